Context: an optimization exercise on an open-source flow, tuned for small area. The choices shown serve that exercise and are no tape-out recipe. Where RTL was checked, it was by simulation tests only, not by an equivalence proof against the original. Order is by start time. A run may have started before the one above it ended, and the first run may already hold edits. Some runs may be left out. An edit can pass the tests and still lose a function that they never use. Only the layout flow was run in runs 3, 4 and 6; the RTL was not checked for function there.

### flow/run.sh
#!/bin/bash
# synth_recipe.tcl (not shown) runs the flow's synth.tcl, then flattens the netlist and writes it again
# the make line also repeats each setting of config.mk as NAME=value (left out here)
make -C /OpenROAD-flow-scripts/flow DESIGN_CONFIG=/design/flow/config.mk WORK_HOME=/design/flow/orfs CLKGATE_MAP_FILE= SYNTH_SCRIPT=/design/flow/synth_recipe.tcl finish
### flow/config.mk
export PLATFORM = sky130hd
export DESIGN_NAME = Tradeoff_52bits
export DESIGN_NICKNAME = Tradeoff_52bits
export VERILOG_FILES = /design/flow/design.v
export SDC_FILE = /design/flow/constraint.sdc
export NUM_CORES = 4
export LEC_CHECK = 0
export CAP_MARGIN = 20
export CORE_MARGIN = 2
export CORE_UTILIZATION = 30
export SLEW_MARGIN = 20
### flow/constraint.sdc
create_clock -name core_clock -period 110.0 [get_ports {clk}]
set_input_delay 22.0000 -clock core_clock [delete_from_list [all_inputs] [get_ports {clk}]]
set_output_delay 22.0000 -clock core_clock [all_outputs]
set_load 0.01 [all_outputs]
### flow/design.v
`timescale 1ns/1ps
module Tradeoff_52bits(clk, rst_n, W, found, N);
parameter A = 50861 , W_BITS = 69, A_BITS = 16 , N_BITS = 53 , L_BITS = 7;
localparam [2:0] idle=3'b000, pre=3'b001,load=3'b010, lLUT=3'b011, 
                 R2_stage=3'b100, rLUT=3'b101, out=3'b110, done=3'b111;
input clk, rst_n;
input   [W_BITS-1:0]   W;
output reg  [N_BITS-1:0]   N;
output reg  found;
reg [2:0] ps;
reg [A_BITS-1 :0] R2, R1;
wire signed [L_BITS:0] l_val;
SEC_rLUT52bits rLUT_inst (
    .r(R2),
    .l(l_val) 
);
reg signed [L_BITS:0] h1, h2;
wire  [A_BITS-1:0] r_val;
SEC_lLUT52bits lLUT_inst (
    .l(h1),
    .r(r_val) 
);
function [L_BITS:0] abs;
    input signed [L_BITS:0] val;
    abs = val[L_BITS] ? ~val + 1 : val;
endfunction
reg     [L_BITS:0] H;
reg     s;               
reg 	[N_BITS-1:0]	Q;
reg 	[A_BITS-1:0]	R;
wire signed [A_BITS:0] decide;
assign decide = R - R1;
reg [W_BITS-1:0]  W_new;
always@(posedge clk or negedge rst_n) begin
    if(!rst_n) begin
        ps <= idle;
        R <= 0;
        Q <= 0;
        found <= 0;
        N <= 0;
        h1 <= 0;
        h2 <= 0;
        R1 <= 0;
        R2 <= 0;
    end
    else begin
        case(ps)
            idle: begin
                found <= 0;
                s <= 0;
                H <= 0;
                ps <= pre;
                end
		pre: begin
		     Q <= W / A;
		     ps <= load;
		   end
            load: begin
                R <= W - (A * Q);
                h1 <= (s == 0) ? -(H + 1) : (H + 1); 
                ps <= lLUT;
                end
            lLUT: begin
                if(R == 0) begin
                    N <= Q;
                    found <= 1;
                    ps <= idle;
                end
                else begin
                    R1 <= r_val;
                    ps <= R2_stage;
                    end
                end
            R2_stage: begin
                R2 <= (decide < 0) ? (decide + A) : (decide);
                ps <= rLUT;
            end
            rLUT: begin
                h2 <= l_val;
                ps <= out;
                end
	    	out: begin
		     W_new <= W - ((s ? 1 : -1) * (1 << (abs(h1) - 1))) - ((h2[L_BITS] ? -1 : 1) * (1 << (abs(h2) - 1)));
		     ps <= done;
		   end
            done: begin
                if(h2 != 0)begin
                   N <= W_new / A ;
                   found <= 1;
                   ps <= idle;
                end
                else begin
                    ps <= load; 
                    if (s == 0) 
                        s <= 1;
                    else begin 
                        s <= 0; 
                        H <= H + 1; 
                    end
                    if (H == (W_BITS - 1) && s == 1) begin
                        ps <= idle;      
                        found <= 1;
                        N <= Q;
                    end
                end
            end
        endcase
    end
end
endmodule
module SEC_lLUT52bits(l, r);
input	signed	[7:0]	l;
output	reg	[15:0]	r;
always@(*) begin
	case(l)
		1: r = 1;
		-1: r = 50860;
		2: r = 2;
		-2: r = 50859;
		3: r = 4;
		-3: r = 50857;
		4: r = 8;
		-4: r = 50853;
		5: r = 16;
		-5: r = 50845;
		6: r = 32;
		-6: r = 50829;
		7: r = 64;
		-7: r = 50797;
		8: r = 128;
		-8: r = 50733;
		9: r = 256;
		-9: r = 50605;
		10: r = 512;
		-10: r = 50349;
		11: r = 1024;
		-11: r = 49837;
		12: r = 2048;
		-12: r = 48813;
		13: r = 4096;
		-13: r = 46765;
		14: r = 8192;
		-14: r = 42669;
		15: r = 16384;
		-15: r = 34477;
		16: r = 32768;
		-16: r = 18093;
		17: r = 14675;
		-17: r = 36186;
		18: r = 29350;
		-18: r = 21511;
		19: r = 7839;
		-19: r = 43022;
		20: r = 15678;
		-20: r = 35183;
		21: r = 31356;
		-21: r = 19505;
		22: r = 11851;
		-22: r = 39010;
		23: r = 23702;
		-23: r = 27159;
		24: r = 47404;
		-24: r = 3457;
		25: r = 43947;
		-25: r = 6914;
		26: r = 37033;
		-26: r = 13828;
		27: r = 23205;
		-27: r = 27656;
		28: r = 46410;
		-28: r = 4451;
		29: r = 41959;
		-29: r = 8902;
		30: r = 33057;
		-30: r = 17804;
		31: r = 15253;
		-31: r = 35608;
		32: r = 30506;
		-32: r = 20355;
		33: r = 10151;
		-33: r = 40710;
		34: r = 20302;
		-34: r = 30559;
		35: r = 40604;
		-35: r = 10257;
		36: r = 30347;
		-36: r = 20514;
		37: r = 9833;
		-37: r = 41028;
		38: r = 19666;
		-38: r = 31195;
		39: r = 39332;
		-39: r = 11529;
		40: r = 27803;
		-40: r = 23058;
		41: r = 4745;
		-41: r = 46116;
		42: r = 9490;
		-42: r = 41371;
		43: r = 18980;
		-43: r = 31881;
		44: r = 37960;
		-44: r = 12901;
		45: r = 25059;
		-45: r = 25802;
		46: r = 50118;
		-46: r = 743;
		47: r = 49375;
		-47: r = 1486;
		48: r = 47889;
		-48: r = 2972;
		49: r = 44917;
		-49: r = 5944;
		50: r = 38973;
		-50: r = 11888;
		51: r = 27085;
		-51: r = 23776;
		52: r = 3309;
		-52: r = 47552;
		53: r = 6618;
		-53: r = 44243;
		54: r = 13236;
		-54: r = 37625;
		55: r = 26472;
		-55: r = 24389;
		56: r = 2083;
		-56: r = 48778;
		57: r = 4166;
		-57: r = 46695;
		58: r = 8332;
		-58: r = 42529;
		59: r = 16664;
		-59: r = 34197;
		60: r = 33328;
		-60: r = 17533;
		61: r = 15795;
		-61: r = 35066;
		62: r = 31590;
		-62: r = 19271;
		63: r = 12319;
		-63: r = 38542;
		64: r = 24638;
		-64: r = 26223;
		65: r = 49276;
		-65: r = 1585;
		66: r = 47691;
		-66: r = 3170;
		67: r = 44521;
		-67: r = 6340;
		68: r = 38181;
		-68: r = 12680;
		default: r = 0;
	endcase
end
endmodule
module SEC_rLUT52bits(r, l);
input 	[15:0]	r;
output	reg	signed	[7:0]	l;
always@(*) begin
	case(r)
		1: l = +1;
		50860: l = -1;
		2: l = +2;
		50859: l = -2;
		4: l = +3;
		50857: l = -3;
		8: l = +4;
		50853: l = -4;
		16: l = +5;
		50845: l = -5;
		32: l = +6;
		50829: l = -6;
		64: l = +7;
		50797: l = -7;
		128: l = +8;
		50733: l = -8;
		256: l = +9;
		50605: l = -9;
		512: l = +10;
		50349: l = -10;
		1024: l = +11;
		49837: l = -11;
		2048: l = +12;
		48813: l = -12;
		4096: l = +13;
		46765: l = -13;
		8192: l = +14;
		42669: l = -14;
		16384: l = +15;
		34477: l = -15;
		32768: l = +16;
		18093: l = -16;
		14675: l = +17;
		36186: l = -17;
		29350: l = +18;
		21511: l = -18;
		7839: l = +19;
		43022: l = -19;
		15678: l = +20;
		35183: l = -20;
		31356: l = +21;
		19505: l = -21;
		11851: l = +22;
		39010: l = -22;
		23702: l = +23;
		27159: l = -23;
		47404: l = +24;
		3457: l = -24;
		43947: l = +25;
		6914: l = -25;
		37033: l = +26;
		13828: l = -26;
		23205: l = +27;
		27656: l = -27;
		46410: l = +28;
		4451: l = -28;
		41959: l = +29;
		8902: l = -29;
		33057: l = +30;
		17804: l = -30;
		15253: l = +31;
		35608: l = -31;
		30506: l = +32;
		20355: l = -32;
		10151: l = +33;
		40710: l = -33;
		20302: l = +34;
		30559: l = -34;
		40604: l = +35;
		10257: l = -35;
		30347: l = +36;
		20514: l = -36;
		9833: l = +37;
		41028: l = -37;
		19666: l = +38;
		31195: l = -38;
		39332: l = +39;
		11529: l = -39;
		27803: l = +40;
		23058: l = -40;
		4745: l = +41;
		46116: l = -41;
		9490: l = +42;
		41371: l = -42;
		18980: l = +43;
		31881: l = -43;
		37960: l = +44;
		12901: l = -44;
		25059: l = +45;
		25802: l = -45;
		50118: l = +46;
		743: l = -46;
		49375: l = +47;
		1486: l = -47;
		47889: l = +48;
		2972: l = -48;
		44917: l = +49;
		5944: l = -49;
		38973: l = +50;
		11888: l = -50;
		27085: l = +51;
		23776: l = -51;
		3309: l = +52;
		47552: l = -52;
		6618: l = +53;
		44243: l = -53;
		13236: l = +54;
		37625: l = -54;
		26472: l = +55;
		24389: l = -55;
		2083: l = +56;
		48778: l = -56;
		4166: l = +57;
		46695: l = -57;
		8332: l = +58;
		42529: l = -58;
		16664: l = +59;
		34197: l = -59;
		33328: l = +60;
		17533: l = -60;
		15795: l = +61;
		35066: l = -61;
		31590: l = +62;
		19271: l = -62;
		12319: l = +63;
		38542: l = -63;
		24638: l = +64;
		26223: l = -64;
		49276: l = +65;
		1585: l = -65;
		47691: l = +66;
		3170: l = -66;
		44521: l = +67;
		6340: l = -67;
		38181: l = +68;
		12680: l = -68;
		default: l = 0;
	endcase
end
endmodule
==> reports/metrics.cfg, run 1 <==
[cts]
root_buffer=clkbuf_16
worstSkewPairLatency_ns=0.79
clkSinkCount=252
cts_tree=yes
numCtsBuffers=46
h-tree-depth=2
cts_buffer_depth=3
clk_pin_slew_worst_paths_ns=0.07

[detailed_routing]
firstDrtPassIters=10
ant_nets=0
routed_wl_um=998000
num_vias=250000
drc=0
wl_per_cell_um=23.9
initialDrtViolationCount=27200
viasPerCell=6.00

[yosys]
netlist_area_um2=238000
synth_top_cells_by_area=fa_1 (12%), xnor2_1 (7.0%), nor2_1 (4.3%)
synth_top_area_frac=0.121
async_reset_ff_frac=0.690
synth_cells=30900
yosysWarningCount=3
synthMuxAreaShare=0.0266
synth_compound_area_frac=0.297
synth-seq-area-share=0.0281
synth_seq_cells=252
synth-simple-area-share=0.278
yosys.area.top_type=fa_1
synth_edf_count=78
ys_types=261
synthAdderAreaFrac=0.165
syn_area_per_cell_um2=7.71
synth-xor-area-share=0.108
ys.flop_type=dfrtp_1
synth_nets=33200
synth_top_family_by_area=compound AO/OA/AOI/OAI gates

[placement]
place_hpwl_um=829000
gp_congestion=0.998
place_ws_ns=-0.553
io_buffers=124

[timing]
finalHoldViolCount=0
finalSetupViolCount=0
final.period_utilization=0.966
layout_min_cycle_time_ns=106.31
relSlewSlack=0.152
worstMarginPinSlew_ns=1.26
fmax_ghz=0.00941
grt_setup_unrepaired=true
clock_skew_ns=0.129
layout_setup_ws_ns=3.69
setup_tns_ns=0
slew_violations=0

[cells_and_area]
nets=33400
final_cell_mix=nor2_1 (2713), nand2_1 (2671), inv_1 (2107), xnor2_1 (1874), a21oi_1 (1669)
drive_gt1_frac=0.181
syn2layout_area_growth_pct=5.90
regArea_um2=6700
final_common_cell=nor2_1
multiInputGateArea_um2=209000
fin_util=0.318
nFillCells=85500

[worst_hold_path]
hold_path.class=reg2reg
hold_start=N[49]

[grt]
grt_pass1_wl_um=1510000
grtUsageTotal=0.236
antenna_found_initial=40
gr-total-overflow=0
grt_pass1_vias=238000
grt_start_max_net_pins=75

[worst_setup_path]
path_class=in2reg
crit_start=W[2]
critPathRequiredTime_ns=110.64
path_max_fanout=53
start_kind=input pin
reg2reg_from=W_new[1]
rrSetupSlack_ns=6.11
slowest_stage=or4_1
worstSetupEndpointType=register
critPathMostFrequentCell=buf_4
critPathArrivalTime_ns=106.95
max_stage_delay_ns=0.72

[die]
dieArea_um2=801000
ios=125
die_w_um=895
fp.dieH_um=895
row_count=327
start_util=0.301
core_um2=792000

[flow_run]
max_cap_viol_count=0

[status]
outcome=timing/DRC/antenna clean

what timing repair did:
action	in CTS	in global routing
cloned	0	10
gates resized for setup	1	150
endpoints found under the setup margin	1	5
pin swaps	0	35
hold buffers	0	0
buffers inserted	0	46
synthesized netlist by cell type (142+ instances only):
cell,n
a2111oi_0,142
a211oi_1,372
a21o_1,181
a21o_2,166
a21oi_1,1672
a21oi_2,169
a31oi_1,406
and2_1,242
and2_2,204
and3_1,176
and3_2,198
buf_6,316
clkbuf_1,341
clkbuf_8,364
dfrtp_1,174
fa_1,1436
ha_1,814
inv_1,2111
mux2i_1,368
nand2_1,2672
nand2b_1,168
nand3_1,1046
nand4_1,497
nor2_1,2726
nor3_1,1093
nor4_1,428
o2111ai_1,168
o211ai_1,310
o21a_1,282
o21ai_0,1356
o21ai_1,248
o21bai_1,172
o22ai_1,249
o31ai_1,266
or2_2,259
or3_1,271
or4_1,168
xnor2_1,1895
xor2_1,665
routing by layer:
metal,wire length [um],vias to the layer above,share of wire,global-route usage
li1,-,115000,-,-
met1,452000,123000,0.45,0.336
met2,439000,10600,0.44,0.373
met3,72900,1422,0.073,0.0305
met4,34400,18,0.034,0.0698
met5,115,-,0.00012,0
through the flow:
stage | cells | hold WS [ns] | cell area (um^2)
6_report | 41700 | 0.475 | 252000
5_1_grt | 41700 | 0.514 | 252000
3_5_place_dp | 41500 | 0.471 | 249000
3_3_place_gp | 41500 | 0.466 | 249000
4_1_cts | 41600 | 0.481 | 251000
2_1_floorplan | 30900 | 0.449 | 238000
cells by family (layout without fill, tap and decap cells):
| family | Yosys count | after routing |
|---|---|---|
| simple gates | 12200 | 12200 |
| buf+inv | 3651 | 3911 |
| xor+xnor | 2745 | 2745 |
| flops | 252 | 252 |
| other cells | 0 | 15 |
| compound gates | 9218 | 9227 |
| fa+ha+maj | 2285 | 2285 |
| mux | 573 | 573 |
final cells by class:
class / count / share of cell area
Sequential cell: 252 / 0.0266
Clock inverter: 32 / 0.00144
Multi-Input combinational cell: 27000 / 0.830
Tap cell: 10500 / 0.0522
Antenna cell: 15 / 0.000149
Inverter: 2150 / 0.0322
Clock buffer: 54 / 0.00505
Timing Repair Buffer: 1675 / 0.0519
final timing paths:
check,to,depth (start not counted)
min reg2reg,N[49],2
min in group asynchronous,Q[25],1
max in group asynchronous,R2[10],3
max reg2reg,N[0],254
min,N[49],2
max,Q[0],278
state kept, by name (all words and copies together) (netlist names), 16 cells and up:
| name | cells |
|---|---|
| R1 | 16 |
| N | 53 |
| R | 16 |
| W_new | 69 |
| Q | 53 |
| R2 | 16 |
critical path: cells and delay by family:
family | cells | cell delay [ns]
AOI/OAI and AO/OA | 136 | 41.58
adders and majority gates | 1 | 0.39
and+or+nand+nor | 87 | 28.30
muxes | 6 | 1.90
buffers and inverters | 38 | 10.03
xor gates and xnor gates | 10 | 2.33
Power of run 1 is left out: the tool's default activity adds up to more than one toggle a clock period on the data nets, which glitch-free logic cannot reach.
==> inputs of run 2 (changes only) <==
==> flow/design.v (replaced) <==
`timescale 1ns/1ps
module Tradeoff_52bits(clk, rst_n, W, found, N);
input clk, rst_n;
input [68:0] W;
output reg found;
output reg [52:0] N;
localparam [17:0] A = 18'd50861;
localparam [2:0] P1 = 3'd0, SRCH = 3'd1, BRW = 3'd2, LOAD = 3'd3, HENS = 3'd4;
reg [2:0] ph;
reg [6:0] cnt;           
reg [2:0] kk;            
reg sc;                  
reg cyc;                 
reg sgn;                 
reg [16:0] V;            
reg [6:0] bc, bb;        
reg bsc, bsh;            
reg [1:0] car;           
wire wi = W[cnt];
wire dc = (cnt == bc);
wire db = (cnt == bb);
wire [2:0] dlt = (dc ? (bsc ? 3'd1 : 3'd7) : 3'd0) +
                 (db ? (bsh ? 3'd1 : 3'd7) : 3'd0);       
wire is_dbl = (cnt[6] & cnt[2]) | (kk > cnt[6:4]);
wire dbl = (ph == SRCH) & is_dbl & (cnt != 7'd0);
wire chk = (ph == SRCH) & ~is_dbl;
wire [2:0] xd = (ph == P1) ? {2'b00, wi} : (dlt - {2'b00, wi});
wire xzero = ((ph == P1) & (cnt == 7'd0)) | (ph == LOAD);
wire [17:0] Vx = {V[16], V};
wire [17:0] X = xzero ? 18'd0 : (dbl ? {V[15:0], 2'b00} : Vx);
wire odd = X[0] ^ xd[0];
wire f = (V[15:0] >= 16'd25431);
reg [17:0] Kc;
always @(*) begin
    case (kk)
        3'd0: Kc = 18'd1;
        3'd1: Kc = 18'd22819;
        3'd2: Kc = 18'd42704;
        3'd3: Kc = 18'd16677;
        default: Kc = 18'd10461;
    endcase
end
wire [17:0] C0 = sc ? (18'd0 - Kc) : (Kc - A);
wire [17:0] Cc = cyc ? (sgn ? C0 + A : C0 - A) : C0;
reg [17:0] Y;
always @(*) begin
    if (ph == SRCH)
        Y = dbl ? (f ? (18'd0 - (A << 1)) : 18'd0) : Cc;
    else if (ph == LOAD)
        Y = (car == 2'b11) ? 18'd282 : (car == 2'b01) ? ((A - 18'd141) << 1) : 18'd0;
    else
        Y = (odd ? A : 18'd0) + {{15{xd[2]}}, xd};
end
wire [17:0] S = X + Y;
reg [3:0] e;
integer j;
always @(*) begin
    e = 4'd0;
    for (j = 15; j >= 0; j = j - 1)
        if (S[j]) e = j;
end
wire nz = |S[15:0];
wire [17:0] above = S & ~((18'd2 << e) - 18'd1);    
wire [17:0] fill = S[17] ? ~((18'd2 << e) - 18'd1) : 18'd0;
wire pat = nz & (above == fill);
wire [6:0] bnew = cnt + {3'd0, e};
wire bok = ~(bnew[6] & (|bnew[5:2]));
wire [6:0] cnew = {cnt[6:4] - kk, cnt[3:0]};
wire better = {cnew, sc} < {bc, bsc};
wire hit = chk & pat & bok & better;
wire valid = ~(bc[6] & bc[5]);
wire zero = (V == 17'd0) | (V == A[16:0]);
wire [3:0] bt = {3'b000, wi} - {dlt[2], dlt} + {{2{car[1]}}, car};
always @(posedge clk) begin
    N <= {odd, N[52:1]};
    if ((ph == P1) | (ph == HENS) | (ph == LOAD) | dbl)
        V <= S[17:1];
    if (ph == P1) begin
        bc <= 7'h7f; bsc <= 1'b1; bb <= 7'h7f; bsh <= 1'b1;
        car <= 2'b00;
    end else if (hit) begin
        bc <= cnew; bsc <= sc; bb <= bnew; bsh <= ~S[17];
    end else if (ph == BRW)
        car <= bt[2:1];
    if (chk & ~cyc) sgn <= S[17];
end
always @(posedge clk or negedge rst_n) begin
    if (!rst_n) begin
        ph <= P1; cnt <= 7'd0; found <= 1'b0;
        kk <= 3'd0; sc <= 1'b0; cyc <= 1'b0;
    end else begin
        found <= 1'b0;
        case (ph)
            P1: begin
                if (cnt == 7'd68) begin ph <= SRCH; cnt <= 7'd69; end
                else cnt <= cnt + 7'd1;
                {kk, sc, cyc} <= 5'd0;
            end
            SRCH: begin
                if ((cnt == 7'd69) & zero) begin ph <= LOAD; end
                else if (is_dbl) begin
                    {kk, sc, cyc} <= 5'd0;
                    if (cnt == 7'd0) ph <= valid ? BRW : HENS;
                    else cnt <= cnt - 7'd1;
                end else
                    {kk, sc, cyc} <= {kk, sc, cyc} + 5'd1;
            end
            BRW: begin
                if (cnt == 7'd68) begin ph <= LOAD; cnt <= 7'd0; end
                else cnt <= cnt + 7'd1;
            end
            LOAD: begin ph <= HENS; cnt <= 7'd0; end
            default: begin
                if (cnt == 7'd52) begin ph <= P1; cnt <= 7'd0; found <= 1'b1; end
                else cnt <= cnt + 7'd1;
            end
        endcase
    end
end
endmodule
==> reports/metrics.cfg, run 2 <==
[worst_hold_path]
hold_start=N[41]
whs_path_depth=0  ; -2
hold_path.class=reg2reg
worstHoldEndpoint=N[40]

[timing]
setup_tns_ns=0  ; unchanged
relSlewSlack=0.337  ; +0.185
fmax_ghz=0.0304  ; +220%
grt_setup_unrepaired=false
finalHoldViolCount=0  ; unchanged
worstMarginPinSlew_ns=0.991  ; -0.269 ns
clock_skew_ns=0.00886  ; -0.120 ns
finalSetupViolCount=0  ; unchanged
slew_violations=0  ; unchanged
layout_min_cycle_time_ns=32.91  ; -73.39 ns
final.period_utilization=0.299  ; -0.667

[grt]
grtUsageTotal=0.169  ; -0.0677
grt_start_max_net_pins=37  ; -51%
gr-total-overflow=0  ; unchanged
grt_pass1_vias=8058  ; -97%
grt_pass1_wl_um=43100  ; -97%
antenna_found_initial=0  ; -100%

[die]
dieArea_um2=31800  ; -96%
row_count=63  ; -81%
die_w_um=178  ; -80%
fp.dieH_um=178  ; -80%
start_util=0.306  ; +0.00569
ios=125  ; unchanged
core_um2=29800  ; -96%

[yosys]
yosysMostFrequentCell=nor2_1
synth_commonest_cells=nor2_1 (90), nand2_1 (73), dfxtp_1 (71)
yosys.area.top_type=dfxtp_1
synth_cells=1043  ; -97%
yosysWarningCount=1  ; -2
synth_top_area_frac=0.156  ; +0.0350
synth_seq_cells=105  ; -58%
async_reset_ff_frac=0.152  ; -0.538
syn_area_per_cell_um2=8.75  ; +13%
ys.flop_type=dfxtp_1
synth-seq-area-share=0.259  ; +0.231
synth_nets=1192  ; -96%
synth_top_cells_by_area=dfxtp_1 (16%), ha_1 (9.6%), edfxtp_1 (5.9%)
synth_edf_count=18  ; -77%
netlist_area_um2=9130  ; -96%
ys_types=102  ; -61%

[worst_setup_path]
start_kind=input pin
max_stage_delay_ns=0.76  ; +0.04 ns
path_max_fanout=11  ; -79%
slowest_stage=nor2_1
r2r_end=bb[4]
r2r_cells=40  ; -84%
critPathMostFrequentCell=ha_1
reg2reg_from=cnt[0]
path_class=in2reg
rrSetupSlack_ns=98.31  ; +92.20 ns
critPathRequiredTime_ns=110.20  ; -0.44 ns
worstSetupEndpointType=register
crit_start=W[38]
critPathArrivalTime_ns=33.11  ; -73.84 ns

[cells_and_area]
reg_top3=N (53), V (17)
drive_gt1_frac=0.0841  ; -0.0968
num_antenna_cells=0  ; -15
largest_reg_flops=53  ; -23%
nFillCells=3032  ; -96%
syn2layout_area_growth_pct=20.5
final_common_cell=clkdlybuf4s50_1
final_cell_mix=clkdlybuf4s50_1 (124), nor2_1 (90), nand2_1 (73), dfxtp_1 (71), ha_1 (70)
nets=1285  ; -96%
regMostFlops=N

[detailed_routing]
viasPerCell=5.54  ; -7.8%
num_vias=8476  ; -97%
wl_per_cell_um=17.5  ; -27%
ant_nets=0  ; unchanged
initialDrtViolationCount=761  ; -97%
drc=0  ; unchanged
firstDrtPassIters=8  ; -2
routed_wl_um=26800  ; -97%

[cts]
root_buffer=clkbuf_16
cts_buffer_depth=2  ; -1
holdBufCountCts=0  ; unchanged
clkSinkCount=105  ; -58%
cts_tree=yes
worstSkewPairLatency_ns=0.35  ; -0.44 ns
ctsResizeCount=0  ; -1
clk_pin_slew_worst_paths_ns=0.08  ; about the same
cts_setup_buffers=0  ; unchanged
numCtsBuffers=9  ; -80%
h-tree-depth=3  ; +1

[placement]
io_buffers=124  ; unchanged
gp_congestion=0.959  ; -3.8%
place_hpwl_um=21200  ; -97%

[flow_run]
max_cap_viol_count=0  ; unchanged

[status]
outcome=timing/DRC/antenna clean

==> run 2: cell types whose count changed in the layout (fill, tap and decap cells not counted), sizes merged, moves of 505 or more <==
cell,delta
a21oi,-1809
buf,-1555
fa,-1428
ha,-744
inv,-2083
nand2,-2679
nand3,-1048
nand4,-505
nor2,-2776
nor3,-1148
o21ai,-1651
xnor2,-1995
xor2,-680
==> run 2: kinds of logic (layout without fill, tap and decap cells) <==
kind of cell | count (synthesis) | in the layout | share of synthesized area
XOR/XNOR | 66 | 66 | 0.0718
AO/OA/AOI/OAI | 311 | 311 | 0.240
buffers and inverters | 98 | 196 | 0.0432
multiplexers | 43 | 43 | 0.0775
adder cells (fa/ha/maj) | 78 | 78 | 0.114
AND/OR/NAND/NOR | 342 | 342 | 0.195
flip-flops | 105 | 105 | 0.259
==> run 2: worst max path at each step <==
| stage | end | slack (ns) | cells past startpoint |
|---|---|---|---|
| 3_5_place_dp | bb[4] | 76.87 | 40 |
| 6_report | bb[4] | 77.09 | 40 |
| 5_1_grt | bb[4] | 76.24 | 40 |
| 4_1_cts | bb[4] | 77.25 | 40 |
| 2_1_floorplan | bb[0] | 78.93 | 41 |
| 3_3_place_gp | bsc | 77.13 | 40 |
==> run 2: per-stage QoR <==
step	hold slack [ns]	area [um^2]	util	cells	setup slack, ns
after global placement	0.334	10700	0.359	1515	77.13
after floorplan	0.382	9130	-	1043	78.93
final	0.348	11000	0.369	1531	77.09
after global routing	0.356	11000	0.369	1531	76.24
after detailed placement	0.336	10700	0.359	1515	76.87
after CTS	0.348	11000	0.369	1531	77.25
==> run 2: critical path, delay by kind of cell <==
family,cells,cell delay [ns]
XOR/XNOR,4,0.79
buffers and inverters,2,0.48
AND/OR/NAND/NOR,12,3.56
adder cells (fa/ha/maj),5,1.52
multiplexers,3,1.44
AO/OA/AOI/OAI,14,3.32
==> run 2: area by class of cell <==
type / count / area, um^2 / share of cell area
Inverter: 49 / 184 / 0.0167
Clock inverter: 7 / 76.3 / 0.00694
Timing Repair Buffer: 131 / 1290 / 0.118
Multi-Input combinational cell: 840 / 6370 / 0.579
Clock buffer: 9 / 225 / 0.0205
Tap cell: 390 / 488 / 0.0444
Sequential cell: 105 / 2360 / 0.215
==> run 2: metal layers <==
metal	track usage	up-vias	share of wire
met1	0.235	4084	0.47
met4	0.0349	0	0.017
met5	0	-	0
met3	0.0279	42	0.059
li1	-	4089	-
met2	0.275	261	0.46
Power of run 2 is not shown: the default activity estimate is doubtful for this run.
==> inputs of run 3 (changes only) <==
==> flow/design.v (replaced) <==
`timescale 1ns/1ps
module Tradeoff_52bits(clk, rst_n, W, found, N);
input clk, rst_n;
input [68:0] W;
output reg found;
output reg [52:0] N;
localparam [17:0] A = 18'd50861;
localparam [1:0] P1 = 2'd0, SRCH = 2'd1, BRW = 2'd2, HENS = 2'd3;
reg [1:0] ph;
reg [6:0] cnt;           
reg [2:0] kk;            
reg sc;                  
reg cyc;                 
reg sgn;                 
reg [16:0] V;            
reg [6:0] bc, bb;        
reg bsc, bsh;            
reg [1:0] car;           
wire p1 = (ph == P1);
wire srch = (ph == SRCH);
wire brw = (ph == BRW);
wire hens = (ph == HENS);
wire wi = W[cnt];
wire [6:0] t = ~cnt;
wire valid = ~(bc[6] & bc[5]);
wire dc = (cnt == bc);
wire db = valid & (cnt == bb);
wire [2:0] dlt = (dc ? (bsc ? 3'd1 : 3'd7) : 3'd0) +
                 (db ? (bsh ? 3'd1 : 3'd7) : 3'd0);       
wire is_dbl = (t[6] & t[2]) | (kk > t[6:4]);
wire dbl = srch & is_dbl & (t != 7'd0);
wire chk = srch & ~is_dbl;
wire [2:0] xd = p1 ? {2'b00, wi} : (dlt - {2'b00, wi});
wire [3:0] bt = {3'b000, wi} - {dlt[2], dlt} + {{2{car[1]}}, car};
wire [1:0] carn = bt[2:1];
wire ldr = brw & (cnt == 7'd68);
wire xzero = (p1 & (cnt == 7'd0)) | ldr;
wire [17:0] X = xzero ? 18'd0 : (dbl ? {V[15:0], 2'b00} : {V[16], V});
wire odd = X[0] ^ xd[0];
wire f = (V[15:0] >= 16'd25431);
reg [17:0] Yc;
always @(*) begin
    case ({kk, sc, cyc, sgn})
        6'b000000: Yc = 18'd211284;   
        6'b000001: Yc = 18'd211284;   
        6'b000010: Yc = 18'd160423;   
        6'b000011: Yc = 18'd1;   
        6'b000100: Yc = 18'd262143;   
        6'b000101: Yc = 18'd262143;   
        6'b000110: Yc = 18'd211282;   
        6'b000111: Yc = 18'd50860;   
        6'b001000: Yc = 18'd234102;   
        6'b001001: Yc = 18'd234102;   
        6'b001010: Yc = 18'd183241;   
        6'b001011: Yc = 18'd22819;   
        6'b001100: Yc = 18'd239325;   
        6'b001101: Yc = 18'd239325;   
        6'b001110: Yc = 18'd188464;   
        6'b001111: Yc = 18'd28042;   
        6'b010000: Yc = 18'd253987;   
        6'b010001: Yc = 18'd253987;   
        6'b010010: Yc = 18'd203126;   
        6'b010011: Yc = 18'd42704;   
        6'b010100: Yc = 18'd219440;   
        6'b010101: Yc = 18'd219440;   
        6'b010110: Yc = 18'd168579;   
        6'b010111: Yc = 18'd8157;   
        6'b011000: Yc = 18'd227960;   
        6'b011001: Yc = 18'd227960;   
        6'b011010: Yc = 18'd177099;   
        6'b011011: Yc = 18'd16677;   
        6'b011100: Yc = 18'd245467;   
        6'b011101: Yc = 18'd245467;   
        6'b011110: Yc = 18'd194606;   
        6'b011111: Yc = 18'd34184;   
        6'b100000: Yc = 18'd221744;   
        6'b100001: Yc = 18'd221744;   
        6'b100010: Yc = 18'd170883;   
        6'b100011: Yc = 18'd10461;   
        6'b100100: Yc = 18'd251683;   
        6'b100101: Yc = 18'd251683;   
        6'b100110: Yc = 18'd200822;   
        6'b100111: Yc = 18'd40400;   
        default: Yc = 18'd0;
    endcase
end
wire [17:0] Yh = {odd ? A[17:3] : {15{xd[2]}}, odd ? (3'd5 + xd) : xd};
wire [17:0] Yl = (carn == 2'b11) ? 18'd282 : (carn == 2'b01) ? 18'd101440 : 18'd0;
wire [17:0] Y = srch ? (dbl ? (f ? 18'd160422 : 18'd0) : Yc) : (ldr ? Yl : Yh);
wire [17:0] S = X + Y;
wire [15:0] lo = S[15:0] & ~{S[14:0], 1'b0};       
wire [3:0] e = {|(lo & 16'hff00), |(lo & 16'hf0f0), |(lo & 16'hcccc), |(lo & 16'haaaa)};
reg any_, mul_;
integer q;
always @(*) begin
    any_ = 1'b0; mul_ = 1'b0;
    for (q = 0; q < 16; q = q + 1) begin
        mul_ = mul_ | (any_ & S[q]);
        any_ = any_ | S[q];
    end
end
wire onehot = ~S[17] & ~S[16] & any_ & ~mul_;
wire negpat = S[17] & S[16] & S[15] & ~(|(S[14:0] & ~S[15:1]));
wire pat = onehot | negpat;
wire [6:0] bnew = t + {3'd0, e};
wire bok = ~(bnew[6] & (|bnew[5:2]));
wire [6:0] cnew = {t[6:4] - kk, t[3:0]};
wire better = {cnew, sc} < {bc, bsc};
wire hit = chk & pat & bok & better;
wire [16:0] Vn = S[17:1];
wire zero = (Vn == 17'd0) | (Vn == A[16:0]);
always @(posedge clk) begin
    N <= {odd, N[52:1]};
    if (p1 | hens | ldr | dbl)
        V <= Vn;
    if (p1) begin
        bc[6:5] <= 2'b11;
        car <= 2'b00;
    end else if (hit) begin
        bc <= cnew; bsc <= sc; bb <= bnew; bsh <= ~S[17];
    end else if (brw)
        car <= carn;
    if (~cyc) sgn <= S[17];
    if (p1 | dbl)
        {kk, sc, cyc} <= 5'd0;
    else if (chk)
        {kk, sc, cyc} <= {kk, sc, cyc} + 5'd1;
end
always @(posedge clk or negedge rst_n) begin
    if (!rst_n) begin
        ph <= P1; cnt <= 7'd0; found <= 1'b0;
    end else begin
        found <= 1'b0;
        case (ph)
            P1: begin
                if (cnt == 7'd68) begin
                    if (zero) begin ph <= BRW; cnt <= 7'd0; end
                    else begin ph <= SRCH; cnt <= ~7'd69; end
                end else cnt <= cnt + 7'd1;
            end
            SRCH: begin
                if (is_dbl) begin
                    cnt <= cnt + 7'd1;
                    if (t == 7'd0) ph <= valid ? BRW : HENS;
                end
            end
            BRW: begin
                if (cnt == 7'd68) begin ph <= HENS; cnt <= 7'd0; end
                else cnt <= cnt + 7'd1;
            end
            default: begin
                if (cnt == 7'd52) begin ph <= P1; cnt <= 7'd0; found <= 1'b1; end
                else cnt <= cnt + 7'd1;
            end
        endcase
    end
end
endmodule
==> flow/flow/run.sh (new file) <==
#!/bin/bash
cp standard.sh standard_sh_copy.txt
export BUFFER_PORTS_ARGS="-buffer_cell sky130_fd_sc_hd__buf_1"
bash standard.sh > standard_flow.log 2>&1
==> flow/standard.sh (new file) <==
#!/bin/bash
# synth_recipe.tcl (not shown) runs the flow's synth.tcl, then flattens the netlist and writes it again
# the make line also repeats each setting of config.mk as NAME=value (left out here)
make -C /OpenROAD-flow-scripts/flow DESIGN_CONFIG=/design/flow/config.mk WORK_HOME=/design/flow/orfs CLKGATE_MAP_FILE= SYNTH_SCRIPT=/design/flow/synth_recipe.tcl "${@:-finish}"
removed: flow/run.sh
==> reports/metrics.cfg, run 3 <==
[cts]
cts_buffer_depth=2  ; unchanged
h-tree-depth=3  ; unchanged
numCtsBuffers=9  ; unchanged
worstSkewPairLatency_ns=0.35  ; about the same
holdBufCountCts=0  ; unchanged
cts_setup_buffers=0  ; unchanged
clk_pin_slew_worst_paths_ns=0.07  ; about the same
cts_tree=yes
root_buffer=clkbuf_16
ctsResizeCount=0  ; unchanged
clkSinkCount=104  ; -0.95%

[yosys]
ys_types=84  ; -18%
synth_edf_count=32  ; +14
synth_cells=875  ; -16%
synth_top_area_frac=0.164  ; +0.00779
netlist_area_um2=7590  ; -17%
yosysWarningCount=1  ; unchanged
synth_commonest_cells=nand2_1 (92), nor2_1 (77), a21oi_1 (74)
async_reset_ff_frac=0.0962  ; -0.0562
syn_area_per_cell_um2=8.67  ; -0.87%
synth-seq-area-share=0.323  ; +0.0643
ys.flop_type=dfxtp_1
synth_seq_cells=104  ; -0.95%
yosys.area.top_type=dfxtp_1
yosysMostFrequentCell=nand2_1
synth_nets=997  ; -16%
synth_top_cells_by_area=dfxtp_1 (16%), edfxtp_1 (13%), ha_1 (7.4%)

[timing]
setup_tns_ns=0  ; unchanged
worstMarginPinSlew_ns=0.919  ; -0.0715 ns
slew_violations=0  ; unchanged
finalHoldViolCount=0  ; unchanged
grt_setup_unrepaired=false
finalSetupViolCount=0  ; unchanged
final.period_utilization=0.288  ; -0.0111
relSlewSlack=0.386  ; +0.0484
layout_min_cycle_time_ns=31.69  ; -1.22 ns
fmax_ghz=0.0316  ; +3.8%
clock_skew_ns=0.0101  ; +0.00125 ns

[placement]
place_hpwl_um=16500  ; -22%
io_buffers=124  ; unchanged
gp_congestion=0.888  ; -7.4%
dpl_cell_area_um2=8400  ; -21%

[detailed_routing]
ant_nets=0  ; unchanged
firstDrtPassIters=5  ; -3
initialDrtViolationCount=588  ; -23%
viasPerCell=5.35  ; -3.3%
wl_met3_um=1280  ; -19%
wl_met2_um=10100  ; -18%
routed_wl_um=21400  ; -20%
top_layer=met4
drt-met1-wl_um=9750  ; -22%
num_vias=7035  ; -17%
drc=0  ; unchanged
wl_per_cell_um=16.3  ; -7.3%

[worst_setup_path]
worstSetupPathDepth=36  ; -10%
reg2reg_from=cnt[2]
critPathArrivalTime_ns=31.75  ; -1.36 ns
rrSetupSlack_ns=98.54  ; +0.23 ns
worstSetupEndpointType=register
slowest_stage=or4_1
path_buf_inv=4  ; +2
start_kind=input pin
critPathRequiredTime_ns=110.05  ; -0.15 ns
max_stage_delay_ns=0.61  ; -0.15 ns
path_class=in2reg
crit_family=compound AO/OA/AOI/OAI gates
path_max_fanout=14  ; +3
r2r_end=bb[6]
r2r_cells=37  ; -7.5%

[worst_hold_path]
whs_path_depth=0  ; unchanged
worstHoldEndpoint=N[2]
hold_start=N[3]
hold_path.class=reg2reg

[grt]
grt_pass1_wl_um=34600  ; -20%
grt_pass1_vias=6546  ; -19%
antenna_found_initial=0  ; unchanged
gr-total-overflow=0  ; unchanged
grt_start_max_net_pins=37  ; unchanged
grtUsageTotal=0.161  ; -0.00751

[die]
die_w_um=163  ; -8.6%
dieArea_um2=26600  ; -16%
fp.dieH_um=163  ; -8.6%
row_count=58  ; -7.9%
core_um2=25000  ; -16%
ios=125  ; unchanged
start_util=0.303  ; -0.00314

[cells_and_area]
final_common_cell=buf_1
final_cell_mix=buf_1 (124), nand2_1 (92), nor2_1 (77), a21oi_1 (74), dfxtp_1 (62)
syn2layout_area_growth_pct=14.5
design_area_um2=8690  ; -21%
largest_reg_flops=53  ; unchanged
nets=1101  ; -14%
fin_util=0.347  ; -0.0219
num_antenna_cells=0  ; unchanged
regMostFlops=N
reg_top3=N (53), V (17)
drive_gt1_frac=0.0762  ; -0.00792

[flow_run]
max_cap_viol_count=0  ; unchanged

[status]
outcome=timing/DRC/antenna clean

[run 3: cell count changes after synthesis, sizes merged, moves of 10 or more]
cell    change
ha         -25
o21ai      -23
nand2      +18
nand3      -16
mux2i      -15
nor2       -15
edfxtp     +14
xor2       -13
buf        -12
a21o       -10
[run 3: worst register-to-register path: cells and delay by family, from the launching register on]
family                     cells  cell delay (ns)
AOI/OAI and AO/OA              7             2.40
adders and majority gates      7             2.42
and+or+nand+nor               13             3.45
buffers and inverters          5             0.94
DFF                            1             0.87
xor gates and xnor gates       5             1.08
[run 3: cells by family after synthesis]
kind of cell | count (synthesis) | synth area share
buffers and inverters | 102 | 0.0508
DFF | 104 | 0.323
muxes | 33 | 0.0808
adders and majority gates | 51 | 0.0900
xor gates and xnor gates | 40 | 0.0471
AOI/OAI and AO/OA | 252 | 0.221
and+or+nand+nor | 293 | 0.187
[run 3: metal layers]
metal | GRT usage | vias to the layer above
met5 | 0 | -
met4 | 0.0394 | 0
met3 | 0.0223 | 24
met2 | 0.268 | 248
met1 | 0.221 | 3328
li1 | - | 3435
[run 3: final cells by class]
cell class                 count  area [um^2]
clock buffer                  10          239
timing repair buffer         137          563
inverter                      58          218
fill                        2569        16300
sequential                   104         2450
tap                          330          413
clock inverter                 6         56.3
multi-input combinational    669         4750
[run 3: worst max path at each step]
| stage | startpoint | endpoint | slack, ns |
|---|---|---|---|
| 3_3_place_gp | W[63] | bb[0] | 78.18 |
| 5_1_grt | W[31] | bb[3] | 77.41 |
| 4_1_cts | W[59] | bc[2] | 78.29 |
| 6_report | W[59] | bb[6] | 78.31 |
| 3_5_place_dp | W[31] | bc[2] | 77.94 |
| 2_1_floorplan | W[31] | bb[0] | 78.73 |
[run 3: per-stage QoR]
| step | std cells | hold WS (ns) | setup WS, ns |
|---|---|---|---|
| 2_1_floorplan | 875 | 0.382 | 78.73 |
| 3_3_place_gp | 1298 | 0.334 | 78.18 |
| 3_5_place_dp | 1298 | 0.335 | 77.94 |
| 4_1_cts | 1314 | 0.351 | 78.29 |
| 5_1_grt | 1314 | 0.356 | 77.41 |
| 6_report | 1314 | 0.348 | 78.31 |
Power of run 3 is not shown: the default activity estimate is doubtful for this run.
==> inputs of run 4 (changes only) <==
--- a/flow/design.v
+++ b/flow/design.v
@@ -8,6 +8,9 @@
 localparam [1:0] P1 = 2'd0, SRCH = 2'd1, BRW = 2'd2, HENS = 2'd3;
 reg [1:0] ph;
 reg [6:0] cnt;           
+reg [6:0] cnt1;
+reg [4:0] sub1;
+wire [4:0] sub = {kk, sc, cyc};
 reg [2:0] kk;            
 reg sc;                  
 reg cyc;                 
@@ -16,6 +19,20 @@
 reg [6:0] bc, bb;        
 reg bsc, bsh;            
 reg [1:0] car;           
+integer ii;
+reg icy;
+always @(*) begin
+    icy = 1'b1;
+    for (ii = 0; ii < 7; ii = ii + 1) begin
+        cnt1[ii] = cnt[ii] ^ icy;
+        icy = icy & cnt[ii];
+    end
+    icy = 1'b1;
+    for (ii = 0; ii < 5; ii = ii + 1) begin
+        sub1[ii] = sub[ii] ^ icy;
+        icy = icy & sub[ii];
+    end
+end
 wire p1 = (ph == P1);
 wire srch = (ph == SRCH);
 wire brw = (ph == BRW);
@@ -27,7 +44,8 @@
 wire db = valid & (cnt == bb);
 wire [2:0] dlt = (dc ? (bsc ? 3'd1 : 3'd7) : 3'd0) +
                  (db ? (bsh ? 3'd1 : 3'd7) : 3'd0);       
-wire is_dbl = (t[6] & t[2]) | (kk > t[6:4]);
+wire kgt = (kk[2] & ~t[6]) | (~(kk[2] ^ t[6]) & ((kk[1] & ~t[5]) | (~(kk[1] ^ t[5]) & kk[0] & ~t[4])));
+wire is_dbl = (t[6] & t[2]) | kgt;
 wire dbl = srch & is_dbl & (t != 7'd0);
 wire chk = srch & ~is_dbl;
 wire [2:0] xd = p1 ? {2'b00, wi} : (dlt - {2'b00, wi});
@@ -37,7 +55,13 @@
 wire xzero = (p1 & (cnt == 7'd0)) | ldr;
 wire [17:0] X = xzero ? 18'd0 : (dbl ? {V[15:0], 2'b00} : {V[16], V});
 wire odd = X[0] ^ xd[0];
-wire f = (V[15:0] >= 16'd25431);
+reg f;
+integer fi;
+always @(*) begin
+    f = 1'b1;                       
+    for (fi = 0; fi < 16; fi = fi + 1)
+        f = ((16'd25431 >> fi) & 16'd1) ? (V[fi] & f) : (V[fi] | f);
+end
 reg [17:0] Yc;
 always @(*) begin
     case ({kk, sc, cyc, sgn})
@@ -87,7 +111,16 @@
 wire [17:0] Yh = {odd ? A[17:3] : {15{xd[2]}}, odd ? (3'd5 + xd) : xd};
 wire [17:0] Yl = (carn == 2'b11) ? 18'd282 : (carn == 2'b01) ? 18'd101440 : 18'd0;
 wire [17:0] Y = srch ? (dbl ? (f ? 18'd160422 : 18'd0) : Yc) : (ldr ? Yl : Yh);
-wire [17:0] S = X + Y;
+reg [17:0] S;
+reg ac;
+integer ai;
+always @(*) begin
+    ac = 1'b0;
+    for (ai = 0; ai < 18; ai = ai + 1) begin
+        S[ai] = X[ai] ^ Y[ai] ^ ac;
+        ac = (X[ai] & Y[ai]) | (ac & (X[ai] ^ Y[ai]));
+    end
+end
 wire [15:0] lo = S[15:0] & ~{S[14:0], 1'b0};       
 wire [3:0] e = {|(lo & 16'hff00), |(lo & 16'hf0f0), |(lo & 16'hcccc), |(lo & 16'haaaa)};
 reg any_, mul_;
@@ -102,10 +135,36 @@
 wire onehot = ~S[17] & ~S[16] & any_ & ~mul_;
 wire negpat = S[17] & S[16] & S[15] & ~(|(S[14:0] & ~S[15:1]));
 wire pat = onehot | negpat;
-wire [6:0] bnew = t + {3'd0, e};
+wire [6:0] e7 = {3'b000, e};
+reg [6:0] bnew;
+reg bcy;
+integer bi;
+always @(*) begin
+    bcy = 1'b0;
+    for (bi = 0; bi < 7; bi = bi + 1) begin
+        bnew[bi] = t[bi] ^ e7[bi] ^ bcy;
+        bcy = (t[bi] & e7[bi]) | (bcy & (t[bi] ^ e7[bi]));
+    end
+end
 wire bok = ~(bnew[6] & (|bnew[5:2]));
-wire [6:0] cnew = {t[6:4] - kk, t[3:0]};
-wire better = {cnew, sc} < {bc, bsc};
+reg [2:0] ch;
+reg chb;
+integer ci;
+always @(*) begin
+    chb = 1'b0;                     
+    for (ci = 0; ci < 3; ci = ci + 1) begin
+        ch[ci] = t[ci+4] ^ kk[ci] ^ chb;
+        chb = (~t[ci+4] & kk[ci]) | (chb & ~(t[ci+4] ^ kk[ci]));
+    end
+end
+wire [6:0] cnew = {ch, t[3:0]};
+reg better;
+integer li;
+always @(*) begin
+    better = ~sc & bsc;             
+    for (li = 0; li < 7; li = li + 1)
+        better = (~cnew[li] & bc[li]) | (~(cnew[li] ^ bc[li]) & better);
+end
 wire hit = chk & pat & bok & better;
 wire [16:0] Vn = S[17:1];
 wire zero = (Vn == 17'd0) | (Vn == A[16:0]);
@@ -124,7 +183,7 @@
     if (p1 | dbl)
         {kk, sc, cyc} <= 5'd0;
     else if (chk)
-        {kk, sc, cyc} <= {kk, sc, cyc} + 5'd1;
+        {kk, sc, cyc} <= sub1;
 end
 always @(posedge clk or negedge rst_n) begin
     if (!rst_n) begin
@@ -136,21 +195,21 @@
                 if (cnt == 7'd68) begin
                     if (zero) begin ph <= BRW; cnt <= 7'd0; end
                     else begin ph <= SRCH; cnt <= ~7'd69; end
-                end else cnt <= cnt + 7'd1;
+                end else cnt <= cnt1;
             end
             SRCH: begin
                 if (is_dbl) begin
-                    cnt <= cnt + 7'd1;
+                    cnt <= cnt1;
                     if (t == 7'd0) ph <= valid ? BRW : HENS;
                 end
             end
             BRW: begin
                 if (cnt == 7'd68) begin ph <= HENS; cnt <= 7'd0; end
-                else cnt <= cnt + 7'd1;
+                else cnt <= cnt1;
             end
             default: begin
                 if (cnt == 7'd52) begin ph <= P1; cnt <= 7'd0; found <= 1'b1; end
-                else cnt <= cnt + 7'd1;
+                else cnt <= cnt1;
             end
         endcase
     end
==> reports/metrics.cfg, run 4 <==
[status]
outcome=timing/DRC/antenna clean

[detailed_routing]
initialDrtViolationCount=505  ; -14%
drc=0  ; unchanged
ant_nets=0  ; unchanged
wl_per_cell_um=15.6  ; -3.8%
viasPerCell=5.11  ; -4.5%
num_vias=6034  ; -14%
firstDrtPassIters=5  ; unchanged
routed_wl_um=18400  ; -14%

[cells_and_area]
final_cell_mix=buf_1 (124), nand2_1 (105), dfxtp_1 (62), nor2_1 (54), o21ai_0 (49)
regMostFlops=N
largest_reg_flops=53  ; unchanged
reg_top3=N (53), V (17)
drive_gt1_frac=0.0704  ; -0.00586
num_antenna_cells=0  ; unchanged
syn2layout_area_growth_pct=14.7
nets=992  ; -9.9%
final_common_cell=buf_1

[worst_setup_path]
critPathMostFrequentCell=fa_1
path_class=in2reg
start_kind=input pin
worstSetupEndpointType=register
slowest_stage=or4_1
critPathArrivalTime_ns=35.54  ; +3.79 ns
path_max_fanout=14  ; unchanged
critPathRequiredTime_ns=109.99  ; -0.06 ns
max_stage_delay_ns=0.57  ; -0.04 ns

[grt]
grt_start_max_net_pins=41  ; +11%
grt_pass1_vias=5680  ; -13%
gr-total-overflow=0  ; unchanged
grt_pass1_wl_um=29700  ; -14%
antenna_found_initial=0  ; unchanged
grtUsageTotal=0.152  ; -0.00895

[yosys]
synth-seq-area-share=0.351  ; +0.0276
syn_area_per_cell_um2=9.18  ; +5.8%
synth_top_cells_by_area=dfxtp_1 (18%), edfxtp_1 (14%), fa_1 (6.6%)
netlist_area_um2=6990  ; -7.9%
ys.flop_type=dfxtp_1
async_reset_ff_frac=0.0962  ; unchanged
synth_cells=762  ; -13%
yosysMostFrequentCell=nand2_1
synth_top_area_frac=0.177  ; +0.0140
synth_nets=892  ; -11%
yosysWarningCount=1  ; unchanged
synth_commonest_cells=nand2_1 (105), dfxtp_1 (62), nor2_1 (55)
ys_types=82  ; -2.4%
synth_edf_count=32  ; unchanged
yosys.area.top_type=dfxtp_1
synth_seq_cells=104  ; unchanged

[cts]
cts_buffer_depth=2  ; unchanged
ctsResizeCount=0  ; unchanged
holdBufCountCts=0  ; unchanged
root_buffer=clkbuf_16
h-tree-depth=3  ; unchanged
worstSkewPairLatency_ns=0.36  ; about the same
cts_setup_buffers=0  ; unchanged
clk_pin_slew_worst_paths_ns=0.07  ; about the same
clkSinkCount=104  ; unchanged
numCtsBuffers=9  ; unchanged
cts_tree=yes

[die]
ios=125  ; unchanged
fp.dieH_um=157  ; -3.9%
dieArea_um2=24500  ; -7.7%
row_count=55  ; -5.2%
die_w_um=157  ; -3.9%
core_um2=22800  ; -9.0%
start_util=0.307  ; +0.00386

[timing]
worstMarginPinSlew_ns=0.932  ; +0.0131 ns
finalHoldViolCount=0  ; unchanged
fmax_ghz=0.0281  ; -11%
clock_skew_ns=0.0102  ; +0.000118 ns
grt_setup_unrepaired=false
layout_min_cycle_time_ns=35.55  ; +3.86 ns
final.period_utilization=0.323  ; +0.0351
slew_violations=0  ; unchanged
relSlewSlack=0.378  ; -0.00705
setup_tns_ns=0  ; unchanged
finalSetupViolCount=0  ; unchanged

[placement]
gp_congestion=0.854  ; -3.8%
io_buffers=124  ; unchanged
place_hpwl_um=14100  ; -15%

[worst_hold_path]
hold_path.class=reg2reg

[flow_run]
max_cap_viol_count=0  ; unchanged

==> run 4: cell types whose count changed after synthesis, sizes merged, moves of 13 or more <==
cell / previous run / this run
nand2: 92 / 105
inv: 56 / 40
nor2: 77 / 55
fa: 6 / 23
mux2i: 5 / 25
a21oi: 74 / 43
==> run 4: final timing paths <==
path | end | cells after the start | slack, ns | start
min in group asynchronous | cnt[0] | 1 | 21.61 | rst_n
max | bc[2] | 51 | 74.45 | W[41]
min reg2reg | N[2] | 0 | 0.35 | N[3]
max in group asynchronous | cnt[6] | 1 | 88.01 | rst_n
max reg2reg | bc[2] | 49 | 94.59 | cnt[3]
min | N[2] | 0 | 0.35 | N[3]
==> run 4: layer usage <==
| metal | routed length (um) | global-route usage | vias up |
|---|---|---|---|
| met4 | 221 | 0.0354 | 0 |
| met3 | 1060 | 0.0274 | 19 |
| li1 | - | - | 2950 |
| met2 | 8660 | 0.252 | 205 |
| met5 | 0 | 0 | - |
| met1 | 8500 | 0.207 | 2860 |
==> run 4: worst max-delay path, delay by kind of cell <==
kind                     cells  cell delay, ns
AO/OA/AOI/OAI                9            2.61
adder cells (fa/ha/maj)     22            7.52
buffers and inverters       11            0.86
XOR/XNOR                     2            0.43
AND/OR/NAND/NOR              7            2.09
==> run 4: per-stage QoR <==
stage | std cells | setup WS [ns] | utilization | hold slack (ns) | area [um^2]
after global routing | 1180 | 73.48 | 0.352 | 0.354 | 8020
after global placement | 1164 | 74.03 | 0.339 | 0.334 | 7710
after CTS | 1180 | 74.09 | 0.352 | 0.351 | 8020
after floorplan | 762 | 74.86 | - | 0.382 | 6990
after detailed placement | 1164 | 73.71 | 0.339 | 0.336 | 7710
final | 1180 | 74.45 | 0.352 | 0.348 | 8020
==> run 4: area by class of cell <==
type | count | area, um^2
repair buffers | 132 | 526
flip-flops and latches | 104 | 2450
clock buffers | 11 | 254
fillers | 2353 | 14800
well taps | 313 | 392
inverters | 41 | 154
clock inverters | 5 | 53.8
multi-input cells | 574 | 4190
==> run 4: cells by family after synthesis <==
group | Yosys count | synth area share
AOI/OAI and AO/OA | 192 | 0.184
xor gates and xnor gates | 27 | 0.0370
adders and majority gates | 59 | 0.130
buffers and inverters | 84 | 0.0503
DFF | 104 | 0.351
muxes | 38 | 0.0734
and+or+nand+nor | 258 | 0.174
Power of run 4 is not shown: the default activity estimate is doubtful for this run.
==> inputs of run 5 (changes only) <==
--- a/flow/design.v
+++ b/flow/design.v
@@ -62,63 +62,40 @@
     for (fi = 0; fi < 16; fi = fi + 1)
         f = ((16'd25431 >> fi) & 16'd1) ? (V[fi] & f) : (V[fi] | f);
 end
-reg [17:0] Yc;
+reg [15:0] Kc;
 always @(*) begin
-    case ({kk, sc, cyc, sgn})
-        6'b000000: Yc = 18'd211284;   
-        6'b000001: Yc = 18'd211284;   
-        6'b000010: Yc = 18'd160423;   
-        6'b000011: Yc = 18'd1;   
-        6'b000100: Yc = 18'd262143;   
-        6'b000101: Yc = 18'd262143;   
-        6'b000110: Yc = 18'd211282;   
-        6'b000111: Yc = 18'd50860;   
-        6'b001000: Yc = 18'd234102;   
-        6'b001001: Yc = 18'd234102;   
-        6'b001010: Yc = 18'd183241;   
-        6'b001011: Yc = 18'd22819;   
-        6'b001100: Yc = 18'd239325;   
-        6'b001101: Yc = 18'd239325;   
-        6'b001110: Yc = 18'd188464;   
-        6'b001111: Yc = 18'd28042;   
-        6'b010000: Yc = 18'd253987;   
-        6'b010001: Yc = 18'd253987;   
-        6'b010010: Yc = 18'd203126;   
-        6'b010011: Yc = 18'd42704;   
-        6'b010100: Yc = 18'd219440;   
-        6'b010101: Yc = 18'd219440;   
-        6'b010110: Yc = 18'd168579;   
-        6'b010111: Yc = 18'd8157;   
-        6'b011000: Yc = 18'd227960;   
-        6'b011001: Yc = 18'd227960;   
-        6'b011010: Yc = 18'd177099;   
-        6'b011011: Yc = 18'd16677;   
-        6'b011100: Yc = 18'd245467;   
-        6'b011101: Yc = 18'd245467;   
-        6'b011110: Yc = 18'd194606;   
-        6'b011111: Yc = 18'd34184;   
-        6'b100000: Yc = 18'd221744;   
-        6'b100001: Yc = 18'd221744;   
-        6'b100010: Yc = 18'd170883;   
-        6'b100011: Yc = 18'd10461;   
-        6'b100100: Yc = 18'd251683;   
-        6'b100101: Yc = 18'd251683;   
-        6'b100110: Yc = 18'd200822;   
-        6'b100111: Yc = 18'd40400;   
-        default: Yc = 18'd0;
+    case (kk)
+        3'd0: Kc = 16'd1;
+        3'd1: Kc = 16'd22819;
+        3'd2: Kc = 16'd42704;
+        3'd3: Kc = 16'd16677;
+        default: Kc = 16'd10461;
     endcase
 end
-wire [17:0] Yh = {odd ? A[17:3] : {15{xd[2]}}, odd ? (3'd5 + xd) : xd};
-wire [17:0] Yl = (carn == 2'b11) ? 18'd282 : (carn == 2'b01) ? 18'd101440 : 18'd0;
-wire [17:0] Y = srch ? (dbl ? (f ? 18'd160422 : 18'd0) : Yc) : (ldr ? Yl : Yh);
-reg [17:0] S;
+wire [17:0] T1 = chk ? ({2'b00, Kc} ^ {18{sc}}) :
+                 ldr ? ((carn == 2'b11) ? 18'd282 : (carn == 2'b01) ? 18'd261862 : 18'd0) :
+                 dbl ? 18'd0 : {{15{xd[2]}}, xd};
+wire cin = chk & sc;
+wire mneg, m1, m2;      
+assign m1 = chk ? (sc ? cyc : ~cyc) : (p1 | hens) ? odd : 1'b0;
+assign m2 = chk ? (~sc & cyc & ~sgn) : dbl ? f : ldr ? (carn == 2'b01) : 1'b0;
+assign mneg = chk ? (sc ? ~sgn : 1'b1) : dbl;
+wire [17:0] Am = (m1 ? A : 18'd0) | (m2 ? {A[16:0], 1'b0} : 18'd0);
+wire [17:0] T2 = mneg ? (18'd0 - Am) : Am;
+reg [17:0] S, ps, pc;
 reg ac;
 integer ai;
 always @(*) begin
-    ac = 1'b0;
     for (ai = 0; ai < 18; ai = ai + 1) begin
-        S[ai] = X[ai] ^ Y[ai] ^ ac;
-        ac = (X[ai] & Y[ai]) | (ac & (X[ai] ^ Y[ai]));
+        ps[ai] = X[ai] ^ T1[ai] ^ T2[ai];
+        pc[ai] = (X[ai] & T1[ai]) | (T2[ai] & (X[ai] ^ T1[ai]));
+    end
+    ac = cin;
+    S[0] = ps[0] ^ ac;
+    ac = ps[0] & ac;
+    for (ai = 1; ai < 18; ai = ai + 1) begin
+        S[ai] = ps[ai] ^ pc[ai-1] ^ ac;
+        ac = (ps[ai] & pc[ai-1]) | (ac & (ps[ai] ^ pc[ai-1]));
     end
 end
 wire [15:0] lo = S[15:0] & ~{S[14:0], 1'b0};       
--- a/flow/config.mk
+++ b/flow/config.mk
@@ -8,4 +8,5 @@
 export CAP_MARGIN = 20
 export CORE_MARGIN = 2
 export CORE_UTILIZATION = 30
+export CTS_BUF_LIST = sky130_fd_sc_hd__clkbuf_8
 export SLEW_MARGIN = 20
==> reports/metrics.cfg, run 5 <==
[cts]
clkSinkCount=104  ; unchanged
h-tree-depth=3  ; unchanged
cts_buffer_depth=2  ; unchanged
numCtsBuffers=9  ; unchanged
root_buffer=clkbuf_8
holdBufCountCts=0  ; unchanged
clk_pin_slew_worst_paths_ns=0.11  ; +0.04 ns
worstSkewPairLatency_ns=0.39  ; +0.03 ns
ctsResizeCount=0  ; unchanged
cts_setup_buffers=0  ; unchanged
cts_tree=yes

[yosys]
synth_top_area_frac=0.187  ; +0.00943
async_reset_ff_frac=0.0962  ; unchanged
synth_cells=614  ; -19%
synth_commonest_cells=dfxtp_1 (62), inv_1 (58), nand2_1 (56)
ys.flop_type=dfxtp_1
synth-seq-area-share=0.369  ; +0.0186
synth_seq_cells=104  ; unchanged
yosysWarningCount=1  ; unchanged
synth_edf_count=32  ; unchanged
syn_area_per_cell_um2=10.8  ; +18%
yosys.area.top_type=dfxtp_1
ys_types=67  ; -18%
yosysMostFrequentCell=dfxtp_1
synth_top_cells_by_area=dfxtp_1 (19%), edfxtp_1 (14%), fa_1 (12%)
synth_nets=763  ; -14%
netlist_area_um2=6640  ; -5.0%

[detailed_routing]
num_vias=5049  ; -16%
ant_nets=0  ; unchanged
viasPerCell=4.99  ; -2.4%
routed_wl_um=16800  ; -8.9%
firstDrtPassIters=5  ; unchanged
drc=0  ; unchanged
initialDrtViolationCount=329  ; -35%
wl_per_cell_um=16.6  ; +6.2%

[timing]
worstMarginPinSlew_ns=1.02  ; +0.0861 ns
layout_min_cycle_time_ns=35.81  ; +0.259 ns
slew_violations=0  ; unchanged
finalHoldViolCount=0  ; unchanged
fmax_ghz=0.0279  ; -0.72%
finalSetupViolCount=0  ; unchanged
final.period_utilization=0.326  ; +0.00236
clock_skew_ns=0.0103  ; +0.0000503 ns
grt_setup_unrepaired=false
relSlewSlack=0.321  ; -0.0574
setup_tns_ns=0  ; unchanged

[cells_and_area]
nFillCells=2187  ; -7.1%
largest_reg_flops=53  ; unchanged
regMostFlops=N
syn2layout_area_growth_pct=13.8
fin_util=0.347  ; -0.00490
final_common_cell=buf_1
nets=876  ; -12%
reg_top3=N (53), V (17)
final_cell_mix=buf_1 (124), dfxtp_1 (62), inv_1 (59), nand2_1 (56), fa_1 (40)
num_antenna_cells=0  ; unchanged
drive_gt1_frac=0.0915  ; +0.0212

[die]
ios=125  ; unchanged
row_count=54  ; -1.8%
fp.dieH_um=153  ; -2.5%
die_w_um=153  ; -2.5%
core_um2=21800  ; -4.5%
start_util=0.305  ; -0.00179
dieArea_um2=23300  ; -4.9%

[status]
outcome=timing/DRC/antenna clean

[grt]
antenna_found_initial=0  ; unchanged
grt_pass1_wl_um=27300  ; -7.9%
grt_start_max_net_pins=29  ; -29%
gr-total-overflow=0  ; unchanged
grtUsageTotal=0.147  ; -0.00536
grt_pass1_vias=5065  ; -11%

[placement]
gp_congestion=0.812  ; -5.0%
place_hpwl_um=13200  ; -6.3%
io_buffers=124  ; unchanged

[worst_setup_path]
critPathMostFrequentCell=fa_1
max_stage_delay_ns=0.69  ; +0.12 ns
worstSetupEndpointType=register
critPathArrivalTime_ns=35.85  ; +0.31 ns
path_class=in2reg
path_buf_inv=8  ; -3
slowest_stage=or4b_2
critPathRequiredTime_ns=110.04  ; +0.05 ns
start_kind=input pin
path_max_fanout=14  ; unchanged
crit_family=adder cells

[flow_run]
max_cap_viol_count=0  ; unchanged

[worst_hold_path]
hold_path.class=reg2reg

[run 5: cell count changes in the layout (fill, tap and decap cells not counted), sizes merged, moves of 8 or more]
| cell | before | now |
|---|---|---|
| a31oi | 12 | 4 |
| nand3 | 20 | 12 |
| mux2i | 25 | 14 |
| xnor2 | 15 | 24 |
| o21ai | 53 | 24 |
| fa | 23 | 40 |
| nor2 | 55 | 26 |
| inv | 44 | 64 |
| a21oi | 43 | 23 |
| mux4 | 10 | 20 |
| mux2 | 3 | 17 |
| nand2 | 105 | 56 |
[run 5: final timing paths]
| path | startpoint | to | slack, ns | cells after the start |
|---|---|---|---|---|
| min in group asynchronous | rst_n | cnt[5] | 21.56 | 1 |
| min | N[27] | N[26] | 0.35 | 0 |
| max in group asynchronous | rst_n | ph[1] | 88.08 | 1 |
| max reg2reg | cnt[1] | bb[3] | 94.30 | 49 |
| max | W[22] | bb[3] | 74.19 | 50 |
| min reg2reg | N[27] | N[26] | 0.35 | 0 |
[run 5: cell type report]
type / instances / area [um^2] / area share
inverter: 60 / 225 / 0.0298
clock buffer: 9 / 124 / 0.0164
clock inverter: 7 / 58.8 / 0.00778
tap: 280 / 350 / 0.0464
multi-input combinational: 425 / 3860 / 0.511
sequential: 104 / 2450 / 0.325
timing repair buffer: 127 / 488 / 0.0646
[run 5: worst register-to-register path, delay by kind of cell, from the launching register on]
family / cells / cell delay, ns
adder cells (fa/ha/maj): 26 / 8.95
AND/OR/NAND/NOR: 6 / 2.58
buffers and inverters: 7 / 0.53
XOR/XNOR: 2 / 0.31
multiplexers: 2 / 0.51
AO/OA/AOI/OAI: 6 / 1.52
flip-flops: 1 / 0.94
[run 5: cell families after synthesis]
logic type | after synthesis | share of synthesized area
compound gates | 103 | 0.104
xor+xnor | 33 | 0.0447
fa+ha+maj | 78 | 0.192
buf+inv | 85 | 0.0501
flops | 104 | 0.369
mux | 51 | 0.118
simple gates | 160 | 0.121
[run 5: routing by layer]
layer | track usage | wire length [um] | up-vias | share of wire
met5 | 0 | 0 | - | 0
met1 | 0.207 | 7900 | 2480 | 0.47
li1 | - | - | 2387 | -
met4 | 0.0542 | 323 | 0 | 0.019
met2 | 0.229 | 7790 | 159 | 0.46
met3 | 0.0222 | 787 | 23 | 0.047
[run 5: per-stage QoR]
| stage | cells | cell area [um^2] | setup slack [ns] | hold slack, ns |
|---|---|---|---|---|
| finish | 1012 | 7560 | 74.19 | 0.352 |
| floorplan | 614 | 6640 | 74.65 | 0.382 |
| detailed placement | 996 | 7370 | 73.38 | 0.335 |
| global placement | 996 | 7370 | 73.77 | 0.332 |
| global route | 1012 | 7560 | 73.28 | 0.359 |
| CTS | 1012 | 7550 | 73.88 | 0.355 |
Power of run 5 is not shown: the default activity estimate is doubtful for this run.
==> inputs of run 6 (changes only) <==
--- a/flow/design.v
+++ b/flow/design.v
@@ -4,23 +4,27 @@
 input [68:0] W;
 output reg found;
 output reg [52:0] N;
-localparam [17:0] A = 18'd50861;
+localparam [16:0] A = 17'd50861;
 localparam [1:0] P1 = 2'd0, SRCH = 2'd1, BRW = 2'd2, HENS = 2'd3;
 reg [1:0] ph;
 reg [6:0] cnt;           
-reg [6:0] cnt1;
-reg [4:0] sub1;
-wire [4:0] sub = {kk, sc, cyc};
 reg [2:0] kk;            
 reg sc;                  
 reg cyc;                 
 reg sgn;                 
-reg [16:0] V;            
+reg [15:0] V;            
 reg [6:0] bc, bb;        
 reg bsc, bsh;            
 reg [1:0] car;           
+wire p1 = (ph == P1);
+wire srch = (ph == SRCH);
+wire brw = (ph == BRW);
+wire hens = (ph == HENS);
+wire [4:0] sub = {kk, sc, cyc};
+reg [6:0] cnt1;
+reg [4:0] sub1;
+reg icy;
 integer ii;
-reg icy;
 always @(*) begin
     icy = 1'b1;
     for (ii = 0; ii < 7; ii = ii + 1) begin
@@ -33,10 +37,6 @@
         icy = icy & sub[ii];
     end
 end
-wire p1 = (ph == P1);
-wire srch = (ph == SRCH);
-wire brw = (ph == BRW);
-wire hens = (ph == HENS);
 wire wi = W[cnt];
 wire [6:0] t = ~cnt;
 wire valid = ~(bc[6] & bc[5]);
@@ -48,12 +48,13 @@
 wire is_dbl = (t[6] & t[2]) | kgt;
 wire dbl = srch & is_dbl & (t != 7'd0);
 wire chk = srch & ~is_dbl;
-wire [2:0] xd = p1 ? {2'b00, wi} : (dlt - {2'b00, wi});
 wire [3:0] bt = {3'b000, wi} - {dlt[2], dlt} + {{2{car[1]}}, car};
 wire [1:0] carn = bt[2:1];
 wire ldr = brw & (cnt == 7'd68);
+wire h0 = hens & (cnt == 7'd0);
+wire [3:0] xd = p1 ? {3'b000, wi} : ({dlt[2], dlt} - {3'b000, wi} + (h0 ? 4'd6 : 4'd3));
 wire xzero = (p1 & (cnt == 7'd0)) | ldr;
-wire [17:0] X = xzero ? 18'd0 : (dbl ? {V[15:0], 2'b00} : {V[16], V});
+wire [16:0] X = xzero ? 17'd0 : (dbl ? {V[14:0], 2'b00} : {1'b0, V});
 wire odd = X[0] ^ xd[0];
 reg f;
 integer fi;
@@ -72,33 +73,32 @@
         default: Kc = 16'd10461;
     endcase
 end
-wire [17:0] T1 = chk ? ({2'b00, Kc} ^ {18{sc}}) :
-                 ldr ? ((carn == 2'b11) ? 18'd282 : (carn == 2'b01) ? 18'd261862 : 18'd0) :
-                 dbl ? 18'd0 : {{15{xd[2]}}, xd};
+wire [16:0] T1 = chk ? ({1'b0, Kc} ^ {17{sc}}) :
+                 ldr ? ((carn == 2'b11) ? 17'd282 : (carn == 2'b01) ? 17'd130790 : 17'd0) :
+                 dbl ? 17'd0 : {13'd0, xd};
 wire cin = chk & sc;
-wire mneg, m1, m2;      
-assign m1 = chk ? (sc ? cyc : ~cyc) : (p1 | hens) ? odd : 1'b0;
-assign m2 = chk ? (~sc & cyc & ~sgn) : dbl ? f : ldr ? (carn == 2'b01) : 1'b0;
-assign mneg = chk ? (sc ? ~sgn : 1'b1) : dbl;
-wire [17:0] Am = (m1 ? A : 18'd0) | (m2 ? {A[16:0], 1'b0} : 18'd0);
-wire [17:0] T2 = mneg ? (18'd0 - Am) : Am;
-reg [17:0] S, ps, pc;
+wire m1 = chk ? (sc ? cyc : ~cyc) : (p1 | hens) ? odd : 1'b0;
+wire m2 = chk ? (~sc & cyc & ~sgn) : dbl ? f : ldr ? (carn == 2'b01) : 1'b0;
+wire mneg = chk ? (sc ? ~sgn : 1'b1) : dbl;
+wire [16:0] Am = (m1 ? A : 17'd0) | (m2 ? {A[15:0], 1'b0} : 17'd0);
+wire [16:0] T2 = mneg ? (17'd0 - Am) : Am;
+reg [16:0] S, ps, pc;
 reg ac;
 integer ai;
 always @(*) begin
-    for (ai = 0; ai < 18; ai = ai + 1) begin
+    for (ai = 0; ai < 17; ai = ai + 1) begin
         ps[ai] = X[ai] ^ T1[ai] ^ T2[ai];
         pc[ai] = (X[ai] & T1[ai]) | (T2[ai] & (X[ai] ^ T1[ai]));
     end
     ac = cin;
     S[0] = ps[0] ^ ac;
     ac = ps[0] & ac;
-    for (ai = 1; ai < 18; ai = ai + 1) begin
+    for (ai = 1; ai < 17; ai = ai + 1) begin
         S[ai] = ps[ai] ^ pc[ai-1] ^ ac;
         ac = (ps[ai] & pc[ai-1]) | (ac & (ps[ai] ^ pc[ai-1]));
     end
 end
-wire [15:0] lo = S[15:0] & ~{S[14:0], 1'b0};       
+wire [15:0] lo = S[15:0] & ~{S[14:0], 1'b0};
 wire [3:0] e = {|(lo & 16'hff00), |(lo & 16'hf0f0), |(lo & 16'hcccc), |(lo & 16'haaaa)};
 reg any_, mul_;
 integer q;
@@ -109,8 +109,8 @@
         any_ = any_ | S[q];
     end
 end
-wire onehot = ~S[17] & ~S[16] & any_ & ~mul_;
-wire negpat = S[17] & S[16] & S[15] & ~(|(S[14:0] & ~S[15:1]));
+wire onehot = ~S[16] & any_ & ~mul_;
+wire negpat = S[16] & S[15] & ~(|(S[14:0] & ~S[15:1]));
 wire pat = onehot | negpat;
 wire [6:0] e7 = {3'b000, e};
 reg [6:0] bnew;
@@ -128,7 +128,7 @@
 reg chb;
 integer ci;
 always @(*) begin
-    chb = 1'b0;                     
+    chb = 1'b0;
     for (ci = 0; ci < 3; ci = ci + 1) begin
         ch[ci] = t[ci+4] ^ kk[ci] ^ chb;
         chb = (~t[ci+4] & kk[ci]) | (chb & ~(t[ci+4] ^ kk[ci]));
@@ -138,13 +138,13 @@
 reg better;
 integer li;
 always @(*) begin
-    better = ~sc & bsc;             
+    better = ~sc & bsc;
     for (li = 0; li < 7; li = li + 1)
         better = (~cnew[li] & bc[li]) | (~(cnew[li] ^ bc[li]) & better);
 end
 wire hit = chk & pat & bok & better;
-wire [16:0] Vn = S[17:1];
-wire zero = (Vn == 17'd0) | (Vn == A[16:0]);
+wire [15:0] Vn = S[16:1];
+wire zero = (Vn == 16'd0) | (Vn == A[15:0]);
 always @(posedge clk) begin
     N <= {odd, N[52:1]};
     if (p1 | hens | ldr | dbl)
@@ -153,10 +153,10 @@
         bc[6:5] <= 2'b11;
         car <= 2'b00;
     end else if (hit) begin
-        bc <= cnew; bsc <= sc; bb <= bnew; bsh <= ~S[17];
+        bc <= cnew; bsc <= sc; bb <= bnew; bsh <= ~S[16];
     end else if (brw)
         car <= carn;
-    if (~cyc) sgn <= S[17];
+    if (~cyc) sgn <= S[16];
     if (p1 | dbl)
         {kk, sc, cyc} <= 5'd0;
     else if (chk)
==> flow/flow/run.sh (replaced) <==
#!/bin/bash
# The standard layout, with two changes:
#  - synthesis maps the logic with an area-oriented ABC script (flow/abc.script)
#    instead of ORFS's delay-oriented one; everything else in synthesis is the
#    standard synth_recipe.tcl, so the registers are the standard ones;
#  - the port buffers use the smallest buffer cell.
set -euo pipefail
cp -r "$FLOW_HOME/scripts" scripts_area
cp flow/abc.script scripts_area/abc_speed.script
cp flow/abc.script scripts_area/abc_area.script
SCRIPTS_DIR="$PWD/scripts_area" bash standard.sh synth > synth.log 2>&1
export BUFFER_PORTS_ARGS="-buffer_cell sky130_fd_sc_hd__buf_1"
bash standard.sh > layout.log 2>&1
==> flow/flow/abc.script (new file) <==
strash
dc2
&get -n
&dch -f
&nf -R 1000 -F 8 -A 4 -C 32
&put
==> reports/metrics.cfg, run 6 <==
[yosys]
synth_top_area_frac=0.200  ; +0.0126
netlist_area_um2=6220  ; -6.3%
async_reset_ff_frac=0.0971  ; +0.000934
yosys.area.top_type=dfxtp_1
synth_seq_cells=103  ; -0.96%
synth-simple-area-share=0.126  ; +0.00454
yosysMostFrequentCell=clkinv_1
synth-seq-area-share=0.389  ; +0.0201
ys.flop_type=dfxtp_1
synth_compound_area_frac=0.138  ; +0.0336
synth_top_cells_by_area=dfxtp_1 (20%), edfxtp_1 (15%), fa_1 (13%)
synth_commonest_cells=clkinv_1 (68), nand2_1 (63), dfxtp_1 (62)
ys_types=45  ; -33%
synth-xor-area-share=0.0338  ; -0.0109
syn_area_per_cell_um2=10.2  ; -5.4%
synth_top_family_by_area=adder cells
synthAdderAreaFrac=0.206  ; +0.0138
synth_cells=608  ; -0.98%
synth_nets=758  ; -0.66%
synth_edf_count=31  ; -3.1%
synthMuxAreaShare=0.0664  ; -0.0520
yosysWarningCount=1  ; unchanged

[grt]
gr-total-overflow=0  ; unchanged
grt_start_max_net_pins=24  ; -17%
antenna_found_initial=1  ; +1
grt_pass1_vias=5070  ; +0.099%
use_met3=0.0364  ; +0.0142
met1_usage=0.211  ; +0.00378
busiest_layer=met2
grt_use_met2=0.239  ; +0.0104
grtUsageTotal=0.154  ; +0.00670
grt_pass1_wl_um=26600  ; -2.8%

[worst_setup_path]
reg2reg_from=cnt[1]
critPathMostFrequentCell=fa_1
worstSetupEndpointType=register
start_kind=input pin
path_class=in2reg
path_max_fanout=14  ; unchanged
rrSetupSlack_ns=93.53  ; -0.77 ns
slowest_stage=fa_1
critPathArrivalTime_ns=36.41  ; +0.56 ns
max_stage_delay_ns=0.65  ; -0.04 ns
crit_start=W[47]
critPathRequiredTime_ns=110.02  ; -0.02 ns

[cts]
clk_pin_slew_worst_paths_ns=0.10  ; about the same
holdBufCountCts=0  ; unchanged
clkSinkCount=103  ; -0.96%
cts_tree=yes
worstSkewPairLatency_ns=0.39  ; about the same
numCtsBuffers=9  ; unchanged
ctsResizeCount=0  ; unchanged
h-tree-depth=3  ; unchanged
cts_setup_buffers=0  ; unchanged
root_buffer=clkbuf_8
cts_buffer_depth=2  ; unchanged

[cells_and_area]
nFillCells=2092  ; -4.3%
final_common_cell=buf_1
drive_gt1_frac=0.0492  ; -0.0423
reg_top3=N (53), V (16)
num_antenna_cells=0  ; unchanged
final_cell_mix=buf_1 (124), clkinv_1 (68), nand2_1 (63), dfxtp_1 (62), nor2_1 (55)
nets=897  ; +2.4%
multiInputGateArea_um2=3550  ; -8.1%
syn2layout_area_growth_pct=16.7
regMostFlops=N
regArea_um2=2420  ; -1.2%
largest_reg_flops=53  ; unchanged

[timing]
final.period_utilization=0.331  ; +0.00523
whs_ns=0.350  ; -0.00227 ns
setup_tns_ns=0  ; unchanged
fmax_ghz=0.0275  ; -1.6%
clock_skew_ns=0.0168  ; +0.00655 ns
finalSetupViolCount=0  ; unchanged
worstMarginPinSlew_ns=0.889  ; -0.129 ns
grt_setup_unrepaired=false
relSlewSlack=0.406  ; +0.0846
slew_violations=0  ; unchanged
finalHoldViolCount=0  ; unchanged
layout_min_cycle_time_ns=36.39  ; +0.575 ns

[detailed_routing]
wl_per_cell_um=15.9  ; -4.0%
initialDrtViolationCount=402  ; +22%
drc=0  ; unchanged
viasPerCell=5.03  ; +0.85%
routed_wl_um=16300  ; -3.1%
ant_nets=0  ; unchanged
num_vias=5142  ; +1.8%
firstDrtPassIters=5  ; unchanged

[placement]
io_buffers=124  ; unchanged
gp_congestion=0.899  ; +11%
place_hpwl_um=12800  ; -2.8%

[die]
dieArea_um2=21900  ; -6.2%
row_count=52  ; -3.7%
die_w_um=148  ; -3.1%
fp.dieH_um=148  ; -3.1%
ios=125  ; unchanged
start_util=0.306  ; +0.00125
core_um2=20300  ; -6.7%

[worst_hold_path]
hold_path.class=reg2reg
hold_start=N[35]

[status]
outcome=timing/DRC/antenna clean

[flow_run]
max_cap_viol_count=0  ; unchanged

run 6: changes by cell type in the layout (fill, tap and decap cells not counted), moves of 8 or more:
cell	before	now
a21oi_1	23	48
clkinv_1	2	68
inv_1	59	1
mux2_2	17	0
mux2i_1	14	3
nor2_1	24	55
o21a_1	8	0
o21ai_0	23	38
xnor2_1	24	14
run 6: layer usage:
layer  share of wire  up-vias
li1                -     2454
met1            0.47     2499
met2            0.45      164
met3           0.061       25
met4           0.023        0
met5               0        -
run 6: kinds of logic (layout without fill, tap and decap cells):
| kind of cell | after synthesis | after routing |
|---|---|---|
| xor gates and xnor gates | 24 | 24 |
| buffers and inverters | 68 | 212 |
| AOI/OAI and AO/OA | 138 | 138 |
| adders and majority gates | 79 | 79 |
| DFF | 103 | 103 |
| muxes | 20 | 20 |
| and+or+nand+nor | 176 | 176 |
run 6: path summary, 6_finish.rpt:
check | to | cells past startpoint
min reg2reg | N[34] | 0
max in group asynchronous | found | 1
min in group asynchronous | cnt[3] | 1
max | bsh | 48
max reg2reg | bsh | 47
min | N[34] | 0
run 6: worst max-delay path: cells and delay by family:
family                   cells  cell delay (ns)
AO/OA/AOI/OAI                9             2.16
XOR/XNOR                     2             0.32
adder cells (fa/ha/maj)     25             9.11
buffers and inverters        5             0.40
multiplexers                 1             0.45
AND/OR/NAND/NOR              6             1.98
run 6: final cells by class:
class / instances / share of cell area
Tap cell: 270 / 0.0465
Clock inverter: 7 / 0.0109
Clock buffer: 9 / 0.0171
Multi-Input combinational cell: 437 / 0.488
Inverter: 68 / 0.0352
Timing Repair Buffer: 128 / 0.0683
Sequential cell: 103 / 0.334
run 6: through the flow:
stage               utilization  std cells  cell area [um^2]  worst slack [ns]
floorplan                     -        608              6220             74.13
global placement          0.348       1006              7050             73.30
detailed placement        0.348       1006              7050             72.82
CTS                       0.357       1022              7260             73.37
global route              0.358       1022              7260             72.73
finish                    0.358       1022              7260             73.61
Power of run 6 is not shown: the default activity estimate is doubtful for this run.
==> inputs of run 7 (changes only) <==
--- a/flow/design.v
+++ b/flow/design.v
@@ -42,17 +42,63 @@
 wire valid = ~(bc[6] & bc[5]);
 wire dc = (cnt == bc);
 wire db = valid & (cnt == bb);
-wire [2:0] dlt = (dc ? (bsc ? 3'd1 : 3'd7) : 3'd0) +
-                 (db ? (bsh ? 3'd1 : 3'd7) : 3'd0);       
+wire dp = (dc & bsc) | (db & bsh);       
+wire dm = (dc & ~bsc) | (db & ~bsh);     
+wire d2 = dc & db;                       
 wire kgt = (kk[2] & ~t[6]) | (~(kk[2] ^ t[6]) & ((kk[1] & ~t[5]) | (~(kk[1] ^ t[5]) & kk[0] & ~t[4])));
 wire is_dbl = (t[6] & t[2]) | kgt;
 wire dbl = srch & is_dbl & (t != 7'd0);
 wire chk = srch & ~is_dbl;
-wire [3:0] bt = {3'b000, wi} - {dlt[2], dlt} + {{2{car[1]}}, car};
-wire [1:0] carn = bt[2:1];
+reg [1:0] carn;
+always @(*) begin
+    case ({car, d2, dp, dm})
+        5'b00000: carn = 2'b00;
+        5'b00010: carn = wi ? 2'b00 : 2'b11;            
+        5'b00001: carn = wi ? 2'b01 : 2'b00;            
+        5'b00110: carn = 2'b11;                         
+        5'b00101: carn = 2'b01;                         
+        5'b01000: carn = wi ? 2'b01 : 2'b00;
+        5'b01010: carn = 2'b00;
+        5'b01001: carn = 2'b01;
+        5'b01110: carn = wi ? 2'b00 : 2'b11;
+        5'b01101: carn = 2'b01;
+        5'b11000: carn = wi ? 2'b00 : 2'b11;
+        5'b11010: carn = 2'b11;
+        5'b11001: carn = 2'b00;
+        5'b11110: carn = 2'b11;
+        5'b11101: carn = wi ? 2'b01 : 2'b00;
+        default:  carn = 2'b00;
+    endcase
+end
 wire ldr = brw & (cnt == 7'd68);
 wire h0 = hens & (cnt == 7'd0);
-wire [3:0] xd = p1 ? {3'b000, wi} : ({dlt[2], dlt} - {3'b000, wi} + (h0 ? 4'd6 : 4'd3));
+reg [3:0] xh;
+always @(*) begin
+    case ({h0, d2, dp, dm, wi})
+        5'b00000: xh = 4'd3;
+        5'b00001: xh = 4'd2;
+        5'b00100: xh = 4'd4;
+        5'b00101: xh = 4'd3;
+        5'b00010: xh = 4'd2;
+        5'b00011: xh = 4'd1;
+        5'b01100: xh = 4'd5;
+        5'b01101: xh = 4'd4;
+        5'b01010: xh = 4'd1;
+        5'b01011: xh = 4'd0;
+        5'b10000: xh = 4'd6;
+        5'b10001: xh = 4'd5;
+        5'b10100: xh = 4'd7;
+        5'b10101: xh = 4'd6;
+        5'b10010: xh = 4'd5;
+        5'b10011: xh = 4'd4;
+        5'b11100: xh = 4'd8;
+        5'b11101: xh = 4'd7;
+        5'b11010: xh = 4'd4;
+        5'b11011: xh = 4'd3;
+        default: xh = 4'd0;
+    endcase
+end
+wire [3:0] xd = p1 ? {3'b000, wi} : xh;
 wire xzero = (p1 & (cnt == 7'd0)) | ldr;
 wire [16:0] X = xzero ? 17'd0 : (dbl ? {V[14:0], 2'b00} : {1'b0, V});
 wire odd = X[0] ^ xd[0];
@@ -81,7 +127,7 @@
 wire m2 = chk ? (~sc & cyc & ~sgn) : dbl ? f : ldr ? (carn == 2'b01) : 1'b0;
 wire mneg = chk ? (sc ? ~sgn : 1'b1) : dbl;
 wire [16:0] Am = (m1 ? A : 17'd0) | (m2 ? {A[15:0], 1'b0} : 17'd0);
-wire [16:0] T2 = mneg ? (17'd0 - Am) : Am;
+wire [16:0] T2 = Am ^ {17{mneg}};      
 reg [16:0] S, ps, pc;
 reg ac;
 integer ai;
@@ -91,8 +137,8 @@
         pc[ai] = (X[ai] & T1[ai]) | (T2[ai] & (X[ai] ^ T1[ai]));
     end
     ac = cin;
-    S[0] = ps[0] ^ ac;
-    ac = ps[0] & ac;
+    S[0] = ps[0] ^ mneg ^ ac;
+    ac = (ps[0] & mneg) | (ac & (ps[0] ^ mneg));
     for (ai = 1; ai < 17; ai = ai + 1) begin
         S[ai] = ps[ai] ^ pc[ai-1] ^ ac;
         ac = (ps[ai] & pc[ai-1]) | (ac & (ps[ai] ^ pc[ai-1]));
==> reports/metrics.cfg, run 7 <==
[status]
outcome=timing/DRC/antenna clean

[cts]
clkSinkCount=103  ; unchanged
cts_tree=yes
h-tree-depth=3  ; unchanged
worstSkewPairLatency_ns=0.38  ; about the same
cts_buffer_depth=2  ; unchanged
clk_pin_slew_worst_paths_ns=0.10  ; about the same
cts_setup_buffers=0  ; unchanged
numCtsBuffers=9  ; unchanged
holdBufCountCts=0  ; unchanged
root_buffer=clkbuf_8
ctsResizeCount=0  ; unchanged

[grt]
grt_pass1_vias=5295  ; +4.4%
grt_start_max_net_pins=23  ; -4.2%
gr-total-overflow=0  ; unchanged
grt_pass1_wl_um=27400  ; +3.1%
antenna_found_initial=0  ; -1
grtUsageTotal=0.158  ; +0.00484

[cells_and_area]
fin_util=0.354  ; -0.00344
nets=922  ; +2.8%
syn2layout_area_growth_pct=16.4
final_common_cell=buf_1
drive_gt1_frac=0.0318  ; -0.0174
final_cell_mix=buf_1 (124), nor2_1 (88), o21ai_0 (67), dfxtp_1 (62), clkinv_1 (54)
reg_top3=N (53), V (16)
num_antenna_cells=0  ; unchanged
largest_reg_flops=53  ; unchanged
regMostFlops=N
design_area_um2=7120  ; -1.9%

[die]
row_count=52  ; unchanged
fp.dieH_um=147  ; -0.82%
ios=125  ; unchanged
dieArea_um2=21500  ; -1.6%
die_w_um=147  ; -0.82%
start_util=0.304  ; -0.00225
core_um2=20100  ; -0.96%

[detailed_routing]
num_vias=5393  ; +4.9%
wl_per_cell_um=15.6  ; -1.8%
initialDrtViolationCount=479  ; +19%
firstDrtPassIters=5  ; unchanged
drc=0  ; unchanged
ant_nets=0  ; unchanged
viasPerCell=5.10  ; +1.4%
routed_wl_um=16500  ; +1.5%

[worst_setup_path]
critPathMostFrequentCell=fa_1
critPathArrivalTime_ns=37.52  ; +1.11 ns
critPathRequiredTime_ns=110.02  ; about the same
path_max_fanout=14  ; unchanged
worstSetupEndpointType=register
max_stage_delay_ns=0.73  ; +0.08 ns
reg2reg_from=cnt[0]
start_kind=input pin
slowest_stage=xnor2_1
rrSetupSlack_ns=92.66  ; -0.87 ns
path_class=in2reg
crit_start=W[31]

[timing]
fmax_ghz=0.0267  ; -3.0%
slew_violations=0  ; unchanged
grt_setup_unrepaired=false
final.period_utilization=0.341  ; +0.0101
worstMarginPinSlew_ns=0.929  ; +0.0399 ns
clock_skew_ns=0.0160  ; -0.000851 ns
finalSetupViolCount=0  ; unchanged
relSlewSlack=0.376  ; -0.0294
setup_tns_ns=0  ; unchanged
layout_min_cycle_time_ns=37.50  ; +1.11 ns
finalHoldViolCount=0  ; unchanged

[yosys]
syn_area_per_cell_um2=9.48  ; -7.3%
synth_commonest_cells=nor2_1 (89), o21ai_0 (67), dfxtp_1 (62)
yosys.area.top_type=dfxtp_1
synth-seq-area-share=0.396  ; +0.00669
async_reset_ff_frac=0.0971  ; unchanged
yosysMostFrequentCell=nor2_1
yosysWarningCount=1  ; unchanged
netlist_area_um2=6120  ; -1.7%
synth_cells=645  ; +6.1%
synth_nets=784  ; +3.4%
synth_top_area_frac=0.203  ; +0.00343
synth_top_cells_by_area=dfxtp_1 (20%), edfxtp_1 (15%), fa_1 (12%)
ys.flop_type=dfxtp_1
synth_edf_count=31  ; unchanged
ys_types=44  ; -2.2%
synth_seq_cells=103  ; unchanged

[placement]
gp_congestion=0.853  ; -5.1%
place_hpwl_um=12900  ; +0.58%
dpl_cell_area_um2=6940  ; -1.6%
io_buffers=124  ; unchanged

[worst_hold_path]
hold_start=N[17]
hold_path.class=reg2reg

[flow_run]
max_cap_viol_count=0  ; unchanged

==> run 7: changes by cell type in the layout (fill, tap and decap cells not counted), sizes merged, moves of 5 or more <==
cell    delta
nand3      -5
nor2b      +5
ha         -8
nor3       +6
nor2      +33
nand4      +6
nand2     -12
o211ai     -5
mux4      -11
o21ai     +29
a211oi     +5
a22oi      +9
clkinv    -13
==> run 7: cell type report <==
class | instances | area [um^2]
inverters | 54 | 203
repair buffers | 127 | 488
clock buffers | 9 | 124
fillers | 2067 | 13000
multi-input cells | 488 | 3490
clock inverters | 6 | 52.6
flip-flops and latches | 103 | 2420
well taps | 270 | 338
==> run 7: worst max-delay path, delay by kind of cell <==
family,cells,cell delay [ns]
adder cells (fa/ha/maj),24,9.28
AO/OA/AOI/OAI,12,2.46
AND/OR/NAND/NOR,8,1.77
XOR/XNOR,2,0.95
buffers and inverters,6,0.61
multiplexers,1,0.46
==> run 7: layer usage <==
layer | vias to the layer above | wire [um] | track usage
met1 | 2588 | 7370 | 0.209
met3 | 18 | 901 | 0.0252
met4 | 0 | 284 | 0.0500
met5 | - | 0 | 0
met2 | 203 | 7970 | 0.268
li1 | 2584 | - | -
==> run 7: final timing paths <==
kind | end | cells past startpoint
setup / recovery | bc[1] | 53
hold / removal | N[16] | 0
setup reg to reg | bc[1] | 51
hold reg to reg | N[16] | 0
max in group asynchronous | cnt[5] | 1
min in group asynchronous | ph[1] | 1
==> run 7: logic make-up after synthesis <==
logic type                 synth area share
adders and majority gates             0.183
buffers and inverters                0.0331
xor gates and xnor gates             0.0344
AOI/OAI and AO/OA                     0.171
and+or+nand+nor                       0.155
DFF                                   0.396
muxes                                0.0272
==> run 7: metrics by stage <==
stage          worst slack, ns  cells  hold slack [ns]
2_1_floorplan            73.27    645            0.382
3_3_place_gp             72.24   1042            0.332
3_5_place_dp             71.77   1042            0.333
4_1_cts                  72.19   1057            0.348
5_1_grt                  71.42   1057            0.360
6_report                 72.50   1057            0.349
Power of run 7 is not shown: the default activity estimate is doubtful for this run.
==> inputs of run 8 (changes only) <==
--- a/flow/design.v
+++ b/flow/design.v
@@ -2,7 +2,7 @@
 module Tradeoff_52bits(clk, rst_n, W, found, N);
 input clk, rst_n;
 input [68:0] W;
-output reg found;
+output found;
 output reg [52:0] N;
 localparam [16:0] A = 17'd50861;
 localparam [1:0] P1 = 2'd0, SRCH = 2'd1, BRW = 2'd2, HENS = 2'd3;
@@ -15,11 +15,12 @@
 reg [15:0] V;            
 reg [6:0] bc, bb;        
 reg bsc, bsh;            
-reg [1:0] car;           
 wire p1 = (ph == P1);
+wire [1:0] car = {sc, cyc};   
 wire srch = (ph == SRCH);
 wire brw = (ph == BRW);
 wire hens = (ph == HENS);
+assign found = hens & (cnt == 7'd53);
 wire [4:0] sub = {kk, sc, cyc};
 reg [6:0] cnt1;
 reg [4:0] sub1;
@@ -51,23 +52,42 @@
 wire chk = srch & ~is_dbl;
 reg [1:0] carn;
 always @(*) begin
-    case ({car, d2, dp, dm})
-        5'b00000: carn = 2'b00;
-        5'b00010: carn = wi ? 2'b00 : 2'b11;            
-        5'b00001: carn = wi ? 2'b01 : 2'b00;            
-        5'b00110: carn = 2'b11;                         
-        5'b00101: carn = 2'b01;                         
-        5'b01000: carn = wi ? 2'b01 : 2'b00;
-        5'b01010: carn = 2'b00;
-        5'b01001: carn = 2'b01;
-        5'b01110: carn = wi ? 2'b00 : 2'b11;
-        5'b01101: carn = 2'b01;
-        5'b11000: carn = wi ? 2'b00 : 2'b11;
-        5'b11010: carn = 2'b11;
-        5'b11001: carn = 2'b00;
-        5'b11110: carn = 2'b11;
-        5'b11101: carn = wi ? 2'b01 : 2'b00;
-        default:  carn = 2'b00;
+    case ({car, d2, dp, dm, wi})
+        7'b000000: carn = 2'b00;
+        7'b000001: carn = 2'b00;
+        7'b000100: carn = 2'b11;
+        7'b000101: carn = 2'b00;
+        7'b000010: carn = 2'b00;
+        7'b000011: carn = 2'b01;
+        7'b001100: carn = 2'b11;
+        7'b001101: carn = 2'b11;
+        7'b001010: carn = 2'b01;
+        7'b001011: carn = 2'b01;
+        7'b001110: carn = 2'b00;
+        7'b001111: carn = 2'b00;
+        7'b010000: carn = 2'b00;
+        7'b010001: carn = 2'b01;
+        7'b010100: carn = 2'b00;
+        7'b010101: carn = 2'b00;
+        7'b010010: carn = 2'b01;
+        7'b010011: carn = 2'b01;
+        7'b011100: carn = 2'b11;
+        7'b011101: carn = 2'b00;
+        7'b011010: carn = 2'b01;
+        7'b011110: carn = 2'b00;
+        7'b011111: carn = 2'b01;
+        7'b110000: carn = 2'b11;
+        7'b110001: carn = 2'b00;
+        7'b110100: carn = 2'b11;
+        7'b110101: carn = 2'b11;
+        7'b110010: carn = 2'b00;
+        7'b110011: carn = 2'b00;
+        7'b111101: carn = 2'b11;
+        7'b111010: carn = 2'b00;
+        7'b111011: carn = 2'b01;
+        7'b111110: carn = 2'b11;
+        7'b111111: carn = 2'b00;
+        default: carn = 2'b00;
     endcase
 end
 wire ldr = brw & (cnt == 7'd68);
@@ -85,6 +105,8 @@
         5'b01101: xh = 4'd4;
         5'b01010: xh = 4'd1;
         5'b01011: xh = 4'd0;
+        5'b01110: xh = 4'd3;
+        5'b01111: xh = 4'd2;
         5'b10000: xh = 4'd6;
         5'b10001: xh = 4'd5;
         5'b10100: xh = 4'd7;
@@ -95,6 +117,8 @@
         5'b11101: xh = 4'd7;
         5'b11010: xh = 4'd4;
         5'b11011: xh = 4'd3;
+        5'b11110: xh = 4'd6;
+        5'b11111: xh = 4'd5;
         default: xh = 4'd0;
     endcase
 end
@@ -190,35 +214,31 @@
 end
 wire hit = chk & pat & bok & better;
 wire [15:0] Vn = S[16:1];
-wire zero = (Vn == 16'd0) | (Vn == A[15:0]);
 always @(posedge clk) begin
     N <= {odd, N[52:1]};
     if (p1 | hens | ldr | dbl)
         V <= Vn;
-    if (p1) begin
+    if (p1)
         bc[6:5] <= 2'b11;
-        car <= 2'b00;
-    end else if (hit) begin
+    else if (hit) begin
         bc <= cnew; bsc <= sc; bb <= bnew; bsh <= ~S[16];
-    end else if (brw)
-        car <= carn;
+    end
     if (~cyc) sgn <= S[16];
     if (p1 | dbl)
         {kk, sc, cyc} <= 5'd0;
     else if (chk)
         {kk, sc, cyc} <= sub1;
+    else if (brw)
+        {sc, cyc} <= carn;
 end
 always @(posedge clk or negedge rst_n) begin
     if (!rst_n) begin
-        ph <= P1; cnt <= 7'd0; found <= 1'b0;
+        ph <= P1; cnt <= 7'd0;
     end else begin
-        found <= 1'b0;
         case (ph)
             P1: begin
-                if (cnt == 7'd68) begin
-                    if (zero) begin ph <= BRW; cnt <= 7'd0; end
-                    else begin ph <= SRCH; cnt <= ~7'd69; end
-                end else cnt <= cnt1;
+                if (cnt == 7'd68) begin ph <= SRCH; cnt <= ~7'd69; end
+                else cnt <= cnt1;
             end
             SRCH: begin
                 if (is_dbl) begin
@@ -231,7 +251,7 @@
                 else cnt <= cnt1;
             end
             default: begin
-                if (cnt == 7'd52) begin ph <= P1; cnt <= 7'd0; found <= 1'b1; end
+                if (cnt == 7'd53) begin ph <= P1; cnt <= 7'd0; end
                 else cnt <= cnt1;
             end
         endcase
==> reports/metrics.cfg, run 8 <==
[status]
outcome=timing/DRC/antenna clean

[timing]
fmax_ghz=0.0270  ; +1.4%
setup_tns_ns=0  ; unchanged
layout_setup_ws_ns=73.02  ; +0.514 ns
finalSetupViolCount=0  ; unchanged
relSlewSlack=0.380  ; +0.00400
clock_skew_ns=0.0124  ; -0.00358 ns
finalHoldViolCount=0  ; unchanged
worstMarginPinSlew_ns=0.929  ; +0.000146 ns
slew_violations=0  ; unchanged
layout_min_cycle_time_ns=36.98  ; -0.514 ns
grt_setup_unrepaired=false
whs_ns=0.348  ; -0.0000570 ns
final.period_utilization=0.336  ; -0.00468

[yosys]
syn_area_per_cell_um2=10.4  ; +10%
synth_nets=712  ; -9.2%
netlist_area_um2=5940  ; -2.8%
synth_top_area_frac=0.202  ; -0.000841
synth_seq_cells=100  ; -2.9%
synth-seq-area-share=0.397  ; +0.000560
yosys.area.top_type=dfxtp_1
ys_types=49  ; +11%
async_reset_ff_frac=0.0900  ; -0.00709
synth_edf_count=31  ; unchanged
synth_top_cells_by_area=dfxtp_1 (20%), edfxtp_1 (16%), fa_1 (12%)
ys.flop_type=dfxtp_1
yosysWarningCount=1  ; unchanged
yosysMostFrequentCell=dfxtp_1
synth_commonest_cells=dfxtp_1 (60), nand2_1 (55), nor2_1 (55)
synth_cells=570  ; -12%

[worst_setup_path]
path_class=in2reg
start_kind=input pin
crit_family=adder cells
reg2reg_from=cnt[1]
r2r_cells=52  ; +2.0%
crit_start=W[15]
r2r_end=bc[0]
max_stage_delay_ns=0.66  ; -0.07 ns
path_max_fanout=8  ; -6
critPathRequiredTime_ns=110.12  ; +0.10 ns
slowest_stage=xnor2_1
critPathMostFrequentCell=fa_1
path_buf_inv=7  ; +1
worstSetupEndpointType=register
rrSetupSlack_ns=93.45  ; +0.79 ns
critPathArrivalTime_ns=37.10  ; -0.42 ns

[grt]
grt_pass1_wl_um=24100  ; -12%
grt_start_max_net_pins=26  ; +13%
gr-total-overflow=0  ; unchanged
antenna_found_initial=0  ; unchanged
grt_pass1_vias=4749  ; -10%
grtUsageTotal=0.148  ; -0.0104

[flow_run]
max_cap_viol_count=0  ; unchanged

[detailed_routing]
wl_per_cell_um=15.3  ; -2.0%
ant_nets=0  ; unchanged
initialDrtViolationCount=356  ; -26%
viasPerCell=4.90  ; -4.0%
firstDrtPassIters=5  ; unchanged
drc=0  ; unchanged
routed_wl_um=15000  ; -9.2%
num_vias=4794  ; -11%

[cells_and_area]
final_cell_mix=buf_1 (124), dfxtp_1 (60), nor2_1 (55), nand2_1 (55), clkinv_1 (51)
syn2layout_area_growth_pct=17.3
regMostFlops=N
drive_gt1_frac=0.0518  ; +0.0201
reg_top3=N (53), V (16)
num_antenna_cells=0  ; unchanged
largest_reg_flops=53  ; unchanged
nets=851  ; -7.7%
final_common_cell=buf_1
nFillCells=1968  ; -4.8%
fin_util=0.358  ; +0.00397

[placement]
place_hpwl_um=11800  ; -8.6%
io_buffers=124  ; unchanged
place_ws_ns=72.60  ; +0.828 ns
gp_congestion=0.870  ; +1.9%

[worst_hold_path]
hold_path.class=reg2reg
hold_start=N[28]
worstHoldEndpoint=N[27]
whs_path_depth=0  ; unchanged

[cts]
h-tree-depth=3  ; unchanged
worstSkewPairLatency_ns=0.40  ; +0.02 ns
cts_tree=yes
holdBufCountCts=0  ; unchanged
ctsResizeCount=0  ; unchanged
numCtsBuffers=9  ; unchanged
root_buffer=clkbuf_8
cts_setup_buffers=0  ; unchanged
cts_buffer_depth=2  ; unchanged
clk_pin_slew_worst_paths_ns=0.10  ; about the same
clkSinkCount=100  ; -2.9%

[die]
fp.dieH_um=145  ; -1.4%
ios=125  ; unchanged
die_w_um=145  ; -1.4%
core_um2=19500  ; -3.2%
start_util=0.305  ; +0.00116
dieArea_um2=21000  ; -2.7%
row_count=51  ; -1.9%

-- run 8: cell count changes in the layout (fill, tap and decap cells not counted), sizes merged, moves of 5 or more --
cell | before | now
nor2 | 89 | 55
o211ai | 1 | 6
nand4 | 13 | 4
mux4 | 6 | 17
a22oi | 11 | 0
o21ai | 67 | 38
a21oi | 50 | 37
nor3 | 15 | 7
-- run 8: layout make-up --
type | instances | area (um^2) | share of cell area
multi-input combinational | 419 | 3390 | 0.487
timing repair buffer | 128 | 499 | 0.0716
clock buffer | 9 | 124 | 0.0178
tap | 265 | 332 | 0.0476
inverter | 51 | 191 | 0.0275
sequential | 100 | 2360 | 0.338
clock inverter | 7 | 72.6 | 0.0104
-- run 8: worst max-delay path by stage --
stage            end  cells past startpoint
3_3_place_gp   bb[3]                     54
4_1_cts        bb[0]                     54
3_5_place_dp   bc[0]                     54
2_1_floorplan  bb[0]                     53
6_report       bc[0]                     55
5_1_grt        bc[0]                     55
-- run 8: routing by layer --
metal	up-vias	track usage	wire (um)
li1	2340	-	-
met4	0	0.0347	203
met5	-	0	0
met3	23	0.0342	940
met2	153	0.240	6870
met1	2278	0.201	6980
-- run 8: logic make-up (layout without fill, tap and decap cells) --
logic type	after synthesis	after routing	synth area share
buf+inv	51	195	0.0322
fa+ha+maj	72	72	0.197
xor+xnor	23	23	0.0339
simple gates	169	169	0.130
compound gates	134	134	0.140
mux	21	21	0.0712
flops	100	100	0.397
-- run 8: through the flow --
stage / std cells / instance area, um^2
detailed placement: 963 / 6770
global placement: 962 / 6760
finish: 979 / 6970
global route: 979 / 6970
CTS: 979 / 6970
floorplan: 570 / 5940
Power of run 8 is not shown: the default activity estimate is doubtful for this run.
==> inputs of run 9 (changes only) <==
--- a/flow/config.mk
+++ b/flow/config.mk
@@ -5,8 +5,8 @@
 export SDC_FILE = /design/flow/constraint.sdc
 export NUM_CORES = 4
 export LEC_CHECK = 0
-export CAP_MARGIN = 20
+export CAP_MARGIN = 0
 export CORE_MARGIN = 2
 export CORE_UTILIZATION = 30
 export CTS_BUF_LIST = sky130_fd_sc_hd__clkbuf_8
-export SLEW_MARGIN = 20
+export SLEW_MARGIN = 0
==> reports/metrics.cfg, run 9 <==
[timing]
slew_violations=0  ; unchanged
setup_tns_ns=0  ; unchanged
clock_skew_ns=0.0152  ; +0.00280 ns
grt_setup_unrepaired=false
layout_min_cycle_time_ns=37.22  ; +0.234 ns
fmax_ghz=0.0269  ; -0.63%
finalHoldViolCount=0  ; unchanged
final.period_utilization=0.338  ; +0.00212
layout_setup_ws_ns=72.78  ; -0.234 ns
finalSetupViolCount=0  ; unchanged
relSlewSlack=0.245  ; -0.135
worstMarginPinSlew_ns=1.13  ; +0.201 ns

[yosys]
yosysWarningCount=1  ; unchanged
synth_top_family_by_area=adder cells
synth_nets=712  ; unchanged
synth-seq-area-share=0.397  ; unchanged
synth_top_area_frac=0.202  ; unchanged
synth-xor-area-share=0.0339  ; unchanged
synthMuxAreaShare=0.0712  ; unchanged
synth_cells=570  ; unchanged
synth_commonest_cells=dfxtp_1 (60), nand2_1 (55), nor2_1 (55)
synthAdderAreaFrac=0.197  ; unchanged
synth_seq_cells=100  ; unchanged
yosys.area.top_type=dfxtp_1
yosysMostFrequentCell=dfxtp_1
synth_edf_count=31  ; unchanged
netlist_area_um2=5940  ; unchanged
async_reset_ff_frac=0.0900  ; unchanged
synth_compound_area_frac=0.140  ; unchanged
synth-simple-area-share=0.130  ; unchanged
ys_types=49  ; unchanged
synth_top_cells_by_area=dfxtp_1 (20%), edfxtp_1 (16%), fa_1 (12%)
ys.flop_type=dfxtp_1
syn_area_per_cell_um2=10.4  ; unchanged

[worst_hold_path]
whs_path_depth=0  ; unchanged
hold_start=N[11]
worstHoldEndpoint=N[10]
hold_path.class=reg2reg

[die]
die_w_um=145  ; unchanged
start_util=0.305  ; unchanged
row_count=51  ; unchanged
core_um2=19500  ; unchanged
ios=125  ; unchanged
dieArea_um2=21000  ; unchanged
fp.dieH_um=145  ; unchanged

[worst_setup_path]
max_stage_delay_ns=0.96  ; +0.30 ns
critPathArrivalTime_ns=37.22  ; +0.12 ns
rrSetupSlack_ns=93.17  ; -0.28 ns
reg2reg_from=cnt[1]
r2r_cells=51  ; -1.9%
crit_start=W[51]
path_class=in2reg
start_kind=input pin
critPathRequiredTime_ns=110.00  ; -0.12 ns
critPathMostFrequentCell=fa_1
worstSetupEndpointType=register
path_max_fanout=14  ; +6
r2r_end=bb[4]
slowest_stage=nor2b_1

[detailed_routing]
wl_per_cell_um=15.4  ; +0.52%
routed_wl_um=15000  ; +0.31%
firstDrtPassIters=5  ; unchanged
viasPerCell=4.94  ; +0.85%
initialDrtViolationCount=379  ; +6.5%
drc=0  ; unchanged
num_vias=4825  ; +0.65%
ant_nets=0  ; unchanged

[grt]
grt_start_max_net_pins=26  ; unchanged
antenna_found_initial=0  ; unchanged
grt_pass1_vias=4803  ; +1.1%
gr-total-overflow=0  ; unchanged
grtUsageTotal=0.149  ; +0.00134
grt_pass1_wl_um=24200  ; +0.60%

[cells_and_area]
nFillCells=1949  ; -0.97%
regMostFlops=N
largest_reg_flops=53  ; unchanged
nets=850  ; -0.12%
num_antenna_cells=0  ; unchanged
fin_util=0.357  ; -0.00135
drive_gt1_frac=0.0492  ; -0.00266
syn2layout_area_growth_pct=16.8
reg_top3=N (53), V (16)
final_cell_mix=buf_1 (124), dfxtp_1 (60), nor2_1 (55), nand2_1 (55), clkinv_1 (51)
final_common_cell=buf_1

[flow_run]
max_cap_viol_count=0  ; unchanged

[placement]
io_buffers=124  ; unchanged
place_hpwl_um=11800  ; about the same
gp_congestion=0.870  ; unchanged
place_ws_ns=72.35  ; -0.249 ns

[cts]
numCtsBuffers=9  ; unchanged
ctsResizeCount=0  ; unchanged
holdBufCountCts=0  ; unchanged
clkSinkCount=100  ; unchanged
cts_buffer_depth=2  ; unchanged
cts_setup_buffers=0  ; unchanged
clk_pin_slew_worst_paths_ns=0.10  ; about the same
root_buffer=clkbuf_8
h-tree-depth=3  ; unchanged
worstSkewPairLatency_ns=0.39  ; about the same
cts_tree=yes

[status]
outcome=timing/DRC/antenna clean

-- run 9: routing by layer --
layer  track usage  routed length [um]  up-vias
met2         0.241                6890      162
li1              -                   -     2343
met4        0.0409                 197        0
met5             0                   0        -
met3        0.0329                 927       23
met1         0.203                7040     2297
-- run 9: layout make-up --
cell class              instances  area, um^2  area share
flip-flops and latches        100        2360       0.339
clock buffers                   9         124      0.0178
clock inverters                 6        57.6     0.00829
repair buffers                127         488      0.0703
multi-input cells             419        3390       0.489
well taps                     265         332      0.0477
inverters                      51         191      0.0276
-- run 9: how the worst max path moves through the flow --
stage	slack, ns	endpoint	depth (start not counted)
after floorplan	74.09	bb[0]	53
after global placement	72.81	bb[3]	54
after detailed placement	72.35	bb[3]	53
after CTS	72.78	bb[4]	53
after global routing	71.67	bb[4]	54
final	72.78	bb[4]	53
-- run 9: through the flow --
step / cells / cell area (um^2) / hold slack [ns]
after CTS: 977 / 6940 / 0.353
after global placement: 962 / 6760 / 0.332
after floorplan: 570 / 5940 / 0.382
final: 977 / 6940 / 0.352
after global routing: 977 / 6940 / 0.357
after detailed placement: 962 / 6760 / 0.334
-- run 9: critical path, delay by kind of cell --
| family | cells | cell delay, ns |
|---|---|---|
| AO/OA/AOI/OAI | 11 | 2.69 |
| XOR/XNOR | 2 | 0.97 |
| adder cells (fa/ha/maj) | 24 | 8.28 |
| buffers and inverters | 6 | 0.62 |
| multiplexers | 2 | 0.61 |
| AND/OR/NAND/NOR | 8 | 2.01 |
-- run 9: cells by family (layout without fill, tap and decap cells) --
group	count (synthesis)	in the layout
multiplexers	21	21
AND/OR/NAND/NOR	169	169
XOR/XNOR	23	23
adder cells (fa/ha/maj)	72	72
buffers and inverters	51	193
flip-flops	100	100
AO/OA/AOI/OAI	134	134
Power of run 9 is not shown: the default activity estimate is doubtful for this run.
==> inputs of run 10 (changes only) <==
--- a/flow/flow/run.sh
+++ b/flow/flow/run.sh
@@ -1,6 +1,6 @@
 #!/bin/bash
 # The standard layout, with two changes:
-#  - synthesis maps the logic with an area-oriented ABC script (flow/abc.script)
+#  - synthesis maps the logic with an area-oriented ABC script (flow/abc.script: SAT-based resynthesis, then area-recovering mapping)
 #    instead of ORFS's delay-oriented one; everything else in synthesis is the
 #    standard synth_recipe.tcl, so the registers are the standard ones;
 #  - the port buffers use the smallest buffer cell.
==> flow/flow/abc.script (replaced) <==
strash
&get -n
&deepsyn -J 50
&put
&get -n
&dch -f
&nf -R 1000 -F 8 -A 4 -C 32
&put
==> reports/metrics.cfg, run 10 <==
[grt]
grt_pass1_wl_um=25400  ; +4.8%
met1_usage=0.215  ; +0.0122
grt_start_max_net_pins=18  ; -31%
busiest_layer=met2
use_met3=0.0458  ; +0.0129
grt_use_met2=0.248  ; +0.00659
gr-total-overflow=0  ; unchanged
grtUsageTotal=0.160  ; +0.0104
grt_pass1_vias=4884  ; +1.7%
antenna_found_initial=0  ; unchanged

[cells_and_area]
final_common_cell=buf_1
syn2layout_area_growth_pct=17.8
largest_reg_flops=53  ; unchanged
reg_top3=N (53), V (16)
regMostFlops=N
final_cell_mix=buf_1 (124), dfxtp_1 (60), clkinv_1 (55), nand2_1 (55), nor2_1 (44)
num_antenna_cells=0  ; unchanged
drive_gt1_frac=0.0292  ; -0.0200
nets=856  ; +0.71%

[worst_setup_path]
start_kind=input pin
r2r_end=bsc
path_max_fanout=15  ; +1
critical_path.endpoint=bsc
crit_start=W[2]
slowest_stage=nor3_1
r2r_cells=50  ; -2.0%
critPathMostFrequentCell=fa_1
critPathArrivalTime_ns=35.83  ; -1.39 ns
max_stage_delay_ns=0.67  ; -0.29 ns
reg2reg_from=cnt[0]
path_class=in2reg
worstSetupEndpointType=register
rrSetupSlack_ns=94.22  ; +1.05 ns
critPathRequiredTime_ns=110.07  ; +0.07 ns

[detailed_routing]
num_vias=5065  ; +5.0%
drc=0  ; unchanged
firstDrtPassIters=5  ; unchanged
routed_wl_um=15800  ; +5.0%
ant_nets=0  ; unchanged
viasPerCell=5.31  ; +7.6%
initialDrtViolationCount=462  ; +22%
wl_per_cell_um=16.6  ; +7.7%

[timing]
layout_min_cycle_time_ns=35.76  ; -1.46 ns
final.period_utilization=0.325  ; -0.0133
setup_tns_ns=0  ; unchanged
grt_setup_unrepaired=false
relSlewSlack=0.404  ; +0.159
slew_violations=0  ; unchanged
clock_skew_ns=0.00909  ; -0.00611 ns
fmax_ghz=0.0280  ; +4.1%
finalSetupViolCount=0  ; unchanged
worstMarginPinSlew_ns=0.891  ; -0.239 ns
finalHoldViolCount=0  ; unchanged

[die]
fp.dieH_um=142  ; -1.6%
dieArea_um2=20300  ; -3.2%
die_w_um=142  ; -1.6%
row_count=50  ; -2.0%
core_um2=18800  ; -3.6%
ios=125  ; unchanged
start_util=0.306  ; +0.000765

[cts]
cts_buffer_depth=2  ; unchanged
numCtsBuffers=9  ; unchanged
holdBufCountCts=0  ; unchanged
cts_setup_buffers=0  ; unchanged
clkSinkCount=100  ; unchanged
ctsResizeCount=0  ; unchanged
cts_tree=yes
h-tree-depth=3  ; unchanged
clk_pin_slew_worst_paths_ns=0.09  ; about the same
worstSkewPairLatency_ns=0.37  ; -0.02 ns
root_buffer=clkbuf_8

[yosys]
synth_edf_count=31  ; unchanged
syn_area_per_cell_um2=9.99  ; -4.2%
synth-seq-area-share=0.410  ; +0.0136
ys_types=48  ; -2.0%
yosysWarningCount=1  ; unchanged
synth_top_area_frac=0.209  ; +0.00695
synth_cells=575  ; +0.88%
ys.flop_type=dfxtp_1
synth_top_cells_by_area=dfxtp_1 (21%), edfxtp_1 (16%), fa_1 (13%)
synth_seq_cells=100  ; unchanged
yosysMostFrequentCell=dfxtp_1
yosys.area.top_type=dfxtp_1
synth_commonest_cells=dfxtp_1 (60), clkinv_1 (55), nand2_1 (55)
netlist_area_um2=5750  ; -3.3%
async_reset_ff_frac=0.0900  ; unchanged
synth_nets=717  ; +0.70%

[placement]
io_buffers=124  ; unchanged
place_hpwl_um=12200  ; +3.7%
gp_congestion=0.931  ; +7.1%

[status]
outcome=timing/DRC/antenna clean

[worst_hold_path]
hold_start=N[1]
hold_path.class=reg2reg

[flow_run]
max_cap_viol_count=0  ; unchanged

## run 10: stage by stage
stage | worst slack [ns] | utilization | hold slack (ns) | instances | instance area (um^2)
final | 74.24 | 0.361 | 0.345 | 953 | 6770
after global routing | 73.28 | 0.361 | 0.355 | 953 | 6770
after CTS | 74.22 | 0.361 | 0.346 | 953 | 6770
after detailed placement | 73.88 | 0.348 | 0.333 | 937 | 6540
after global placement | 74.08 | 0.348 | 0.331 | 937 | 6540
after floorplan | 73.89 | - | 0.382 | 575 | 5750
## run 10: metal layers
metal  up-vias  routed length [um]
met4         0                 320
met2       194                7050
met5         -                   0
met1      2463                7280
met3        27                1150
li1       2381                   -
## run 10: logic make-up after synthesis
kind of cell             after synthesis  share of synthesized area
AND/OR/NAND/NOR                      174                      0.140
AO/OA/AOI/OAI                        159                      0.188
flip-flops                           100                      0.410
adder cells (fa/ha/maj)               72                      0.203
buffers and inverters                 55                     0.0359
XOR/XNOR                              14                     0.0213
multiplexers                           1                    0.00174
## run 10: layout make-up
type | count | area [um^2]
clock buffers | 10 | 138
clock inverters | 6 | 92.6
fillers | 1866 | 12000
inverters | 55 | 206
multi-input cells | 420 | 3190
flip-flops and latches | 100 | 2360
well taps | 234 | 293
repair buffers | 128 | 495
## run 10: worst max-delay path, delay by kind of cell
family / cells / cell delay, ns
adders and majority gates: 24 / 8.25
xor gates and xnor gates: 2 / 0.85
buffers and inverters: 6 / 0.86
and+or+nand+nor: 6 / 1.67
AOI/OAI and AO/OA: 11 / 2.19
## run 10: worst min path at each step
stage	end	cells past startpoint	slack, ns
5_1_grt	N[0]	0	0.36
6_report	N[0]	0	0.34
4_1_cts	N[0]	0	0.35
3_3_place_gp	N[45]	0	0.33
3_5_place_dp	N[45]	0	0.33
2_1_floorplan	N[0]	0	0.38
Power of run 10 is not shown: the default activity estimate is doubtful for this run.
==> inputs of run 11 (changes only) <==
==> flow/flow/run.sh (replaced) <==
#!/bin/bash
# The standard layout, with these changes:
#  - synthesis maps the logic with an area-oriented ABC script (flow/abc.script:
#    SAT-based resynthesis, then area-recovering mapping) instead of ORFS's
#    delay-oriented one; everything else in synthesis is the standard
#    synth_recipe.tcl, so the registers are the standard ones;
#  - the port buffers use the smallest buffer cell;
#  - clock tree synthesis inserts no dummy loads.
set -euo pipefail
cp -r "$FLOW_HOME/scripts" scripts_area
cp flow/abc.script scripts_area/abc_speed.script
cp flow/abc.script scripts_area/abc_area.script
SCRIPTS_DIR="$PWD/scripts_area" bash standard.sh synth > synth.log 2>&1
export BUFFER_PORTS_ARGS="-buffer_cell sky130_fd_sc_hd__buf_1"
export CTS_ARGS="-sink_clustering_enable -repair_clock_nets -buf_list sky130_fd_sc_hd__clkbuf_8 -dont_use_dummy_load"
bash standard.sh > layout.log 2>&1
--- a/flow/config.mk
+++ b/flow/config.mk
@@ -8,5 +8,5 @@
 export CAP_MARGIN = 0
 export CORE_MARGIN = 2
 export CORE_UTILIZATION = 30
-export CTS_BUF_LIST = sky130_fd_sc_hd__clkbuf_8
+export GPL_TIMING_DRIVEN = 0
 export SLEW_MARGIN = 0
==> reports/metrics.cfg, run 11 <==
[status]
outcome=timing/DRC/antenna clean

[cells_and_area]
nets=854  ; -0.23%
regMostFlops=N
drive_gt1_frac=0.0169  ; -0.0123
final_common_cell=buf_1
largest_reg_flops=53  ; unchanged
syn2layout_area_growth_pct=15.7
final_cell_mix=buf_1 (124), dfxtp_1 (60), clkinv_1 (55), nand2_1 (55), nor2_1 (44)
num_antenna_cells=0  ; unchanged
reg_top3=N (53), V (16)

[worst_setup_path]
reg2reg_from=cnt[1]
worstSetupPathDepth=50  ; +2.0%
path_class=in2reg
critPathRequiredTime_ns=110.08  ; about the same
start_kind=input pin
slowest_stage=nor3_1
crit_family=adder cells
worstSetupEndpointType=register
rrSetupSlack_ns=93.55  ; -0.67 ns
path_buf_inv=7  ; +1
max_stage_delay_ns=0.75  ; +0.08 ns
critPathArrivalTime_ns=36.54  ; +0.71 ns
r2r_cells=51  ; +2.0%
path_max_fanout=8  ; -7
r2r_end=bb[0]
critPathMostFrequentCell=fa_1

[die]
start_util=0.306  ; unchanged
fp.dieH_um=142  ; unchanged
core_um2=18800  ; unchanged
die_w_um=142  ; unchanged
row_count=50  ; unchanged
ios=125  ; unchanged
dieArea_um2=20300  ; unchanged

[cts]
ctsResizeCount=0  ; unchanged
cts_buffer_depth=2  ; unchanged
holdBufCountCts=0  ; unchanged
clkSinkCount=100  ; unchanged
numCtsBuffers=9  ; unchanged
h-tree-depth=3  ; unchanged
clk_pin_slew_worst_paths_ns=0.09  ; about the same
cts_tree=yes
root_buffer=clkbuf_8
worstSkewPairLatency_ns=0.37  ; about the same
cts_setup_buffers=0  ; unchanged

[yosys]
synth_nets=717  ; unchanged
synth_cells=575  ; unchanged
synth-seq-area-share=0.410  ; unchanged
synth_seq_cells=100  ; unchanged
yosysMostFrequentCell=dfxtp_1
syn_area_per_cell_um2=9.99  ; unchanged
synth_commonest_cells=dfxtp_1 (60), clkinv_1 (55), nand2_1 (55)
synth_top_cells_by_area=dfxtp_1 (21%), edfxtp_1 (16%), fa_1 (13%)
synth_top_area_frac=0.209  ; unchanged
yosys.area.top_type=dfxtp_1
synth_edf_count=31  ; unchanged
ys_types=48  ; unchanged
yosysWarningCount=1  ; unchanged
netlist_area_um2=5750  ; unchanged
async_reset_ff_frac=0.0900  ; unchanged
ys.flop_type=dfxtp_1

[grt]
grtUsageTotal=0.154  ; -0.00537
grt_start_max_net_pins=18  ; unchanged
antenna_found_initial=0  ; unchanged
grt_pass1_wl_um=24700  ; -2.8%
gr-total-overflow=0  ; unchanged
grt_pass1_vias=4738  ; -3.0%

[timing]
relSlewSlack=0.214  ; -0.191
final.period_utilization=0.331  ; +0.00638
layout_min_cycle_time_ns=36.46  ; +0.701 ns
worstMarginPinSlew_ns=1.18  ; +0.284 ns
clock_skew_ns=0.0261  ; +0.0170 ns
grt_setup_unrepaired=false
fmax_ghz=0.0274  ; -1.9%
slew_violations=0  ; unchanged
setup_tns_ns=0  ; unchanged
finalSetupViolCount=0  ; unchanged
finalHoldViolCount=0  ; unchanged

[detailed_routing]
firstDrtPassIters=5  ; unchanged
routed_wl_um=15400  ; -2.4%
viasPerCell=5.24  ; -1.3%
num_vias=4950  ; -2.3%
initialDrtViolationCount=425  ; -8.0%
wl_per_cell_um=16.3  ; -1.5%
drc=0  ; unchanged
ant_nets=0  ; unchanged

[flow_run]
max_cap_viol_count=0  ; unchanged

[placement]
gp_congestion=0.876  ; -5.9%
io_buffers=124  ; unchanged
place_hpwl_um=12100  ; -1.0%

[worst_hold_path]
hold_path.class=reg2reg
hold_start=N[8]
worstHoldEndpoint=N[7]
whs_path_depth=0  ; unchanged

run 11: cell count changes in the layout (fill, tap and decap cells not counted):
cell | previous run | this run
bufinv_16 | 2 | 0
inv_6 | 1 | 0
inv_4 | 2 | 0
buf_4 | 4 | 2
clkbuf_8 | 10 | 9
inv_8 | 1 | 0
run 11: kinds of logic (layout without fill, tap and decap cells):
family | after synthesis | after routing | share of synthesized area
mux | 1 | 1 | 0.00174
simple gates | 174 | 174 | 0.140
flops | 100 | 100 | 0.410
buf+inv | 55 | 190 | 0.0359
xor+xnor | 14 | 14 | 0.0213
fa+ha+maj | 72 | 72 | 0.203
compound gates | 159 | 159 | 0.188
run 11: how the worst max path moves through the flow:
stage | from | endpoint | slack, ns
final | W[1] | bb[0] | 73.54
after global routing | W[1] | bb[1] | 72.68
after CTS | W[2] | bb[0] | 73.48
after detailed placement | W[2] | bb[3] | 73.14
after global placement | W[1] | bb[3] | 71.57
after floorplan | W[1] | bb[0] | 73.89
run 11: layout make-up:
type / instances / area, um^2
fillers: 1924 / 12100
clock buffers: 9 / 124
repair buffers: 126 / 480
well taps: 234 / 293
multi-input cells: 420 / 3190
inverters: 55 / 206
flip-flops and latches: 100 / 2360
run 11: worst register-to-register path, delay by kind of cell, from the launching register on:
family | cells | cell delay, ns
buffers and inverters | 7 | 1.40
AOI/OAI and AO/OA | 11 | 2.61
adders and majority gates | 24 | 8.42
DFF | 1 | 0.56
xor gates and xnor gates | 2 | 0.84
and+or+nand+nor | 7 | 2.31
run 11: per-layer routing:
metal | vias to the layer above | global-route usage | part of all wire
li1 | 2372 | - | -
met1 | 2404 | 0.214 | 0.47
met2 | 156 | 0.241 | 0.45
met3 | 18 | 0.0363 | 0.060
met4 | 0 | 0.0443 | 0.016
met5 | - | 0 | 0
run 11: through the flow:
| step | util | std cells | hold slack (ns) | cell area [um^2] | setup WS (ns) |
|---|---|---|---|---|---|
| after floorplan | - | 575 | 0.382 | 5750 | 73.89 |
| after global placement | 0.347 | 933 | 0.331 | 6500 | 71.57 |
| after detailed placement | 0.348 | 935 | 0.333 | 6530 | 73.14 |
| after CTS | 0.354 | 944 | 0.335 | 6650 | 73.48 |
| after global routing | 0.354 | 944 | 0.344 | 6650 | 72.68 |
| final | 0.354 | 944 | 0.335 | 6650 | 73.54 |
Power of run 11 is not shown: the default activity estimate is doubtful for this run.
==> inputs of run 12 (changes only) <==
--- a/flow/flow/run.sh
+++ b/flow/flow/run.sh
@@ -12,5 +12,5 @@
 cp flow/abc.script scripts_area/abc_area.script
 SCRIPTS_DIR="$PWD/scripts_area" bash standard.sh synth > synth.log 2>&1
 export BUFFER_PORTS_ARGS="-buffer_cell sky130_fd_sc_hd__buf_1"
-export CTS_ARGS="-sink_clustering_enable -repair_clock_nets -buf_list sky130_fd_sc_hd__clkbuf_8 -dont_use_dummy_load"
+export CTS_ARGS="-sink_clustering_enable -repair_clock_nets -buf_list sky130_fd_sc_hd__clkbuf_8 -sink_clustering_size 20 -dont_use_dummy_load"
 bash standard.sh > layout.log 2>&1
==> reports/metrics.cfg, run 12 <==
[die]
ios=125  ; unchanged
fp.dieH_um=142  ; unchanged
core_um2=18800  ; unchanged
die_w_um=142  ; unchanged
start_util=0.306  ; unchanged
dieArea_um2=20300  ; unchanged
row_count=50  ; unchanged

[cts]
ctsResizeCount=0  ; unchanged
root_buffer=clkbuf_8
cts_buffer_depth=2  ; unchanged
holdBufCountCts=0  ; unchanged
worstSkewPairLatency_ns=0.37  ; about the same
clk_pin_slew_worst_paths_ns=0.09  ; about the same
cts_setup_buffers=0  ; unchanged
numCtsBuffers=9  ; unchanged
clkSinkCount=100  ; unchanged
cts_tree=yes
h-tree-depth=3  ; unchanged

[detailed_routing]
viasPerCell=5.24  ; unchanged
ant_nets=0  ; unchanged
routed_wl_um=15400  ; unchanged
firstDrtPassIters=5  ; unchanged
initialDrtViolationCount=425  ; unchanged
wl_per_cell_um=16.3  ; unchanged
num_vias=4950  ; unchanged
drc=0  ; unchanged

[placement]
place_ws_ns=73.14  ; unchanged
gp_congestion=0.876  ; unchanged
dpl_cell_area_um2=6530  ; unchanged
place_hpwl_um=12100  ; unchanged
io_buffers=124  ; unchanged

[cells_and_area]
num_antenna_cells=0  ; unchanged
nets=854  ; unchanged
syn2layout_area_growth_pct=15.7  ; unchanged
design_area_um2=6650  ; unchanged
largest_reg_flops=53  ; unchanged
final_cell_mix=buf_1 (124), dfxtp_1 (60), clkinv_1 (55), nand2_1 (55), nor2_1 (44)
regMostFlops=N
final_common_cell=buf_1
nFillCells=1924  ; unchanged
reg_top3=N (53), V (16)
fin_util=0.354  ; unchanged
drive_gt1_frac=0.0169  ; unchanged

[timing]
final.period_utilization=0.331  ; unchanged
relSlewSlack=0.214  ; unchanged
fmax_ghz=0.0274  ; unchanged
slew_violations=0  ; unchanged
layout_min_cycle_time_ns=36.46  ; unchanged
layout_setup_ws_ns=73.54  ; unchanged
setup_tns_ns=0  ; unchanged
grt_setup_unrepaired=false
worstMarginPinSlew_ns=1.18  ; unchanged
finalSetupViolCount=0  ; unchanged
clock_skew_ns=0.0261  ; unchanged
finalHoldViolCount=0  ; unchanged

[yosys]
synth_top_area_frac=0.209  ; unchanged
synth_cells=575  ; unchanged
yosysWarningCount=1  ; unchanged
synthMuxAreaShare=0.00174  ; unchanged
syn_area_per_cell_um2=9.99  ; unchanged
synth-simple-area-share=0.140  ; unchanged
synth_top_cells_by_area=dfxtp_1 (21%), edfxtp_1 (16%), fa_1 (13%)
netlist_area_um2=5750  ; unchanged
yosysMostFrequentCell=dfxtp_1
synth_compound_area_frac=0.188  ; unchanged
synth-seq-area-share=0.410  ; unchanged
synth_edf_count=31  ; unchanged
synth_commonest_cells=dfxtp_1 (60), clkinv_1 (55), nand2_1 (55)
synth_seq_cells=100  ; unchanged
async_reset_ff_frac=0.0900  ; unchanged
synth_top_family_by_area=adder cells
synth_nets=717  ; unchanged
ys.flop_type=dfxtp_1
ys_types=48  ; unchanged
synth-xor-area-share=0.0213  ; unchanged
synthAdderAreaFrac=0.203  ; unchanged
yosys.area.top_type=dfxtp_1

[worst_setup_path]
critPathMostFrequentCell=fa_1
r2r_end=bb[0]
r2r_cells=51  ; unchanged
worstSetupEndpointType=register
slowest_stage=nor3_1
start_kind=input pin
path_class=in2reg
max_stage_delay_ns=0.75  ; about the same
rrSetupSlack_ns=93.55  ; about the same
critPathRequiredTime_ns=110.08  ; about the same
path_max_fanout=8  ; unchanged
critPathArrivalTime_ns=36.54  ; about the same
reg2reg_from=cnt[1]

[grt]
grt_pass1_vias=4738  ; unchanged
grt_pass1_wl_um=24700  ; unchanged
gr-total-overflow=0  ; unchanged
grtUsageTotal=0.154  ; unchanged
antenna_found_initial=0  ; unchanged
grt_start_max_net_pins=18  ; unchanged

[worst_hold_path]
whs_path_depth=0  ; unchanged
hold_start=N[8]
hold_path.class=reg2reg
worstHoldEndpoint=N[7]

[flow_run]
max_cap_viol_count=0  ; unchanged

[status]
outcome=timing/DRC/antenna clean

## run 12: kinds of logic after synthesis
family,after synthesis
adders and majority gates,72
DFF,100
AOI/OAI and AO/OA,159
xor gates and xnor gates,14
and+or+nand+nor,174
buffers and inverters,55
muxes,1
## run 12: worst max path at each step
stage / from / end / slack (ns) / cells after the start
after floorplan: W[1] / bb[0] / 73.89 / 47
after global placement: W[1] / bb[3] / 71.57 / 48
after detailed placement: W[2] / bb[3] / 73.14 / 50
after CTS: W[2] / bb[0] / 73.48 / 50
after global routing: W[1] / bb[1] / 72.68 / 50
final: W[1] / bb[0] / 73.54 / 50
## run 12: area by class of cell
class / count / area, um^2 / area share
inverter: 55 / 206 / 0.0311
timing repair buffer: 126 / 480 / 0.0723
clock buffer: 9 / 124 / 0.0186
multi-input combinational: 420 / 3190 / 0.479
tap: 234 / 293 / 0.0440
sequential: 100 / 2360 / 0.355
## run 12: layer usage
layer	up-vias	track usage	part of all wire
met1	2404	0.214	0.47
li1	2372	-	-
met4	0	0.0443	0.016
met5	-	0	0
met3	18	0.0363	0.060
met2	156	0.241	0.45
## run 12: metrics by stage
stage / hold slack (ns) / cells
6_report: 0.335 / 944
3_5_place_dp: 0.333 / 935
3_3_place_gp: 0.331 / 933
2_1_floorplan: 0.382 / 575
5_1_grt: 0.344 / 944
4_1_cts: 0.335 / 944
## run 12: worst max-delay path: cells and delay by family
family                   cells  cell delay, ns
adder cells (fa/ha/maj)     24            8.42
AO/OA/AOI/OAI               11            2.50
AND/OR/NAND/NOR              6            1.72
buffers and inverters        7            1.04
XOR/XNOR                     2            0.84
Power of run 12 is not shown: the default activity estimate is doubtful for this run.
==> inputs of run 13 (changes only) <==
--- a/flow/design.v
+++ b/flow/design.v
@@ -92,40 +92,13 @@
 end
 wire ldr = brw & (cnt == 7'd68);
 wire h0 = hens & (cnt == 7'd0);
-reg [3:0] xh;
-always @(*) begin
-    case ({h0, d2, dp, dm, wi})
-        5'b00000: xh = 4'd3;
-        5'b00001: xh = 4'd2;
-        5'b00100: xh = 4'd4;
-        5'b00101: xh = 4'd3;
-        5'b00010: xh = 4'd2;
-        5'b00011: xh = 4'd1;
-        5'b01100: xh = 4'd5;
-        5'b01101: xh = 4'd4;
-        5'b01010: xh = 4'd1;
-        5'b01011: xh = 4'd0;
-        5'b01110: xh = 4'd3;
-        5'b01111: xh = 4'd2;
-        5'b10000: xh = 4'd6;
-        5'b10001: xh = 4'd5;
-        5'b10100: xh = 4'd7;
-        5'b10101: xh = 4'd6;
-        5'b10010: xh = 4'd5;
-        5'b10011: xh = 4'd4;
-        5'b11100: xh = 4'd8;
-        5'b11101: xh = 4'd7;
-        5'b11010: xh = 4'd4;
-        5'b11011: xh = 4'd3;
-        5'b11110: xh = 4'd6;
-        5'b11111: xh = 4'd5;
-        default: xh = 4'd0;
-    endcase
-end
-wire [3:0] xd = p1 ? {3'b000, wi} : xh;
+wire [2:0] xh = {2'b00, dp & d2} + {2'b00, dp} + {2'b00, ~(dm & d2)} + (h0 ? 3'd3 : 3'd0);
+wire [2:0] xd = p1 ? 3'd0 : xh;
+wire sl1 = p1 ? wi : ~wi;             
+wire sl2 = ~dm;                       
 wire xzero = (p1 & (cnt == 7'd0)) | ldr;
 wire [16:0] X = xzero ? 17'd0 : (dbl ? {V[14:0], 2'b00} : {1'b0, V});
-wire odd = X[0] ^ xd[0];
+wire odd = X[0] ^ xd[0] ^ sl1 ^ (hens & sl2);
 reg f;
 integer fi;
 always @(*) begin
@@ -145,8 +118,9 @@
 end
 wire [16:0] T1 = chk ? ({1'b0, Kc} ^ {17{sc}}) :
                  ldr ? ((carn == 2'b11) ? 17'd282 : (carn == 2'b01) ? 17'd130790 : 17'd0) :
-                 dbl ? 17'd0 : {13'd0, xd};
-wire cin = chk & sc;
+                 dbl ? 17'd0 : {14'd0, xd};
+wire cin = chk ? sc : (p1 | hens) & sl1;
+wire slot0 = (chk | dbl) ? mneg : hens & sl2;
 wire m1 = chk ? (sc ? cyc : ~cyc) : (p1 | hens) ? odd : 1'b0;
 wire m2 = chk ? (~sc & cyc & ~sgn) : dbl ? f : ldr ? (carn == 2'b01) : 1'b0;
 wire mneg = chk ? (sc ? ~sgn : 1'b1) : dbl;
@@ -161,8 +135,8 @@
         pc[ai] = (X[ai] & T1[ai]) | (T2[ai] & (X[ai] ^ T1[ai]));
     end
     ac = cin;
-    S[0] = ps[0] ^ mneg ^ ac;
-    ac = (ps[0] & mneg) | (ac & (ps[0] ^ mneg));
+    S[0] = ps[0] ^ slot0 ^ ac;
+    ac = (ps[0] & slot0) | (ac & (ps[0] ^ slot0));
     for (ai = 1; ai < 17; ai = ai + 1) begin
         S[ai] = ps[ai] ^ pc[ai-1] ^ ac;
         ac = (ps[ai] & pc[ai-1]) | (ac & (ps[ai] ^ pc[ai-1]));
--- a/flow/flow/run.sh
+++ b/flow/flow/run.sh
@@ -12,5 +12,5 @@
 cp flow/abc.script scripts_area/abc_area.script
 SCRIPTS_DIR="$PWD/scripts_area" bash standard.sh synth > synth.log 2>&1
 export BUFFER_PORTS_ARGS="-buffer_cell sky130_fd_sc_hd__buf_1"
-export CTS_ARGS="-sink_clustering_enable -repair_clock_nets -buf_list sky130_fd_sc_hd__clkbuf_8 -sink_clustering_size 20 -dont_use_dummy_load"
+export CTS_ARGS="-sink_clustering_enable -repair_clock_nets -buf_list sky130_fd_sc_hd__clkbuf_8 -dont_use_dummy_load"
 bash standard.sh > layout.log 2>&1
==> reports/metrics.cfg, run 13 <==
[status]
outcome=timing/DRC/antenna clean

[die]
fp.dieH_um=142  ; -0.42%
start_util=0.306  ; -0.000630
dieArea_um2=20100  ; -0.85%
core_um2=18600  ; -0.67%
row_count=50  ; unchanged
ios=125  ; unchanged
die_w_um=142  ; -0.42%

[cts]
root_buffer=clkbuf_8
clkSinkCount=100  ; unchanged
clk_pin_slew_worst_paths_ns=0.11  ; +0.02 ns
cts_tree=yes
numCtsBuffers=9  ; unchanged
holdBufCountCts=0  ; unchanged
h-tree-depth=3  ; unchanged
cts_buffer_depth=2  ; unchanged
ctsResizeCount=0  ; unchanged
cts_setup_buffers=0  ; unchanged
worstSkewPairLatency_ns=0.39  ; +0.02 ns

[detailed_routing]
num_vias=4833  ; -2.4%
ant_nets=0  ; unchanged
initialDrtViolationCount=491  ; +16%
drc=0  ; unchanged
firstDrtPassIters=8  ; +3
routed_wl_um=14400  ; -6.6%
viasPerCell=5.24  ; -0.14%
wl_per_cell_um=15.6  ; -4.5%

[yosys]
yosysWarningCount=1  ; unchanged
synth_top_cells_by_area=dfxtp_1 (21%), edfxtp_1 (16%), fa_1 (13%)
async_reset_ff_frac=0.0900  ; unchanged
synth_seq_cells=100  ; unchanged
syn_area_per_cell_um2=10.2  ; +2.5%
synth_cells=556  ; -3.3%
netlist_area_um2=5700  ; -0.87%
ys.flop_type=dfxtp_1
synth_nets=699  ; -2.5%
yosys.area.top_type=dfxtp_1
yosysMostFrequentCell=dfxtp_1
synth-seq-area-share=0.414  ; +0.00361
synth_edf_count=31  ; unchanged
synth_top_area_frac=0.211  ; +0.00184
synth_commonest_cells=dfxtp_1 (60), clkinv_1 (55), nand2_1 (52)
ys_types=47  ; -2.1%

[worst_setup_path]
slowest_stage=nor2_1
path_buf_inv=7  ; unchanged
path_class=in2reg
path_max_fanout=16  ; +8
critPathArrivalTime_ns=36.04  ; -0.50 ns
critPathMostFrequentCell=fa_1
max_stage_delay_ns=1.06  ; +0.31 ns
critPathRequiredTime_ns=109.97  ; -0.11 ns
crit_family=adder cells
start_kind=input pin
worstSetupEndpointType=register

[cells_and_area]
final_common_cell=buf_1
stdcell_count=923  ; -2.2%
num_antenna_cells=0  ; unchanged
drive_gt1_frac=0.0131  ; -0.00384
nets=834  ; -2.3%
syn2layout_area_growth_pct=15.5
final_cell_mix=buf_1 (124), dfxtp_1 (60), clkinv_1 (55), nand2_1 (52), nor2_1 (43)
largest_reg_flops=53  ; unchanged
regMostFlops=N
reg_top3=N (53), V (16)

[placement]
io_buffers=124  ; unchanged
dp.cells=914  ; -2.2%
place_hpwl_um=11400  ; -5.5%
gp_congestion=0.872  ; -0.49%

[grt]
grtUsageTotal=0.146  ; -0.00849
grt_start_max_net_pins=21  ; +3
antenna_found_initial=0  ; unchanged
grt_pass1_wl_um=23200  ; -6.1%
gr-total-overflow=0  ; unchanged
grt_pass1_vias=4533  ; -4.3%

[timing]
grt_setup_unrepaired=false
finalHoldViolCount=0  ; unchanged
setup_tns_ns=0  ; unchanged
slew_violations=0  ; unchanged
final.period_utilization=0.328  ; -0.00352
fmax_ghz=0.0277  ; +1.1%
clock_skew_ns=0.0259  ; -0.000217 ns
worstMarginPinSlew_ns=1.34  ; +0.167 ns
finalSetupViolCount=0  ; unchanged
relSlewSlack=0.102  ; -0.112
layout_min_cycle_time_ns=36.07  ; -0.387 ns

[worst_hold_path]
hold_path.class=reg2reg

[flow_run]
max_cap_viol_count=0  ; unchanged

-- run 13: changes by cell type after synthesis, moves of 4 or more --
cell | previous run | this run
o2111ai_1 | 0 | 5
a222oi_1 | 3 | 13
a221oi_1 | 9 | 4
o21ai_0 | 37 | 22
nand2b_1 | 8 | 3
a22oi_1 | 20 | 14
xnor2_1 | 8 | 12
a21oi_1 | 25 | 30
-- run 13: logic make-up (layout without fill, tap and decap cells) --
group,after synthesis,after routing,synth area share
AOI/OAI and AO/OA,147,147,0.181
xor gates and xnor gates,17,17,0.0261
adders and majority gates,72,72,0.208
buffers and inverters,55,188,0.0362
DFF,100,100,0.414
muxes,2,2,0.00373
and+or+nand+nor,163,163,0.130
-- run 13: layer usage --
layer / wire, um / share of wire / GRT usage / vias to the layer above
li1: - / - / - / 2310
met1: 6650 / 0.46 / 0.199 / 2346
met2: 6740 / 0.47 / 0.234 / 153
met3: 691 / 0.048 / 0.0267 / 24
met4: 314 / 0.022 / 0.0500 / 0
met5: 0 / 0 / 0 / -
-- run 13: final timing paths --
kind                            slack [ns]  endpoint  startpoint  cells past startpoint
worst max-delay path                 73.93     bb[0]       W[25]                     50
worst min-delay path                  0.33     N[49]       N[50]                      0
worst max register to register       93.70     bb[0]      cnt[2]                     52
worst min register to register        0.33     N[49]       N[50]                      0
max in group asynchronous            88.02     ph[1]       rst_n                      1
min in group asynchronous            21.60    cnt[1]       rst_n                      1
-- run 13: layout make-up --
class / instances / area (um^2)
Multi-Input combinational cell: 401 / 3130
Clock buffer: 9 / 124
Sequential cell: 100 / 2360
Tap cell: 234 / 293
Inverter: 55 / 206
Fill cell: 1888 / 12100
Timing Repair Buffer: 124 / 465
-- run 13: metrics by stage --
stage               cell area, um^2   util  hold WS (ns)  setup WS [ns]
detailed placement             6450  0.346         0.336          73.48
CTS                            6580  0.353         0.333          73.78
floorplan                      5700      -         0.382          75.65
global placement               6450  0.346         0.333          73.52
global route                   6580  0.353         0.332          73.04
finish                         6580  0.353         0.329          73.93
-- run 13: worst register-to-register path, delay by kind of cell, from the launching register on --
family	cells	cell delay (ns)
buf+inv	7	1.28
flops	1	0.69
fa+ha+maj	23	7.97
compound gates	16	3.76
simple gates	6	2.21
Power of run 13 is not shown: the default activity estimate is doubtful for this run.
==> inputs of run 14 (changes only) <==
==> flow/flow/run.sh (replaced) <==
#!/bin/bash
# The standard layout, with these changes:
#  - synthesis maps all the logic with an area-oriented ABC script
#    (flow/abc.script: SAT-based resynthesis, then area-recovering mapping)
#    instead of ORFS's delay-oriented one, and leaves the adders to ABC too
#    (no separate full/half adder extraction); everything else in synthesis
#    is the standard synth_recipe.tcl, so the registers are the standard ones;
#  - the port buffers use the smallest buffer cell;
#  - clock tree synthesis inserts no dummy loads.
set -euo pipefail
cp -r "$FLOW_HOME/scripts" scripts_area
cp flow/abc.script scripts_area/abc_speed.script
cp flow/abc.script scripts_area/abc_area.script
SCRIPTS_DIR="$PWD/scripts_area" ADDER_MAP_FILE= bash standard.sh synth > synth.log 2>&1
export BUFFER_PORTS_ARGS="-buffer_cell sky130_fd_sc_hd__buf_1"
export CTS_ARGS="-sink_clustering_enable -repair_clock_nets -buf_list sky130_fd_sc_hd__clkbuf_8 -dont_use_dummy_load"
bash standard.sh > layout.log 2>&1
==> reports/metrics.cfg, run 14 <==
[timing]
grt_setup_unrepaired=false
final.period_utilization=0.326  ; -0.00191
slew_violations=0  ; unchanged
fmax_ghz=0.0279  ; +0.59%
setup_tns_ns=0  ; unchanged
layout_setup_ws_ns=74.14  ; +0.211 ns
layout_min_cycle_time_ns=35.86  ; -0.211 ns
worstMarginPinSlew_ns=1.27  ; -0.0683 ns
finalHoldViolCount=0  ; unchanged
finalSetupViolCount=0  ; unchanged
relSlewSlack=0.147  ; +0.0457
clock_skew_ns=0.0360  ; +0.0100 ns

[worst_setup_path]
crit_family=compound AO/OA/AOI/OAI gates
slowest_stage=a2111oi_0
path_class=in2reg
start_kind=input pin
max_stage_delay_ns=0.86  ; -0.20 ns
worstSetupEndpointType=register
critPathRequiredTime_ns=110.25  ; +0.28 ns
path_buf_inv=2  ; -5
critPathArrivalTime_ns=36.11  ; +0.07 ns
path_max_fanout=16  ; unchanged

[die]
start_util=0.308  ; +0.00289
dieArea_um2=19800  ; -1.7%
fp.dieH_um=141  ; -0.85%
core_um2=18100  ; -2.7%
row_count=49  ; -2.0%
die_w_um=141  ; -0.85%
ios=125  ; unchanged

[yosys]
syn_area_per_cell_um2=8.72  ; -15%
synth_compound_area_frac=0.233  ; +0.0515
ys.flop_type=dfxtp_1
synthMuxAreaShare=0.00179  ; -0.00195
netlist_area_um2=5600  ; -1.7%
synth_cells=642  ; +15%
synth_commonest_cells=nand2_1 (66), nor2_1 (66), dfxtp_1 (60)
synth-seq-area-share=0.421  ; +0.00731
synth_top_area_frac=0.215  ; +0.00372
async_reset_ff_frac=0.0900  ; unchanged
ys_types=42  ; -11%
synth_top_cells_by_area=dfxtp_1 (21%), edfxtp_1 (17%), xnor2_1 (8.9%)
yosysWarningCount=1  ; unchanged
yosys.area.top_type=dfxtp_1
synth_top_family_by_area=compound AO/OA/AOI/OAI gates
synth-simple-area-share=0.174  ; +0.0439
synth_nets=713  ; +2.0%
synth_edf_count=31  ; unchanged
synth_seq_cells=100  ; unchanged
synthAdderAreaFrac=0.0233  ; -0.185
synth-xor-area-share=0.121  ; +0.0944

[status]
outcome=timing/DRC/antenna clean

[placement]
dpl_cell_area_um2=6350  ; -1.6%
dp.cells=995  ; +8.9%
place_ws_ns=73.83  ; +0.353 ns
gp_congestion=0.810  ; -7.1%
io_buffers=124  ; unchanged
place_hpwl_um=11400  ; about the same

[cells_and_area]
largest_reg_flops=53  ; unchanged
syn2layout_area_growth_pct=15.6
drive_gt1_frac=0.0116  ; -0.00145
nFillCells=1867  ; -1.1%
final_cell_mix=buf_1 (124), nor2_1 (66), nand2_1 (66), dfxtp_1 (60)
reg_top3=N (53), V (16)
regArea_um2=2360  ; unchanged
design_area_um2=6470  ; -1.6%
nets=848  ; +1.7%
multiInputGateArea_um2=3090  ; -1.2%
stdcell_count=1004  ; +8.8%
num_antenna_cells=0  ; unchanged
final_common_cell=buf_1
regMostFlops=N

[detailed_routing]
viasPerCell=5.19  ; -0.86%
ant_nets=0  ; unchanged
wl_per_cell_um=14.9  ; -4.3%
num_vias=5212  ; +7.8%
initialDrtViolationCount=493  ; +0.41%
drc=0  ; unchanged
routed_wl_um=15000  ; +4.1%
firstDrtPassIters=5  ; -3

[flow_run]
max_cap_viol_count=0  ; unchanged

[grt]
antenna_found_initial=0  ; unchanged
grtUsageTotal=0.149  ; +0.00318
grt_start_max_net_pins=22  ; +4.8%
gr-total-overflow=0  ; unchanged
grt_pass1_wl_um=23900  ; +2.9%
grt_pass1_vias=4731  ; +4.4%

[cts]
cts_buffer_depth=2  ; unchanged
holdBufCountCts=0  ; unchanged
cts_setup_buffers=0  ; unchanged
worstSkewPairLatency_ns=0.38  ; about the same
root_buffer=clkbuf_8
clkSinkCount=100  ; unchanged
clk_pin_slew_worst_paths_ns=0.09  ; -0.02 ns
numCtsBuffers=9  ; unchanged
ctsResizeCount=0  ; unchanged
cts_tree=yes
h-tree-depth=3  ; unchanged

[worst_hold_path]
hold_path.class=reg2reg

## run 14: cell count changes after synthesis, moves of 14 or more
cell / change
fa_1: -38
clkinv_1: -16
a21oi_1: +27
nand2_1: +14
o21ai_0: +23
ha_1: -34
xnor2_1: +45
nor2_1: +23
xor2_1: +15
## run 14: cells by family after synthesis
kind of cell,count (synthesis)
simple gates,212
compound gates,200
flops,100
xor+xnor,77
buf+inv,39
fa+ha+maj,13
mux,1
## run 14: final cells by class
class | count | area share
Timing Repair Buffer | 124 | 0.0719
Multi-Input combinational cell | 503 | 0.478
Inverter | 39 | 0.0226
Sequential cell | 100 | 0.364
Clock buffer | 9 | 0.0191
Tap cell | 229 | 0.0443
## run 14: metrics by stage
step | hold slack (ns) | utilization
after global placement | 0.332 | 0.350
after CTS | 0.332 | 0.357
final | 0.334 | 0.357
after detailed placement | 0.334 | 0.350
after floorplan | 0.382 | -
after global routing | 0.336 | 0.357
## run 14: path summary, 6_finish.rpt
path | startpoint | to | cells after the start | slack, ns
max | W[21] | bc[5] | 57 | 74.14
min | N[34] | N[33] | 0 | 0.33
max reg2reg | cnt[0] | bc[5] | 58 | 93.80
min reg2reg | N[34] | N[33] | 0 | 0.33
max in group asynchronous | rst_n | ph[1] | 1 | 88.11
min in group asynchronous | rst_n | cnt[3] | 1 | 21.54
## run 14: metal layers
layer / vias up / part of all wire / track usage
met5: - / 0 / 0
met3: 18 / 0.048 / 0.0187
met2: 146 / 0.46 / 0.244
met4: 0 / 0.018 / 0.0532
li1: 2614 / - / -
met1: 2434 / 0.48 / 0.204
Power of run 14 is not shown: the default activity estimate is doubtful for this run.
==> inputs of run 15 (changes only) <==
--- a/flow/design.v
+++ b/flow/design.v
@@ -53,40 +53,40 @@
 reg [1:0] carn;
 always @(*) begin
     case ({car, d2, dp, dm, wi})
-        7'b000000: carn = 2'b00;
-        7'b000001: carn = 2'b00;
-        7'b000100: carn = 2'b11;
-        7'b000101: carn = 2'b00;
-        7'b000010: carn = 2'b00;
-        7'b000011: carn = 2'b01;
-        7'b001100: carn = 2'b11;
-        7'b001101: carn = 2'b11;
-        7'b001010: carn = 2'b01;
-        7'b001011: carn = 2'b01;
-        7'b001110: carn = 2'b00;
-        7'b001111: carn = 2'b00;
-        7'b010000: carn = 2'b00;
-        7'b010001: carn = 2'b01;
-        7'b010100: carn = 2'b00;
-        7'b010101: carn = 2'b00;
-        7'b010010: carn = 2'b01;
-        7'b010011: carn = 2'b01;
-        7'b011100: carn = 2'b11;
-        7'b011101: carn = 2'b00;
-        7'b011010: carn = 2'b01;
-        7'b011110: carn = 2'b00;
-        7'b011111: carn = 2'b01;
-        7'b110000: carn = 2'b11;
-        7'b110001: carn = 2'b00;
-        7'b110100: carn = 2'b11;
-        7'b110101: carn = 2'b11;
-        7'b110010: carn = 2'b00;
-        7'b110011: carn = 2'b00;
-        7'b111101: carn = 2'b11;
-        7'b111010: carn = 2'b00;
-        7'b111011: carn = 2'b01;
-        7'b111110: carn = 2'b11;
-        7'b111111: carn = 2'b00;
+        6'b000000: carn = 2'b00;
+        6'b000001: carn = 2'b00;
+        6'b000100: carn = 2'b11;
+        6'b000101: carn = 2'b00;
+        6'b000010: carn = 2'b00;
+        6'b000011: carn = 2'b01;
+        6'b001100: carn = 2'b11;
+        6'b001101: carn = 2'b11;
+        6'b001010: carn = 2'b01;
+        6'b001011: carn = 2'b01;
+        6'b001110: carn = 2'b00;
+        6'b001111: carn = 2'b00;
+        6'b010000: carn = 2'b00;
+        6'b010001: carn = 2'b01;
+        6'b010100: carn = 2'b00;
+        6'b010101: carn = 2'b00;
+        6'b010010: carn = 2'b01;
+        6'b010011: carn = 2'b01;
+        6'b011100: carn = 2'b11;
+        6'b011101: carn = 2'b00;
+        6'b011010: carn = 2'b01;
+        6'b011110: carn = 2'b00;
+        6'b011111: carn = 2'b01;
+        6'b110000: carn = 2'b11;
+        6'b110001: carn = 2'b00;
+        6'b110100: carn = 2'b11;
+        6'b110101: carn = 2'b11;
+        6'b110010: carn = 2'b00;
+        6'b110011: carn = 2'b00;
+        6'b111101: carn = 2'b11;
+        6'b111010: carn = 2'b00;
+        6'b111011: carn = 2'b01;
+        6'b111110: carn = 2'b11;
+        6'b111111: carn = 2'b00;
         default: carn = 2'b00;
     endcase
 end
==> reports/metrics.cfg, run 15 <==
[cells_and_area]
largest_reg_flops=53  ; unchanged
syn2layout_area_growth_pct=15.6  ; unchanged
multiInputGateArea_um2=3090  ; unchanged
nets=848  ; unchanged
drive_gt1_frac=0.0116  ; unchanged
regMostFlops=N
nFillCells=1867  ; unchanged
num_antenna_cells=0  ; unchanged
final_common_cell=buf_1
regArea_um2=2360  ; unchanged
final_cell_mix=buf_1 (124), nor2_1 (66), nand2_1 (66), dfxtp_1 (60)
reg_top3=N (53), V (16)
design_area_um2=6470  ; unchanged

[worst_setup_path]
r2r_cells=58  ; unchanged
path_buf_inv=2  ; unchanged
critPathRequiredTime_ns=110.25  ; about the same
path_class=in2reg
reg2reg_from=cnt[0]
slowest_stage=a2111oi_0
rrSetupSlack_ns=93.80  ; about the same
crit_family=compound AO/OA/AOI/OAI gates
r2r_end=bc[5]
critPathArrivalTime_ns=36.11  ; about the same
max_stage_delay_ns=0.86  ; about the same
path_max_fanout=16  ; unchanged
start_kind=input pin
worstSetupEndpointType=register

[cts]
holdBufCountCts=0  ; unchanged
cts_setup_buffers=0  ; unchanged
clkSinkCount=100  ; unchanged
clk_pin_slew_worst_paths_ns=0.09  ; about the same
numCtsBuffers=9  ; unchanged
ctsResizeCount=0  ; unchanged
cts_buffer_depth=2  ; unchanged
root_buffer=clkbuf_8
cts_tree=yes
worstSkewPairLatency_ns=0.38  ; about the same
h-tree-depth=3  ; unchanged

[yosys]
synth_nets=713  ; unchanged
synth_commonest_cells=nand2_1 (66), nor2_1 (66), dfxtp_1 (60)
synth_cells=642  ; unchanged
syn_area_per_cell_um2=8.72  ; unchanged
synth-seq-area-share=0.421  ; unchanged
yosysWarningCount=1  ; unchanged
synth_top_cells_by_area=dfxtp_1 (21%), edfxtp_1 (17%), xnor2_1 (8.9%)
ys.flop_type=dfxtp_1
yosys.area.top_type=dfxtp_1
synth_seq_cells=100  ; unchanged
ys_types=42  ; unchanged
synth_top_area_frac=0.215  ; unchanged
async_reset_ff_frac=0.0900  ; unchanged
synth_edf_count=31  ; unchanged
netlist_area_um2=5600  ; unchanged

[detailed_routing]
wl_per_cell_um=14.9  ; unchanged
num_vias=5212  ; unchanged
initialDrtViolationCount=493  ; unchanged
viasPerCell=5.19  ; unchanged
ant_nets=0  ; unchanged
drc=0  ; unchanged
routed_wl_um=15000  ; unchanged
firstDrtPassIters=5  ; unchanged

[worst_hold_path]
whs_path_depth=0  ; unchanged
worstHoldEndpoint=N[33]
hold_path.class=reg2reg
hold_start=N[34]

[grt]
grtUsageTotal=0.149  ; unchanged
grt_pass1_wl_um=23900  ; unchanged
grt_pass1_vias=4731  ; unchanged
gr-total-overflow=0  ; unchanged
grt_start_max_net_pins=22  ; unchanged
antenna_found_initial=0  ; unchanged

[timing]
final.period_utilization=0.326  ; unchanged
finalHoldViolCount=0  ; unchanged
slew_violations=0  ; unchanged
fmax_ghz=0.0279  ; unchanged
layout_min_cycle_time_ns=35.86  ; unchanged
relSlewSlack=0.147  ; unchanged
finalSetupViolCount=0  ; unchanged
grt_setup_unrepaired=false
clock_skew_ns=0.0360  ; unchanged
worstMarginPinSlew_ns=1.27  ; unchanged
setup_tns_ns=0  ; unchanged

[placement]
dpl_cell_area_um2=6350  ; unchanged
io_buffers=124  ; unchanged
place_hpwl_um=11400  ; unchanged
gp_congestion=0.810  ; unchanged

[die]
dieArea_um2=19800  ; unchanged
row_count=49  ; unchanged
core_um2=18100  ; unchanged
fp.dieH_um=141  ; unchanged
die_w_um=141  ; unchanged
ios=125  ; unchanged
start_util=0.308  ; unchanged

[flow_run]
max_cap_viol_count=0  ; unchanged

[status]
outcome=timing/DRC/antenna clean

run 15: logic make-up after synthesis:
group	share of synthesized area
AND/OR/NAND/NOR	0.174
AO/OA/AOI/OAI	0.233
flip-flops	0.421
XOR/XNOR	0.121
buffers and inverters	0.0262
adder cells (fa/ha/maj)	0.0232
multiplexers	0.00179
run 15: layer usage:
metal  vias to the layer above  wire [um]  global-route usage
li1                       2614          -                   -
met4                         0        270              0.0532
met3                        18        722              0.0187
met5                         -          0                   0
met1                      2434       7180               0.204
met2                       146       6820               0.244
run 15: through the flow:
stage | hold slack [ns] | util | worst slack [ns] | cells
floorplan | 0.382 | - | 76.53 | 642
global placement | 0.332 | 0.350 | 74.04 | 995
detailed placement | 0.334 | 0.350 | 73.83 | 995
CTS | 0.332 | 0.357 | 74.16 | 1004
global route | 0.336 | 0.357 | 72.82 | 1004
finish | 0.334 | 0.357 | 74.14 | 1004
run 15: worst max path at each step:
stage | start | endpoint | slack [ns] | cells past startpoint
2_1_floorplan | W[23] | bc[5] | 76.53 | 56
3_3_place_gp | W[23] | bc[5] | 74.04 | 57
3_5_place_dp | W[21] | bc[5] | 73.83 | 57
4_1_cts | W[21] | bc[5] | 74.16 | 57
5_1_grt | W[21] | bc[5] | 72.82 | 57
6_report | W[21] | bc[5] | 74.14 | 57
run 15: layout make-up:
| type | count | share of cell area |
|---|---|---|
| repair buffers | 124 | 0.0719 |
| well taps | 229 | 0.0443 |
| flip-flops and latches | 100 | 0.364 |
| multi-input cells | 503 | 0.478 |
| clock buffers | 9 | 0.0191 |
| inverters | 39 | 0.0226 |
Power of run 15 is not shown: the default activity estimate is doubtful for this run.
==> inputs of run 16 (changes only) <==
--- a/flow/design.v
+++ b/flow/design.v
@@ -42,7 +42,7 @@
 wire [6:0] t = ~cnt;
 wire valid = ~(bc[6] & bc[5]);
 wire dc = (cnt == bc);
-wire db = valid & (cnt == bb);
+wire db = (cnt == bb);
 wire dp = (dc & bsc) | (db & bsh);       
 wire dm = (dc & ~bsc) | (db & ~bsh);     
 wire d2 = dc & db;                       
@@ -192,8 +192,10 @@
     N <= {odd, N[52:1]};
     if (p1 | hens | ldr | dbl)
         V <= Vn;
-    if (p1)
+    if (p1) begin
         bc[6:5] <= 2'b11;
+        bb[6:5] <= 2'b11;
+    end
     else if (hit) begin
         bc <= cnew; bsc <= sc; bb <= bnew; bsh <= ~S[16];
     end
==> reports/metrics.cfg, run 16 <==
[status]
outcome=timing/DRC/antenna clean

[grt]
grt_start_max_net_pins=21  ; -4.5%
gr-total-overflow=0  ; unchanged
grtUsageTotal=0.155  ; +0.00575
antenna_found_initial=0  ; unchanged
grt_pass1_vias=4791  ; +1.3%
grt_pass1_wl_um=24400  ; +2.3%

[cts]
clkSinkCount=100  ; unchanged
clk_pin_slew_worst_paths_ns=0.10  ; about the same
holdBufCountCts=0  ; unchanged
h-tree-depth=3  ; unchanged
cts_tree=yes
cts_setup_buffers=0  ; unchanged
root_buffer=clkbuf_8
ctsResizeCount=0  ; unchanged
worstSkewPairLatency_ns=0.37  ; about the same
cts_buffer_depth=2  ; unchanged
numCtsBuffers=9  ; unchanged

[cells_and_area]
regArea_um2=2340  ; -0.85%
syn2layout_area_growth_pct=15.7  ; about the same
num_antenna_cells=0  ; unchanged
final_common_cell=buf_1
drive_gt1_frac=0.0117  ; +0.0000754
largest_reg_flops=53  ; unchanged
reg_top3=N (53), V (16)
regMostFlops=N
multiInputGateArea_um2=3130  ; +1.1%
nets=843  ; -0.59%
nFillCells=1886  ; +1.0%
final_cell_mix=buf_1 (124), nor2_1 (82), nand2_1 (65), dfxtp_1 (62), xnor2_1 (58)

[placement]
gp_congestion=0.829  ; +2.3%
io_buffers=124  ; unchanged
place_hpwl_um=11700  ; +2.7%

[yosys]
synth-seq-area-share=0.420  ; -0.000946
syn_area_per_cell_um2=8.73  ; +0.15%
ys_types=51  ; +21%
yosysMostFrequentCell=nor2_1
ys.flop_type=dfxtp_1
synth_cells=637  ; -0.78%
yosys.area.top_type=dfxtp_1
netlist_area_um2=5560  ; -0.63%
synth_edf_count=29  ; -6.5%
synth_nets=708  ; -0.70%
synth_top_cells_by_area=dfxtp_1 (22%), edfxtp_1 (16%), xnor2_1 (9.1%)
async_reset_ff_frac=0.0900  ; unchanged
synth_seq_cells=100  ; unchanged
synth_top_area_frac=0.223  ; +0.00855
synth_commonest_cells=nor2_1 (82), nand2_1 (65), dfxtp_1 (62)
yosysWarningCount=1  ; unchanged

[timing]
finalHoldViolCount=0  ; unchanged
grt_setup_unrepaired=false
relSlewSlack=0.173  ; +0.0253
fmax_ghz=0.0289  ; +3.7%
layout_min_cycle_time_ns=34.57  ; -1.29 ns
setup_tns_ns=0  ; unchanged
worstMarginPinSlew_ns=1.24  ; -0.0378 ns
finalSetupViolCount=0  ; unchanged
final.period_utilization=0.314  ; -0.0118
slew_violations=0  ; unchanged
clock_skew_ns=0.0257  ; -0.0102 ns

[detailed_routing]
ant_nets=0  ; unchanged
firstDrtPassIters=29  ; +24
viasPerCell=5.16  ; -0.58%
num_vias=5156  ; -1.1%
drc=0  ; unchanged
initialDrtViolationCount=438  ; -11%
wl_per_cell_um=15.2  ; +1.6%
routed_wl_um=15200  ; +1.1%

[die]
fp.dieH_um=140  ; -0.31%
start_util=0.308  ; -0.000892
core_um2=18100  ; -0.34%
dieArea_um2=19600  ; -0.61%
ios=125  ; unchanged
die_w_um=140  ; -0.31%
row_count=49  ; unchanged

[worst_hold_path]
worstHoldEndpoint=N[1]
whs_path_depth=0  ; unchanged
hold_path.class=reg2reg
hold_start=N[2]

[worst_setup_path]
worstSetupEndpointType=register
slowest_stage=a21oi_1
crit_start=W[56]
start_kind=input pin
max_stage_delay_ns=0.74  ; -0.12 ns
r2r_cells=53  ; -8.6%
critPathRequiredTime_ns=109.95  ; -0.30 ns
path_max_fanout=14  ; -2
critPathMostFrequentCell=a21oi_1
reg2reg_from=cnt[2]
path_class=in2reg
critPathArrivalTime_ns=34.52  ; -1.59 ns
rrSetupSlack_ns=95.92  ; +2.12 ns
r2r_end=bsh

[flow_run]
max_cap_viol_count=0  ; unchanged

-- run 16: final cells by class --
class | count | area share
inverters | 26 | 0.0152
well taps | 229 | 0.0445
repair buffers | 124 | 0.0723
multi-input cells | 511 | 0.486
flip-flops and latches | 100 | 0.363
clock buffers | 9 | 0.0192
-- run 16: how the worst max path moves through the flow --
stage | to | slack (ns) | cells past startpoint
4_1_cts | bsh | 75.31 | 53
3_5_place_dp | bsh | 74.99 | 53
2_1_floorplan | bb[0] | 77.19 | 52
6_report | bsh | 75.43 | 53
3_3_place_gp | bb[0] | 75.16 | 53
5_1_grt | bsh | 74.29 | 53
-- run 16: worst max-delay path: cells and delay by family --
kind / cells / cell delay (ns)
buffers and inverters: 4 / 0.99
XOR/XNOR: 5 / 1.00
adder cells (fa/ha/maj): 7 / 2.79
AND/OR/NAND/NOR: 14 / 2.32
AO/OA/AOI/OAI: 22 / 5.01
multiplexers: 1 / 0.39
-- run 16: metrics by stage --
| stage | hold slack [ns] | instances | setup WS, ns | util | area [um^2] |
|---|---|---|---|---|---|
| 2_1_floorplan | 0.382 | 637 | 77.19 | - | 5560 |
| 3_3_place_gp | 0.332 | 990 | 75.16 | 0.349 | 6310 |
| 3_5_place_dp | 0.336 | 990 | 74.99 | 0.349 | 6310 |
| 4_1_cts | 0.334 | 999 | 75.31 | 0.356 | 6440 |
| 5_1_grt | 0.341 | 999 | 74.29 | 0.356 | 6440 |
| 6_report | 0.330 | 999 | 75.43 | 0.356 | 6440 |
-- run 16: logic make-up after synthesis --
| logic type | share of synthesized area |
|---|---|
| DFF | 0.420 |
| xor gates and xnor gates | 0.134 |
| AOI/OAI and AO/OA | 0.205 |
| buffers and inverters | 0.0175 |
| muxes | 0.0112 |
| adders and majority gates | 0.0234 |
| and+or+nand+nor | 0.189 |
-- run 16: metal layers --
metal | vias to the layer above | GRT usage | share of wire
li1 | 2572 | - | -
met1 | 2374 | 0.216 | 0.49
met2 | 191 | 0.241 | 0.44
met3 | 19 | 0.0301 | 0.056
met4 | 0 | 0.0526 | 0.018
met5 | - | 0 | 0
Power of run 16 is not shown: the default activity estimate is doubtful for this run.

## static timing again, ports no longer ideal
The flow's constraints put no driver on any port. The routed layouts listed below were extracted and timed again, unchanged, in two steps. Step 1 (the two cells are an assumption about what drives the block):
set clk [get_ports {clk}]
set_driving_cell -lib_cell sky130_fd_sc_hd__clkbuf_16 $clk
set_driving_cell -lib_cell sky130_fd_sc_hd__buf_2 [delete_from_list [all_inputs] $clk]
Step 2 moves the port delays by t, midway between the first and last clock arrival at a register: inputs arrive t later, outputs are due t later. That takes back most of the time a late clock gives input paths. Slacks: ideal / step 1 / step 2; pairs: ideal / step 1.
run	t, ns	setup WS [ns]	worst setup path at the end
run 1	0.841	3.694 / 3.746 / 2.905	input to register
run 2	0.386	77.087 / 77.103 / 76.717	input to register
run 3	0.389	78.306 / 78.327 / 77.939	input to register
run 4	0.392	74.446 / 74.458 / 74.066	input to register
run 5	0.418	74.187 / 74.205 / 73.787	input to register
run 6	0.413	73.611 / 73.625 / 73.212	input to register
run 7	0.416	72.504 / 72.521 / 72.105	input to register
run 8	0.419	73.018 / 73.027 / 72.608	input to register
run 9	0.411	72.784 / 72.793 / 72.382	input to register
run 10	0.407	74.242 / 74.258 / 73.851	input to register
run 11	0.398	73.541 / 73.540 / 73.142	input to register
run 12	0.398	73.541 / 73.540 / 73.142	input to register
run 13	0.406	73.928 / 73.937 / 73.531	input to register
run 14	0.393	74.138 / 74.139 / 73.746	input to register
run 15	0.393	74.138 / 74.139 / 73.746	input to register
run 16	0.400	75.432 / 75.446 / 75.046	input to register
After both steps setup and hold are still met in every run listed. For run 1, which loses most, drivers alone change the setup slack by +0.052 ns; drivers and shift together by -0.789 ns.
